This is an optimization exercise on Yosys and OpenROAD, whose aim is small area, a short achievable clock period and few clock cycles, not a production implementation. Where RTL was checked, it was by simulation tests only, not by an equivalence proof against the original. Order is by start time. A run may have started before the one above it ended, and the first run may already hold edits. Not every run is shown, and edits may drop behaviour that the tests do not exercise. Only the layout flow was run in runs 3 to 15; the RTL was not checked for function there.

File: flow/run.sh
#!/bin/bash
# synth_recipe.tcl (not shown) runs the flow's synth.tcl, then flattens the netlist and writes it again
# the make line also repeats each setting of config.mk as NAME=value (left out here)
make -C /OpenROAD-flow-scripts/flow DESIGN_CONFIG=/design/flow/config.mk WORK_HOME=/design/flow/orfs CLKGATE_MAP_FILE= SYNTH_SCRIPT=/design/flow/synth_recipe.tcl finish
File: flow/design.v
module SME(clk,reset,chardata,isstring,ispattern,valid,match,match_index);
input clk;
input reset;
input [7:0] chardata;
input isstring;
input ispattern;
output reg match;
output [4:0] match_index;
output  valid;
reg [3:0]cur_state,next_state;
parameter IDLE=4'd0,STRING=4'd1,PATTERN=4'd2,STR_MATCH=4'd3,PAT_MATCH=4'd4,OUT=4'd5;
parameter wbeg=8'h5E,wend=8'h24,wany=8'h2E;
reg true;
reg new_str;
reg [31:0]vec_beg;
reg [5:0]strm_counter,patm_counter;
reg [5:0]string_counter,pattern_counter;
reg [7:0]string_data[31:0];
reg [7:0]pattern_data[31:0];
reg fir_match,match_finish2;
reg [5:0]string_number;
wire is_str,is_pat;
wire match_finish1;
assign is_str=isstring;
assign is_pat=ispattern;
assign valid=(cur_state==OUT)?1:0;
assign match_finish1=((cur_state==STR_MATCH)&(strm_counter==string_number))?1:0;
assign match_index=strm_counter-1; 
always @(posedge clk) begin
    match<=true;
end
always @(*) begin
    if(cur_state==PAT_MATCH)begin
       if((patm_counter==pattern_counter-1)&(true)) 
            match_finish2=1;
        else
            match_finish2=0;
    end
    else
        match_finish2=0;
end
wire pbeg=(pattern_data[0]==wbeg);
wire [5:0]fk=pbeg?6'd1:6'd0;
wire [7:0]fpc=pattern_data[fk];
wire [6:0]fq={1'b0,strm_counter};
wire [7:0]fsc=string_data[fq[4:0]];
reg fbeg_ok,fchr_ok;
always @(*) begin
    fbeg_ok=(~pbeg)|(strm_counter==0)|(string_data[strm_counter[4:0]-5'd1]==8'h20);
    if((fpc==wend)&(fk==pattern_counter-1))
        fchr_ok=(fq=={1'b0,string_number})|((fq<{1'b0,string_number})&(fsc==8'h20));
    else
        fchr_ok=(fq<{1'b0,string_number})&((fpc==wany)|(fpc==fsc));
end
always @(*) begin
    if(cur_state==STR_MATCH)
        fir_match=fbeg_ok&fchr_ok;
    else
        fir_match=0;
end
always @(posedge clk or posedge reset) begin
    if(reset)
        cur_state<=IDLE;
    else
        cur_state<=next_state;
end
always @(*) begin
    case (cur_state)
        IDLE:next_state=(is_str)?STRING:(is_pat)?PATTERN:IDLE;
        STRING:next_state=(is_str)?STRING:PATTERN;
        PATTERN:next_state=(ispattern)?PATTERN:STR_MATCH;
        STR_MATCH:begin
            if(match_finish1)
                next_state=OUT;
            else if(fir_match)
                next_state=PAT_MATCH;
            else
                next_state=STR_MATCH;
        end
        PAT_MATCH:begin
            if((true)|(patm_counter==0))begin
                if(match_finish2)
                    next_state=OUT;
                else 
                    next_state=PAT_MATCH;
            end
            else
            next_state=STR_MATCH;
        end
        OUT:next_state=(is_str)?STRING:(is_pat)?PATTERN:IDLE;
        default: next_state=IDLE;
    endcase    
end
always @(posedge clk) begin
    if(ispattern)
        new_str<=1;
    else if(is_str)
        new_str<=0;
end
always @(posedge clk or posedge reset) begin
    if(reset)
        string_counter<=0;
    else if(is_str)
       string_counter<=string_counter+1;
    else 
        string_counter<=0;
end
always @(posedge clk or posedge reset) begin
    if(reset)
        string_number<=0;
    else if(is_str)
        string_number<=string_counter+1;
end
always @(posedge clk or posedge reset) begin
    if(reset)
        pattern_counter<=0;
    else if(ispattern)
        pattern_counter<=pattern_counter+1;
    else if(match_finish2|match_finish1)
        pattern_counter<=0;
end
always @(posedge clk) begin
    if(is_str)
        string_data[string_counter]<=chardata;
end
always @(posedge clk) begin
    if(is_pat)
        pattern_data[pattern_counter]<=chardata;
end
always @(posedge clk or posedge reset) begin
    if(reset)
        strm_counter<=0;
    else if(cur_state==STR_MATCH)
        strm_counter<=strm_counter+1;
    else if(cur_state==OUT)
        strm_counter<=0;
end
always @(posedge clk or posedge reset) begin
    if(reset)
        patm_counter<=0;
    else if(cur_state==PAT_MATCH)begin
        patm_counter<=patm_counter+1;
    end
    else
        patm_counter<=0;
end
wire [7:0]tpc=pattern_data[patm_counter[4:0]];
wire [6:0]tq={1'b0,strm_counter}+{1'b0,patm_counter}-7'd1-{6'd0,pbeg};
wire [7:0]tsc=string_data[tq[4:0]];
always @(*) begin
    if(cur_state==PAT_MATCH)begin
        if(pbeg&(patm_counter==0))
            true=1;
        else if((tpc==wend)&(patm_counter==pattern_counter-1))
            true=(tq=={1'b0,string_number})|((tq<{1'b0,string_number})&(tsc==8'h20));
        else
            true=(tq<{1'b0,string_number})&((tpc==wany)|(tpc==tsc));
    end
    else
        true=0;
end
endmodule
File: flow/config.mk
export PLATFORM = sky130hd
export DESIGN_NAME = SME
export DESIGN_NICKNAME = SME
export VERILOG_FILES = /design/flow/design.v
export SDC_FILE = /design/flow/constraint.sdc
export NUM_CORES = 4
export LEC_CHECK = 0
export CAP_MARGIN = 20
export CORE_MARGIN = 2
export CORE_UTILIZATION = 40
export SLEW_MARGIN = 20
File: flow/constraint.sdc
create_clock -name core_clock -period 6.5 [get_ports {clk}]
set_input_delay 1.3000 -clock core_clock [delete_from_list [all_inputs] [get_ports {clk}]]
set_output_delay 1.3000 -clock core_clock [all_outputs]
set_load 0.01 [all_outputs]
==> results of run 1 <==
## flip-flops by register name, summed over array words and instances, names as in the netlist, 3 cells and up
| register | flops |
|---|---|
| pattern_counter | 6 |
| patm_counter | 6 |
| strm_counter | 6 |
| string_number | 6 |
| pattern_data | 256 |
| string_data | 256 |
| string_counter | 6 |
| cur_state | 3 |
## cell usage after synthesis (8+ instances only)
cell	number	area share
and2_1	8	0.0019
nand4_1	24	0.0058
buf_2	30	0.0058
nor2b_1	14	0.0034
nand3_1	89	0.017
mux4_1	9	0.0091
nand2_1	87	0.013
mux4_2	147	0.13
nor3_1	20	0.0038
buf_1	17	0.0024
xnor2_1	27	0.0091
o21ai_0	30	0.0058
edfxtp_1	512	0.59
dfrtp_1	33	0.032
ha_1	37	0.018
nor4b_1	22	0.0074
nor2_1	113	0.016
clkbuf_1	40	0.0058
nand2b_1	9	0.0022
a21oi_1	38	0.0073
a31oi_1	16	0.0038
nor4_1	30	0.0072
a22oi_1	19	0.0055
mux2i_1	114	0.044
a22o_1	8	0.0027
inv_1	41	0.0059
mux2_2	9	0.0039
or3_1	12	0.0029
## worst max-delay path: stages (launching register included)
cell and delay, ps:
edfxtp_1 430, nor3_1 250, and4_1 330, clkinv_1 130, fa_2 390, ha_1 250
fa_2 450, xnor2_4 190, clkinv_1 430, buf_4 390, buf_4 180, mux4_2 220
o21ai_0 90, o211a_1 200, or3_1 300, a2111oi_0 490, a31oi_1 180, o22ai_2 260
o21ai_1 120, and3_1 260, a211o_1 320
## routing by layer
layer,up-vias,share of wire,GRT usage
met3,154,0.086,0.0423
li1,6837,-,-
met5,-,0,0
met2,880,0.47,0.384
met1,8345,0.40,0.324
met4,0,0.040,0.0872
## worst max path at each step
stage	start	endpoint	depth (start not counted)
after floorplan	strm_counter[1]	pattern_counter[5]	23
after global placement	pattern_data[0][0]	pattern_counter[4]	20
after detailed placement	pattern_data[0][0]	pattern_counter[4]	20
after CTS	pattern_data[0][0]	pattern_counter[4]	20
after global routing	pattern_data[0][1]	pattern_counter[4]	18
final	pattern_data[0][0]	pattern_counter[4]	20
## cell families after synthesis
family	count (synthesis)
flip-flops	546
multiplexers	279
XOR/XNOR	36
AO/OA/AOI/OAI	177
AND/OR/NAND/NOR	469
adder cells (fa/ha/maj)	39
buffers and inverters	144
## area by class of cell
type / instances / area (sq um) / share of cell area
timing repair buffer: 56 / 438 / 0.0149
clock inverter: 44 / 629 / 0.0215
multi-input combinational: 1000 / 9300 / 0.317
clock buffer: 61 / 1440 / 0.0492
sequential: 546 / 16200 / 0.554
inverter: 50 / 188 / 0.00641
antenna: 1 / 2.50 / 0.0000854
tap: 855 / 1070 / 0.0365
## per-stage QoR
step                instances  hold WS [ps]   util
global route             2612           573  0.454
finish                   2613           535  0.455
global placement         2507           527  0.422
CTS                      2612           540  0.454
detailed placement       2507           531  0.422
floorplan                1690           483      -
==> results.json, run 1 <==
{
  "outcome": "no timing/DRC/antenna violations",
  "setup.worst_path.class": "reg2reg",
  "fin_area_sq_um": 29300,
  "slew_headroom": 0.281,
  "htree_levels": 2,
  "setup_viol": 0,
  "grt_max_degree": 65,
  "yosys.cell_types.count": 76,
  "num_vias": 16216,
  "synth_area_sq_um": 26100,
  "netlist_instances": 1690,
  "post-cts-setup-buffer-count": 0,
  "cts_buffers": 57,
  "hold_violations": 0,
  "synth-simple-area-share": 0.0929,
  "cts_tree": "done",
  "die_x_microns": 259,
  "hpwlAfterDp_microns": 54500,
  "routed_via_density": 6.21,
  "ios": 19,
  "fillers": 5650,
  "clock_path_buffers": 3,
  "rsz0062_at_grt": "no",
  "die_h_microns": 259,
  "reg2reg_to": "pattern_counter[4]",
  "layout.cells.most_common": "edfxtp_1",
  "port_buffers": 18,
  "drive_gt1_frac": 0.183,
  "period_share": 0.922,
  "antenna_found_initial": 0,
  "fin_skew_ps": 43.8,
  "worstHoldPathType": "reg2reg",
  "r2r_slack_ps": 510,
  "ys_warn_count": 1,
  "critPathCaptureType": "flip-flop",
  "worstHoldEndpoint": "strm_counter[5]",
  "yosysSeqAreaShare": 0.621,
  "cts_root_buf": "clkbuf_16",
  "ys_ff_latch": 546,
  "max_freq_mhz": 167,
  "ant_nets": 0,
  "grt_usage": 0.238,
  "ctsResizeCount": 0,
  "row_count": 93,
  "synth-adder-area-share": 0.0193,
  "setup_ws_ps": 509,
  "grt_pass1_vias": 16254,
  "synth_edf_count": 512,
  "drc": 0,
  "gp_congestion": 1.01,
  "syn_avg_cell_area_sq_um": 15.4,
  "synth_top_family_by_area": "multiplexers",
  "synth-async-reset-ratio": 0.0604,
  "fp.coreArea_sq_um": 64500,
  "initial_core_util": 0.405,
  "place_ws_ps": 565,
  "fin_nets": 1762,
  "wirelength_microns": 79700,
  "die-area_sq_um": 67300,
  "cts_hold_buf": 0,
  "synth_flop_cell": "edfxtp_1",
  "reg2reg_depth": 20,
  "cap_violations": 0,
  "drtPass1Iterations": 8,
  "clkTransAtPathRegs_ps": 70,
  "path_max_fanout": 17,
  "finalSetupTns_ps": 0,
  "cp.required_ps": 7020,
  "place_area_sq_um": 27200,
  "hp-start": "strm_counter[5]",
  "synth-xor-area-share": 0.0133,
  "synthesis.nets": 1741,
  "clkLatencyLatePin_ps": 640,
  "finalMaxSlewViolations": 0,
  "r2r-start": "pattern_data[0][0]",
  "synth_mux_area_frac": 0.183,
  "grt-ovfl-total": 0,
  "drt-wirelength-per-cell_microns": 30.5,
  "drt_iter0_drc": 2026,
  "layout_common_cells": "edfxtp_1, mux4_2, mux2i_1",
  "synth_compound_area_frac": 0.0462,
  "arrival_ps": 6510,
  "fin_crit_ps": 5990,
  "grt_pass1_wl_microns": 116000,
  "worst_pin_slew_ps": 1080,
  "hold_depth": 1,
  "clock-sinks": 546,
  "area_growth_pct": 12.2,
  "start_kind": "flip-flop"
}
Testbench counts, summed over its fixed seeds: cycles 64,889.
Power of run 1 is not shown: the default activity estimate is doubtful for this run.
==> run 2, diff against run 1 <==
==> flow/design.v (replaced) <==
module SME(clk,reset,chardata,isstring,ispattern,valid,match,match_index);
input clk;
input reset;
input [7:0] chardata;
input isstring;
input ispattern;
output match;
output [4:0] match_index;
output valid;
reg [7:0] str [0:31];
reg [31:0] d;
reg [4:0] len_m1;      
reg [4:0] base;        
reg str_r, pat_r, anch;
reg valid_r, match_r;
reg [4:0] idx_r;
wire first = ~pat_r;
wire is_beg = (chardata == 8'h5E);
wire is_end = (chardata == 8'h24);
wire is_any = (chardata == 8'h2E);
integer i;
always @(posedge clk) begin
    if (isstring) begin
        str[0] <= chardata;
        for (i = 1; i < 32; i = i + 1)
            str[i] <= str[i-1];
    end
end
reg [31:0] mask, sp, eq, begok, endok;
always @(*) begin
    for (i = 0; i < 32; i = i + 1) begin
        mask[i] = (i <= len_m1);
        sp[i]   = (str[i] == 8'h20);
        eq[i]   = is_any | (str[i] == chardata);
    end
    for (i = 0; i < 32; i = i + 1) begin
        begok[i] = mask[i] & ((i == 31) ? 1'b1 : (~mask[i+1] | sp[i+1]));
        endok[i] = (i == 0) ? 1'b1 : sp[i-1];
    end
end
reg [31:0] x, d_next;
always @(*) begin
    for (i = 0; i < 32; i = i + 1)
        x[i] = first ? mask[i] : anch ? begok[i] : ((i == 31) ? 1'b0 : d[i+1]);
    if (is_end)
        d_next = d & endok;
    else
        d_next = eq & x;
end
always @(posedge clk) d <= d_next;
always @(posedge clk or posedge reset) begin
    if (reset) begin
        str_r <= 1'b0;
        pat_r <= 1'b0;
        valid_r <= 1'b0;
    end else begin
        str_r <= isstring;
        pat_r <= ispattern;
        valid_r <= pat_r & ~ispattern;
    end
end
always @(posedge clk) begin
    anch <= first & is_beg;
    if (isstring)
        len_m1 <= str_r ? len_m1 + 5'd1 : 5'd0;
    if (ispattern) begin
        if (first)
            base <= is_beg ? len_m1 + 5'd1 : len_m1;
        else if (!is_end)
            base <= base - 5'd1;
    end
end
reg [4:0] hi;
always @(*) begin
    hi = 5'd0;
    for (i = 0; i < 32; i = i + 1)
        if (d[i]) hi = i;
end
always @(posedge clk) begin
    match_r <= |d;
    idx_r <= base - hi;
end
assign valid = valid_r;
assign match = match_r;
assign match_index = idx_r;
endmodule
==> run 2 against run 1 <==
Net effect:
- wire length shrank 56%
- non-clock buffer count shrank 24
- setup slack gained 2700 ps
- final cell count shrank 36%
- die area shrank 43%
- sequential share of layout area shrank 1.6 points
- synthesized area shrank 44%
- largest cell class unchanged
==> results.json, run 2 <==
{
  "fp.coreArea_sq_um": 36400,
  "critPathCaptureType": "flip-flop",
  "wirelength_microns": 34800,
  "synth_area_sq_um": 14700,
  "worstHoldPathType": "reg2reg",
  "critPathMaxStageDelay_ps": 700,
  "arrival_ps": 3690,
  "worst_pin_slew_ps": 1060,
  "clock_path_buffers": 3,
  "num_vias": 9400,
  "ys_ff_latch": 308,
  "place_inst": 1596,
  "clkTransAtPathRegs_ps": 60,
  "grt_max_degree": 148,
  "slew_headroom": 0.289,
  "hold_violations": 0,
  "synth_flop_cell": "edfxtp_1",
  "routed_via_density": 5.66,
  "clock-sinks": 308,
  "fin_crit_ps": 3260,
  "htree_levels": 2,
  "clkLatencyLatePin_ps": 530,
  "synthesis.nets": 1180,
  "grt_pass1_vias": 9528,
  "die_h_microns": 196,
  "grt_pass1_wl_microns": 54100,
  "drtPass1Iterations": 5,
  "die_x_microns": 196,
  "syn_avg_cell_area_sq_um": 12.7,
  "num_antenna_cells": 0,
  "grt-ovfl-total": 0,
  "row_count": 70,
  "max_freq_mhz": 306,
  "largest-register": "str",
  "area_growth_pct": 11.8,
  "hpwlAfterDp_microns": 22400,
  "reg_top3": "str (256), d (32)",
  "drive_gt1_frac": 0.0797,
  "post-cts-setup-buffer-count": 0,
  "largest_register_ffs": 256,
  "start_kind": "input pin",
  "place_ws_ps": 2720,
  "die-area_sq_um": 38400,
  "port_buffers": 18,
  "period_share": 0.502,
  "yosys.cell_types.count": 68,
  "crit_path_cell_trace": "buf_2 -> buf_4 -> or4b_4 -> nor2_4 -> a21oi_1 -> a221o_1 -> o21ai_0",
  "antenna_found_initial": 0,
  "final_cells": 1660,
  "cp.required_ps": 6930,
  "finalMaxSlewViolations": 0,
  "slowest_stage": "nor2_4",
  "drc": 0,
  "ant_nets": 0,
  "synth_top_area_share": 0.545,
  "drt_iter0_drc": 747,
  "yosysSeqAreaShare": 0.601,
  "setup_viol": 0,
  "initial_core_util": 0.404,
  "path_max_fanout": 35,
  "finalSetupTns_ps": 0,
  "netlist_instances": 1158,
  "synth_edf_count": 267,
  "ios": 19,
  "fin_skew_ps": 29.1,
  "fin_nets": 1187,
  "setup.worst_path.class": "in2reg",
  "layout.cells.most_common": "edfxtp_1",
  "yosysMostFrequentCell": "edfxtp_1",
  "ys_warn_count": 2,
  "rsz0062_at_grt": "no",
  "cts_tree": "done",
  "synth-async-reset-ratio": 0.00974,
  "cts_buffers": 35,
  "synthTopCellsByCount": "edfxtp_1, xor2_1, nor4_1",
  "cts_root_buf": "clkbuf_16",
  "gp_congestion": 0.869,
  "layout_common_cells": "edfxtp_1, xor2_1, nor4_1",
  "drt-wirelength-per-cell_microns": 20.9,
  "outcome": "no timing/DRC/antenna violations",
  "synth_area_leaders": "edfxtp_1, xor2_1, dfxtp_1",
  "cap_violations": 0,
  "ctsResizeCount": 0,
  "setup_ws_ps": 3240,
  "yosys.area.top_type": "edfxtp_1",
  "grt_usage": 0.180,
  "cts_hold_buf": 0
}
[run 2: cell families after synthesis]
logic type / after synthesis / synth area share
adders and majority gates: 10 / 0.00901
DFF: 308 / 0.601
buffers and inverters: 84 / 0.0262
AOI/OAI and AO/OA: 180 / 0.0806
xor gates and xnor gates: 268 / 0.159
muxes: 7 / 0.00493
and+or+nand+nor: 301 / 0.119
[run 2: per-layer routing]
metal,part of all wire,global-route usage,up-vias
met4,0.022,0.0513,0
met1,0.46,0.249,4728
met2,0.47,0.299,224
met3,0.046,0.0241,62
met5,0,0,-
li1,-,-,4386
[run 2: worst max-delay path: cells and delay by family]
family,cells,cell delay (ps)
and+or+nand+nor,2,1370
AOI/OAI and AO/OA,3,590
buffers and inverters,2,400
[run 2: final timing paths]
check,start,end,slack (ps),depth (start not counted)
max,chardata[4],d[20],3240,7
min,str[19][4],str[20][4],490,0
max reg2reg,len_m1[0],d[25],3580,7
min reg2reg,str[19][4],str[20][4],490,0
max in group asynchronous,reset,pat_r,5390,2
min in group asynchronous,reset,valid_r,950,2
[run 2: stage by stage]
| stage | hold WS (ps) | utilization | cell area [sq um] |
|---|---|---|---|
| 6_report | 491 | 0.452 | 16500 |
| 5_1_grt | 504 | 0.452 | 16500 |
| 4_1_cts | 490 | 0.452 | 16500 |
| 3_5_place_dp | 477 | 0.419 | 15300 |
| 3_3_place_gp | 469 | 0.419 | 15300 |
| 2_1_floorplan | 439 | - | 14700 |
[run 2: layout make-up]
cell class | count | area, sq um
Inverter | 22 | 82.6
Fill cell | 3264 | 20000
Timing Repair Buffer | 32 | 263
Sequential cell | 308 | 8850
Multi-Input combinational cell | 766 | 5490
Tap cell | 468 | 586
Clock buffer | 44 | 981
Clock inverter | 20 | 214
Testbench counts for the RTL of run 2, summed over its fixed seeds: cycles 24,912.
Power of run 2 is not shown: the default activity estimate is doubtful for this run.
==> run 3, diff against run 2 <==
==> flow/design.v (replaced) <==
module SME(clk,reset,chardata,isstring,ispattern,valid,match,match_index);
input clk;
input reset;
input [7:0] chardata;
input isstring;
input ispattern;
output match;
output [4:0] match_index;
output valid;
localparam N = 33;
reg [7:0] ring [0:N-1];
reg [N-1:0] vld;
reg [N-1:0] d;
reg [5:0] p;           
reg [3:0] m;           
reg [4:0] pm;          
reg str_r, pat_r, anch;
reg valid_r, match_r;
reg [4:0] idx_r;
wire first = ~pat_r;
wire newstr = isstring & ~str_r;
wire is_beg = (chardata == 8'h5E);
wire is_end = (chardata == 8'h24);
wire is_any = (chardata == 8'h2E);
integer i;
always @(posedge clk) begin
    ring[0] <= isstring ? chardata : ring[N-1];
    for (i = 1; i < N; i = i + 1)
        ring[i] <= ring[i-1];
    vld[0] <= isstring | (vld[N-1] & ~newstr);
    for (i = 1; i < N; i = i + 1)
        vld[i] <= vld[i-1] & ~newstr;
end
reg [N-1:0] sp, eq, begok, endok, x, d_next;
always @(*) begin
    for (i = 0; i < N; i = i + 1) begin
        sp[i] = (ring[i] == 8'h20);
        eq[i] = is_any | (ring[i] == chardata);
    end
    for (i = 0; i < N; i = i + 1) begin
        begok[i] = vld[i] & (~vld[(i+1)%N] | sp[(i+1)%N]);
        endok[i] = ~vld[(i+N-1)%N] | sp[(i+N-1)%N];
        x[i] = first ? vld[i] : anch ? begok[i] : (d[(i+1)%N] & vld[i]);
    end
    for (i = 0; i < N; i = i + 1)
        d_next[(i+1)%N] = is_end ? (d[i] & endok[i]) : (eq[i] & x[i]);
end
always @(posedge clk) d <= d_next;
reg [5:0] p_next;
reg [3:0] m_next;
always @(*) begin
    p_next = newstr ? 6'd0 : (p == N-1) ? 6'd0 : p + 6'd1;
    m_next = m;
    if (ispattern) begin
        if (first)
            m_next = is_beg ? 4'd0 : 4'd1;
        else if (!is_end)
            m_next = m + 4'd1;
    end
end
always @(posedge clk) begin
    p <= p_next;
    m <= m_next;
    pm <= p_next[4:0] - {1'b0, m_next} + 5'd1;
    anch <= first & is_beg;
end
always @(posedge clk or posedge reset) begin
    if (reset) begin
        str_r <= 1'b0;
        pat_r <= 1'b0;
        valid_r <= 1'b0;
    end else begin
        str_r <= isstring;
        pat_r <= ispattern;
        valid_r <= pat_r & ~ispattern;
    end
end
reg [N-1:0] lo;
reg [4:0] jl, jd;
reg wrap;
always @(*) begin
    for (i = 0; i < N; i = i + 1)
        lo[i] = d[i] & (i <= p);
    jl = 5'd0;
    jd = 5'd0;
    for (i = 0; i < N; i = i + 1) begin
        if (lo[i]) jl = i;
        if (d[i]) jd = i;
    end
    wrap = ~|lo;
end
always @(posedge clk) begin
    match_r <= |d;
    idx_r <= pm - (wrap ? jd : jl) + {4'd0, wrap};
end
assign valid = valid_r;
assign match = match_r;
assign match_index = idx_r;
endmodule
==> run 3 against run 2 <==
Net effect:
- setup slack worse by 1500 ps
- final cell count up 16%
- sequential share of layout area shrank 9.5 points
- synthesized area down 1.9%
- clock-buffer cell count increased by 9
- critical path depth grew 13
- maximum frequency down 31%
- first-iteration DRC count rose by 1.9%
==> results.json, run 3 <==
{
  "cts_hold_buf": 0,
  "slowest_stage": "or4_1",
  "synth_flop_cell": "dfxtp_1",
  "netlist_instances": 1449,
  "clock_path_buffers": 3,
  "period_share": 0.726,
  "critPathMaxStageDelay_ps": 660,
  "grt_pass1_wl_microns": 60600,
  "cts_buffers": 37,
  "yosys.cell_types.count": 71,
  "drc": 0,
  "yosysSeqAreaShare": 0.493,
  "syn_avg_cell_area_sq_um": 9.97,
  "clkLatencyLatePin_ps": 520,
  "hold_violations": 0,
  "clock-sinks": 355,
  "critPathCaptureType": "flip-flop",
  "fillers": 3357,
  "drt-wirelength-per-cell_microns": 19.8,
  "worstHoldPathType": "reg2reg",
  "layout_common_cells": "dfxtp_1, xnor2_1, o21ai_0",
  "reg_top3": "ring (264), d (33), vld (33)",
  "post-cts-setup-buffer-count": 0,
  "hpwlAfterDp_microns": 25400,
  "ant_nets": 0,
  "routed_via_density": 5.50,
  "outcome": "no timing/DRC/antenna violations",
  "cp.required_ps": 6900,
  "die_x_microns": 194,
  "ctsResizeCount": 0,
  "synth_area_sq_um": 14400,
  "synth_area_leaders": "dfxtp_1, xnor2_1, o21ai_0",
  "ios": 19,
  "row_count": 69,
  "fp.coreArea_sq_um": 35600,
  "grt-ovfl-total": 0,
  "largest-register": "ring",
  "layout.cells.most_common": "dfxtp_1",
  "antenna_found_initial": 0,
  "grt_pass1_vias": 10585,
  "drtPass1Iterations": 5,
  "synth_top_area_share": 0.488,
  "arrival_ps": 5120,
  "cts_tree": "done",
  "fin_skew_ps": 22.5,
  "setup.worst_path.class": "reg2reg",
  "critPathBufInv": 4,
  "reg2reg_depth": 20,
  "area_growth_pct": 11.3,
  "fin_crit_ps": 4720,
  "synth-async-reset-ratio": 0.00845,
  "start_kind": "flip-flop",
  "cpMostUsedCell": "inv_1",
  "drive_gt1_frac": 0.0868,
  "finalMaxSlewViolations": 0,
  "critical_path_depth": 20,
  "cts_root_buf": "clkbuf_16",
  "num_antenna_cells": 0,
  "yosysMostFrequentCell": "dfxtp_1",
  "finalSetupTns_ps": 0,
  "path_max_fanout": 11,
  "grt_usage": 0.199,
  "hold_depth": 0,
  "rsz0062_at_grt": "no",
  "die_h_microns": 194,
  "cap_violations": 0,
  "synthesis.nets": 1482,
  "wirelength_microns": 38100,
  "synthTopCellsByCount": "dfxtp_1, xnor2_1, o21ai_0",
  "final_util": 0.452,
  "crit_family": "simple AND/OR/NAND/NOR gates",
  "setup_viol": 0,
  "port_buffers": 18,
  "crit_path_cell_trace": "inv_1 -> ha_1 -> or2_1 -> and3_1 -> a2111oi_0 -> nand2_1 -> or4_1 -> nand2_1 -> o2bb2ai_1 -> o31ai_1 -> ha_1 -> inv_1 -> ha_1 -> inv_1 -> fa_1 -> inv_1 -> a21o_1 -> a21oi_1 -> xnor2_1 -> xnor2_1",
  "fin_nets": 1472,
  "clkTransAtPathRegs_ps": 60,
  "slew_headroom": 0.380,
  "largest_register_ffs": 264,
  "ys_ff_latch": 355,
  "drt_iter0_drc": 761,
  "gp_congestion": 0.897,
  "worst_pin_slew_ps": 928,
  "yosys.area.top_type": "dfxtp_1",
  "synth_edf_count": 0,
  "die-area_sq_um": 37700,
  "max_freq_mhz": 212,
  "initial_core_util": 0.406,
  "grt_max_degree": 45,
  "num_vias": 10579,
  "htree_levels": 2,
  "ys_warn_count": 2
}
==> run 3: cell types whose count changed after synthesis, moves of 82 or more <==
cell      change
dfxtp_1     +314
edfxtp_1    -267
nor4_1       -82
o21ai_0     +100
xnor2_1     +210
xor2_1      -203
==> run 3: worst paths after layout <==
path | from | slack [ps] | to
max | p[0] | 1780 | idx_r[4]
min | ring[12][3] | 360 | ring[13][3]
max reg2reg | p[0] | 1780 | idx_r[4]
min reg2reg | ring[12][3] | 360 | ring[13][3]
max in group asynchronous | reset | 5390 | pat_r
min in group asynchronous | reset | 970 | valid_r
==> run 3: cells by family (layout without fill, tap and decap cells) <==
group | count (synthesis) | in the layout | synth area share
simple gates | 389 | 389 | 0.158
flops | 355 | 355 | 0.493
buf+inv | 118 | 132 | 0.0321
xor+xnor | 275 | 275 | 0.167
mux | 32 | 32 | 0.0229
compound gates | 259 | 259 | 0.108
fa+ha+maj | 21 | 21 | 0.0192
==> run 3: layout make-up <==
| cell class | instances | area [sq um] | area share |
|---|---|---|---|
| sequential | 355 | 7120 | 0.443 |
| multi-input combinational | 976 | 6870 | 0.427 |
| clock buffer | 53 | 1040 | 0.0645 |
| tap | 461 | 577 | 0.0359 |
| timing repair buffer | 33 | 253 | 0.0157 |
| inverter | 36 | 135 | 0.00841 |
| clock inverter | 10 | 78.8 | 0.00490 |
==> run 3: metal layers <==
metal / track usage / up-vias / routed length, microns / part of all wire
li1: - / 5089 / - / -
met1: 0.293 / 5158 / 18900 / 0.50
met2: 0.310 / 280 / 16900 / 0.44
met3: 0.0238 / 52 / 1670 / 0.044
met4: 0.0508 / 0 / 701 / 0.018
met5: 0 / - / 0 / 0
==> run 3: metrics by stage <==
stage / hold slack (ps) / setup WS [ps] / cell area [sq um] / instances
floorplan: 359 / 1970 / 14400 / 1449
global placement: 367 / 1680 / 15000 / 1861
detailed placement: 367 / 1670 / 15000 / 1861
CTS: 370 / 1880 / 16100 / 1924
global route: 375 / 1480 / 16100 / 1924
finish: 362 / 1780 / 16100 / 1924
Power of run 3 is not shown: the default activity estimate is doubtful for this run.
==> run 4, diff against run 3 <==
--- a/flow/config.mk
+++ b/flow/config.mk
@@ -9,3 +9,4 @@
 export CORE_MARGIN = 2
-export CORE_UTILIZATION = 40
+export CORE_UTILIZATION = 60
+export SETUP_SLACK_MARGIN = 4.0
 export SLEW_MARGIN = 20
==> run 4 against run 3 <==
Net effect:
- non-clock buffer count grew 50
- via count up 4.4%
- first-iteration DRC count is 50% higher
- wire length up 3.2%
- global-route usage increased by 11 points
- sequential cell count unchanged
- design area up 5.7%
- synthesized cell count unchanged
- register-to-register slack better by 810 ps
- clock skew shrank 5.7 ps
- critical path type unchanged
- highest routed layer unchanged
==> results.json, run 4 <==
{
  "num_vias": 11040,
  "layout_common_cells": "dfxtp_1, xnor2_1, o21ai_0",
  "cap_violations": 0,
  "synth-async-reset-ratio": 0.00845,
  "cts_buffers": 36,
  "synthTopCellsByCount": "dfxtp_1, xnor2_1, o21ai_0",
  "outcome": "no timing/DRC/antenna violations",
  "grt_pass1_wl_microns": 61800,
  "place_area_sq_um": 14900,
  "num_antenna_cells": 0,
  "reg_top3": "ring (264), d (33), vld (33)",
  "synth_flop_cell": "dfxtp_1",
  "grt_max_degree": 44,
  "fin_hold_ws_ps": 368,
  "cts_tree": "done",
  "slowest_stage": "or4_4",
  "hold_violations": 0,
  "finalMaxSlewViolations": 0,
  "largest_register_ffs": 264,
  "drt_iter0_drc": 1141,
  "grt-ovfl-total": 0,
  "largest-register": "ring",
  "drt-wirelength-per-cell_microns": 21.5,
  "ios": 19,
  "gp_congestion": 0.904,
  "wirelength_microns": 39300,
  "drive_gt1_frac": 0.165,
  "clkTransAtPathRegs_ps": 60,
  "worstHoldPathType": "reg2reg",
  "hpwlAfterDp_microns": 24300,
  "synth-xor-area-share": 0.167,
  "worst_pin_slew_ps": 770,
  "fp.coreArea_sq_um": 23500,
  "synth_area_sq_um": 14400,
  "setup.worst_path.class": "reg2reg",
  "clock_path_buffers": 3,
  "path_max_fanout": 8,
  "die-area_sq_um": 25300,
  "htree_levels": 2,
  "synth_edf_count": 0,
  "grt_usage": 0.305,
  "synthesis.nets": 1482,
  "finalSetupTns_ps": 0,
  "synth_area_leaders": "dfxtp_1, xnor2_1, o21ai_0",
  "rsz0062_at_grt": "yes",
  "critPathMaxStageDelay_ps": 550,
  "period_share": 0.602,
  "synth_top_area_share": 0.488,
  "synth_compound_area_frac": 0.108,
  "clkLatencyLatePin_ps": 520,
  "critPathCaptureType": "flip-flop",
  "yosysSeqAreaShare": 0.493,
  "ys_warn_count": 2,
  "synth_top_family_by_area": "XOR/XNOR gates",
  "setup_viol": 0,
  "slew_headroom": 0.487,
  "yosys.cell_types.count": 71,
  "fin_crit_ps": 3910,
  "fin_skew_ps": 16.8,
  "synth_mux_area_frac": 0.0229,
  "area_growth_pct": 17.6,
  "row_count": 56,
  "die_h_microns": 159,
  "yosysMostFrequentCell": "dfxtp_1",
  "initial_core_util": 0.614,
  "routed_via_density": 6.03,
  "fin_nets": 1522,
  "synth-simple-area-share": 0.158,
  "antenna_found_initial": 0,
  "cp.required_ps": 6900,
  "start_kind": "flip-flop",
  "ys_ff_latch": 355,
  "ant_nets": 0,
  "netlist_instances": 1449,
  "grt_pass1_vias": 11059,
  "syn_avg_cell_area_sq_um": 9.97,
  "crit_path_cell_trace": "or3_4 -> o31ai_4 -> a31oi_4 -> a2111o_1 -> or4_4 -> buf_6 -> o21ai_2 -> a21oi_2 -> ha_1 -> inv_2 -> fa_2 -> inv_1 -> a21o_1 -> a21oi_2 -> xnor2_1 -> xnor2_1",
  "drtPass1Iterations": 6,
  "synth-adder-area-share": 0.0192,
  "fin_area_sq_um": 17000,
  "arrival_ps": 4310,
  "max_freq_mhz": 256,
  "cts_root_buf": "clkbuf_16",
  "die_x_microns": 159,
  "layout.cells.most_common": "dfxtp_1",
  "drc": 0,
  "yosys.area.top_type": "dfxtp_1",
  "port_buffers": 18,
  "clock-sinks": 355
}
==> run 4: kinds of logic after synthesis <==
family          count (synthesis)
flops                         355
xor+xnor                      275
mux                            32
simple gates                  389
compound gates                259
fa+ha+maj                      21
buf+inv                       118
==> run 4: final timing paths <==
check	from	to	slack, ps	cells after the start
worst max-delay path	p[0]	idx_r[4]	2590	16
min in group asynchronous	reset	pat_r	950	2
worst max register to register	p[0]	idx_r[4]	2590	16
max in group asynchronous	reset	str_r	5410	2
worst min register to register	ring[16][7]	ring[17][7]	370	0
worst min-delay path	ring[16][7]	ring[17][7]	370	0
==> run 4: timing repair <==
| item | 4_1_cts | 5_1_grt |
|---|---|---|
| endpoints found under the setup margin | 59 | 48 |
| gates resized for setup | 75 | 61 |
| pin swaps | 14 | 25 |
| hold buffers | 0 | 0 |
| setup buffers | 27 | 18 |
| cloned | 4 | 4 |
==> run 4: final cells by class <==
class	count	area (sq um)
clock buffers	51	1070
clock inverters	10	114
fillers	1830	6560
inverters	36	143
multi-input cells	977	7240
flip-flops and latches	355	7150
well taps	319	399
repair buffers	83	880
==> run 4: critical path: cells and delay by family (launching register included) <==
family,cells,cell delay [ps]
AOI/OAI and AO/OA,7,1190
and+or+nand+nor,2,980
adders and majority gates,2,720
DFF,1,380
xor gates and xnor gates,2,270
buffers and inverters,3,260
==> run 4: layer usage <==
layer  GRT usage  wire, microns  up-vias
li1            -              -     5189
met1       0.415          17200     5340
met2       0.494          18200      426
met3      0.0576           2940       85
met4      0.0934           1070        0
met5           0              0        -
==> run 4: through the flow <==
stage | setup WS, ps | cells | util
2_1_floorplan | 2150 | 1449 | -
3_3_place_gp | 1890 | 1717 | 0.632
3_5_place_dp | 1820 | 1717 | 0.632
4_1_cts | 2580 | 1809 | 0.706
5_1_grt | 2420 | 1831 | 0.722
6_report | 2590 | 1831 | 0.722
Power of run 4 is not shown: the default activity estimate is doubtful for this run.
==> run 5, diff against run 4 <==
--- a/flow/design.v
+++ b/flow/design.v
@@ -16,3 +16,3 @@
 reg [4:0] pm;          
-reg str_r, pat_r, anch;
+reg str_r, pat_r;
 reg valid_r, match_r;
@@ -24,2 +24,3 @@
 wire is_any = (chardata == 8'h2E);
+wire [7:0] cc = (is_beg | is_end) ? 8'h20 : chardata;
 integer i;
@@ -33,15 +34,12 @@
 end
-reg [N-1:0] sp, eq, begok, endok, x, d_next;
+reg [N-1:0] eq, vb, ve, d_next;
 always @(*) begin
     for (i = 0; i < N; i = i + 1) begin
-        sp[i] = (ring[i] == 8'h20);
-        eq[i] = is_any | (ring[i] == chardata);
-    end
-    for (i = 0; i < N; i = i + 1) begin
-        begok[i] = vld[i] & (~vld[(i+1)%N] | sp[(i+1)%N]);
-        endok[i] = ~vld[(i+N-1)%N] | sp[(i+N-1)%N];
-        x[i] = first ? vld[i] : anch ? begok[i] : (d[(i+1)%N] & vld[i]);
+        eq[i] = is_any | (ring[i] == cc);
+        vb[i] = ~vld[i] & vld[(i+N-1)%N];    
+        ve[i] = ~vld[i] & vld[(i+1)%N];      
     end
     for (i = 0; i < N; i = i + 1)
-        d_next[(i+1)%N] = is_end ? (d[i] & endok[i]) : (eq[i] & x[i]);
+        d_next[(i+1)%N] = ((eq[i] & vld[i]) | (first & is_beg & vb[i]) | (is_end & ve[i]))
+                          & (first | d[(i+1)%N]);
 end
@@ -53,8 +51,4 @@
     m_next = m;
-    if (ispattern) begin
-        if (first)
-            m_next = is_beg ? 4'd0 : 4'd1;
-        else if (!is_end)
-            m_next = m + 4'd1;
-    end
+    if (ispattern)
+        m_next = first ? {3'd0, ~is_beg} : m + 4'd1;
 end
@@ -64,3 +58,2 @@
     pm <= p_next[4:0] - {1'b0, m_next} + 5'd1;
-    anch <= first & is_beg;
 end
@@ -78,4 +71,3 @@
 reg [N-1:0] lo;
-reg [4:0] jl, jd;
-reg wrap;
+reg [5:0] jl, jd;
 always @(*) begin
@@ -83,4 +75,4 @@
         lo[i] = d[i] & (i <= p);
-    jl = 5'd0;
-    jd = 5'd0;
+    jl = 6'd0;
+    jd = 6'd0;
     for (i = 0; i < N; i = i + 1) begin
@@ -89,7 +81,8 @@
     end
-    wrap = ~|lo;
 end
+wire [4:0] idx_lo = pm - jl[4:0];
+wire [4:0] idx_wr = pm - jd[4:0] + 5'd1;
 always @(posedge clk) begin
     match_r <= |d;
-    idx_r <= pm - (wrap ? jd : jl) + {4'd0, wrap};
+    idx_r <= (|lo) ? idx_lo : idx_wr;
 end
==> run 5 against run 4 <==
Net effect:
- sequential share of layout area decreased by 1.8 points
- first-iteration DRC count fell by 6.6%
- via count increased by 1.3%
- critical path depth unchanged
- sequential cell count shrank 1
- clock-buffer cell count is 2 lower
- global-route usage up 2.7 points
- setup slack better by 480 ps
- non-clock buffer count grew 26
- utilization grew 3.4 points
- wire length increased by 4.9%
- register-to-register slack better by 480 ps
- highest routed layer unchanged
==> results.json, run 5 <==
{
  "clock-sinks": 354,
  "reg_top3": "ring (264), d (33), vld (33)",
  "grt_max_degree": 47,
  "worst_pin_slew_ps": 628,
  "place_inst": 1717,
  "drive_gt1_frac": 0.194,
  "hp-start": "ring[22][7]",
  "synth_top_area_share": 0.493,
  "row_count": 56,
  "max_freq_mhz": 291,
  "setup.worst_path.class": "reg2reg",
  "die-area_sq_um": 25000,
  "yosysMostFrequentCell": "dfxtp_1",
  "num_vias": 11189,
  "grt_usage": 0.331,
  "wirelength_microns": 41300,
  "num_antenna_cells": 0,
  "yosys.cell_types.count": 71,
  "finalMaxSlewViolations": 0,
  "cap_violations": 0,
  "hpwlAfterDp_microns": 22600,
  "clkLatencyLatePin_ps": 530,
  "finalSetupTns_ps": 0,
  "synth-async-reset-ratio": 0.00847,
  "synth_edf_count": 0,
  "initial_core_util": 0.609,
  "hold_violations": 0,
  "layout.cells.most_common": "dfxtp_1",
  "htree_levels": 2,
  "fin_hold_ws_ps": 351,
  "drt-wirelength-per-cell_microns": 22.2,
  "clkTransAtPathRegs_ps": 60,
  "fin_crit_ps": 3430,
  "die_h_microns": 158,
  "synth_area_leaders": "dfxtp_1, xor2_1, xnor2_1",
  "ys_ff_latch": 354,
  "outcome": "no timing/DRC/antenna violations",
  "grt_pass1_wl_microns": 62200,
  "r2r-start": "p[1]",
  "drtPass1Iterations": 5,
  "cts_tree": "done",
  "yosysSeqAreaShare": 0.499,
  "startpoint": "p[1]",
  "area_growth_pct": 24.2,
  "ant_nets": 0,
  "gp_congestion": 0.915,
  "ys_warn_count": 2,
  "critPathCaptureType": "flip-flop",
  "clock_path_buffers": 3,
  "largest-register": "ring",
  "largest_register_ffs": 264,
  "final_cells": 1860,
  "fin_nets": 1554,
  "synthTopCellsByCount": "dfxtp_1, xor2_1, a21oi_1",
  "port_buffers": 18,
  "setup_viol": 0,
  "synthesis.nets": 1484,
  "worstHoldPathType": "reg2reg",
  "arrival_ps": 3880,
  "antenna_found_initial": 0,
  "ios": 19,
  "period_share": 0.528,
  "grt_pass1_vias": 10734,
  "slew_headroom": 0.581,
  "die_x_microns": 158,
  "syn_avg_cell_area_sq_um": 9.85,
  "grt-ovfl-total": 0,
  "drt_iter0_drc": 1066,
  "cts_root_buf": "clkbuf_16",
  "layout_common_cells": "dfxtp_1, xor2_1, a21oi_1",
  "yosys.area.top_type": "dfxtp_1",
  "fin_skew_ps": 21.8,
  "routed_via_density": 6.02,
  "netlist_instances": 1446,
  "cts_buffers": 36,
  "cts_hold_buf": 0,
  "fp.coreArea_sq_um": 23400,
  "drc": 0,
  "path_max_fanout": 7,
  "rsz0062_at_grt": "yes",
  "synth_flop_cell": "dfxtp_1",
  "start_kind": "flip-flop",
  "synth_area_sq_um": 14200,
  "cp.required_ps": 6950
}
[run 5: cells by family after synthesis]
family	count (synthesis)	synth area share
multiplexers	13	0.0102
buffers and inverters	111	0.0342
XOR/XNOR	246	0.151
adder cells (fa/ha/maj)	26	0.0244
flip-flops	354	0.499
AO/OA/AOI/OAI	356	0.160
AND/OR/NAND/NOR	340	0.122
[run 5: worst max-delay path, stage by stage (launching register included)]
cell and delay, ps:
dfxtp_4 380, ha_4 200, or4_4 530, o21ai_2 190
nand2b_1 100, a21oi_2 150, o311ai_2 150, a21oi_2 180
ha_2 180, inv_1 50, fa_2 360, a21o_1 200
a21oi_2 160, xor2_2 190, xor2_1 160, nor2_1 60
a21oi_1 110
[run 5: metrics by stage]
stage / instance area, sq um / utilization / worst slack [ps]
2_1_floorplan: 14600 / - / 3140
4_1_cts: 17300 / 0.741 / 3090
5_1_grt: 17700 / 0.756 / 2900
6_report: 17700 / 0.756 / 3070
3_5_place_dp: 14800 / 0.634 / 2170
3_3_place_gp: 14800 / 0.634 / 2230
[run 5: cell type report]
| class | count | area, sq um |
|---|---|---|
| multi-input combinational | 983 | 7380 |
| clock inverter | 14 | 159 |
| clock buffer | 49 | 1000 |
| timing repair buffer | 109 | 1500 |
| sequential | 354 | 7130 |
| inverter | 32 | 123 |
| tap | 319 | 399 |
| fill | 1603 | 5720 |
[run 5: worst paths after layout]
| check | endpoint | slack, ps | cells past startpoint |
|---|---|---|---|
| worst max-delay path | idx_r[4] | 3070 | 16 |
| worst min-delay path | ring[23][7] | 350 | 0 |
| worst max register to register | idx_r[4] | 3070 | 16 |
| worst min register to register | ring[23][7] | 350 | 0 |
| max in group asynchronous | pat_r | 5440 | 2 |
| min in group asynchronous | valid_r | 940 | 2 |
[run 5: what timing repair did]
item | CTS | global route
gates resized for setup | 174 | 46
endpoints found under the setup margin | 55 | 42
setup buffers | 44 | 18
cloned | 17 | 1
pin swaps | 59 | 30
[run 5: metal layers]
layer | GRT usage | vias up | wire (microns)
met2 | 0.547 | 441 | 19500
met4 | 0.124 | 0 | 1430
met1 | 0.431 | 5417 | 17600
met3 | 0.0676 | 116 | 2670
met5 | 0 | - | 0
li1 | - | 5215 | -
Power of run 5 is not shown: the default activity estimate is doubtful for this run.
==> run 6, diff against run 5 <==
--- a/flow/config.mk
+++ b/flow/config.mk
@@ -9,4 +9,3 @@
 export CORE_MARGIN = 2
-export CORE_UTILIZATION = 60
-export SETUP_SLACK_MARGIN = 4.0
+export CORE_UTILIZATION = 40
 export SLEW_MARGIN = 20
==> run 6 against run 5 <==
Net effect:
- first-iteration DRC count is 47% lower
- design area fell by 9.4%
- highest routed layer unchanged
- clock-buffer cell count grew 4
- critical path type unchanged
- critical endpoint unchanged
- final cell count rose by 3.7%
- utilization fell by 30 points
- synthesized area unchanged
- setup slack worse by 720 ps
- synthesized cell count unchanged
==> results.json, run 6 <==
{
  "drt-wirelength-per-cell_microns": 16.9,
  "fin_hold_ws_ps": 347,
  "synth_top_area_share": 0.493,
  "ys_ff_latch": 354,
  "start_kind": "flip-flop",
  "grt-ovfl-total": 0,
  "initial_core_util": 0.403,
  "routed_via_density": 5.24,
  "arrival_ps": 4610,
  "cap_violations": 0,
  "worst_pin_slew_ps": 888,
  "largest-register": "ring",
  "yosys.cell_types.count": 71,
  "synthesis.nets": 1484,
  "cts_root_buf": "clkbuf_16",
  "yosysMostFrequentCell": "dfxtp_1",
  "cts_hold_buf": 0,
  "post-cts-setup-buffer-count": 0,
  "outcome": "no timing/DRC/antenna violations",
  "synth_area_leaders": "dfxtp_1, xor2_1, xnor2_1",
  "met2_usage": 0.294,
  "fin_nets": 1479,
  "hold_violations": 0,
  "ctsResizeCount": 0,
  "cts_tree": "done",
  "fin_skew_ps": 18.4,
  "grt_max_degree": 69,
  "die_x_microns": 193,
  "syn_avg_cell_area_sq_um": 9.85,
  "fp.coreArea_sq_um": 35300,
  "clock_path_buffers": 3,
  "yosysSeqAreaShare": 0.499,
  "max_freq_mhz": 241,
  "synth-async-reset-ratio": 0.00847,
  "worstHoldPathType": "reg2reg",
  "grt_usage": 0.181,
  "grt_pass1_vias": 9949,
  "num_vias": 10102,
  "num_antenna_cells": 0,
  "netlist_instances": 1446,
  "use_met1": 0.246,
  "die-area_sq_um": 37100,
  "clkTransAtPathRegs_ps": 60,
  "final_util": 0.454,
  "rsz0062_at_grt": "no",
  "setup_viol": 0,
  "port_buffers": 18,
  "clock-sinks": 354,
  "reg_top3": "ring (264), d (33), vld (33)",
  "ant_nets": 0,
  "row_count": 69,
  "htree_levels": 2,
  "drtPass1Iterations": 6,
  "die_h_microns": 193,
  "setup.worst_path.class": "reg2reg",
  "top_usage_layer": "met2",
  "cp.required_ps": 6950,
  "synth_edf_count": 0,
  "layout.cells.most_common": "dfxtp_1",
  "path_max_fanout": 13,
  "critPathCaptureType": "flip-flop",
  "slew_headroom": 0.408,
  "ys_warn_count": 2,
  "yosys.area.top_type": "dfxtp_1",
  "ios": 19,
  "synthTopCellsByCount": "dfxtp_1, xor2_1, a21oi_1",
  "period_share": 0.639,
  "drt_iter0_drc": 566,
  "finalSetupTns_ps": 0,
  "antenna_found_initial": 0,
  "hpwlAfterDp_microns": 22300,
  "area_growth_pct": 12.5,
  "use_met3": 0.0253,
  "reg2reg_depth": 17,
  "largest_register_ffs": 264,
  "synth_flop_cell": "dfxtp_1",
  "hold_depth": 0,
  "layout_common_cells": "dfxtp_1, xor2_1, a21oi_1",
  "synth_area_sq_um": 14200,
  "wirelength_microns": 32700,
  "gp_congestion": 0.943,
  "finalMaxSlewViolations": 0,
  "drive_gt1_frac": 0.0722,
  "clkLatencyLatePin_ps": 530,
  "grt_pass1_wl_microns": 53600,
  "fin_crit_ps": 4150,
  "cts_buffers": 38,
  "drc": 0
}
run 6: cell counts after synthesis:
No cell type changed its count.
run 6: final timing paths:
kind,startpoint,endpoint,slack (ps)
worst max register to register,p[0],idx_r[4],2350
worst min-delay path,ring[29][1],ring[30][1],350
min in group asynchronous,reset,str_r,950
worst min register to register,ring[29][1],ring[30][1],350
worst max-delay path,p[0],idx_r[4],2350
max in group asynchronous,reset,valid_r,5420
run 6: kinds of logic (layout without fill, tap and decap cells):
family                   count (synthesis)  count (layout)  share of synthesized area
multiplexers                            13              13                     0.0102
adder cells (fa/ha/maj)                 26              26                     0.0244
XOR/XNOR                               246             246                      0.151
buffers and inverters                  111             133                     0.0342
flip-flops                             354             354                      0.499
AO/OA/AOI/OAI                          356             356                      0.160
AND/OR/NAND/NOR                        340             340                      0.122
run 6: area by class of cell:
type                            instances  area (sq um)
Clock buffer                           53          1070
Clock inverter                         14           204
Fill cell                            3259         19300
Inverter                               32           120
Multi-Input combinational cell        981          6670
Sequential cell                       354          7100
Tap cell                              461           577
Timing Repair Buffer                   34           280
run 6: critical path, stage by stage, from the launching register on:
cell and delay, ps:
dfxtp_1 560, inv_1 120, ha_1 320, or4_1 520
o21ai_0 300, nand2b_1 90, a21oi_1 150, o311ai_0 210
a21oi_1 240, ha_1 170, inv_1 60, fa_1 410
a21o_1 200, a21oi_1 170, xor2_1 230, xor2_1 170
nor2_1 50, a21oi_1 100
run 6: metal layers:
layer,part of all wire,wire length [microns]
met2,0.45,14800
met3,0.045,1470
met4,0.026,853
met1,0.48,15500
met5,0,0
run 6: stage by stage:
step                      setup slack (ps)  cells  area, sq um
final                                 2350   1929        16000
after global routing                  2090   1929        16000
after CTS                             2370   1929        16000
after detailed placement              1980   1862        14700
after global placement                2020   1862        14700
after floorplan                       2890   1446        14200
Power of run 6 is not shown: the default activity estimate is doubtful for this run.
==> run 7, diff against run 6 <==
--- a/flow/config.mk
+++ b/flow/config.mk
@@ -7,5 +7,7 @@
 export LEC_CHECK = 0
+export ABC_AREA = 1
 export CAP_MARGIN = 20
 export CORE_MARGIN = 2
-export CORE_UTILIZATION = 40
+export CORE_UTILIZATION = 60
+export SETUP_SLACK_MARGIN = 4.0
 export SLEW_MARGIN = 20
==> run 7 against run 6 <==
Net effect:
- still clean on timing, DRC and antenna
- die area shrank 36%
- first-iteration DRC count grew to 2.8 times the previous value
- critical path depth up 26
- wire length is 63% higher
- utilization increased by 36 points
- setup slack improved by 460 ps
- design area is 12% higher
- critical endpoint unchanged
==> results.json, run 7 <==
{
  "largest_register_ffs": 264,
  "num_vias": 12553,
  "place_ws_ps": 1620,
  "area_growth_pct": 32.1,
  "routed_via_density": 6.33,
  "drc": 0,
  "cp.required_ps": 6910,
  "drt-wirelength-per-cell_microns": 26.9,
  "cts_root_buf": "clkbuf_16",
  "num_antenna_cells": 0,
  "synth_flop_cell": "dfxtp_1",
  "max_freq_mhz": 271,
  "layout_common_cells": "dfxtp_1, nand2_1, nor2_1",
  "cap_violations": 0,
  "ios": 19,
  "die_h_microns": 154,
  "antenna_found_initial": 0,
  "finalMaxSlewViolations": 0,
  "layout.cells.most_common": "dfxtp_1",
  "fin_nets": 1713,
  "worst_pin_slew_ps": 735,
  "ant_nets": 0,
  "synth_edf_count": 0,
  "clkLatencyLatePin_ps": 540,
  "grt_pass1_vias": 11783,
  "hp-start": "ring[16][6]",
  "setup.worst_path.class": "reg2reg",
  "gp_congestion": 0.965,
  "yosys.cell_types.count": 48,
  "hpwlAfterDp_microns": 25000,
  "fin_hold_ws_ps": 357,
  "ys_ff_latch": 354,
  "reg_top3": "ring (264), d (33), vld (33)",
  "rsz0062_at_grt": "yes",
  "yosys.area.top_type": "dfxtp_1",
  "drt_iter0_drc": 1603,
  "cts_tree": "done",
  "synth-async-reset-ratio": 0.00847,
  "grt_usage": 0.385,
  "critPathBufInv": 2,
  "initial_core_util": 0.616,
  "cts_buffers": 36,
  "grt-ovfl-total": 0,
  "die-area_sq_um": 23800,
  "drive_gt1_frac": 0.240,
  "crit_family": "simple AND/OR/NAND/NOR gates",
  "grt_max_degree": 33,
  "synth_top_area_share": 0.519,
  "netlist_instances": 1508,
  "r2r-start": "p[0]",
  "fin_crit_ps": 3690,
  "final_util": 0.814,
  "met2_usage": 0.645,
  "clkTransAtPathRegs_ps": 60,
  "cpMostUsedCell": "nand2_1",
  "hold_violations": 0,
  "critPathMaxStageDelay_ps": 390,
  "synth_area_leaders": "dfxtp_1, xor2_1, nand2_1",
  "setup_viol": 0,
  "row_count": 54,
  "slowest_stage": "dfxtp_4",
  "clock-sinks": 354,
  "synthTopCellsByCount": "dfxtp_1, nand2_1, nor2_1",
  "port_buffers": 18,
  "wirelength_microns": 53200,
  "start_kind": "flip-flop",
  "worstHoldPathType": "reg2reg",
  "grt_pass1_wl_microns": 69300,
  "clock_path_buffers": 3,
  "largest-register": "ring",
  "yosysMostFrequentCell": "dfxtp_1",
  "ys_warn_count": 2,
  "drtPass1Iterations": 8,
  "startpoint": "p[0]",
  "outcome": "no timing/DRC/antenna violations",
  "setup_ws_ps": 2810,
  "use_met1": 0.468,
  "synth_area_sq_um": 13500,
  "top_usage_layer": "met2",
  "use_met3": 0.0719,
  "fin_skew_ps": 29.8,
  "synthesis.nets": 1546,
  "slew_headroom": 0.509,
  "period_share": 0.568,
  "critPathCaptureType": "flip-flop",
  "path_max_fanout": 4,
  "fp.coreArea_sq_um": 22000,
  "arrival_ps": 4100,
  "die_x_microns": 154,
  "finalSetupTns_ps": 0,
  "syn_avg_cell_area_sq_um": 8.97,
  "htree_levels": 2,
  "yosysSeqAreaShare": 0.525
}
==> run 7: cell count changes after synthesis, sizes merged, moves of 30 or more <==
cell   delta
inv     +110
and2     -34
or2      +31
o22a     -33
xnor2    -31
nor2     +42
a21oi   -103
nand2   +158
o22ai    +30
a21o     -40
==> run 7: metal layers <==
metal	part of all wire	up-vias	wire, microns
met4	0.094	0	5030
met2	0.45	965	24000
met3	0.11	342	6050
met5	0	-	0
met1	0.34	5944	18200
li1	-	5302	-
==> run 7: cell type report <==
| type | count | area, sq um |
|---|---|---|
| sequential | 354 | 7110 |
| multi-input combinational | 960 | 6560 |
| fill | 1189 | 4090 |
| timing repair buffer | 170 | 1910 |
| clock buffer | 57 | 1070 |
| inverter | 142 | 603 |
| tap | 280 | 350 |
| timing repair inverter | 11 | 146 |
| clock inverter | 8 | 120 |
==> run 7: final timing paths <==
| kind | slack (ps) | depth (start not counted) | endpoint |
|---|---|---|---|
| hold / removal | 360 | 0 | ring[17][6] |
| hold reg to reg | 360 | 0 | ring[17][6] |
| setup reg to reg | 2810 | 43 | idx_r[4] |
| setup / recovery | 2810 | 43 | idx_r[4] |
| min in group asynchronous | 1010 | 2 | str_r |
| max in group asynchronous | 5250 | 2 | pat_r |
==> run 7: worst reg2reg max path: cells and delay by family, from the launching register on <==
family          cells  cell delay (ps)
simple gates       34             1950
fa+ha+maj           3              700
flops               1              390
xor+xnor            2              260
compound gates      1              130
buf+inv             2               90
mux                 1               80
==> run 7: timing repair <==
item,in CTS,in global routing
resized for setup,247,68
pin swaps,86,80
cloned,16,1
hold buffers,0,0
endpoints found under the setup margin,58,41
buffers inserted,94,41
==> run 7: stage by stage <==
| step | instances | area (sq um) |
|---|---|---|
| after global placement | 1765 | 14100 |
| after detailed placement | 1765 | 14100 |
| after global routing | 1982 | 17900 |
| final | 1982 | 17900 |
| after floorplan | 1508 | 13900 |
| after CTS | 1940 | 17100 |
==> run 7: cells by family after synthesis <==
| group | after synthesis | synth area share |
|---|---|---|
| flip-flops | 354 | 0.525 |
| buffers and inverters | 196 | 0.0577 |
| AO/OA/AOI/OAI | 195 | 0.0889 |
| multiplexers | 2 | 0.00157 |
| XOR/XNOR | 187 | 0.121 |
| AND/OR/NAND/NOR | 548 | 0.180 |
| adder cells (fa/ha/maj) | 26 | 0.0257 |
Power of run 7 is not shown: the default activity estimate is doubtful for this run.
==> run 8, diff against run 7 <==
--- a/flow/design.v
+++ b/flow/design.v
@@ -16,2 +16,4 @@
 reg [4:0] pm;          
+reg [4:0] pm1;         
+reg [N-1:0] le;        
 reg str_r, pat_r;
@@ -58,2 +60,5 @@
     pm <= p_next[4:0] - {1'b0, m_next} + 5'd1;
+    pm1 <= p_next[4:0] - {1'b0, m_next} + 5'd2;
+    for (i = 0; i < N; i = i + 1)
+        le[i] <= (i <= p_next);
 end
@@ -74,3 +79,3 @@
     for (i = 0; i < N; i = i + 1)
-        lo[i] = d[i] & (i <= p);
+        lo[i] = d[i] & le[i];
     jl = 6'd0;
@@ -83,3 +88,3 @@
 wire [4:0] idx_lo = pm - jl[4:0];
-wire [4:0] idx_wr = pm - jd[4:0] + 5'd1;
+wire [4:0] idx_wr = pm1 - jd[4:0];
 always @(posedge clk) begin
==> run 8 against run 7 <==
Net effect:
- still clean on timing, DRC and antenna
- sequential cell count rose by 38
- first-iteration DRC count is 40% lower
- sequential share of layout area rose by 2.4 points
- final cell count grew 3.3%
- clock-buffer cell count down 5
- clock skew is 14 ps lower
- die area is 5.5% higher
- hold slack about the same
- critical path type unchanged
- highest routed layer is now met5
==> results.json, run 8 <==
{
  "outcome": "no timing/DRC/antenna violations",
  "area_growth_pct": 30.5,
  "setup.worst_path.class": "reg2reg",
  "grt-ovfl-total": 0,
  "antenna_found_initial": 4,
  "drt-wirelength-per-cell_microns": 22.1,
  "final_cells": 2048,
  "fin_skew_ps": 15.5,
  "grt_max_degree": 37,
  "critPathCapture": "idx_r[4]",
  "fp.coreArea_sq_um": 23400,
  "largest_register_ffs": 264,
  "hpwlAfterDp_microns": 23300,
  "crit_family": "simple AND/OR/NAND/NOR gates",
  "yosys.area.top_type": "dfxtp_1",
  "path_max_fanout": 5,
  "arrival_ps": 3820,
  "die-area_sq_um": 25100,
  "synth_top_area_share": 0.545,
  "gp_congestion": 0.875,
  "htree_levels": 2,
  "grt_pass1_wl_microns": 64400,
  "initial_core_util": 0.610,
  "critPathCaptureType": "flip-flop",
  "r2r_slack_ps": 3100,
  "ant_nets": 0,
  "clock_path_buffers": 3,
  "ios": 19,
  "grt_pass1_vias": 11365,
  "syn_avg_cell_area_sq_um": 9.34,
  "reg2reg_depth": 36,
  "port_buffers": 18,
  "row_count": 56,
  "hold_violations": 0,
  "drive_gt1_frac": 0.235,
  "largest-register": "ring",
  "fin_area_sq_um": 18600,
  "drt_iter0_drc": 960,
  "yosysSeqAreaShare": 0.550,
  "place_inst": 1829,
  "rsz0062_at_grt": "yes",
  "routed_via_density": 5.70,
  "num_antenna_cells": 0,
  "cts_root_buf": "clkbuf_16",
  "cap_violations": 0,
  "period_share": 0.523,
  "cp.required_ps": 6920,
  "num_vias": 11664,
  "synthesis.nets": 1561,
  "reg2reg_to": "idx_r[4]",
  "synth_area_leaders": "dfxtp_1, xor2_1, nand2_1",
  "cts_tree": "done",
  "worstHoldPathType": "reg2reg",
  "start_kind": "flip-flop",
  "critPathMaxStageDelay_ps": 430,
  "cts_buffers": 40,
  "startpoint": "d[5]",
  "ys_ff_latch": 392,
  "yosysMostFrequentCell": "dfxtp_1",
  "synth_area_sq_um": 14300,
  "drtPass1Iterations": 6,
  "place_area_sq_um": 14800,
  "worst_pin_slew_ps": 851,
  "max_freq_mhz": 294,
  "finalMaxSlewViolations": 0,
  "fin_crit_ps": 3400,
  "setup_viol": 0,
  "yosys.cell_types.count": 58,
  "slowest_stage": "dfxtp_1",
  "fillers": 1468,
  "synth_edf_count": 0,
  "finalSetupTns_ps": 0,
  "synth-async-reset-ratio": 0.00765,
  "synthTopCellsByCount": "dfxtp_1, nand2_1, nor2_1",
  "ys_warn_count": 2,
  "r2r-start": "d[5]",
  "slew_headroom": 0.429,
  "synth_flop_cell": "dfxtp_1",
  "critical_path_depth": 36,
  "die_x_microns": 158,
  "clkTransAtPathRegs_ps": 60,
  "die_h_microns": 158,
  "grt_usage": 0.344,
  "clkLatencyLatePin_ps": 540,
  "cpMostUsedCell": "nand2_1",
  "layout.cells.most_common": "dfxtp_1",
  "layout_common_cells": "dfxtp_1, nand2_1, nor2_1",
  "fin_nets": 1729,
  "clock-sinks": 392,
  "drc": 0,
  "wirelength_microns": 45200,
  "netlist_instances": 1529,
  "fin_hold_ws_ps": 357,
  "critPathBufInv": 1
}
run 8: cell types whose count changed after synthesis, moves of 17 or more:
cell,change
o22ai_1,-64
dfxtp_1,+38
nand2_1,+20
nor2_1,-17
o221ai_1,+31
o21ai_0,+23
run 8: final cells by class:
type	instances	area, sq um	share of cell area
Multi-Input combinational cell	964	6580	0.353
Clock buffer	52	1140	0.0610
Timing Repair Buffer	163	1750	0.0941
Inverter	130	554	0.0297
Clock inverter	22	277	0.0148
Sequential cell	392	7870	0.422
Timing Repair inverter	6	68.8	0.00369
Tap cell	319	399	0.0214
run 8: repair_timing:
action | CTS | global route
gates resized for setup | 216 | 81
hold buffers | 0 | 0
buffers inserted | 103 | 25
endpoints found under the setup margin | 91 | 55
pin swaps | 88 | 87
gates cloned | 14 | 2
run 8: kinds of logic (layout without fill, tap and decap cells):
group | Yosys count | in the layout | share of synthesized area
AND/OR/NAND/NOR | 535 | 539 | 0.166
flip-flops | 392 | 392 | 0.550
AO/OA/AOI/OAI | 211 | 211 | 0.0946
XOR/XNOR | 192 | 192 | 0.118
buffers and inverters | 177 | 373 | 0.0509
adder cells (fa/ha/maj) | 20 | 20 | 0.0191
other | 1 | 1 | 0.000262
multiplexers | 1 | 1 | 0.000701
run 8: routing by layer:
layer,GRT usage,vias up,part of all wire
met5,0,-,0.00051
met4,0.173,4,0.056
met3,0.0645,181,0.062
met2,0.583,529,0.49
met1,0.421,5587,0.40
li1,-,5363,-
run 8: worst min-delay path by stage:
stage	slack [ps]	cells after the start	endpoint	startpoint
global route	360	0	ring[31][4]	ring[30][4]
floorplan	330	0	ring[16][5]	ring[15][5]
CTS	360	0	ring[31][5]	ring[30][5]
detailed placement	340	0	ring[20][5]	ring[19][5]
global placement	340	0	ring[20][5]	ring[19][5]
finish	360	0	ring[31][5]	ring[30][5]
run 8: metrics by stage:
stage	util	setup slack, ps
finish	0.796	3100
global route	0.796	2750
CTS	0.768	3090
detailed placement	0.632	1440
global placement	0.632	1550
floorplan	-	3020
Power of run 8 is not shown: the default activity estimate is doubtful for this run.
==> run 9, diff against run 8 <==
==> flow/design.v (replaced) <==
module SME(clk,reset,chardata,isstring,ispattern,valid,match,match_index);
input clk;
input reset;
input [7:0] chardata;
input isstring;
input ispattern;
output match;
output [4:0] match_index;
output valid;
reg [7:0] str [0:31];
reg [32:0] d;          
reg dn;                
reg [4:0] len_m1;      
reg [3:0] m;           
reg [4:0] base;        
reg str_r, pat_r;
reg valid_r, match_r;
reg [4:0] idx_r;
wire first = ~pat_r;
wire is_beg = (chardata == 8'h5E);
wire is_end = (chardata == 8'h24);
wire is_any = (chardata == 8'h2E);
wire [7:0] cc = (is_beg | is_end) ? 8'h20 : chardata;
integer i;
always @(posedge clk) begin
    if (isstring) begin
        str[0] <= chardata;
        for (i = 1; i < 32; i = i + 1)
            str[i] <= str[i-1];
    end
end
reg [31:0] mask, pos0;
reg [32:0] d_next;
wire [31:0] eq;
genvar g;
generate
    for (g = 0; g < 32; g = g + 1) begin : cmp
        SME_eq8 u_eq (.a(str[g]), .b(cc), .eq(eq[g]));
    end
endgenerate
always @(*) begin
    for (i = 0; i < 32; i = i + 1) begin
        mask[i] = (i <= len_m1);
        pos0[i] = (i == 0) ? 1'b0 : (mask[i-1] & ~mask[i]);    
    end
    for (i = 0; i < 32; i = i + 1)
        d_next[i] = ((first | d[i+1]) & (is_any | eq[i]) & mask[i]) | (first & is_beg & pos0[i]);
    d_next[32] = first & is_beg & mask[31];
end
reg [3:0] m_next;
always @(*) begin
    m_next = m;
    if (ispattern)
        m_next = first ? {3'd0, ~is_beg} : m + 4'd1;
end
always @(posedge clk) begin
    d <= d_next;
    dn <= is_end & d[0];
    m <= m_next;
    base <= len_m1 + 5'd1 - {1'b0, m_next};
    if (isstring)
        len_m1 <= str_r ? len_m1 + 5'd1 : 5'd0;
end
always @(posedge clk or posedge reset) begin
    if (reset) begin
        str_r <= 1'b0;
        pat_r <= 1'b0;
        valid_r <= 1'b0;
    end else begin
        str_r <= isstring;
        pat_r <= ispattern;
        valid_r <= pat_r & ~ispattern;
    end
end
function [4:0] pe32;
    input [31:0] x;
    reg [15:0] a1; reg [15:0] i1;
    reg [7:0] a2; reg [15:0] i2;
    reg [3:0] a3; reg [11:0] i3;
    reg [1:0] a4; reg [7:0] i4;
    integer k;
    begin
        for (k = 0; k < 16; k = k + 1) begin
            a1[k] = x[2*k+1] | x[2*k];
            i1[k] = x[2*k+1] | ~x[2*k];
        end
        for (k = 0; k < 8; k = k + 1) begin
            a2[k] = a1[2*k+1] | a1[2*k];
            i2[2*k+:2] = (a1[2*k+1] | ~a1[2*k]) ? {1'b1, i1[2*k+1]} : {1'b0, i1[2*k]};
        end
        for (k = 0; k < 4; k = k + 1) begin
            a3[k] = a2[2*k+1] | a2[2*k];
            i3[3*k+:3] = (a2[2*k+1] | ~a2[2*k]) ? {1'b1, i2[4*k+2+:2]} : {1'b0, i2[4*k+:2]};
        end
        for (k = 0; k < 2; k = k + 1) begin
            a4[k] = a3[2*k+1] | a3[2*k];
            i4[4*k+:4] = (a3[2*k+1] | ~a3[2*k]) ? {1'b1, i3[6*k+3+:3]} : {1'b0, i3[6*k+:3]};
        end
        pe32 = (a4[1] | ~a4[0]) ? {1'b1, i4[7:4]} : {1'b0, i4[3:0]};
    end
endfunction
always @(posedge clk) begin
    match_r <= (|d[31:0]) | dn;
    idx_r <= base - pe32(d[31:0]);
end
assign valid = valid_r;
assign match = match_r;
assign match_index = idx_r;
endmodule
module SME_eq8(a, b, eq);
input [7:0] a;
input [7:0] b;
output eq;
assign eq = (a == b);
endmodule
--- a/flow/config.mk
+++ b/flow/config.mk
@@ -7,3 +7,2 @@
 export LEC_CHECK = 0
-export ABC_AREA = 1
 export CAP_MARGIN = 20
@@ -11,3 +10,4 @@
 export CORE_UTILIZATION = 60
-export SETUP_SLACK_MARGIN = 4.0
+export SETUP_SLACK_MARGIN = 3.5
 export SLEW_MARGIN = 20
+export SYNTH_HIERARCHICAL = 1
==> run 9 against run 8 <==
Net effect:
- still clean on timing, DRC and antenna
- sequential share of layout area rose by 10 points
- via count fell by 26%
- utilization shrank 4.5 points
- register-to-register slack better by 280 ps
- clock skew decreased by 0.73 ps
- design area decreased by 9.2%
- critical path type is now in2reg
- highest routed layer is now met4
==> results.json, run 9 <==
{
  "area_growth_pct": 23.5,
  "gp_congestion": 0.899,
  "ys_warn_count": 9,
  "slew_headroom": 0.401,
  "fin_nets": 1117,
  "layout.cells.most_common": "edfxtp_1",
  "row_count": 55,
  "path_max_fanout": 8,
  "fin_skew_ps": 14.8,
  "largest_register_ffs": 256,
  "num_antenna_cells": 0,
  "drt_iter0_drc": 797,
  "rsz0062_at_grt": "yes",
  "synth_area_sq_um": 13700,
  "synth_top_area_share": 0.572,
  "fp.coreArea_sq_um": 22500,
  "outcome": "no timing/DRC/antenna violations",
  "critPathCaptureType": "flip-flop",
  "synthTopCellsByCount": "xnor2_1, edfxtp_1, nand4_1",
  "reg2reg_depth": 11,
  "wirelength_microns": 35700,
  "r2r_slack_ps": 3380,
  "clock_path_buffers": 3,
  "yosysSeqAreaShare": 0.649,
  "finalMaxSlewViolations": 0,
  "die-area_sq_um": 24000,
  "htree_levels": 2,
  "initial_core_util": 0.609,
  "synth_edf_count": 261,
  "setup.worst_path.class": "in2reg",
  "synthesis.nets": 1021,
  "drive_gt1_frac": 0.245,
  "hp-start": "str[10][4]",
  "synth-async-reset-ratio": 0.00958,
  "worst_pin_slew_ps": 898,
  "place_inst": 1282,
  "setup_viol": 0,
  "yosys.area.top_type": "edfxtp_1",
  "clkTransAtPathRegs_ps": 60,
  "grt_pass1_vias": 8644,
  "cap_violations": 0,
  "die_h_microns": 155,
  "grt_max_degree": 158,
  "start_kind": "input pin",
  "synth_area_leaders": "edfxtp_1, xnor2_1, dfxtp_1",
  "drtPass1Iterations": 6,
  "max_freq_mhz": 314,
  "reg2reg_to": "idx_r[4]",
  "routed_via_density": 6.19,
  "synth_flop_cell": "edfxtp_1",
  "hold_violations": 0,
  "drc": 0,
  "yosys.cell_types.count": 58,
  "num_vias": 8654,
  "yosysMostFrequentCell": "xnor2_1",
  "r2r-start": "d[8]",
  "layout_common_cells": "edfxtp_1, xnor2_1, xnor2_2",
  "period_share": 0.490,
  "clkLatencyLatePin_ps": 510,
  "finalSetupTns_ps": 0,
  "worstHoldEndpoint": "str[11][4]",
  "final_cells": 1397,
  "drt-wirelength-per-cell_microns": 25.6,
  "worstHoldPathType": "reg2reg",
  "ant_nets": 0,
  "syn_avg_cell_area_sq_um": 13.8,
  "ios": 19,
  "grt-ovfl-total": 0,
  "fin_crit_ps": 3190,
  "grt_usage": 0.299,
  "clock-sinks": 313,
  "ys_ff_latch": 313,
  "arrival_ps": 3580,
  "cts_root_buf": "clkbuf_16",
  "die_x_microns": 155,
  "cts_tree": "done",
  "cts_buffers": 34,
  "cts_hold_buf": 0,
  "grt_pass1_wl_microns": 53100,
  "cp.required_ps": 6890,
  "largest-register": "str",
  "port_buffers": 18,
  "hpwlAfterDp_microns": 18900,
  "reg_top3": "str (256), d (33)",
  "hold_depth": 0,
  "antenna_found_initial": 1,
  "netlist_instances": 994
}
-- run 9: changes by cell type in the layout (fill, tap and decap cells not counted), sizes merged, moves of 36 or more --
cell    change
a31oi      -36
buf        -91
dfxtp     -340
edfxtp    +261
inv       -103
nand2     -233
nand4      +40
nor2       -76
o21ai      -40
or2        -36
xnor2     +179
xor2      -105
-- run 9: cells by family (layout without fill, tap and decap cells) --
group | Yosys count | count (layout) | synth area share
flops | 313 | 313 | 0.649
xor+xnor | 266 | 266 | 0.170
simple gates | 236 | 248 | 0.0932
compound gates | 113 | 113 | 0.0555
buf+inv | 46 | 152 | 0.0132
fa+ha+maj | 15 | 15 | 0.0148
mux | 5 | 5 | 0.00375
-- run 9: what timing repair did --
item	CTS	global route
endpoints found under the setup margin	38	36
pin swaps	61	103
gates resized for setup	117	112
cloned	15	1
setup buffers	32	9
-- run 9: cell type report --
cell class | count | area [sq um]
fillers | 1392 | 5590
well taps | 285 | 357
inverters | 24 | 90.1
repair buffers | 70 | 881
clock buffers | 48 | 945
clock inverters | 10 | 97.6
flip-flops and latches | 313 | 8910
multi-input cells | 647 | 5640
-- run 9: per-module statistics from Yosys (local to each module, per instance) --
module | cells | flops+latches
SME | 642 | 313
SME_eq8 | 11 | 0
-- run 9: how the worst max path moves through the flow --
stage | slack [ps] | to | from | cells past startpoint
floorplan | 3070 | base[4] | chardata[0] | 10
global placement | 2350 | base[4] | chardata[2] | 12
detailed placement | 2280 | d[20] | chardata[5] | 11
CTS | 3320 | idx_r[4] | d[8] | 11
global route | 3290 | d[13] | chardata[6] | 13
finish | 3310 | d[13] | chardata[6] | 13
-- run 9: through the flow --
step | area, sq um | setup slack (ps) | utilization | hold slack (ps)
floorplan | 13800 | 3070 | - | 392
CTS | 16100 | 3320 | 0.717 | 463
detailed placement | 14300 | 2280 | 0.634 | 456
global route | 16900 | 3290 | 0.752 | 473
finish | 16900 | 3310 | 0.752 | 462
global placement | 14300 | 2350 | 0.634 | 453
-- run 9: per-layer routing --
metal | part of all wire | wire [microns] | vias up | global-route usage
met5 | 0 | 0 | - | 0
met4 | 0.044 | 1560 | 0 | 0.134
met3 | 0.084 | 3000 | 105 | 0.0727
met2 | 0.46 | 16500 | 375 | 0.461
met1 | 0.41 | 14600 | 4301 | 0.407
li1 | - | - | 3873 | -
-- run 9: critical path, stage by stage --
cell and delay, ps:
buf_12 100, or3b_4 410, nor3_4 170, o21ai_4 100, buf_12 180, buf_16 130
and2_4 240, buf_4 170, xnor2_2 140, nand4_1 160, nor2_2 180, nor2_1 90
o32ai_2 180
Power of run 9 is not shown: the default activity estimate is doubtful for this run.
==> run 10, diff against run 9 <==
--- a/flow/config.mk
+++ b/flow/config.mk
@@ -10,3 +10,3 @@
 export CORE_UTILIZATION = 60
-export SETUP_SLACK_MARGIN = 3.5
+export SETUP_SLACK_MARGIN = 4.0
 export SLEW_MARGIN = 20
==> run 10 against run 9 <==
Net effect:
- design area rose by 3.8%
- via count rose by 2.3%
- non-clock buffer count rose by 49
- utilization rose by 2.9 points
- highest routed layer unchanged
- synthesized cell count did not move
- synthesized area did not move
==> results.json, run 10 <==
{
  "outcome": "no timing/DRC/antenna violations",
  "fin_skew_ps": 12.9,
  "cts_buffers": 34,
  "crit_path_cell_trace": "buf_12 -> or3b_4 -> nor3_4 -> o21ai_4 -> buf_6 -> and2_4 -> buf_4 -> xnor2_2 -> nand4_1 -> nor2_4 -> o221ai_2 -> o31ai_2 -> a22o_1",
  "clkLatencyLatePin_ps": 510,
  "num_antenna_cells": 0,
  "ys_warn_count": 9,
  "initial_core_util": 0.609,
  "synth_area_leaders": "edfxtp_1, xnor2_1, dfxtp_1",
  "grt_max_degree": 145,
  "drtPass1Iterations": 6,
  "synth_flop_cell": "edfxtp_1",
  "critPathBufInv": 3,
  "max_freq_mhz": 317,
  "setup.worst_path.class": "in2reg",
  "crit_family": "simple AND/OR/NAND/NOR gates",
  "yosys.area.top_type": "edfxtp_1",
  "ant_nets": 0,
  "antenna_found_initial": 0,
  "critPathMaxStageDelay_ps": 410,
  "grt-ovfl-total": 0,
  "finalMaxSlewViolations": 0,
  "largest-register": "str",
  "area_growth_pct": 28.2,
  "die_x_microns": 155,
  "die-area_sq_um": 24000,
  "grt_usage": 0.294,
  "start_kind": "input pin",
  "grt_pass1_vias": 8991,
  "synth_area_sq_um": 13700,
  "yosysSeqAreaShare": 0.649,
  "drc": 0,
  "fillers": 1287,
  "worst_pin_slew_ps": 876,
  "ios": 19,
  "layout.cells.most_common": "edfxtp_1",
  "layout_common_cells": "edfxtp_1, xnor2_1, xnor2_2",
  "cts_hold_buf": 0,
  "drt-wirelength-per-cell_microns": 24.7,
  "cts_root_buf": "clkbuf_16",
  "hpwlAfterDp_microns": 18500,
  "fin_crit_ps": 3160,
  "final_util": 0.780,
  "cp.required_ps": 6960,
  "synthTopCellsByCount": "xnor2_1, edfxtp_1, nand4_1",
  "period_share": 0.486,
  "cap_violations": 0,
  "cts_tree": "done",
  "synth_edf_count": 261,
  "port_buffers": 18,
  "path_max_fanout": 8,
  "rsz0062_at_grt": "yes",
  "syn_avg_cell_area_sq_um": 13.8,
  "slowest_stage": "or3b_4",
  "netlist_instances": 994,
  "synth-async-reset-ratio": 0.00958,
  "num_vias": 8857,
  "drive_gt1_frac": 0.294,
  "die_h_microns": 155,
  "hold_violations": 0,
  "clock-sinks": 313,
  "largest_register_ffs": 256,
  "grt_pass1_wl_microns": 52700,
  "critPathCaptureType": "flip-flop",
  "htree_levels": 2,
  "gp_congestion": 0.964,
  "reg_top3": "str (256), d (33)",
  "setup_viol": 0,
  "arrival_ps": 3610,
  "fin_nets": 1166,
  "synth_top_area_share": 0.572,
  "finalSetupTns_ps": 0,
  "fp.coreArea_sq_um": 22500,
  "yosys.cell_types.count": 58,
  "clock_path_buffers": 3,
  "ys_ff_latch": 313,
  "clkTransAtPathRegs_ps": 60,
  "wirelength_microns": 35800,
  "routed_via_density": 6.12,
  "row_count": 55,
  "yosysMostFrequentCell": "xnor2_1",
  "worstHoldPathType": "reg2reg",
  "slew_headroom": 0.416,
  "synthesis.nets": 1021,
  "drt_iter0_drc": 1028
}
==> run 10: cell count changes in the layout (fill, tap and decap cells not counted), sizes merged <==
cell           delta
buf              +49
dlygate4sd2       +8
bufinv            -1
clkinv            +2
clkdlybuf4s50     -8
bufbuf            +1
==> run 10: path summary, 6_finish.rpt <==
path	start	to	slack, ps	depth (start not counted)
max reg2reg	d[0]	idx_r[4]	3420	11
max	chardata[4]	d[11]	3340	13
max in group asynchronous	reset	pat_r	5400	2
min	str[19][7]	str[20][7]	470	0
min in group asynchronous	reset	str_r	950	2
min reg2reg	str[19][7]	str[20][7]	470	0
==> run 10: metrics by stage <==
step                      instance area, sq um  worst slack, ps  hold slack [ps]  cells
after floorplan                          13800             3070              392    994
after global placement                   14300             2300              450   1282
after detailed placement                 14300             2200              456   1282
after CTS                                16900             3350              470   1416
after global routing                     17600             3290              478   1448
final                                    17600             3340              471   1448
==> run 10: logic make-up after synthesis <==
family | after synthesis | synth area share
DFF | 313 | 0.649
xor gates and xnor gates | 266 | 0.170
and+or+nand+nor | 236 | 0.0932
AOI/OAI and AO/OA | 113 | 0.0555
buffers and inverters | 46 | 0.0132
adders and majority gates | 15 | 0.0148
muxes | 5 | 0.00375
==> run 10: per-module statistics from Yosys (local to each module, per instance) <==
| module | flops+latches | times used |
|---|---|---|
| SME | 313 | 1 |
| SME_eq8 | 0 | 32 |
==> run 10: timing repair <==
action | in CTS | in global routing
buffers inserted | 59 | 31
pin swaps | 144 | 91
cloned | 15 | 1
resized for setup | 208 | 66
hold endpoints to repair | 0 | 0
endpoints found under the setup margin | 170 | 93
==> run 10: worst register-to-register path, cell delays in order, from the launching register on <==
cell and delay (ps):
dfxtp_1 340, or4_4 530, or4_4 520, and3b_2 240, buf_4 150, o31ai_4 290, fa_2 250, inv_1 40
a21o_1 180, a21oi_2 140, xor2_1 200, xnor2_1 90
==> run 10: cell type report <==
| class | instances | area (sq um) | share of cell area |
|---|---|---|---|
| clock buffer | 49 | 948 | 0.0540 |
| clock inverter | 11 | 81.3 | 0.00463 |
| inverter | 24 | 90.1 | 0.00513 |
| multi-input combinational | 647 | 5770 | 0.329 |
| sequential | 313 | 8910 | 0.507 |
| tap | 285 | 357 | 0.0203 |
| timing repair buffer | 119 | 1410 | 0.0801 |
==> run 10: layer usage <==
| layer | GRT usage | part of all wire |
|---|---|---|
| met5 | 0 | 0 |
| met4 | 0.142 | 0.049 |
| met3 | 0.0540 | 0.063 |
| met2 | 0.472 | 0.47 |
| met1 | 0.392 | 0.42 |
Power of run 10 is not shown: the default activity estimate is doubtful for this run.
==> run 11, diff against run 10 <==
--- a/flow/design.v
+++ b/flow/design.v
@@ -10,8 +10,7 @@
 reg [7:0] str [0:31];
-reg [32:0] d;          
+reg [31:0] d;
 reg dn;                
 reg [4:0] len_m1;      
-reg [3:0] m;           
 reg [4:0] base;        
-reg str_r, pat_r;
+reg str_r, pat_r, anch;
 reg valid_r, match_r;
@@ -22,3 +21,3 @@
 wire is_any = (chardata == 8'h2E);
-wire [7:0] cc = (is_beg | is_end) ? 8'h20 : chardata;
+wire [7:0] cc = {chardata[7:3], chardata[2] & ~is_end, chardata[1:0]};
 integer i;
@@ -31,31 +30,25 @@
 end
-reg [31:0] mask, pos0;
-reg [32:0] d_next;
-wire [31:0] eq;
+wire [31:0] eq, sp;
 genvar g;
 generate
-    for (g = 0; g < 32; g = g + 1) begin : cmp
+    for (g = 0; g < 32; g = g + 1) begin : stage
         SME_eq8 u_eq (.a(str[g]), .b(cc), .eq(eq[g]));
+        SME_sp u_sp (.a(str[g]), .sp(sp[g]));
     end
 endgenerate
+reg [31:0] mask, begok, x;
 always @(*) begin
+    for (i = 0; i < 32; i = i + 1)
+        mask[i] = (i <= len_m1);
     for (i = 0; i < 32; i = i + 1) begin
-        mask[i] = (i <= len_m1);
-        pos0[i] = (i == 0) ? 1'b0 : (mask[i-1] & ~mask[i]);    
+        begok[i] = mask[i] & ((i == 31) ? 1'b1 : (~mask[i+1] | sp[i+1]));
+        x[i] = first ? mask[i] : anch ? begok[i] : ((i == 31) ? 1'b0 : d[i+1]);
     end
-    for (i = 0; i < 32; i = i + 1)
-        d_next[i] = ((first | d[i+1]) & (is_any | eq[i]) & mask[i]) | (first & is_beg & pos0[i]);
-    d_next[32] = first & is_beg & mask[31];
-end
-reg [3:0] m_next;
-always @(*) begin
-    m_next = m;
-    if (ispattern)
-        m_next = first ? {3'd0, ~is_beg} : m + 4'd1;
 end
 always @(posedge clk) begin
-    d <= d_next;
+    d <= x & (eq | {32{is_any}});
     dn <= is_end & d[0];
-    m <= m_next;
-    base <= len_m1 + 5'd1 - {1'b0, m_next};
+    anch <= first & is_beg;
+    if (ispattern)
+        base <= first ? (is_beg ? len_m1 + 5'd1 : len_m1) : base - 5'd1;
     if (isstring)
@@ -75,3 +68,3 @@
 function [4:0] pe32;
-    input [31:0] x;
+    input [31:0] v;
     reg [15:0] a1; reg [15:0] i1;
@@ -83,4 +76,4 @@
         for (k = 0; k < 16; k = k + 1) begin
-            a1[k] = x[2*k+1] | x[2*k];
-            i1[k] = x[2*k+1] | ~x[2*k];
+            a1[k] = v[2*k+1] | v[2*k];
+            i1[k] = v[2*k+1] | ~v[2*k];
         end
@@ -102,4 +95,4 @@
 always @(posedge clk) begin
-    match_r <= (|d[31:0]) | dn;
-    idx_r <= base - pe32(d[31:0]);
+    match_r <= (|d) | dn;
+    idx_r <= base - pe32(d);
 end
@@ -115 +108,6 @@
 endmodule
+module SME_sp(a, sp);
+input [7:0] a;
+output sp;
+assign sp = (a == 8'h20);
+endmodule
==> run 11 against run 10 <==
Net effect:
- critical path type unchanged
- via count grew 2.7%
- still clean on timing, DRC and antenna
- design area shrank 5.9%
- wire length shrank 6.0%
- hold slack lost 1.9 ps
- die area grew 3.7%
- sequential cell count shrank 4
- clock skew shrank 4.8 ps
- maximum frequency grew 10%
- synthesized area grew 3.8%
- utilization shrank 7.2 points
- register-to-register slack gained 320 ps
- first-iteration DRC count shrank 14%
==> results.json, run 11 <==
{
  "outcome": "no timing/DRC/antenna violations",
  "synth-simple-area-share": 0.131,
  "drive_gt1_frac": 0.137,
  "grt-ovfl-total": 0,
  "fin_skew_ps": 8.10,
  "r2r_slack_ps": 3740,
  "grt_usage": 0.268,
  "ys_warn_count": 9,
  "worstHoldPathType": "reg2reg",
  "ant_nets": 0,
  "fin_hold_ws_ps": 470,
  "fin_nets": 1162,
  "path_max_fanout": 6,
  "die-area_sq_um": 24900,
  "cts_root_buf": "clkbuf_16",
  "area_growth_pct": 16.2,
  "cp.required_ps": 6980,
  "yosys.cell_types.count": 67,
  "max_freq_mhz": 350,
  "crit_path_cell_trace": "buf_6 -> or4b_4 -> nor4_4 -> nor2b_4 -> buf_12 -> buf_16 -> buf_4 -> xnor2_2 -> nand4_1 -> nor2_1 -> o221ai_1 -> nor2_1",
  "cts_tree": "done",
  "cap_violations": 0,
  "synth_top_area_share": 0.562,
  "synth_compound_area_frac": 0.0573,
  "slew_headroom": 0.380,
  "row_count": 56,
  "synth-xor-area-share": 0.165,
  "slowest_stage": "or4b_4",
  "die_x_microns": 158,
  "hold_violations": 0,
  "largest-register": "str",
  "clkLatencyLatePin_ps": 550,
  "fillers": 1661,
  "synth_mux_area_frac": 0.00150,
  "cpMostUsedCell": "nor2_1",
  "yosysSeqAreaShare": 0.624,
  "htree_levels": 1,
  "critPathCaptureType": "flip-flop",
  "yosys.area.top_type": "edfxtp_1",
  "largest_register_ffs": 256,
  "synthTopCellsByCount": "edfxtp_1, xnor2_1, nor2_1",
  "hpwlAfterDp_microns": 20300,
  "layout.cells.most_common": "edfxtp_1",
  "drt-wirelength-per-cell_microns": 22.7,
  "reg_top3": "str (256), d (32)",
  "wirelength_microns": 33600,
  "routed_via_density": 6.13,
  "critPathMaxStageDelay_ps": 570,
  "grt_pass1_vias": 8731,
  "synth-async-reset-ratio": 0.00971,
  "grt_pass1_wl_microns": 50500,
  "die_h_microns": 158,
  "drtPass1Iterations": 7,
  "syn_avg_cell_area_sq_um": 13.2,
  "netlist_instances": 1074,
  "period_share": 0.440,
  "synth_area_leaders": "edfxtp_1, xnor2_1, dfxtp_1",
  "clkTransAtPathRegs_ps": 60,
  "synth_top_family_by_area": "XOR/XNOR gates",
  "r2r-start": "d[11]",
  "ios": 19,
  "ys_ff_latch": 309,
  "fin_crit_ps": 2860,
  "setup.worst_path.class": "in2reg",
  "num_antenna_cells": 0,
  "antenna_found_initial": 0,
  "startpoint": "chardata[4]",
  "drc": 0,
  "reg2reg_depth": 12,
  "initial_core_util": 0.609,
  "crit_family": "simple AND/OR/NAND/NOR gates",
  "layout_common_cells": "edfxtp_1, xnor2_1, nor2_1",
  "reg2reg_to": "idx_r[4]",
  "synth_edf_count": 266,
  "setup_viol": 0,
  "cts_buffers": 31,
  "synth_area_sq_um": 14200,
  "synthesis.nets": 1096,
  "gp_congestion": 0.922,
  "port_buffers": 18,
  "critical_path_depth": 12,
  "rsz0062_at_grt": "yes",
  "arrival_ps": 3340,
  "clock-sinks": 309,
  "worst_pin_slew_ps": 930,
  "fp.coreArea_sq_um": 23300,
  "yosysMostFrequentCell": "edfxtp_1",
  "critPathCapture": "d[7]",
  "drt_iter0_drc": 880,
  "start_kind": "input pin",
  "clock_path_buffers": 3,
  "finalMaxSlewViolations": 0,
  "critPathBufInv": 4,
  "synth_flop_cell": "edfxtp_1",
  "synth-adder-area-share": 0.00933,
  "num_vias": 9097,
  "grt_max_degree": 157,
  "finalSetupTns_ps": 0
}
## run 11: cell types whose count changed after synthesis, moves of 11 or more
cell     before  now
nor3_1       10   21
o21ai_0      28    9
nor2_1       64  103
nor4_1        6   34
a21oi_1      16   38
and4b_1       0   31
and2_1       17    5
## run 11: worst reg2reg max path: stages, from the launching register on
cell and delay (ps):
dfxtp_4 360, or4_4 570, nor2_4 190, nand2_2 90, o32ai_2 230, a21oi_2 110, ha_2 200, fa_2 380
inv_2 60, a21o_1 130, a21oi_2 70, xor2_1 150, xnor2_1 120
## run 11: cell families (layout without fill, tap and decap cells)
logic type | count (synthesis) | after routing
AND/OR/NAND/NOR | 320 | 321
flip-flops | 309 | 309
XOR/XNOR | 268 | 268
AO/OA/AOI/OAI | 121 | 121
buffers and inverters | 44 | 133
adder cells (fa/ha/maj) | 10 | 10
multiplexers | 2 | 2
## run 11: how the worst min path moves through the flow
stage / start / to / cells after the start
6_report: str[0][5] / str[1][5] / 0
5_1_grt: str[0][0] / str[1][0] / 0
4_1_cts: str[0][1] / str[1][1] / 0
3_5_place_dp: str[0][5] / str[1][5] / 0
3_3_place_gp: str[0][7] / str[1][7] / 0
2_1_floorplan: dn / match_r / 2
## run 11: layout make-up
| cell class | instances | area (sq um) | share of cell area |
|---|---|---|---|
| inverters | 21 | 78.8 | 0.00477 |
| multi-input cells | 722 | 5570 | 0.337 |
| well taps | 319 | 399 | 0.0242 |
| flip-flops and latches | 309 | 8870 | 0.537 |
| clock inverters | 9 | 63.8 | 0.00386 |
| clock buffers | 48 | 890 | 0.0539 |
| repair buffers | 55 | 646 | 0.0391 |
## run 11: timing repair
action                     4_1_cts  5_1_grt
pin swaps                       70       63
gates resized for setup         56       35
cloned                           4        1
setup endpoints to repair       45      178
hold buffers                     0        0
setup buffers                   17        4
## run 11: stage by stage
step,setup slack [ps],std cells,cell area (sq um),utilization
floorplan,3450,1074,14300,-
global placement,2710,1399,14800,0.635
detailed placement,2640,1400,14800,0.636
CTS,3730,1478,16300,0.698
global route,3590,1483,16500,0.708
finish,3640,1483,16500,0.708
## run 11: metal layers
layer / wire [microns] / vias to the layer above / GRT usage / part of all wire
li1: - / 4184 / - / -
met1: 14600 / 4560 / 0.392 / 0.44
met2: 16100 / 311 / 0.431 / 0.48
met3: 2390 / 42 / 0.0372 / 0.071
met4: 474 / 0 / 0.0602 / 0.014
met5: 0 / - / 0 / 0
## run 11: Yosys stat by module, one instance, submodules excluded
module / cells / copies in the design
SME_eq8: 11 / 32
SME_sp: 3 / 31
SME: 629 / 1
Power of run 11 is not shown: the default activity estimate is doubtful for this run.
==> run 12, diff against run 11 <==
--- a/flow/config.mk
+++ b/flow/config.mk
@@ -7,2 +7,3 @@
 export LEC_CHECK = 0
+export ABC_CLOCK_PERIOD_IN_PS = 2500
 export CAP_MARGIN = 20
==> run 12 against run 11 <==
Net effect:
- still clean on timing, DRC and antenna
- first-iteration DRC count unchanged
- synthesized cell count unchanged
- design area unchanged
- global-route usage unchanged
- die area unchanged
- clock skew unchanged
- maximum frequency unchanged
- highest routed layer unchanged
==> results.json, run 12 <==
{
  "outcome": "no timing/DRC/antenna violations",
  "crit_family": "simple AND/OR/NAND/NOR gates",
  "place_inst": 1400,
  "slew_headroom": 0.380,
  "synth_area_sq_um": 14200,
  "port_buffers": 18,
  "htree_levels": 1,
  "ys_warn_count": 9,
  "synthTopCellsByCount": "edfxtp_1, xnor2_1, nor2_1",
  "cap_violations": 0,
  "drt-wirelength-per-cell_microns": 22.7,
  "arrival_ps": 3340,
  "cp.required_ps": 6980,
  "routed_via_density": 6.13,
  "grt_pass1_wl_microns": 50500,
  "fin_nets": 1162,
  "drtPass1Iterations": 7,
  "die_h_microns": 158,
  "largest_register_ffs": 256,
  "final_cells": 1483,
  "cpMostUsedCell": "nor2_1",
  "hold_violations": 0,
  "layout_common_cells": "edfxtp_1, xnor2_1, nor2_1",
  "fillers": 1661,
  "startpoint": "chardata[4]",
  "antenna_found_initial": 0,
  "ant_nets": 0,
  "crit_path_cell_trace": "buf_6 -> or4b_4 -> nor4_4 -> nor2b_4 -> buf_12 -> buf_16 -> buf_4 -> xnor2_2 -> nand4_1 -> nor2_1 -> o221ai_1 -> nor2_1",
  "layout.cells.most_common": "edfxtp_1",
  "drt_iter0_drc": 880,
  "cts_buffers": 31,
  "fp.coreArea_sq_um": 23300,
  "critPathMaxStageDelay_ps": 570,
  "num_vias": 9097,
  "ys_ff_latch": 309,
  "area_growth_pct": 16.2,
  "clock_path_buffers": 3,
  "gp_congestion": 0.922,
  "worst_pin_slew_ps": 930,
  "fin_crit_ps": 2860,
  "grt_pass1_vias": 8731,
  "hp-start": "str[0][5]",
  "drc": 0,
  "critPathBufInv": 4,
  "yosysSeqAreaShare": 0.624,
  "synth_area_leaders": "edfxtp_1, xnor2_1, dfxtp_1",
  "setup_viol": 0,
  "num_antenna_cells": 0,
  "start_kind": "input pin",
  "die_x_microns": 158,
  "fin_hold_ws_ps": 470,
  "synth_top_area_share": 0.562,
  "synth_flop_cell": "edfxtp_1",
  "initial_core_util": 0.609,
  "ios": 19,
  "clock-sinks": 309,
  "path_max_fanout": 6,
  "clkTransAtPathRegs_ps": 60,
  "netlist_instances": 1074,
  "synthesis.nets": 1096,
  "yosysMostFrequentCell": "edfxtp_1",
  "critPathCaptureType": "flip-flop",
  "syn_avg_cell_area_sq_um": 13.2,
  "reg_top3": "str (256), d (32)",
  "drive_gt1_frac": 0.137,
  "hpwlAfterDp_microns": 20300,
  "finalSetupTns_ps": 0,
  "cts_root_buf": "clkbuf_16",
  "yosys.cell_types.count": 67,
  "row_count": 56,
  "slowest_stage": "or4b_4",
  "grt-ovfl-total": 0,
  "grt_usage": 0.268,
  "largest-register": "str",
  "synth_edf_count": 266,
  "fin_skew_ps": 8.10,
  "cts_tree": "done",
  "cts_hold_buf": 0,
  "period_share": 0.440,
  "finalMaxSlewViolations": 0,
  "yosys.area.top_type": "edfxtp_1",
  "r2r-start": "d[11]",
  "max_freq_mhz": 350,
  "synth-async-reset-ratio": 0.00971,
  "die-area_sq_um": 24900,
  "setup.worst_path.class": "in2reg",
  "worstHoldPathType": "reg2reg",
  "wirelength_microns": 33600,
  "clkLatencyLatePin_ps": 550,
  "rsz0062_at_grt": "yes",
  "grt_max_degree": 157
}
## run 12: cell counts after synthesis
Identical to the previous run, type by type.
## run 12: final timing paths
check | end | slack, ps | cells past startpoint
min | str[1][5] | 470 | 0
min in group asynchronous | pat_r | 920 | 2
max in group asynchronous | valid_r | 5450 | 2
max | d[7] | 3640 | 12
min reg2reg | str[1][5] | 470 | 0
max reg2reg | idx_r[4] | 3740 | 12
## run 12: cells by family (layout without fill, tap and decap cells)
group                    after synthesis  after routing  synth area share
AND/OR/NAND/NOR                      320            321             0.131
flip-flops                           309            309             0.624
XOR/XNOR                             268            268             0.165
AO/OA/AOI/OAI                        121            121            0.0573
buffers and inverters                 44            133            0.0125
adder cells (fa/ha/maj)               10             10           0.00933
multiplexers                           2              2           0.00150
## run 12: what timing repair did
item	CTS	global route
pin swaps	70	63
gates cloned	4	1
endpoints found under the setup margin	45	178
buffers inserted	17	4
resized for setup	56	35
## run 12: final cells by class
cell class | instances | area, sq um | area share
well taps | 319 | 399 | 0.0242
repair buffers | 55 | 646 | 0.0391
clock buffers | 48 | 890 | 0.0539
multi-input cells | 722 | 5570 | 0.337
clock inverters | 9 | 63.8 | 0.00386
inverters | 21 | 78.8 | 0.00477
flip-flops and latches | 309 | 8870 | 0.537
## run 12: metal layers
metal | global-route usage | vias to the layer above | share of wire
met4 | 0.0602 | 0 | 0.014
met5 | 0 | - | 0
li1 | - | 4184 | -
met2 | 0.431 | 311 | 0.48
met3 | 0.0372 | 42 | 0.071
met1 | 0.392 | 4560 | 0.44
## run 12: through the flow
stage / setup slack [ps] / instance area, sq um / util
2_1_floorplan: 3450 / 14300 / -
6_report: 3640 / 16500 / 0.708
3_5_place_dp: 2640 / 14800 / 0.636
5_1_grt: 3590 / 16500 / 0.708
4_1_cts: 3730 / 16300 / 0.698
3_3_place_gp: 2710 / 14800 / 0.635
## run 12: worst reg2reg max path, cell delays in order (launching register included)
cell and delay (ps):
dfxtp_4 360, or4_4 570, nor2_4 190, nand2_2 90, o32ai_2 230, a21oi_2 110
ha_2 200, fa_2 380, inv_2 60, a21o_1 130, a21oi_2 70, xor2_1 150
xnor2_1 120
## run 12: Yosys stat by module (local to each module, per instance)
module   cells inside  flip-flops and latches  cell area, sq um  copies in the design
SME               629                     309             10800                     1
SME_eq8            11                       0              86.3                    32
SME_sp              3                       0              20.0                    31
Power of run 12 is not shown: the default activity estimate is doubtful for this run.
==> run 13, diff against run 12 <==
==> flow/design.v (replaced) <==
module SME(clk,reset,chardata,isstring,ispattern,valid,match,match_index);
input clk;
input reset;
input [7:0] chardata;
input isstring;
input ispattern;
output match;
output [4:0] match_index;
output valid;
reg [7:0] str [0:31];
reg [31:0] d;
reg dn;                
reg [4:0] len_m1;      
reg [4:0] base;        
reg str_r, pat_r, anch;
reg valid_r, match_r;
reg [4:0] idx_r;
wire first = ~pat_r;
wire is_beg = (chardata == 8'h5E);
wire is_end = (chardata == 8'h24);
wire is_any = (chardata == 8'h2E);
integer i;
always @(posedge clk) begin
    if (isstring) begin
        str[0] <= chardata;
        for (i = 1; i < 32; i = i + 1)
            str[i] <= str[i-1];
    end
end
reg [31:0] mask, begok, x;
wire [31:0] sp, d_next;
genvar g;
generate
    for (g = 0; g < 32; g = g + 1) begin : stage
        SME_stage u_st (.s(str[g]), .c(chardata), .is_any(is_any), .is_end(is_end),
                        .x(x[g]), .d(d_next[g]), .sp(sp[g]));
    end
endgenerate
always @(*) begin
    for (i = 0; i < 32; i = i + 1)
        mask[i] = (i <= len_m1);
    for (i = 0; i < 32; i = i + 1) begin
        begok[i] = mask[i] & ((i == 31) ? 1'b1 : (~mask[i+1] | sp[i+1]));
        x[i] = first ? mask[i] : anch ? begok[i] : ((i == 31) ? 1'b0 : d[i+1]);
    end
end
always @(posedge clk) begin
    d <= d_next;
    dn <= is_end & d[0];
    anch <= first & is_beg;
    if (ispattern)
        base <= first ? (is_beg ? len_m1 + 5'd1 : len_m1) : base - 5'd1;
    if (isstring)
        len_m1 <= str_r ? len_m1 + 5'd1 : 5'd0;
end
always @(posedge clk or posedge reset) begin
    if (reset) begin
        str_r <= 1'b0;
        pat_r <= 1'b0;
        valid_r <= 1'b0;
    end else begin
        str_r <= isstring;
        pat_r <= ispattern;
        valid_r <= pat_r & ~ispattern;
    end
end
function [2:0] pe8;
    input [7:0] v;
    begin
        pe8[2] = |v[7:4];
        pe8[1] = (|v[7:6]) | (~|v[7:4] & |v[3:2]);
        pe8[0] = v[7] | (~v[6] & v[5]) | (~|v[6:4] & v[3]) | (~|v[6:2] & v[1]);
    end
endfunction
wire [3:0] grp;
wire [4:0] cand [0:3];
generate
    for (g = 0; g < 4; g = g + 1) begin : grp_pe
        assign grp[g] = |d[8*g+:8];
        assign cand[g] = base - {g[1:0], pe8(d[8*g+:8])};
    end
endgenerate
always @(posedge clk) begin
    match_r <= (|grp) | dn;
    idx_r <= grp[3] ? cand[3] : grp[2] ? cand[2] : grp[1] ? cand[1] : grp[0] ? cand[0] : base + 5'd1;
end
assign valid = valid_r;
assign match = match_r;
assign match_index = idx_r;
endmodule
module SME_stage(s, c, is_any, is_end, x, d, sp);
input [7:0] s;
input [7:0] c;
input is_any;
input is_end;
input x;
output d;
output sp;
assign sp = (s == 8'h20);
assign d = x & (is_end ? sp : (is_any | (s == c)));
endmodule
--- a/flow/config.mk
+++ b/flow/config.mk
@@ -7,3 +7,2 @@
 export LEC_CHECK = 0
-export ABC_CLOCK_PERIOD_IN_PS = 2500
 export CAP_MARGIN = 20
@@ -11,3 +10,5 @@
 export CORE_UTILIZATION = 60
-export SETUP_SLACK_MARGIN = 4.0
+export CTS_BUF_LIST = sky130_fd_sc_hd__clkbuf_8
+export CTS_CLUSTER_SIZE = 24
+export SETUP_SLACK_MARGIN = 4.2
 export SLEW_MARGIN = 20
==> run 13 against run 12 <==
Net effect:
- utilization increased by 1.6 points
- via count up 8.7%
- global-route usage grew 3.1 points
- first-iteration DRC count up 12%
- hold slack better by 12 ps
- critical path type is now reg2reg
- setup slack gained 2.1 ps
- critical path depth did not move
- synthesized area increased by 2.9%
- final cell count grew 10%
- die area is 2.9% higher
- non-clock buffer count increased by 32
==> results.json, run 13 <==
{
  "worstHoldPathType": "reg2reg",
  "yosysMostFrequentCell": "edfxtp_1",
  "synth-async-reset-ratio": 0.00971,
  "slew_headroom": 0.408,
  "setup.worst_path.class": "reg2reg",
  "finalMaxSlewViolations": 0,
  "cts_tree": "done",
  "startpoint": "d[1]",
  "layout.cells.most_common": "edfxtp_1",
  "r2r_slack_ps": 3640,
  "worstHoldEndpoint": "str[21][5]",
  "layout_common_cells": "edfxtp_1, xnor2_1, nor2_1",
  "syn_avg_cell_area_sq_um": 12.7,
  "start_kind": "flip-flop",
  "die-area_sq_um": 25700,
  "cts_buffers": 50,
  "drtPass1Iterations": 5,
  "critPathCaptureType": "flip-flop",
  "synth_area_leaders": "edfxtp_1, xnor2_1, dfxtp_1",
  "cap_violations": 0,
  "synth_flop_cell": "edfxtp_1",
  "grt-ovfl-total": 0,
  "drive_gt1_frac": 0.190,
  "row_count": 57,
  "ios": 19,
  "crit_path_cell_trace": "or4_4 -> nor4b_4 -> nor4b_4 -> nor3_2 -> o22a_1 -> ha_2 -> fa_2 -> inv_2 -> a21o_1 -> a21oi_2 -> xnor2_1 -> xnor2_1",
  "outcome": "no timing/DRC/antenna violations",
  "clkTransAtPathRegs_ps": 70,
  "hpwlAfterDp_microns": 20600,
  "antenna_found_initial": 0,
  "clock_path_buffers": 3,
  "fin_skew_ps": 18.4,
  "yosys.area.top_type": "edfxtp_1",
  "final_util": 0.724,
  "reg2reg_depth": 12,
  "r2r-start": "d[1]",
  "worst_pin_slew_ps": 887,
  "grt_pass1_vias": 9797,
  "ys_ff_latch": 309,
  "period_share": 0.440,
  "synth_area_sq_um": 14600,
  "reg_top3": "str (256), d (32)",
  "area_growth_pct": 19.3,
  "ys_warn_count": 9,
  "fin_nets": 1295,
  "hp-start": "str[20][5]",
  "drc": 0,
  "arrival_ps": 3330,
  "port_buffers": 18,
  "final-seq-area_sq_um": 8880,
  "grt_max_degree": 140,
  "largest-register": "str",
  "die_x_microns": 160,
  "cts_root_buf": "clkbuf_8",
  "max_freq_mhz": 350,
  "hold_violations": 0,
  "yosysSeqAreaShare": 0.606,
  "path_max_fanout": 4,
  "gp_congestion": 0.855,
  "wirelength_microns": 38200,
  "netlist_instances": 1153,
  "grt_usage": 0.299,
  "fin_hold_ws_ps": 481,
  "fillers": 1628,
  "htree_levels": 2,
  "synth_top_area_share": 0.546,
  "num_antenna_cells": 0,
  "setup_viol": 0,
  "synthesis.nets": 1175,
  "largest_register_ffs": 256,
  "fin_crit_ps": 2860,
  "synthTopCellsByCount": "edfxtp_1, xnor2_1, nor2_1",
  "reg2reg_to": "idx_r[4]",
  "cp.required_ps": 6970,
  "die_h_microns": 160,
  "grt_pass1_wl_microns": 57600,
  "clkLatencyLatePin_ps": 570,
  "hold_depth": 0,
  "ant_nets": 0,
  "routed_via_density": 6.05,
  "rsz0062_at_grt": "yes",
  "num_vias": 9892,
  "finalSetupTns_ps": 0,
  "initial_core_util": 0.607,
  "yosys.cell_types.count": 61,
  "critPathMaxStageDelay_ps": 530,
  "synth_edf_count": 266,
  "slowest_stage": "or4_4",
  "multi_input_area_sq_um": 5760,
  "drt-wirelength-per-cell_microns": 23.4,
  "clock-sinks": 309,
  "fp.coreArea_sq_um": 24100,
  "drt_iter0_drc": 987
}
run 13: cell types whose count changed in the layout (fill, tap and decap cells not counted), sizes merged, moves of 6 or more:
cell         change
a21oi           -13
dlygate4sd2      -6
o22ai           -12
o211a           +33
o21ai           +36
inv             +47
a21o             +7
o32ai            -8
nand2            +6
buf             +36
clkbuf          +11
run 13: how the worst max path moves through the flow:
stage / cells past startpoint / slack [ps] / end
after detailed placement: 8 / 2660 / d[10]
after global routing: 12 / 3560 / idx_r[4]
final: 12 / 3640 / idx_r[4]
after global placement: 8 / 2710 / d[2]
after floorplan: 4 / 2570 / d[0]
after CTS: 12 / 3600 / idx_r[4]
run 13: cell type report:
cell class,count,share of cell area
repair buffers,87,0.0691
clock inverters,31,0.0105
flip-flops and latches,309,0.508
clock buffers,60,0.0473
inverters,52,0.0119
multi-input cells,773,0.330
well taps,324,0.0232
run 13: cells by family after synthesis:
family	Yosys count	synth area share
DFF	309	0.606
adders and majority gates	10	0.00906
and+or+nand+nor	330	0.128
xor gates and xnor gates	268	0.160
buffers and inverters	71	0.0185
AOI/OAI and AO/OA	163	0.0766
muxes	2	0.00145
run 13: stage by stage:
step           instance area, sq um  cells  setup WS (ps)
6_report                      17500   1636           3640
5_1_grt                       17500   1636           3560
4_1_cts                       17100   1625           3600
3_5_place_dp                  15300   1489           2660
3_3_place_gp                  15300   1489           2710
2_1_floorplan                 14700   1153           2570
run 13: repair_timing:
item	4_1_cts	5_1_grt
gates cloned	13	1
hold buffers	0	0
pin swaps	24	24
setup endpoints to repair	188	174
buffers inserted	32	10
gates resized for setup	132	76
run 13: Yosys stat by module, one instance, submodules excluded:
module | cell area (sq um) | copies in the design
SME_stage | 125 | 32
SME | 10600 | 1
run 13: metal layers:
metal | vias up | part of all wire | wire length (microns) | track usage
met4 | 0 | 0.031 | 1170 | 0.106
met5 | - | 0 | 0 | 0
li1 | 4545 | - | - | -
met3 | 78 | 0.077 | 2930 | 0.0639
met2 | 413 | 0.47 | 17800 | 0.470
met1 | 4856 | 0.43 | 16300 | 0.415
run 13: critical path: cells and delay by family (launching register included):
family	cells	cell delay, ps
AND/OR/NAND/NOR	4	1160
flip-flops	1	340
buffers and inverters	1	30
adder cells (fa/ha/maj)	2	400
XOR/XNOR	2	360
AO/OA/AOI/OAI	3	470
Power of run 13 is not shown: the default activity estimate is doubtful for this run.
==> run 14, diff against run 13 <==
--- a/flow/config.mk
+++ b/flow/config.mk
@@ -10,5 +10,3 @@
 export CORE_UTILIZATION = 60
-export CTS_BUF_LIST = sky130_fd_sc_hd__clkbuf_8
-export CTS_CLUSTER_SIZE = 24
-export SETUP_SLACK_MARGIN = 4.2
+export SETUP_SLACK_MARGIN = 4.0
 export SLEW_MARGIN = 20
==> run 14 against run 13 <==
Net effect:
- sequential share of layout area down 0.26 points
- final cell count is 2.0% lower
- highest routed layer unchanged
- clock-buffer cell count shrank 8
- wire length grew 1.3%
- hold slack gained 5.2 ps
- register-to-register slack gained 70 ps
- design area increased by 0.45%
- utilization is 0.33 points higher
- first-iteration DRC count is 7.7% higher
- clock skew is essentially flat
- synthesized cell count stayed put
- maximum frequency grew 2.5%
==> results.json, run 14 <==
{
  "hpwlAfterDp_microns": 20700,
  "rsz0062_at_grt": "yes",
  "synthesis.nets": 1175,
  "grt_max_degree": 134,
  "place_inst": 1490,
  "finalMaxSlewViolations": 0,
  "synth_edf_count": 266,
  "arrival_ps": 3210,
  "synth_area_sq_um": 14600,
  "worst_pin_slew_ps": 797,
  "gp_congestion": 0.868,
  "clkLatencyLatePin_ps": 510,
  "r2r_slack_ps": 3710,
  "max_freq_mhz": 359,
  "die_h_microns": 160,
  "final_cells": 1604,
  "port_buffers": 18,
  "synth_flop_cell": "edfxtp_1",
  "grt_pass1_wl_microns": 57500,
  "path_max_fanout": 2,
  "fin_nets": 1277,
  "period_share": 0.429,
  "ys_ff_latch": 309,
  "area_growth_pct": 19.9,
  "largest_register_ffs": 256,
  "slew_headroom": 0.468,
  "grt_usage": 0.293,
  "fin_crit_ps": 2790,
  "synth_area_leaders": "edfxtp_1, xnor2_1, dfxtp_1",
  "fp.coreArea_sq_um": 24100,
  "clock_path_buffers": 3,
  "netlist_instances": 1153,
  "syn_avg_cell_area_sq_um": 12.7,
  "reg2reg_to": "idx_r[4]",
  "grt_pass1_vias": 9811,
  "drt-wirelength-per-cell_microns": 24.1,
  "ant_nets": 0,
  "reg2reg_depth": 12,
  "final-seq-area_sq_um": 8870,
  "ios": 19,
  "synth-async-reset-ratio": 0.00971,
  "layout.cells.most_common": "edfxtp_1",
  "row_count": 57,
  "initial_core_util": 0.607,
  "drt_iter0_drc": 1063,
  "worstHoldPathType": "reg2reg",
  "hold_violations": 0,
  "finalSetupTns_ps": 0,
  "drive_gt1_frac": 0.159,
  "yosysSeqAreaShare": 0.606,
  "fin_skew_ps": 18.1,
  "grt-ovfl-total": 0,
  "outcome": "no timing/DRC/antenna violations",
  "cts_tree": "done",
  "cap_violations": 0,
  "synth_top_area_share": 0.546,
  "fillers": 1642,
  "critPathCaptureType": "flip-flop",
  "clock-sinks": 309,
  "layout_common_cells": "edfxtp_1, xnor2_1, nor2_1",
  "synthTopCellsByCount": "edfxtp_1, xnor2_1, nor2_1",
  "multi_input_area_sq_um": 5790,
  "die-area_sq_um": 25700,
  "num_antenna_cells": 0,
  "antenna_found_initial": 0,
  "htree_levels": 2,
  "start_kind": "flip-flop",
  "hold_depth": 0,
  "cts_buffers": 34,
  "yosysMostFrequentCell": "edfxtp_1",
  "drtPass1Iterations": 5,
  "r2r-start": "d[2]",
  "yosys.cell_types.count": 61,
  "setup.worst_path.class": "reg2reg",
  "drc": 0,
  "yosys.area.top_type": "edfxtp_1",
  "largest-register": "str",
  "routed_via_density": 6.23,
  "cp.required_ps": 6920,
  "num_vias": 9996,
  "startpoint": "d[2]",
  "die_x_microns": 160,
  "cts_root_buf": "clkbuf_16",
  "setup_viol": 0,
  "ys_warn_count": 9,
  "clkTransAtPathRegs_ps": 60,
  "reg_top3": "str (256), d (32)",
  "critPathCapture": "idx_r[4]",
  "wirelength_microns": 38700
}
## run 14: cell counts after synthesis
No cell type changed its count.
## run 14: worst min path at each step
| stage | from | end | slack [ps] |
|---|---|---|---|
| 3_5_place_dp | dn | match_r | 470 |
| 3_3_place_gp | dn | match_r | 440 |
| 6_report | str[25][6] | str[26][6] | 490 |
| 5_1_grt | str[25][6] | str[26][6] | 500 |
| 4_1_cts | dn | match_r | 490 |
| 2_1_floorplan | dn | match_r | 390 |
## run 14: cell type report
type,count,area share
clock buffers,52,0.0571
inverters,52,0.0114
well taps,324,0.0231
repair buffers,85,0.0686
flip-flops and latches,309,0.506
multi-input cells,773,0.330
clock inverters,9,0.00414
## run 14: cells by family (layout without fill, tap and decap cells)
| logic type | count (synthesis) | after routing | synth area share |
|---|---|---|---|
| flip-flops | 309 | 309 | 0.606 |
| AO/OA/AOI/OAI | 163 | 163 | 0.0766 |
| multiplexers | 2 | 2 | 0.00145 |
| adder cells (fa/ha/maj) | 10 | 10 | 0.00906 |
| buffers and inverters | 71 | 198 | 0.0185 |
| AND/OR/NAND/NOR | 330 | 330 | 0.128 |
| XOR/XNOR | 268 | 268 | 0.160 |
## run 14: per-module statistics from Yosys, one instance, submodules excluded
module / area (sq um) / cells inside / times used / flip-flops and latches
SME: 10600 / 609 / 1 / 309
SME_stage: 125 / 17 / 32 / 0
## run 14: what timing repair did
| action | CTS | global route |
|---|---|---|
| buffers inserted | 26 | 9 |
| gates cloned | 12 | 6 |
| gates resized for setup | 87 | 85 |
| pin swaps | 22 | 22 |
| endpoints found under the setup margin | 181 | 40 |
| hold buffers | 0 | 0 |
## run 14: per-layer routing
layer  track usage  vias up  wire length [microns]  share of wire
met5             0        -                      0              0
met4        0.0897        0                   1140          0.029
met3        0.0483       87                   3490          0.090
met2         0.462      455                  17700           0.46
met1         0.423     4952                  16400           0.42
li1              -     4502                      -              -
## run 14: per-stage QoR
stage	cell area, sq um	utilization	worst slack [ps]	hold slack, ps
floorplan	14700	-	2570	391
global placement	15300	0.634	2900	440
detailed placement	15300	0.634	2830	472
CTS	17100	0.710	3610	487
global route	17500	0.728	3610	499
finish	17500	0.728	3710	487
## run 14: worst max-delay path, cell delays in order, from the launching register on
cell and delay (ps):
dfxtp_2 320, or4_4 560, nor4b_4 300, nor4b_4 90, nor3_2 200, o22a_1 210
ha_2 200, fa_2 200, inv_1 40, a21o_1 150, a21oi_2 130, xnor2_1 140
xnor2_1 160
Power of run 14 is not shown: the default activity estimate is doubtful for this run.
==> run 15, diff against run 14 <==
==> flow/design.v: back to that of run 11 <==
--- a/flow/config.mk
+++ b/flow/config.mk
@@ -10,3 +10,3 @@
 export CORE_UTILIZATION = 60
-export SETUP_SLACK_MARGIN = 4.0
+export SETUP_SLACK_MARGIN = 3.5
 export SLEW_MARGIN = 20
==> run 15 against run 14 <==
Net effect:
- critical path depth stayed put
- design area is 6.8% lower
- non-clock buffer count is 40 lower
- critical path type is now in2reg
==> results.json, run 15 <==
{
  "worstHoldEndpoint": "str[1][0]",
  "grt_pass1_vias": 8893,
  "setup.worst_path.class": "in2reg",
  "clock_path_buffers": 3,
  "clkTransAtPathRegs_ps": 60,
  "clkLatencyLatePin_ps": 510,
  "row_count": 56,
  "routed_via_density": 6.20,
  "reg2reg_to": "idx_r[4]",
  "top_layer": "met4",
  "die-area_sq_um": 24900,
  "synth_area_leaders": "edfxtp_1, xnor2_1, dfxtp_1",
  "port_buffers": 18,
  "cts_tree": "done",
  "fillers": 1618,
  "drt-wirelength-per-cell_microns": 23.4,
  "num_antenna_cells": 0,
  "synth-async-reset-ratio": 0.00971,
  "area_growth_pct": 15.0,
  "num_vias": 9158,
  "rsz0062_at_grt": "yes",
  "place_ws_ps": 2510,
  "synth_flop_cell": "edfxtp_1",
  "slew_headroom": 0.317,
  "clock-sinks": 309,
  "m1WireLength_microns": 14600,
  "wirelength_microns": 34600,
  "synthTopCellsByCount": "edfxtp_1, xnor2_1, nor2_1",
  "r2r_slack_ps": 3650,
  "yosysSeqAreaShare": 0.624,
  "start_kind": "input pin",
  "wl_met3_microns": 2840,
  "reg_top3": "str (256), d (32)",
  "period_share": 0.455,
  "outcome": "no timing/DRC/antenna violations",
  "netlist_instances": 1074,
  "worst_pin_slew_ps": 1020,
  "max_freq_mhz": 338,
  "yosys.area.top_type": "edfxtp_1",
  "worstHoldPathType": "reg2reg",
  "path_max_fanout": 8,
  "route.met2.wl_microns": 16500,
  "hold_depth": 0,
  "grt_usage": 0.281,
  "cap_violations": 0,
  "cts_hold_buf": 0,
  "yosys.cell_types.count": 67,
  "synth_area_sq_um": 14200,
  "ys_warn_count": 9,
  "die_x_microns": 158,
  "hp-start": "str[0][0]",
  "gp_congestion": 0.852,
  "hold_violations": 0,
  "drtPass1Iterations": 5,
  "fp.coreArea_sq_um": 23300,
  "place_area_sq_um": 14800,
  "drt_iter0_drc": 756,
  "drive_gt1_frac": 0.118,
  "fin_skew_ps": 19.5,
  "cts_buffers": 34,
  "grt_max_degree": 143,
  "synthesis.nets": 1096,
  "finalSetupTns_ps": 0,
  "grt_pass1_wl_microns": 51900,
  "initial_core_util": 0.609,
  "finalMaxSlewViolations": 0,
  "htree_levels": 2,
  "slowest_stage": "or4b_4",
  "fin_area_sq_um": 16300,
  "grt-ovfl-total": 0,
  "fin_nets": 1155,
  "yosysMostFrequentCell": "edfxtp_1",
  "die_h_microns": 158,
  "layout_common_cells": "edfxtp_1, xnor2_1, nor2_1",
  "synth_top_area_share": 0.562,
  "layout.cells.most_common": "edfxtp_1",
  "largest-register": "str",
  "arrival_ps": 3370,
  "largest_register_ffs": 256,
  "setup_viol": 0,
  "critPathCaptureType": "flip-flop",
  "fin_crit_ps": 2950,
  "setup_ws_ps": 3550,
  "syn_avg_cell_area_sq_um": 13.2,
  "ant_nets": 0,
  "r2r-start": "d[30]",
  "critPathBufInv": 4,
  "antenna_found_initial": 0,
  "hpwlAfterDp_microns": 20200,
  "ios": 19,
  "reg2reg_depth": 11,
  "ys_ff_latch": 309,
  "cp.required_ps": 6920,
  "cts_root_buf": "clkbuf_16",
  "drc": 0,
  "synth_edf_count": 266,
  "critPathMaxStageDelay_ps": 530,
  "crit_family": "simple AND/OR/NAND/NOR gates",
  "crit_path_cell_trace": "buf_12 -> buf_12 -> or4b_4 -> nor4_4 -> nor2b_4 -> buf_12 -> buf_12 -> xnor2_2 -> nand4_1 -> nor2_1 -> nor2_1 -> a211oi_1",
  "cpMostUsedCell": "buf_12"
}
==> run 15: logic make-up after synthesis <==
group | count (synthesis) | synth area share
xor+xnor | 268 | 0.165
fa+ha+maj | 10 | 0.00933
mux | 2 | 0.00150
buf+inv | 44 | 0.0125
simple gates | 320 | 0.131
flops | 309 | 0.624
compound gates | 121 | 0.0573
==> run 15: per-module statistics from Yosys (local to each module, per instance) <==
module,cell area [sq um],flip-flops and latches
SME_sp,20.0,0
SME,10800,309
SME_eq8,86.3,0
==> run 15: worst max path at each step <==
stage / start / end / slack [ps] / cells after the start
global route: chardata[4] / d[8] / 3430 / 11
detailed placement: chardata[4] / d[2] / 2510 / 11
global placement: chardata[4] / d[2] / 2630 / 11
floorplan: chardata[4] / d[22] / 3450 / 9
CTS: chardata[4] / d[1] / 3450 / 12
finish: chardata[4] / d[25] / 3550 / 12
==> run 15: per-stage QoR <==
step | std cells | utilization | hold slack [ps]
global placement | 1398 | 0.633 | 451
detailed placement | 1398 | 0.633 | 457
CTS | 1472 | 0.694 | 470
floorplan | 1074 | - | 410
global route | 1477 | 0.701 | 484
finish | 1477 | 0.701 | 471
==> run 15: area by class of cell <==
class | count | area, sq um | share of cell area
Multi-Input combinational cell | 722 | 5420 | 0.331
Timing Repair Buffer | 45 | 563 | 0.0344
Tap cell | 319 | 399 | 0.0244
Clock buffer | 53 | 983 | 0.0602
Clock inverter | 8 | 42.5 | 0.00260
Inverter | 21 | 78.8 | 0.00482
Sequential cell | 309 | 8860 | 0.542
==> run 15: repair_timing <==
| action | 4_1_cts | 5_1_grt |
|---|---|---|
| cloned | 5 | 1 |
| buffers inserted | 8 | 4 |
| resized for setup | 38 | 19 |
| pin swaps | 46 | 23 |
| endpoints found under the setup margin | 32 | 34 |
==> run 15: per-layer routing <==
layer	track usage	vias to the layer above
li1	-	4165
met1	0.400	4547
met5	0	-
met2	0.452	398
met3	0.0545	48
met4	0.0641	0
Power of run 15 is not shown: the default activity estimate is doubtful for this run.
==> run 16, diff against run 15 <==
==> flow/design.v (replaced) <==
module SME(clk,reset,chardata,isstring,ispattern,valid,match,match_index);
input clk;
input reset;
input [7:0] chardata;
input isstring;
input ispattern;
output match;
output [4:0] match_index;
output valid;
reg [7:0] str [0:31];
reg [31:0] d;
reg dn;                
reg [4:0] len_m1;      
reg [4:0] base;        
reg str_r, pat_r, anch;
reg valid_r, match_r;
reg [4:0] idx_r;
wire first = ~pat_r;
wire is_beg = (chardata == 8'h5E);
wire is_end = (chardata == 8'h24);
integer i;
always @(posedge clk) begin
    if (isstring) begin
        str[0] <= chardata;
        for (i = 1; i < 32; i = i + 1)
            str[i] <= str[i-1];
    end
end
reg [31:0] mask, begok, x;
wire [31:0] sp, d_next;
genvar g;
generate
    for (g = 0; g < 4; g = g + 1) begin : grp
        SME_grp u_grp (.s({str[8*g+7], str[8*g+6], str[8*g+5], str[8*g+4],
                           str[8*g+3], str[8*g+2], str[8*g+1], str[8*g]}),
                       .c(chardata), .x(x[8*g+:8]), .d(d_next[8*g+:8]), .sp(sp[8*g+:8]));
    end
endgenerate
always @(*) begin
    for (i = 0; i < 32; i = i + 1)
        mask[i] = (i <= len_m1);
    for (i = 0; i < 32; i = i + 1) begin
        begok[i] = mask[i] & ((i == 31) ? 1'b1 : (~mask[i+1] | sp[i+1]));
        x[i] = first ? mask[i] : anch ? begok[i] : ((i == 31) ? 1'b0 : d[i+1]);
    end
end
always @(posedge clk) begin
    d <= d_next;
    dn <= is_end & d[0];
    anch <= first & is_beg;
    if (ispattern)
        base <= first ? (is_beg ? len_m1 + 5'd1 : len_m1) : base - 5'd1;
    if (isstring)
        len_m1 <= str_r ? len_m1 + 5'd1 : 5'd0;
end
always @(posedge clk or posedge reset) begin
    if (reset) begin
        str_r <= 1'b0;
        pat_r <= 1'b0;
        valid_r <= 1'b0;
    end else begin
        str_r <= isstring;
        pat_r <= ispattern;
        valid_r <= pat_r & ~ispattern;
    end
end
wire [3:0] gany;
wire [4:0] cand [0:3];
generate
    for (g = 0; g < 4; g = g + 1) begin : gidx
        wire [1:0] hi0 = base[4:3] - g;
        wire [1:0] hi1 = base[4:3] - g - 1;
        SME_gidx u_gidx (.d(d[8*g+:8]), .lo(base[2:0]), .hi0(hi0), .hi1(hi1),
                         .any(gany[g]), .cand(cand[g]));
    end
endgenerate
always @(posedge clk) begin
    match_r <= (|gany) | dn;
    idx_r <= gany[3] ? cand[3] : gany[2] ? cand[2] : gany[1] ? cand[1] : gany[0] ? cand[0] : base + 5'd1;
end
assign valid = valid_r;
assign match = match_r;
assign match_index = idx_r;
endmodule
module SME_grp(s, c, x, d, sp);
input [63:0] s;
input [7:0] c;
input [7:0] x;
output [7:0] d;
output [7:0] sp;
wire is_any = (c == 8'h2E);
wire is_end = (c == 8'h24);
genvar j;
generate
    for (j = 0; j < 8; j = j + 1) begin : st
        assign sp[j] = (s[8*j+:8] == 8'h20);
        assign d[j] = x[j] & (is_end ? sp[j] : (is_any | (s[8*j+:8] == c)));
    end
endgenerate
endmodule
module SME_gidx(d, lo, hi0, hi1, any, cand);
input [7:0] d;
input [2:0] lo;
input [1:0] hi0;
input [1:0] hi1;
output any;
output [4:0] cand;
wire [2:0] l;
assign l[2] = |d[7:4];
assign l[1] = (|d[7:6]) | (~|d[7:4] & |d[3:2]);
assign l[0] = d[7] | (~d[6] & d[5]) | (~|d[6:4] & d[3]) | (~|d[6:2] & d[1]);
wire [3:0] diff = {1'b0, lo} - {1'b0, l};
assign any = |d;
assign cand = {diff[3] ? hi1 : hi0, diff[2:0]};
endmodule
--- a/flow/config.mk
+++ b/flow/config.mk
@@ -10,3 +10,3 @@
 export CORE_UTILIZATION = 60
-export SETUP_SLACK_MARGIN = 3.5
+export SETUP_SLACK_MARGIN = 4.0
 export SLEW_MARGIN = 20
==> run 16 against run 15 <==
Net effect:
- non-clock buffer count grew 11
- critical endpoint is now base[3]
- die area grew 10%
- largest cell class unchanged
- setup slack gained 420 ps
- still clean on timing, DRC and antenna
==> results.json, run 16 <==
{
  "yosys.area.top_type": "edfxtp_1",
  "clock_path_buffers": 3,
  "synth_flop_cell": "edfxtp_1",
  "ys_warn_count": 9,
  "num_vias": 10453,
  "synthTopCellsByCount": "edfxtp_1, xor2_1, nor4_1",
  "start_kind": "input pin",
  "synth_area_sq_um": 15700,
  "max_freq_mhz": 394,
  "hold_depth": 2,
  "fillers": 1915,
  "cap_violations": 0,
  "fin_skew_ps": 24.4,
  "area_growth_pct": 11.0,
  "grt_pass1_wl_microns": 56700,
  "yosysSeqAreaShare": 0.563,
  "outcome": "no timing/DRC/antenna violations",
  "largest-register": "str",
  "hpwlAfterDp_microns": 23000,
  "cts_tree": "done",
  "synth_area_leaders": "edfxtp_1, xor2_1, dfxtp_1",
  "grt_pass1_vias": 10036,
  "critical_path_depth": 5,
  "netlist_instances": 1269,
  "cts_buffers": 36,
  "ys_ff_latch": 309,
  "worst_pin_slew_ps": 1110,
  "drtPass1Iterations": 6,
  "grt_max_degree": 144,
  "fin_crit_ps": 2540,
  "antenna_found_initial": 0,
  "die_h_microns": 166,
  "synth_edf_count": 266,
  "rsz0062_at_grt": "yes",
  "grt_usage": 0.263,
  "setup.worst_path.class": "in2reg",
  "finalMaxSlewViolations": 0,
  "crit_family": "compound AO/OA/AOI/OAI gates",
  "layout.cells.most_common": "edfxtp_1",
  "synthesis.nets": 1303,
  "syn_avg_cell_area_sq_um": 12.4,
  "critPathCaptureType": "flip-flop",
  "initial_core_util": 0.608,
  "die-area_sq_um": 27500,
  "setup_viol": 0,
  "row_count": 59,
  "drt-wirelength-per-cell_microns": 22.4,
  "cp.required_ps": 6760,
  "arrival_ps": 2800,
  "drt_iter0_drc": 1097,
  "worstHoldPathType": "reg2reg",
  "fin_nets": 1329,
  "drive_gt1_frac": 0.109,
  "die_x_microns": 166,
  "reg_top3": "str (256), d (32)",
  "routed_via_density": 6.31,
  "slowest_stage": "o31a_1",
  "slew_headroom": 0.260,
  "period_share": 0.390,
  "yosys.cell_types.count": 73,
  "crit_path_cell_trace": "buf_6 -> buf_12 -> nand4b_1 -> o31a_1 -> o31a_1",
  "path_max_fanout": 23,
  "finalSetupTns_ps": 0,
  "clkLatencyLatePin_ps": 530,
  "synth_top_area_share": 0.507,
  "clkTransAtPathRegs_ps": 60,
  "critPathMaxStageDelay_ps": 380,
  "num_antenna_cells": 0,
  "drc": 0,
  "largest_register_ffs": 256,
  "htree_levels": 2,
  "cts_root_buf": "clkbuf_16",
  "cpMostUsedCell": "o31a_1",
  "clock-sinks": 309,
  "reg2reg_depth": 11,
  "wirelength_microns": 37100,
  "ant_nets": 0,
  "port_buffers": 18,
  "synth-async-reset-ratio": 0.00971,
  "hold_violations": 0,
  "yosysMostFrequentCell": "edfxtp_1",
  "fp.coreArea_sq_um": 25900,
  "grt-ovfl-total": 0,
  "gp_congestion": 0.903,
  "ios": 19,
  "critPathBufInv": 2,
  "layout_common_cells": "edfxtp_1, xor2_1, nor4_1"
}
## run 16: cell count changes after synthesis, sizes merged, moves of 13 or more
| cell | change |
|---|---|
| xor2 | +258 |
| buf | +29 |
| inv | +22 |
| xnor2 | -256 |
| o21ai | +34 |
| nor4 | +66 |
| nor2 | -51 |
| nand2 | +46 |
| clkbuf | +17 |
| a21oi | +17 |
| nand4 | -61 |
| o31ai | +13 |
## run 16: worst register-to-register path, delay by kind of cell (launching register included)
| family | cells | cell delay [ps] |
|---|---|---|
| simple gates | 6 | 690 |
| compound gates | 2 | 480 |
| flops | 1 | 370 |
| mux | 1 | 340 |
| fa+ha+maj | 1 | 270 |
| buf+inv | 1 | 160 |
## run 16: kinds of logic (layout without fill, tap and decap cells)
family,after synthesis,count (layout),synth area share
multiplexers,9,9,0.00644
AND/OR/NAND/NOR,348,349,0.137
flip-flops,309,309,0.563
buffers and inverters,112,164,0.0390
adder cells (fa/ha/maj),22,22,0.0194
XOR/XNOR,270,270,0.150
AO/OA/AOI/OAI,199,199,0.0850
## run 16: final cells by class
class                           instances  area (sq um)  area share
Sequential cell                       309          8870       0.507
Multi-Input combinational cell        849          6410       0.367
Clock buffer                           48           997      0.0571
Timing Repair Buffer                   56           504      0.0289
Tap cell                              335           419      0.0240
Inverter                               43           161     0.00924
Clock inverter                         17           113     0.00644
## run 16: through the flow
step                cell area (sq um)   util  setup slack [ps]  std cells  hold WS, ps
floorplan                       15700      -              4090       1269          395
global placement                16000  0.616              2910       1566          421
detailed placement              16000  0.616              2810       1566          446
CTS                             17100  0.662              3830       1633          460
global route                    17500  0.674              3930       1657          491
finish                          17500  0.674              3960       1657          467
## run 16: what timing repair did
item                                   in CTS  in global routing
buffers inserted                            2                 23
gates cloned                                0                  1
pin swaps                                   0                  6
endpoints found under the hold margin       0                  0
resized for setup                          22                 26
setup endpoints to repair                 110                160
hold buffers                                0                  0
## run 16: metal layers
layer	GRT usage	share of wire
met2	0.416	0.46
met1	0.379	0.45
met4	0.0703	0.023
met3	0.0503	0.070
met5	0	0
## run 16: worst paths after layout
check,startpoint,to,slack [ps]
max in group asynchronous,reset,valid_r,5340
worst min register to register,dn,match_r,470
worst max register to register,d[19],idx_r[3],4070
worst max-delay path,chardata[6],base[3],3960
min in group asynchronous,reset,pat_r,970
worst min-delay path,dn,match_r,470
## run 16: modules after synthesis (local to each module, per instance)
module | area, sq um | cells inside
SME | 10700 | 609
SME_grp | 1080 | 141
SME_gidx | 175 | 24
Testbench counts for the RTL of run 16, summed over its fixed seeds: cycles 24,912.
Power of run 16 is not shown: the default activity estimate is doubtful for this run.
==> run 17, diff against run 16 <==
--- a/flow/design.v
+++ b/flow/design.v
@@ -51,3 +51,3 @@
     if (ispattern)
-        base <= first ? (is_beg ? len_m1 + 5'd1 : len_m1) : base - 5'd1;
+        base <= first ? len_m1 : anch ? base : base - 5'd1;
     if (isstring)
--- a/flow/config.mk
+++ b/flow/config.mk
@@ -10,3 +10,3 @@
 export CORE_UTILIZATION = 60
-export SETUP_SLACK_MARGIN = 4.0
+export SETUP_SLACK_MARGIN = 4.3
 export SLEW_MARGIN = 20
==> run 17 against run 16 <==
Net effect:
- synthesized cell count fell by 1.4%
- final cell count fell by 0.60%
- critical path depth fell by 4
- synthesized area barely moved
- register-to-register slack improved by 180 ps
- largest cell class unchanged
==> results.json, run 17 <==
{
  "largest-register": "str",
  "ys_warn_count": 9,
  "cp.required_ps": 5200,
  "layout.cells.most_common": "edfxtp_1",
  "critPathMaxStageDelay_ps": 350,
  "setup.worst_path.class": "reg2out",
  "drt_iter0_drc": 1000,
  "synth_top_area_share": 0.507,
  "synth-async-reset-ratio": 0.00971,
  "ys_ff_latch": 309,
  "setup_viol": 0,
  "grt_pass1_wl_microns": 57900,
  "yosys.cell_types.count": 76,
  "start_kind": "flip-flop",
  "drive_gt1_frac": 0.162,
  "clkLatencyLatePin_ps": 520,
  "num_vias": 10392,
  "rsz0062_at_grt": "yes",
  "syn_avg_cell_area_sq_um": 12.6,
  "grt_pass1_vias": 10262,
  "hold_violations": 0,
  "reg_top3": "str (256), d (32)",
  "synth_area_sq_um": 15700,
  "cts_buffers": 34,
  "num_antenna_cells": 0,
  "synthTopCellsByCount": "edfxtp_1, xor2_1, nor4_1",
  "synth_area_leaders": "edfxtp_1, xor2_1, dfxtp_1",
  "slew_headroom": 0.582,
  "die_h_microns": 166,
  "drtPass1Iterations": 5,
  "crit_family": "flip-flops",
  "finalSetupTns_ps": 0,
  "fp.coreArea_sq_um": 25900,
  "cts_tree": "done",
  "period_share": 0.353,
  "ant_nets": 0,
  "port_buffers": 18,
  "critPathCaptureType": "output pin",
  "grt_usage": 0.269,
  "slowest_stage": "dfrtp_1",
  "synth_flop_cell": "edfxtp_1",
  "htree_levels": 2,
  "die-area_sq_um": 27600,
  "row_count": 59,
  "antenna_found_initial": 0,
  "wirelength_microns": 37700,
  "yosys.area.top_type": "edfxtp_1",
  "cts_root_buf": "clkbuf_16",
  "grt_max_degree": 100,
  "synthesis.nets": 1285,
  "path_max_fanout": 1,
  "drc": 0,
  "hpwlAfterDp_microns": 23100,
  "netlist_instances": 1251,
  "initial_core_util": 0.608,
  "ios": 19,
  "fin_crit_ps": 2290,
  "finalMaxSlewViolations": 0,
  "yosysMostFrequentCell": "edfxtp_1",
  "clkTransAtPathRegs_ps": 60,
  "layout_common_cells": "edfxtp_1, xor2_1, nor4_1",
  "arrival_ps": 990,
  "gp_congestion": 0.856,
  "outcome": "no timing/DRC/antenna violations",
  "area_growth_pct": 13.3,
  "largest_register_ffs": 256,
  "cap_violations": 0,
  "routed_via_density": 6.31,
  "clock_path_buffers": 3,
  "yosysSeqAreaShare": 0.563,
  "worst_pin_slew_ps": 625,
  "synth_edf_count": 266,
  "crit_path_cell_trace": "buf_2",
  "die_x_microns": 166,
  "critPathBufInv": 1,
  "drt-wirelength-per-cell_microns": 22.9,
  "grt-ovfl-total": 0,
  "max_freq_mhz": 436,
  "fin_skew_ps": 17.5,
  "fin_nets": 1321,
  "clock-sinks": 309,
  "worstHoldPathType": "reg2reg"
}
## run 17: changes by cell type in the layout (fill, tap and decap cells not counted), sizes merged, moves of 4 or more
cell         delta
o21ai           -8
dlygate4sd2     -7
buf            +12
a21oi           +7
or3             +5
or4             -4
inv             -4
## run 17: area by class of cell
type	instances	area, sq um
flip-flops and latches	309	8890
fillers	1839	8070
well taps	335	419
multi-input cells	839	6530
clock buffers	46	1000
inverters	41	154
clock inverters	15	141
repair buffers	62	704
## run 17: modules after synthesis (local to each module, per instance)
module / times used / area (sq um)
SME: 1 / 10700
SME_grp: 4 / 1080
SME_gidx: 4 / 175
## run 17: per-stage QoR
stage                util  hold WS (ps)  area [sq um]  setup WS, ps  cells
floorplan               -           395         15800          4280   1251
global placement    0.615           449         15900          3180   1553
detailed placement  0.615           450         15900          3190   1553
CTS                 0.679           474         17600          4210   1640
global route        0.688           498         17800          4120   1647
finish              0.688           469         17800          4210   1647
## run 17: final timing paths
kind | from | endpoint | slack (ps) | depth (start not counted)
max | valid_r | valid | 4210 | 1
min | dn | match_r | 470 | 2
max reg2reg | d[20] | idx_r[0] | 4250 | 7
min reg2reg | dn | match_r | 470 | 2
max in group asynchronous | reset | pat_r | 5330 | 2
min in group asynchronous | reset | valid_r | 980 | 2
## run 17: repair_timing
item                                   CTS  global route
gates resized for setup                112            31
buffers inserted                        25             5
hold buffers                             0             0
gates cloned                             1             2
setup endpoints to repair              212           107
endpoints found under the hold margin    0             0
pin swaps                               22            10
## run 17: cell families after synthesis
family / after synthesis / share of synthesized area
xor+xnor: 271 / 0.151
simple gates: 347 / 0.136
mux: 11 / 0.00771
fa+ha+maj: 22 / 0.0194
flops: 309 / 0.563
compound gates: 188 / 0.0807
buf+inv: 103 / 0.0425
## run 17: metal layers
| metal | up-vias | part of all wire | track usage |
|---|---|---|---|
| met5 | - | 0 | 0 |
| met3 | 65 | 0.071 | 0.0469 |
| met1 | 5211 | 0.44 | 0.384 |
| li1 | 4731 | - | - |
| met2 | 385 | 0.47 | 0.427 |
| met4 | 0 | 0.022 | 0.0813 |
## run 17: worst reg2reg max path: stages (launching register included)
cell,delay [ps]
dfxtp_2,350
nor4_4,260
buf_4,180
buf_4,110
nand3_1,430
inv_1,360
o311ai_0,180
a21oi_1,260
Testbench counts for the RTL of run 17, summed over its fixed seeds: cycles 24,912.
Power of run 17 is not shown: the default activity estimate is doubtful for this run.
==> run 18, diff against run 17 <==
--- a/flow/config.mk
+++ b/flow/config.mk
@@ -10,3 +10,3 @@
 export CORE_UTILIZATION = 60
-export SETUP_SLACK_MARGIN = 4.3
+export SETUP_SLACK_MARGIN = 4.6
 export SLEW_MARGIN = 20
==> run 18 against run 17 <==
Net effect:
- critical path depth grew 10
- wire length grew 16%
- non-clock buffer count increased by 50
- clock-buffer cell count rose by 1
- synthesized cell count unchanged
- design area is 6.5% higher
- hold slack better by 15 ps
- critical endpoint is now idx_r[3]
==> results.json, run 18 <==
{
  "outcome": "no timing/DRC/antenna violations",
  "period_share": 0.358,
  "clock-sinks": 309,
  "ant_nets": 0,
  "cp.required_ps": 6880,
  "synth_area_leaders": "edfxtp_1, xor2_1, dfxtp_1",
  "worstHoldPathType": "reg2reg",
  "grt_pass1_wl_microns": 64800,
  "worst_pin_slew_ps": 724,
  "path_max_fanout": 3,
  "clkLatencyLatePin_ps": 520,
  "cts_tree": "done",
  "max_freq_mhz": 430,
  "synth_flop_cell": "edfxtp_1",
  "die_h_microns": 166,
  "layout.cells.most_common": "edfxtp_1",
  "antenna_found_initial": 0,
  "rsz0062_at_grt": "yes",
  "port_buffers": 18,
  "clock_path_buffers": 3,
  "fin_skew_ps": 16.8,
  "row_count": 59,
  "routed_via_density": 6.40,
  "grt-ovfl-total": 0,
  "ios": 19,
  "synthesis.nets": 1285,
  "num_antenna_cells": 0,
  "yosysSeqAreaShare": 0.563,
  "drt-wirelength-per-cell_microns": 25.9,
  "fillers": 1678,
  "synth_top_area_share": 0.507,
  "ys_ff_latch": 309,
  "htree_levels": 2,
  "drc": 0,
  "cts_root_buf": "clkbuf_16",
  "drtPass1Iterations": 7,
  "layout_common_cells": "edfxtp_1, xor2_1, nor4_1",
  "area_growth_pct": 20.7,
  "drt_iter0_drc": 1249,
  "clkTransAtPathRegs_ps": 60,
  "critPathCaptureType": "flip-flop",
  "initial_core_util": 0.608,
  "synth_edf_count": 266,
  "finalSetupTns_ps": 0,
  "finalMaxSlewViolations": 0,
  "synth-async-reset-ratio": 0.00971,
  "fp.coreArea_sq_um": 25900,
  "die_x_microns": 166,
  "yosys.cell_types.count": 76,
  "fin_nets": 1371,
  "syn_avg_cell_area_sq_um": 12.6,
  "grt_usage": 0.312,
  "synth_area_sq_um": 15700,
  "grt_max_degree": 76,
  "hold_violations": 0,
  "grt_pass1_vias": 10580,
  "netlist_instances": 1251,
  "setup.worst_path.class": "reg2reg",
  "slew_headroom": 0.518,
  "start_kind": "flip-flop",
  "arrival_ps": 2700,
  "yosysMostFrequentCell": "edfxtp_1",
  "ys_warn_count": 9,
  "wirelength_microns": 43900,
  "largest_register_ffs": 256,
  "yosys.area.top_type": "edfxtp_1",
  "die-area_sq_um": 27600,
  "num_vias": 10862,
  "synthTopCellsByCount": "edfxtp_1, xor2_1, nor4_1",
  "reg_top3": "str (256), d (32)",
  "hpwlAfterDp_microns": 22900,
  "cap_violations": 0,
  "drive_gt1_frac": 0.222,
  "cts_buffers": 34,
  "setup_viol": 0,
  "gp_congestion": 0.837,
  "largest-register": "str",
  "fin_crit_ps": 2320
}
[run 18: per-module statistics from Yosys (local to each module, per instance)]
module / flops+latches / cells / cell area, sq um
SME: 309 / 591 / 10700
SME_gidx: 0 / 24 / 175
SME_grp: 0 / 141 / 1080
[run 18: cells by family after synthesis]
kind of cell	count (synthesis)	synth area share
simple gates	347	0.136
flops	309	0.563
xor+xnor	271	0.151
compound gates	188	0.0807
buf+inv	103	0.0425
fa+ha+maj	22	0.0194
mux	11	0.00771
[run 18: repair_timing]
item                       CTS  global route
gates cloned                19             1
setup endpoints to repair  310            54
buffers inserted            43            21
hold buffers                 0             0
gates resized for setup    159            56
pin swaps                   59            34
[run 18: worst paths after layout]
path	startpoint	endpoint	slack (ps)	cells after the start
min reg2reg	dn	match_r	480	2
max reg2reg	d[3]	idx_r[3]	4180	11
min in group asynchronous	reset	str_r	970	2
max	d[3]	idx_r[3]	4180	11
max in group asynchronous	reset	pat_r	5350	2
min	dn	match_r	480	2
[run 18: metal layers]
layer  vias up  part of all wire  track usage
met5         -                 0            0
met4         0             0.036        0.110
met3        96             0.090       0.0732
met2       526              0.45        0.480
met1      5401              0.42        0.440
li1       4839                 -            -
[run 18: cell type report]
cell class,instances,area [sq um],share of cell area
inverters,41,154,0.00810
flip-flops and latches,309,8890,0.468
repair buffers,112,1660,0.0873
clock inverters,15,141,0.00744
clock buffers,47,1000,0.0528
multi-input cells,839,6730,0.354
well taps,335,419,0.0221
[run 18: per-stage QoR]
step | hold WS (ps) | instance area (sq um) | cells | setup slack [ps] | utilization
final | 484 | 19000 | 1698 | 4180 | 0.733
after global routing | 500 | 19000 | 1698 | 4100 | 0.733
after CTS | 478 | 18600 | 1676 | 4170 | 0.716
after detailed placement | 469 | 16000 | 1552 | 3250 | 0.616
after global placement | 474 | 16000 | 1552 | 3340 | 0.616
after floorplan | 395 | 15800 | 1251 | 4280 | -
[run 18: critical path, cell delays in order (launching register included)]
cell	delay, ps
dfxtp_4	380
nor2_4	60
nor3_2	200
nor3_2	70
buf_4	160
ha_4	270
nand2_4	60
o21ai_4	170
mux2_4	320
nor2b_2	120
a2111oi_2	50
a221o_1	340
Power of run 18 is not shown: the default activity estimate is doubtful for this run.
==> run 19, diff against run 18 <==
--- a/flow/config.mk
+++ b/flow/config.mk
@@ -10,3 +10,5 @@
 export CORE_UTILIZATION = 60
-export SETUP_SLACK_MARGIN = 4.6
+export CTS_CLUSTER_DIAMETER = 120
+export CTS_CLUSTER_SIZE = 30
+export SETUP_SLACK_MARGIN = 4.3
 export SLEW_MARGIN = 20
==> run 19 against run 18 <==
Net effect:
- sequential share of layout area rose by 5.3 points
- utilization decreased by 7.5 points
- largest cell class unchanged
- clock skew up 7.3 ps
- first-iteration DRC count shrank 26%
==> results.json, run 19 <==
{
  "outcome": "no timing/DRC/antenna violations",
  "fp.coreArea_sq_um": 25900,
  "grt-ovfl-total": 0,
  "arrival_ps": 2740,
  "routed_via_density": 6.26,
  "cts_tree": "done",
  "drc": 0,
  "drtPass1Iterations": 5,
  "reg_top3": "str (256), d (32)",
  "port_buffers": 18,
  "drt_iter0_drc": 925,
  "layout_common_cells": "edfxtp_1, xor2_1, nor4_1",
  "ios": 19,
  "die-area_sq_um": 27600,
  "hpwlAfterDp_microns": 23100,
  "yosysSeqAreaShare": 0.563,
  "finalMaxSlewViolations": 0,
  "clock-sinks": 309,
  "ant_nets": 0,
  "ys_ff_latch": 309,
  "clock_path_buffers": 3,
  "grt_usage": 0.261,
  "start_kind": "flip-flop",
  "reg2reg_to": "idx_r[3]",
  "synthesis.nets": 1285,
  "cap_violations": 0,
  "yosys.cell_types.count": 76,
  "fin_skew_ps": 24.1,
  "largest_register_ffs": 256,
  "final-seq-area_sq_um": 8890,
  "antenna_found_initial": 0,
  "die_h_microns": 166,
  "cts_hold_buf": 0,
  "critPathCaptureType": "flip-flop",
  "cts_root_buf": "clkbuf_16",
  "grt_max_degree": 100,
  "num_antenna_cells": 0,
  "rsz0062_at_grt": "yes",
  "reg2reg_depth": 8,
  "finalSetupTns_ps": 0,
  "layout.cells.most_common": "edfxtp_1",
  "r2r_slack_ps": 4170,
  "syn_avg_cell_area_sq_um": 12.6,
  "fillers": 1933,
  "cts_buffers": 14,
  "ys_warn_count": 9,
  "critPathCapture": "idx_r[3]",
  "multi_input_area_sq_um": 6490,
  "grt_pass1_wl_microns": 56800,
  "yosysMostFrequentCell": "edfxtp_1",
  "period_share": 0.358,
  "netlist_instances": 1251,
  "max_freq_mhz": 429,
  "cp.required_ps": 6910,
  "row_count": 59,
  "worstHoldPathType": "reg2reg",
  "synthTopCellsByCount": "edfxtp_1, xor2_1, nor4_1",
  "largest-register": "str",
  "clkLatencyLatePin_ps": 520,
  "fin_nets": 1303,
  "num_vias": 10090,
  "synth_edf_count": 266,
  "yosys.area.top_type": "edfxtp_1",
  "worst_pin_slew_ps": 578,
  "drt-wirelength-per-cell_microns": 22.5,
  "synth_area_sq_um": 15700,
  "grt_pass1_vias": 10027,
  "setup_viol": 0,
  "synth-async-reset-ratio": 0.00971,
  "setup.worst_path.class": "reg2reg",
  "clkTransAtPathRegs_ps": 120,
  "htree_levels": 1,
  "synth_area_leaders": "edfxtp_1, xor2_1, dfxtp_1",
  "synth_flop_cell": "edfxtp_1",
  "slew_headroom": 0.615,
  "r2r-start": "d[5]",
  "die_x_microns": 166,
  "startpoint": "d[5]",
  "path_max_fanout": 4,
  "initial_core_util": 0.608,
  "area_growth_pct": 8.37,
  "hold_violations": 0,
  "synth_top_area_share": 0.507,
  "wirelength_microns": 36300,
  "gp_congestion": 0.856,
  "drive_gt1_frac": 0.134,
  "fin_crit_ps": 2330
}
==> run 19: cell families after synthesis <==
kind of cell / count (synthesis) / synth area share
flops: 309 / 0.563
mux: 11 / 0.00771
compound gates: 188 / 0.0807
simple gates: 347 / 0.136
fa+ha+maj: 22 / 0.0194
buf+inv: 103 / 0.0425
xor+xnor: 271 / 0.151
==> run 19: worst min-delay path by stage <==
stage | endpoint | cells past startpoint | startpoint | slack (ps)
after floorplan | match_r | 2 | dn | 390
final | match_r | 2 | dn | 480
after CTS | match_r | 2 | dn | 480
after global placement | match_r | 2 | dn | 450
after detailed placement | match_r | 2 | dn | 450
after global routing | str[1][4] | 0 | str[0][4] | 510
==> run 19: timing repair <==
item                       CTS  global route
resized for setup          108            27
gates cloned                 1             0
pin swaps                   21             6
hold endpoints to repair     0             0
setup buffers               28             6
setup endpoints to repair  212            52
==> run 19: per-module statistics from Yosys (local to each module, per instance) <==
| module | times used | flip-flops and latches | cells | cell area [sq um] |
|---|---|---|---|---|
| SME_gidx | 4 | 0 | 24 | 175 |
| SME | 1 | 309 | 591 | 10700 |
| SME_grp | 4 | 0 | 141 | 1080 |
==> run 19: cell type report <==
| cell class | instances | share of cell area |
|---|---|---|
| inverter | 41 | 0.00902 |
| sequential | 309 | 0.521 |
| clock buffer | 23 | 0.0238 |
| timing repair buffer | 64 | 0.0395 |
| clock inverter | 1 | 0.00176 |
| tap | 335 | 0.0246 |
| multi-input combinational | 839 | 0.380 |
==> run 19: metrics by stage <==
stage | cells | setup slack, ps | instance area (sq um) | util | hold WS, ps
finish | 1612 | 4170 | 17100 | 0.658 | 482
global route | 1612 | 4080 | 17100 | 0.658 | 511
CTS | 1606 | 4170 | 16900 | 0.652 | 478
detailed placement | 1553 | 3190 | 15900 | 0.615 | 450
global placement | 1553 | 3180 | 15900 | 0.615 | 449
floorplan | 1251 | 4280 | 15800 | - | 395
==> run 19: per-layer routing <==
| layer | part of all wire | global-route usage | vias to the layer above | wire, microns |
|---|---|---|---|---|
| met4 | 0.022 | 0.0571 | 0 | 785 |
| met1 | 0.45 | 0.383 | 5041 | 16200 |
| met2 | 0.47 | 0.429 | 337 | 17100 |
| li1 | - | - | 4665 | - |
| met5 | 0 | 0 | - | 0 |
| met3 | 0.062 | 0.0265 | 47 | 2260 |
==> run 19: worst max-delay path: stages, from the launching register on <==
cell       delay [ps]
dfxtp_4           390
nor4_4            370
ha_1              360
a21oi_2           200
o21ai_4            90
mux2_4            320
nor2b_4           130
a2111oi_2          50
a221o_1           320
Power of run 19 is not shown: the default activity estimate is doubtful for this run.
==> run 20, diff against run 19 <==
--- a/flow/config.mk
+++ b/flow/config.mk
@@ -9,6 +9,6 @@
 export CORE_MARGIN = 2
-export CORE_UTILIZATION = 60
-export CTS_CLUSTER_DIAMETER = 120
-export CTS_CLUSTER_SIZE = 30
-export SETUP_SLACK_MARGIN = 4.3
+export CORE_UTILIZATION = 70
+export CTS_CLUSTER_DIAMETER = 100
+export CTS_CLUSTER_SIZE = 24
+export SETUP_SLACK_MARGIN = 4.4
 export SLEW_MARGIN = 20
==> run 20 against run 19 <==
Net effect:
- wire length rose by 11%
- utilization rose by 14 points
- critical path depth fell by 7
- non-clock buffer count rose by 23
- setup slack improved by 14 ps
- synthesized area did not move
- sequential share of layout area fell by 1.6 points
- die area fell by 14%
- clock skew fell by 9.6 ps
- synthesized cell count did not move
- critical path type is now reg2out
- critical endpoint is now valid
- highest routed layer unchanged
==> results.json, run 20 <==
{
  "outcome": "no timing/DRC/antenna violations",
  "crit_family": "flip-flops",
  "htree_levels": 1,
  "setup_viol": 0,
  "final_util": 0.802,
  "antenna_found_initial": 0,
  "path_max_fanout": 1,
  "grt_pass1_vias": 10378,
  "fin_nets": 1329,
  "clock_path_buffers": 3,
  "synth_flop_cell": "edfxtp_1",
  "num_vias": 10764,
  "critPathBufInv": 1,
  "yosys.area.top_type": "edfxtp_1",
  "synth_top_family_by_area": "XOR/XNOR gates",
  "synth_edf_count": 266,
  "synth_compound_area_frac": 0.0807,
  "worstHoldPathType": "reg2reg",
  "cp.required_ps": 5200,
  "worst_pin_slew_ps": 583,
  "synth_area_sq_um": 15700,
  "yosysMostFrequentCell": "edfxtp_1",
  "place_ws_ps": 3250,
  "slowest_stage": "dfrtp_1",
  "netlist_instances": 1251,
  "cts_root_buf": "clkbuf_16",
  "layout_common_cells": "edfxtp_1, xor2_1, nor4_1",
  "drive_gt1_frac": 0.166,
  "yosysSeqAreaShare": 0.563,
  "row_count": 54,
  "yosys.cell_types.count": 76,
  "synth_top_area_share": 0.507,
  "hold_violations": 0,
  "fillers": 1252,
  "period_share": 0.356,
  "synthTopCellsByCount": "edfxtp_1, xor2_1, nor4_1",
  "routed_via_density": 6.79,
  "multi_input_area_sq_um": 6590,
  "die-area_sq_um": 23700,
  "fin_crit_ps": 2320,
  "clkTransAtPathRegs_ps": 100,
  "crit_path_cell_trace": "buf_2",
  "syn_avg_cell_area_sq_um": 12.6,
  "rsz0062_at_grt": "yes",
  "area_growth_pct": 11.8,
  "layout.cells.most_common": "edfxtp_1",
  "setup.worst_path.class": "reg2out",
  "synth-adder-area-share": 0.0194,
  "finalMaxSlewViolations": 0,
  "clkLatencyLatePin_ps": 520,
  "drt_iter0_drc": 1400,
  "hpwlAfterDp_microns": 22200,
  "max_freq_mhz": 432,
  "wirelength_microns": 40300,
  "initial_core_util": 0.717,
  "largest-register": "str",
  "synth-async-reset-ratio": 0.00971,
  "synth_area_leaders": "edfxtp_1, xor2_1, dfxtp_1",
  "ios": 19,
  "ys_warn_count": 9,
  "synth-xor-area-share": 0.151,
  "die_h_microns": 154,
  "final-seq-area_sq_um": 8900,
  "cap_violations": 0,
  "critPathCaptureType": "output pin",
  "cts_buffers": 16,
  "arrival_ps": 1020,
  "reg_top3": "str (256), d (32)",
  "critPathMaxStageDelay_ps": 370,
  "synth_mux_area_frac": 0.00771,
  "drc": 0,
  "gp_congestion": 0.846,
  "drtPass1Iterations": 5,
  "start_kind": "flip-flop",
  "ys_ff_latch": 309,
  "finalSetupTns_ps": 0,
  "grt_usage": 0.304,
  "fin_skew_ps": 14.5,
  "grt_pass1_wl_microns": 55700,
  "grt_max_degree": 75,
  "ant_nets": 0,
  "num_antenna_cells": 0,
  "cts_tree": "done",
  "largest_register_ffs": 256,
  "port_buffers": 18,
  "fp.coreArea_sq_um": 22000,
  "grt-ovfl-total": 0,
  "drt-wirelength-per-cell_microns": 25.4,
  "clock-sinks": 309,
  "synthesis.nets": 1285,
  "slew_headroom": 0.611,
  "die_x_microns": 154,
  "setup_ws_ps": 4180,
  "synth-simple-area-share": 0.136
}
[run 20: changes by cell type in the layout (fill, tap and decap cells not counted), sizes merged]
cell	delta
clkbuf	+15
buf	+10
bufbuf	+2
nor2b	+1
[run 20: worst paths after layout]
path	start	to	slack (ps)	cells past startpoint
worst max-delay path	valid_r	valid	4180	1
worst min-delay path	dn	match_r	450	2
worst max register to register	d[6]	idx_r[3]	4240	9
worst min register to register	dn	match_r	450	2
max in group asynchronous	reset	pat_r	5340	2
min in group asynchronous	reset	valid_r	970	2
[run 20: worst reg2reg max path: cells and delay by family, from the launching register on]
kind,cells,cell delay [ps]
AO/OA/AOI/OAI,3,620
adder cells (fa/ha/maj),1,190
buffers and inverters,1,150
flip-flops,1,360
multiplexers,1,340
AND/OR/NAND/NOR,3,480
[run 20: logic make-up after synthesis]
family	count (synthesis)
AOI/OAI and AO/OA	188
muxes	11
buffers and inverters	103
and+or+nand+nor	347
adders and majority gates	22
xor gates and xnor gates	271
DFF	309
[run 20: modules after synthesis, one instance, submodules excluded]
module / cell area, sq um / flops+latches / cells inside / copies in the design
SME_grp: 1080 / 0 / 141 / 4
SME: 10700 / 309 / 591 / 1
SME_gidx: 175 / 0 / 24 / 4
[run 20: metal layers]
metal  up-vias  part of all wire  wire length (microns)  global-route usage
li1       4726                 -                      -                   -
met1      5292              0.39                  15800               0.425
met2       609              0.46                  18700               0.500
met3       137              0.10                   4060              0.0411
met4         0             0.043                   1750              0.0948
met5         -                 0                      0                   0
[run 20: area by class of cell]
| class | count | share of cell area |
|---|---|---|
| timing repair buffer | 87 | 0.0651 |
| sequential | 309 | 0.506 |
| inverter | 41 | 0.00874 |
| clock inverter | 1 | 0.000284 |
| tap | 280 | 0.0199 |
| clock buffer | 27 | 0.0263 |
| multi-input combinational | 840 | 0.374 |
[run 20: through the flow]
step           hold WS, ps  cell area (sq um)  instances
6_report               450              17600       1585
5_1_grt                469              17600       1585
4_1_cts                455              16900       1556
3_5_place_dp           432              15900       1497
3_3_place_gp           435              15900       1497
2_1_floorplan          395              15800       1251
[run 20: repair_timing]
item                       in CTS  in global routing
gates resized for setup       121                 47
setup endpoints to repair     164                 40
pin swaps                      26                 26
hold endpoints to repair        0                  0
setup buffers                  28                 15
cloned                          3                 14
hold buffers                    0                  0
Power of run 20 is not shown: the default activity estimate is doubtful for this run.
==> run 21, diff against run 20 <==
--- a/flow/config.mk
+++ b/flow/config.mk
@@ -9,6 +9,6 @@
 export CORE_MARGIN = 2
-export CORE_UTILIZATION = 70
+export CORE_UTILIZATION = 80
 export CTS_CLUSTER_DIAMETER = 100
 export CTS_CLUSTER_SIZE = 24
-export SETUP_SLACK_MARGIN = 4.4
+export SETUP_SLACK_MARGIN = 4.3
 export SLEW_MARGIN = 20
==> run 21 against run 20 <==
Net effect:
- first-iteration DRC count rose by 23%
- register-to-register slack got worse by 80 ps
- utilization grew 7.3 points
- global-route usage is 6.1 points higher
- critical path type is now reg2reg
- highest routed layer unchanged
==> results.json, run 21 <==
{
  "hp-start": "dn",
  "ios": 19,
  "finalSetupTns_ps": 0,
  "synth_edf_count": 266,
  "critPathCaptureType": "flip-flop",
  "critPathMaxStageDelay_ps": 360,
  "final_util": 0.875,
  "drtPass1Iterations": 6,
  "htree_levels": 1,
  "die_h_microns": 144,
  "synthTopCellsByCount": "edfxtp_1, xor2_1, nor4_1",
  "finalMaxSlewViolations": 0,
  "yosys.area.top_type": "edfxtp_1",
  "cts_root_buf": "clkbuf_16",
  "grt_max_degree": 99,
  "ant_nets": 0,
  "reg_top3": "str (256), d (32)",
  "netlist_instances": 1251,
  "slew_headroom": 0.532,
  "layout_common_cells": "edfxtp_1, xor2_1, nor4_1",
  "hold_depth": 2,
  "drt-wirelength-per-cell_microns": 24.9,
  "drive_gt1_frac": 0.135,
  "yosysSeqAreaShare": 0.563,
  "reg2reg_depth": 10,
  "synth_area_sq_um": 15700,
  "cap_violations": 0,
  "syn_avg_cell_area_sq_um": 12.6,
  "start_kind": "flip-flop",
  "die_x_microns": 144,
  "clock-sinks": 309,
  "fin_crit_ps": 2340,
  "ys_warn_count": 9,
  "fillers": 926,
  "worstHoldPathType": "reg2reg",
  "cts_buffers": 16,
  "synth_flop_cell": "edfxtp_1",
  "fin_skew_ps": 17.3,
  "synth-async-reset-ratio": 0.00971,
  "cpMostUsedCell": "nor3_2",
  "path_max_fanout": 3,
  "rsz0062_at_grt": "yes",
  "grt-ovfl-total": 0,
  "setup.worst_path.class": "reg2reg",
  "grt_pass1_wl_microns": 57700,
  "outcome": "no timing/DRC/antenna violations",
  "die-area_sq_um": 20800,
  "crit_path_cell_trace": "nor2_4 -> nor3_2 -> nor3_2 -> ha_1 -> nand2_1 -> o21ai_2 -> mux2_4 -> nor2b_4 -> a2111oi_2 -> a221o_1",
  "area_growth_pct": 7.77,
  "clock_path_buffers": 3,
  "slowest_stage": "dfxtp_2",
  "arrival_ps": 2720,
  "fin_nets": 1306,
  "gp_congestion": 0.900,
  "antenna_found_initial": 0,
  "synth_top_area_share": 0.507,
  "ys_ff_latch": 309,
  "drc": 0,
  "grt_usage": 0.365,
  "row_count": 51,
  "setup_viol": 0,
  "fp.coreArea_sq_um": 19400,
  "hpwlAfterDp_microns": 22200,
  "synthesis.nets": 1285,
  "drt_iter0_drc": 1728,
  "r2r-start": "d[2]",
  "largest_register_ffs": 256,
  "num_vias": 11019,
  "hold_violations": 0,
  "cts_hold_buf": 0,
  "initial_core_util": 0.812,
  "wirelength_microns": 38500,
  "r2r_slack_ps": 4160,
  "yosysMostFrequentCell": "edfxtp_1",
  "grt_pass1_vias": 10721,
  "layout.cells.most_common": "edfxtp_1",
  "worstHoldEndpoint": "match_r",
  "cts_tree": "done",
  "worst_pin_slew_ps": 699,
  "largest-register": "str",
  "synth_area_leaders": "edfxtp_1, xor2_1, dfxtp_1",
  "cp.required_ps": 6880,
  "num_antenna_cells": 0,
  "reg2reg_to": "idx_r[3]",
  "routed_via_density": 7.12,
  "yosys.cell_types.count": 76,
  "max_freq_mhz": 428,
  "port_buffers": 18,
  "period_share": 0.359,
  "clkLatencyLatePin_ps": 510,
  "clkTransAtPathRegs_ps": 100
}
==> run 21: cell counts after synthesis <==
Identical to the previous run, type by type.
==> run 21: layout make-up <==
cell class                 instances  area (sq um)  area share
sequential                       309          8890       0.524
multi-input combinational        839          6450       0.380
timing repair buffer              65           667      0.0393
clock buffer                      27           463      0.0273
tap                              265           332      0.0195
inverter                          41           154     0.00907
clock inverter                     1          5.00    0.000295
==> run 21: worst max-delay path, delay by kind of cell, from the launching register on <==
family	cells	cell delay (ps)
AOI/OAI and AO/OA	3	620
adders and majority gates	1	200
DFF	1	360
muxes	1	340
and+or+nand+nor	5	690
==> run 21: logic make-up after synthesis <==
| logic type | count (synthesis) | synth area share |
|---|---|---|
| compound gates | 188 | 0.0807 |
| mux | 11 | 0.00771 |
| simple gates | 347 | 0.136 |
| flops | 309 | 0.563 |
| xor+xnor | 271 | 0.151 |
| buf+inv | 103 | 0.0425 |
| fa+ha+maj | 22 | 0.0194 |
==> run 21: metal layers <==
metal  part of all wire  GRT usage  wire length, microns
met3               0.12     0.0623                  4450
met5                  0          0                     0
met4              0.045      0.140                  1720
met2               0.48      0.606                 18600
met1               0.36      0.486                 13700
==> run 21: what timing repair did <==
| action | in CTS | in global routing |
|---|---|---|
| pin swaps | 21 | 5 |
| setup buffers | 30 | 6 |
| setup endpoints to repair | 211 | 29 |
| resized for setup | 101 | 22 |
| cloned | 1 | 0 |
==> run 21: per-module statistics from Yosys (local to each module, per instance) <==
module    flops+latches  cells
SME_grp               0    141
SME_gidx              0     24
SME                 309    591
==> run 21: worst max-delay path by stage <==
stage           startpoint        to  slack [ps]  cells after the start
2_1_floorplan  chardata[6]     d[10]        4280                      5
3_3_place_gp   chardata[2]     d[13]        3400                      6
3_5_place_dp   chardata[2]      d[7]        3260                      6
4_1_cts            valid_r     valid        4200                      1
5_1_grt              d[10]  idx_r[2]        4010                     10
6_report              d[2]  idx_r[3]        4160                     10
==> run 21: stage by stage <==
step	instances	setup slack [ps]	hold slack, ps	area, sq um
CTS	1541	4200	465	16800
detailed placement	1482	3260	442	15800
global route	1547	4010	496	17000
floorplan	1251	4280	395	15800
global placement	1482	3400	437	15800
finish	1547	4160	487	17000
Power of run 21 is not shown: the default activity estimate is doubtful for this run.
==> run 22, diff against run 21 <==
--- a/flow/config.mk
+++ b/flow/config.mk
@@ -9,3 +9,3 @@
 export CORE_MARGIN = 2
-export CORE_UTILIZATION = 80
+export CORE_UTILIZATION = 70
 export CTS_CLUSTER_DIAMETER = 100
@@ -14,2 +14 @@
 export SLEW_MARGIN = 20
-export SYNTH_HIERARCHICAL = 1
==> run 22 against run 21 <==
Net effect:
- clock-buffer cell count did not move
- final cell count fell by 1.5%
- sequential share of layout area fell by 1.4 points
- synthesized cell count fell by 6.6%
- critical path depth fell by 2
- wire length rose by 9.5%
- synthesized area fell by 6.1%
==> results.json, run 22 <==
{
  "rsz0062_at_grt": "yes",
  "arrival_ps": 2910,
  "synth-simple-area-share": 0.127,
  "drive_gt1_frac": 0.195,
  "die_x_microns": 149,
  "port_buffers": 18,
  "drc": 0,
  "clkLatencyLatePin_ps": 530,
  "cts_buffers": 16,
  "crit_path_cell_trace": "buf_12 -> nor3b_4 -> nand3_4 -> nor2_4 -> buf_12 -> a21oi_2 -> a221o_1 -> a311oi_1",
  "clock-sinks": 309,
  "yosys.cell_types.count": 63,
  "fin_nets": 1273,
  "cp.required_ps": 6920,
  "clock_path_buffers": 3,
  "die-area_sq_um": 22300,
  "finalMaxSlewViolations": 0,
  "synthesis.nets": 1203,
  "slew_headroom": 0.488,
  "initial_core_util": 0.708,
  "row_count": 53,
  "largest_register_ffs": 256,
  "crit_family": "simple AND/OR/NAND/NOR gates",
  "ant_nets": 0,
  "worst_pin_slew_ps": 768,
  "synth_compound_area_frac": 0.0671,
  "yosysMostFrequentCell": "edfxtp_1",
  "synth_area_sq_um": 14800,
  "syn_avg_cell_area_sq_um": 12.6,
  "synth_area_leaders": "edfxtp_1, xor2_1, dfxtp_1",
  "ios": 19,
  "path_max_fanout": 5,
  "cts_hold_buf": 0,
  "critPathMaxStageDelay_ps": 320,
  "grt_max_degree": 114,
  "ys_warn_count": 3,
  "wirelength_microns": 42200,
  "finalSetupTns_ps": 0,
  "fillers": 1092,
  "synth_mux_area_frac": 0.00279,
  "num_vias": 10578,
  "r2r-start": "len_m1[3]",
  "layout_common_cells": "edfxtp_1, xor2_1, nor2_1",
  "grt-ovfl-total": 0,
  "fin_crit_ps": 2500,
  "hpwlAfterDp_microns": 21100,
  "reg_top3": "str (256), d (32)",
  "largest-register": "str",
  "cap_violations": 0,
  "synth-adder-area-share": 0.0207,
  "hold_violations": 0,
  "num_antenna_cells": 0,
  "layout.cells.most_common": "edfxtp_1",
  "die_h_microns": 149,
  "synthTopCellsByCount": "edfxtp_1, xor2_1, nor4_1",
  "synth_edf_count": 266,
  "synth_top_family_by_area": "XOR/XNOR gates",
  "outcome": "no timing/DRC/antenna violations",
  "max_freq_mhz": 400,
  "setup.worst_path.class": "in2reg",
  "grt_pass1_wl_microns": 58800,
  "ys_ff_latch": 309,
  "synth-xor-area-share": 0.159,
  "routed_via_density": 6.94,
  "start_kind": "input pin",
  "setup_viol": 0,
  "startpoint": "chardata[0]",
  "drt_iter0_drc": 1625,
  "grt_usage": 0.354,
  "grt_pass1_vias": 9958,
  "area_growth_pct": 17.8,
  "cts_root_buf": "clkbuf_16",
  "fp.coreArea_sq_um": 20900,
  "fin_skew_ps": 26.4,
  "period_share": 0.384,
  "yosysSeqAreaShare": 0.600,
  "critPathCaptureType": "flip-flop",
  "netlist_instances": 1169,
  "worstHoldPathType": "reg2reg",
  "synth-async-reset-ratio": 0.00971,
  "gp_congestion": 0.917,
  "critPathBufInv": 2,
  "synth_top_area_share": 0.540,
  "drtPass1Iterations": 5,
  "clkTransAtPathRegs_ps": 100,
  "synth_flop_cell": "edfxtp_1",
  "hp-start": "str[29][5]",
  "drt-wirelength-per-cell_microns": 27.7,
  "antenna_found_initial": 0,
  "cpMostUsedCell": "buf_12",
  "htree_levels": 1,
  "cts_tree": "done",
  "yosys.area.top_type": "edfxtp_1",
  "slowest_stage": "nor3b_4"
}
-- run 22: changes by cell type in the layout (fill, tap and decap cells not counted), sizes merged, moves of 12 or more --
cell | before | now
and4b | 32 | 9
nand2 | 68 | 55
xor2 | 261 | 235
xnor2 | 10 | 34
inv | 41 | 18
nor2 | 56 | 68
nor4b | 8 | 25
o21ai | 44 | 15
buf | 62 | 97
-- run 22: layout make-up --
type                       instances  area (sq um)  area share
clock inverter                     1          5.00    0.000288
multi-input combinational        782          6220       0.357
sequential                       309          8870       0.510
clock buffer                      27           463      0.0266
tap                              275           344      0.0198
inverter                          19          71.3     0.00410
timing repair buffer             111          1430      0.0822
-- run 22: what timing repair did --
| item | CTS | global route |
|---|---|---|
| resized for setup | 128 | 95 |
| pin swaps | 27 | 31 |
| cloned | 11 | 4 |
| setup buffers | 29 | 36 |
| endpoints found under the setup margin | 157 | 44 |
-- run 22: cells by family (layout without fill, tap and decap cells) --
kind of cell	after synthesis	count (layout)
buf+inv	79	158
compound gates	157	157
xor+xnor	269	269
flops	309	309
fa+ha+maj	22	22
mux	4	4
simple gates	329	330
-- run 22: metrics by stage --
step / worst slack, ps / area (sq um) / hold WS, ps / std cells / util
2_1_floorplan: 3880 / 14900 / 391 / 1169 / -
3_3_place_gp: 2730 / 15100 / 470 / 1416 / 0.725
3_5_place_dp: 2550 / 15100 / 462 / 1416 / 0.725
4_1_cts: 4180 / 16600 / 488 / 1484 / 0.794
5_1_grt: 3980 / 17400 / 516 / 1524 / 0.833
6_report: 4000 / 17400 / 493 / 1524 / 0.833
-- run 22: worst paths after layout --
check / endpoint / slack (ps) / cells past startpoint
setup reg to reg: d[6] / 4200 / 4
max in group asynchronous: str_r / 5430 / 2
hold reg to reg: str[30][5] / 490 / 0
setup / recovery: d[6] / 4000 / 8
min in group asynchronous: pat_r / 940 / 2
hold / removal: str[30][5] / 490 / 0
-- run 22: metal layers --
layer	GRT usage	part of all wire
met1	0.509	0.37
met2	0.552	0.46
met3	0.0615	0.13
met4	0.124	0.039
met5	0	0
Power of run 22 is not shown: the default activity estimate is doubtful for this run.
==> run 23, diff against run 22 <==
--- a/flow/config.mk
+++ b/flow/config.mk
@@ -12,3 +12,4 @@
 export CTS_CLUSTER_SIZE = 24
-export SETUP_SLACK_MARGIN = 4.3
+export SETUP_SLACK_MARGIN = 4.2
 export SLEW_MARGIN = 20
+export SYNTH_HIERARCHICAL = 1
==> run 23 against run 22 <==
Net effect:
- die area up 6.3%
- still clean
- wire length down 17%
- sequential share of layout area up 2.1 points
- highest routed layer unchanged
==> results.json, run 23 <==
{
  "row_count": 54,
  "gp_congestion": 0.891,
  "path_max_fanout": 4,
  "max_freq_mhz": 428,
  "drtPass1Iterations": 5,
  "yosys.area.top_type": "edfxtp_1",
  "die_h_microns": 154,
  "arrival_ps": 2710,
  "cts_root_buf": "clkbuf_16",
  "outcome": "no timing/DRC/antenna violations",
  "critPathMaxStageDelay_ps": 490,
  "ios": 19,
  "hold_violations": 0,
  "cts_buffers": 16,
  "synth-adder-area-share": 0.0194,
  "clkLatencyLatePin_ps": 510,
  "synthesis.nets": 1285,
  "largest_register_ffs": 256,
  "synth_edf_count": 266,
  "fin_crit_ps": 2330,
  "routed_via_density": 6.57,
  "largest-register": "str",
  "synth_area_sq_um": 15700,
  "grt_pass1_wl_microns": 54800,
  "layout_common_cells": "edfxtp_1, xor2_1, nor4_1",
  "synth_top_area_share": 0.507,
  "synth-xor-area-share": 0.151,
  "wirelength_microns": 35100,
  "synthTopCellsByCount": "edfxtp_1, xor2_1, nor4_1",
  "synth-simple-area-share": 0.136,
  "grt-ovfl-total": 0,
  "worstHoldPathType": "reg2reg",
  "final_cells": 1545,
  "ys_warn_count": 9,
  "yosysSeqAreaShare": 0.563,
  "cap_violations": 0,
  "start_kind": "flip-flop",
  "syn_avg_cell_area_sq_um": 12.6,
  "drt-wirelength-per-cell_microns": 22.7,
  "place_inst": 1497,
  "area_growth_pct": 6.24,
  "yosys.cell_types.count": 76,
  "cts_tree": "done",
  "grt_max_degree": 140,
  "fp.coreArea_sq_um": 22000,
  "ys_ff_latch": 309,
  "slew_headroom": 0.365,
  "place_ws_ps": 3180,
  "die_x_microns": 154,
  "drc": 0,
  "drive_gt1_frac": 0.102,
  "crit_path_cell_trace": "nor4_4 -> ha_4 -> a21oi_2 -> o21ai_2 -> mux2_1 -> nand3b_1 -> a21oi_1 -> a221o_1",
  "synth-async-reset-ratio": 0.00971,
  "period_share": 0.359,
  "fin_skew_ps": 22.6,
  "fillers": 1394,
  "synth_mux_area_frac": 0.00771,
  "htree_levels": 1,
  "cp.required_ps": 6880,
  "grt_usage": 0.293,
  "clock_path_buffers": 3,
  "drt_iter0_drc": 1049,
  "ant_nets": 0,
  "rsz0062_at_grt": "yes",
  "hpwlAfterDp_microns": 22300,
  "crit_family": "compound AO/OA/AOI/OAI gates",
  "clock-sinks": 309,
  "port_buffers": 18,
  "worst_pin_slew_ps": 953,
  "setup_ws_ps": 4170,
  "clkTransAtPathRegs_ps": 100,
  "yosysMostFrequentCell": "edfxtp_1",
  "initial_core_util": 0.717,
  "netlist_instances": 1251,
  "setup.worst_path.class": "reg2reg",
  "num_vias": 10152,
  "finalMaxSlewViolations": 0,
  "critPathBufInv": 0,
  "synth_flop_cell": "edfxtp_1",
  "synth_area_leaders": "edfxtp_1, xor2_1, dfxtp_1",
  "critPathCaptureType": "flip-flop",
  "reg_top3": "str (256), d (32)",
  "setup_viol": 0,
  "synth_top_family_by_area": "XOR/XNOR gates",
  "layout.cells.most_common": "edfxtp_1",
  "die-area_sq_um": 23700,
  "grt_pass1_vias": 9850,
  "antenna_found_initial": 0,
  "num_antenna_cells": 0,
  "synth_compound_area_frac": 0.0807,
  "finalSetupTns_ps": 0,
  "slowest_stage": "nor4_4",
  "fin_nets": 1289
}
run 23: area by class of cell:
class	count	area, sq um	area share
clock buffer	27	463	0.0277
clock inverter	1	5.00	0.000299
inverter	41	154	0.00920
multi-input combinational	839	6380	0.382
sequential	309	8870	0.531
tap	280	350	0.0209
timing repair buffer	48	495	0.0296
run 23: routing by layer:
metal | vias to the layer above | GRT usage | wire, microns | part of all wire
met4 | 0 | 0.0881 | 902 | 0.026
met5 | - | 0 | 0 | 0
met2 | 377 | 0.475 | 16600 | 0.47
li1 | 4642 | - | - | -
met3 | 57 | 0.0440 | 2260 | 0.064
met1 | 5076 | 0.416 | 15400 | 0.44
run 23: Yosys stat by module (local to each module, per instance):
module / cells inside / times used / flops+latches
SME: 591 / 1 / 309
SME_gidx: 24 / 4 / 0
SME_grp: 141 / 4 / 0
run 23: per-stage QoR:
step | cell area (sq um) | hold WS [ps] | util
3_3_place_gp | 15800 | 454 | 0.720
4_1_cts | 16500 | 480 | 0.752
3_5_place_dp | 15800 | 449 | 0.720
2_1_floorplan | 15700 | 395 | -
5_1_grt | 16700 | 501 | 0.762
6_report | 16700 | 483 | 0.762
run 23: worst paths after layout:
path                                  from         end  slack, ps  cells after the start
worst min-delay path            str[17][5]  str[18][5]        480                      0
min in group asynchronous            reset       str_r        990                      2
worst min register to register  str[17][5]  str[18][5]        480                      0
worst max-delay path                 d[12]    idx_r[3]       4170                      8
worst max register to register       d[12]    idx_r[3]       4170                      8
max in group asynchronous            reset       pat_r       5330                      2
run 23: logic make-up after synthesis:
family,count (synthesis)
multiplexers,11
buffers and inverters,103
AO/OA/AOI/OAI,188
flip-flops,309
XOR/XNOR,271
AND/OR/NAND/NOR,347
adder cells (fa/ha/maj),22
run 23: repair_timing:
item	in CTS	in global routing
hold buffers	0	0
gates cloned	0	1
gates resized for setup	67	31
setup endpoints to repair	183	135
pin swaps	5	9
setup buffers	12	7
Power of run 23 is not shown: the default activity estimate is doubtful for this run.
==> run 24, diff against run 23 <==
--- a/flow/config.mk
+++ b/flow/config.mk
@@ -12,3 +12,3 @@
 export CTS_CLUSTER_SIZE = 24
-export SETUP_SLACK_MARGIN = 4.2
+export SETUP_SLACK_MARGIN = 4.3
 export SLEW_MARGIN = 20
==> run 24 against run 23 <==
Net effect:
- hold slack lost 13 ps
- via count grew 1.4%
- setup slack better by 27 ps
- critical path type is now reg2out
- global-route usage rose by 0.87 points
==> results.json, run 24 <==
{
  "outcome": "no timing/DRC/antenna violations",
  "finalMaxSlewViolations": 0,
  "yosys.area.top_type": "edfxtp_1",
  "num_antenna_cells": 0,
  "synthesis.nets": 1285,
  "syn_avg_cell_area_sq_um": 12.6,
  "layout_common_cells": "edfxtp_1, xor2_1, nor4_1",
  "critPathBufInv": 1,
  "path_max_fanout": 1,
  "ant_nets": 0,
  "cts_hold_buf": 0,
  "port_buffers": 18,
  "clock_path_buffers": 3,
  "synth_flop_cell": "edfxtp_1",
  "drive_gt1_frac": 0.131,
  "fp.coreArea_sq_um": 22000,
  "fin_skew_ps": 18.4,
  "yosysSeqAreaShare": 0.563,
  "area_growth_pct": 7.87,
  "cp.required_ps": 5200,
  "die_x_microns": 154,
  "cap_violations": 0,
  "ys_warn_count": 9,
  "fin_crit_ps": 2310,
  "grt_max_degree": 75,
  "fin_area_sq_um": 17000,
  "crit_family": "flip-flops",
  "slowest_stage": "dfrtp_1",
  "hold_violations": 0,
  "ys_ff_latch": 309,
  "hpwlAfterDp_microns": 22200,
  "worst_pin_slew_ps": 625,
  "yosysMostFrequentCell": "edfxtp_1",
  "antenna_found_initial": 0,
  "die-area_sq_um": 23700,
  "clock-sinks": 309,
  "setup.worst_path.class": "reg2out",
  "ios": 19,
  "critPathMaxStageDelay_ps": 370,
  "largest_register_ffs": 256,
  "clkLatencyLatePin_ps": 520,
  "htree_levels": 1,
  "place_area_sq_um": 15900,
  "wirelength_microns": 36200,
  "gp_congestion": 0.846,
  "reg_top3": "str (256), d (32)",
  "fillers": 1352,
  "num_vias": 10293,
  "fin_nets": 1300,
  "synth_area_sq_um": 15700,
  "max_freq_mhz": 433,
  "synth_top_area_share": 0.507,
  "largest-register": "str",
  "row_count": 54,
  "layout.cells.most_common": "edfxtp_1",
  "cts_buffers": 16,
  "grt-ovfl-total": 0,
  "synth-async-reset-ratio": 0.00971,
  "synth_edf_count": 266,
  "die_h_microns": 154,
  "drc": 0,
  "drt-wirelength-per-cell_microns": 23.3,
  "r2r_slack_ps": 4250,
  "critPathCaptureType": "output pin",
  "cts_root_buf": "clkbuf_16",
  "crit_path_cell_trace": "buf_2",
  "grt_pass1_wl_microns": 55400,
  "drt_iter0_drc": 1076,
  "grt_usage": 0.302,
  "rsz0062_at_grt": "yes",
  "synth_area_leaders": "edfxtp_1, xor2_1, dfxtp_1",
  "period_share": 0.355,
  "synthTopCellsByCount": "edfxtp_1, xor2_1, nor4_1",
  "slew_headroom": 0.583,
  "cts_tree": "done",
  "grt_pass1_vias": 10316,
  "yosys.cell_types.count": 76,
  "netlist_instances": 1251,
  "clkTransAtPathRegs_ps": 110,
  "routed_via_density": 6.62,
  "drtPass1Iterations": 7,
  "worstHoldPathType": "reg2reg",
  "start_kind": "flip-flop",
  "arrival_ps": 1010,
  "initial_core_util": 0.717,
  "setup_viol": 0,
  "finalSetupTns_ps": 0
}
-- run 24: layout make-up --
cell class                 count  area (sq um)  area share
timing repair buffer          58           667      0.0393
tap                          280           350      0.0206
clock buffer                  27           463      0.0273
sequential                   309          8900       0.524
inverter                      41           154     0.00906
clock inverter                 1          5.00    0.000295
multi-input combinational    840          6450       0.380
-- run 24: per-stage QoR --
step	hold slack (ps)	std cells	worst slack, ps	utilization
2_1_floorplan	395	1251	4280	-
3_3_place_gp	435	1497	3360	0.722
3_5_place_dp	432	1497	3250	0.722
4_1_cts	455	1551	4180	0.766
5_1_grt	469	1556	4160	0.773
6_report	470	1556	4190	0.773
-- run 24: logic make-up (layout without fill, tap and decap cells) --
| group | Yosys count | count (layout) | synth area share |
|---|---|---|---|
| xor gates and xnor gates | 271 | 271 | 0.151 |
| DFF | 309 | 309 | 0.563 |
| muxes | 11 | 11 | 0.00771 |
| adders and majority gates | 22 | 22 | 0.0194 |
| and+or+nand+nor | 347 | 348 | 0.136 |
| AOI/OAI and AO/OA | 188 | 188 | 0.0807 |
| buffers and inverters | 103 | 127 | 0.0425 |
-- run 24: what timing repair did --
item                                    in CTS  in global routing
hold endpoints to repair                     0                  0
setup buffers                               23                  4
gates cloned                                 3                  1
gates resized for setup                     96                 30
endpoints found under the setup margin     163                 40
pin swaps                                   16                 17
-- run 24: worst paths after layout --
path,depth (start not counted),to,from
min reg2reg,2,match_r,dn
max reg2reg,8,idx_r[3],d[20]
max in group asynchronous,2,pat_r,reset
max,1,valid,valid_r
min,2,match_r,dn
min in group asynchronous,2,str_r,reset
-- run 24: Yosys stat by module (local to each module, per instance) --
module    copies in the design  cell area [sq um]
SME_grp                      4               1080
SME_gidx                     4                175
SME                          1              10700
-- run 24: metal layers --
metal,wire length (microns),global-route usage,up-vias
met1,15000,0.423,5068
met2,17400,0.498,485
li1,-,-,4666
met3,2980,0.0443,74
met4,875,0.0877,0
met5,0,0,-
Power of run 24 is not shown: the default activity estimate is doubtful for this run.
==> run 25, diff against run 24 <==
--- a/flow/config.mk
+++ b/flow/config.mk
@@ -12,2 +12,3 @@
 export CTS_CLUSTER_SIZE = 24
+export PLACE_DENSITY = 0.8
 export SETUP_SLACK_MARGIN = 4.3
==> run 25 against run 24 <==
Net effect:
- clock skew is 4.7 ps higher
- via count is 0.25% higher
- final cell count is 0.26% higher
- register-to-register slack worse by 40 ps
- critical path depth stayed put
- die area stayed put
- highest routed layer unchanged
==> results.json, run 25 <==
{
  "grt_pass1_vias": 10109,
  "drt_iter0_drc": 1400,
  "grt_usage": 0.295,
  "die_h_microns": 154,
  "setup_viol": 0,
  "cts_root_buf": "clkbuf_16",
  "layout.cells.most_common": "edfxtp_1",
  "rsz0062_at_grt": "yes",
  "num_antenna_cells": 0,
  "drc": 0,
  "start_kind": "flip-flop",
  "cap_violations": 0,
  "clock-sinks": 309,
  "grt-ovfl-total": 0,
  "clkTransAtPathRegs_ps": 100,
  "clkLatencyLatePin_ps": 520,
  "cp.required_ps": 5200,
  "synthTopCellsByCount": "edfxtp_1, xor2_1, nor4_1",
  "port_buffers": 18,
  "drive_gt1_frac": 0.139,
  "die-area_sq_um": 23700,
  "layout_common_cells": "edfxtp_1, xor2_1, nor4_1",
  "routed_via_density": 6.61,
  "ys_warn_count": 9,
  "critPathMaxStageDelay_ps": 370,
  "fillers": 1352,
  "synth_flop_cell": "edfxtp_1",
  "largest-register": "str",
  "drtPass1Iterations": 6,
  "wirelength_microns": 35400,
  "area_growth_pct": 7.90,
  "yosysSeqAreaShare": 0.563,
  "synth_top_area_share": 0.507,
  "synth_edf_count": 266,
  "hpwlAfterDp_microns": 22000,
  "synth_area_sq_um": 15700,
  "max_freq_mhz": 435,
  "slew_headroom": 0.544,
  "synth-async-reset-ratio": 0.00971,
  "critPathBufInv": 1,
  "cts_buffers": 16,
  "outcome": "no timing/DRC/antenna violations",
  "ios": 19,
  "clock_path_buffers": 3,
  "path_max_fanout": 1,
  "yosysMostFrequentCell": "edfxtp_1",
  "cts_tree": "done",
  "worst_pin_slew_ps": 683,
  "syn_avg_cell_area_sq_um": 12.6,
  "num_vias": 10319,
  "gp_congestion": 0.915,
  "arrival_ps": 1000,
  "hold_violations": 0,
  "synthesis.nets": 1285,
  "yosys.cell_types.count": 76,
  "fin_crit_ps": 2300,
  "ys_ff_latch": 309,
  "fin_nets": 1304,
  "crit_family": "flip-flops",
  "r2r_slack_ps": 4210,
  "setup.worst_path.class": "reg2out",
  "period_share": 0.354,
  "fin_skew_ps": 23.1,
  "fp.coreArea_sq_um": 22000,
  "ant_nets": 0,
  "htree_levels": 1,
  "row_count": 54,
  "slowest_stage": "dfrtp_1",
  "grt_pass1_wl_microns": 54800,
  "worstHoldPathType": "reg2reg",
  "drt-wirelength-per-cell_microns": 22.7,
  "crit_path_cell_trace": "buf_2",
  "critPathCaptureType": "output pin",
  "cts_hold_buf": 0,
  "finalMaxSlewViolations": 0,
  "netlist_instances": 1251,
  "grt_max_degree": 124,
  "yosys.area.top_type": "edfxtp_1",
  "fin_hold_ws_ps": 453,
  "final_util": 0.774,
  "largest_register_ffs": 256,
  "die_x_microns": 154,
  "finalSetupTns_ps": 0,
  "antenna_found_initial": 0,
  "initial_core_util": 0.717,
  "synth_area_leaders": "edfxtp_1, xor2_1, dfxtp_1",
  "reg_top3": "str (256), d (32)"
}
-- run 25: layout make-up --
cell class	count	area, sq um	area share
clock buffer	27	463	0.0273
clock inverter	1	5.00	0.000295
inverter	41	154	0.00906
multi-input combinational	840	6510	0.383
sequential	309	8900	0.524
tap	280	350	0.0206
timing repair buffer	62	603	0.0355
-- run 25: final timing paths --
kind                            startpoint      end  depth (start not counted)
worst max-delay path               valid_r    valid                          1
worst min-delay path                    dn  match_r                          2
worst max register to register   len_m1[2]     d[7]                          6
worst min register to register          dn  match_r                          2
max in group asynchronous            reset    pat_r                          2
min in group asynchronous            reset    str_r                          2
-- run 25: repair_timing --
action,4_1_cts,5_1_grt
gates resized for setup,91,49
pin swaps,18,24
setup buffers,20,11
gates cloned,1,0
setup endpoints to repair,188,97
-- run 25: metal layers --
metal | GRT usage | share of wire | vias to the layer above
met5 | 0 | 0 | -
met4 | 0.0717 | 0.026 | 0
met3 | 0.0586 | 0.10 | 88
met2 | 0.472 | 0.47 | 540
met1 | 0.422 | 0.40 | 5029
li1 | - | - | 4662
-- run 25: logic make-up (layout without fill, tap and decap cells) --
family / Yosys count / count (layout) / synth area share
AND/OR/NAND/NOR: 347 / 348 / 0.136
flip-flops: 309 / 309 / 0.563
XOR/XNOR: 271 / 271 / 0.151
AO/OA/AOI/OAI: 188 / 188 / 0.0807
buffers and inverters: 103 / 131 / 0.0425
adder cells (fa/ha/maj): 22 / 22 / 0.0194
multiplexers: 11 / 11 / 0.00771
-- run 25: per-stage QoR --
stage	worst slack (ps)	cells	cell area, sq um
after floorplan	4280	1251	15800
after global placement	3420	1500	15900
after detailed placement	3390	1500	15900
after CTS	4180	1549	16700
after global routing	4170	1560	17000
final	4200	1560	17000
-- run 25: tightest hold or removal path: cells and delay by family, from the launching register on --
| kind | cells | cell delay, ps |
|---|---|---|
| flops | 1 | 330 |
| simple gates | 2 | 100 |
-- run 25: per-module statistics from Yosys (local to each module, per instance) --
module | times used | area, sq um | cells inside | flip-flops and latches
SME | 1 | 10700 | 591 | 309
SME_grp | 4 | 1080 | 141 | 0
SME_gidx | 4 | 175 | 24 | 0
Power of run 25 is not shown: the default activity estimate is doubtful for this run.
==> run 26, diff against run 25 <==
--- a/flow/config.mk
+++ b/flow/config.mk
@@ -7,3 +7,3 @@
 export LEC_CHECK = 0
-export CAP_MARGIN = 20
+export CAP_MARGIN = 5
 export CORE_MARGIN = 2
@@ -12,5 +12,4 @@
 export CTS_CLUSTER_SIZE = 24
-export PLACE_DENSITY = 0.8
 export SETUP_SLACK_MARGIN = 4.3
-export SLEW_MARGIN = 20
+export SLEW_MARGIN = 5
 export SYNTH_HIERARCHICAL = 1
==> run 26 against run 25 <==
Net effect:
- still clean on timing, DRC and antenna
- hold slack gained 18 ps
- first-iteration DRC count shrank 23%
- global-route usage grew 0.69 points
- wire length grew 2.3%
- register-to-register slack gained 40 ps
- critical endpoint unchanged
- highest routed layer unchanged
==> results.json, run 26 <==
{
  "drt-wirelength-per-cell_microns": 23.3,
  "drt_iter0_drc": 1076,
  "max_freq_mhz": 433,
  "synthTopCellsByCount": "edfxtp_1, xor2_1, nor4_1",
  "fin_hold_ws_ps": 470,
  "die_h_microns": 154,
  "ios": 19,
  "cts_root_buf": "clkbuf_16",
  "synth_top_area_share": 0.507,
  "clkLatencyLatePin_ps": 520,
  "fp.coreArea_sq_um": 22000,
  "synth-adder-area-share": 0.0194,
  "slowest_stage": "dfrtp_1",
  "critPathBufInv": 1,
  "drtPass1Iterations": 7,
  "synth-async-reset-ratio": 0.00971,
  "place_area_sq_um": 15900,
  "outcome": "no timing/DRC/antenna violations",
  "hpwlAfterDp_microns": 22200,
  "finalMaxSlewViolations": 0,
  "layout_common_cells": "edfxtp_1, xor2_1, nor4_1",
  "synth_flop_cell": "edfxtp_1",
  "period_share": 0.355,
  "synthesis.nets": 1285,
  "yosysMostFrequentCell": "edfxtp_1",
  "drc": 0,
  "die_x_microns": 154,
  "final-seq-area_sq_um": 8900,
  "layout.cells.most_common": "edfxtp_1",
  "synth-simple-area-share": 0.136,
  "rsz0062_at_grt": "yes",
  "multi_input_area_sq_um": 6450,
  "synth_top_family_by_area": "XOR/XNOR gates",
  "grt-ovfl-total": 0,
  "routed_via_density": 6.62,
  "syn_avg_cell_area_sq_um": 12.6,
  "area_growth_pct": 7.87,
  "finalSetupTns_ps": 0,
  "worstHoldPathType": "reg2reg",
  "critPathCaptureType": "output pin",
  "clock_path_buffers": 3,
  "yosys.cell_types.count": 76,
  "synth_compound_area_frac": 0.0807,
  "port_buffers": 18,
  "drive_gt1_frac": 0.131,
  "slew_headroom": 0.583,
  "clkTransAtPathRegs_ps": 110,
  "ant_nets": 0,
  "arrival_ps": 1010,
  "htree_levels": 1,
  "synth_area_sq_um": 15700,
  "yosys.area.top_type": "edfxtp_1",
  "die-area_sq_um": 23700,
  "gp_congestion": 0.846,
  "setup_viol": 0,
  "crit_path_cell_trace": "buf_2",
  "ys_ff_latch": 309,
  "fin_crit_ps": 2310,
  "crit_family": "flip-flops",
  "cap_violations": 0,
  "hold_violations": 0,
  "path_max_fanout": 1,
  "initial_core_util": 0.717,
  "fin_skew_ps": 18.4,
  "fin_area_sq_um": 17000,
  "setup.worst_path.class": "reg2out",
  "grt_max_degree": 75,
  "num_antenna_cells": 0,
  "largest_register_ffs": 256,
  "antenna_found_initial": 0,
  "yosysSeqAreaShare": 0.563,
  "cts_buffers": 16,
  "netlist_instances": 1251,
  "synth_mux_area_frac": 0.00771,
  "cp.required_ps": 5200,
  "clock-sinks": 309,
  "worst_pin_slew_ps": 625,
  "row_count": 54,
  "reg_top3": "str (256), d (32)",
  "grt_pass1_wl_microns": 55400,
  "ys_warn_count": 9,
  "largest-register": "str",
  "grt_usage": 0.302,
  "synth-xor-area-share": 0.151,
  "cts_tree": "done",
  "fin_nets": 1300,
  "start_kind": "flip-flop",
  "num_vias": 10293,
  "fillers": 1352,
  "critPathMaxStageDelay_ps": 370,
  "grt_pass1_vias": 10316,
  "wirelength_microns": 36200,
  "synth_area_leaders": "edfxtp_1, xor2_1, dfxtp_1",
  "synth_edf_count": 266
}
[run 26: cell types whose count changed in the layout (fill, tap and decap cells not counted), moves of 3 or more]
cell,delta
buf_4,-6
a21oi_2,+4
buf_6,-4
a21oi_4,-3
[run 26: what timing repair did]
item                       in CTS  in global routing
setup buffers                  23                  4
pin swaps                      16                 17
setup endpoints to repair     163                 40
resized for setup              96                 30
hold buffers                    0                  0
gates cloned                    3                  1
[run 26: modules after synthesis, one instance, submodules excluded]
module | cells inside | cell area [sq um]
SME | 591 | 10700
SME_grp | 141 | 1080
SME_gidx | 24 | 175
[run 26: area by class of cell]
class	instances	share of cell area
Inverter	41	0.00906
Clock inverter	1	0.000295
Sequential cell	309	0.524
Multi-Input combinational cell	840	0.380
Tap cell	280	0.0206
Timing Repair Buffer	58	0.0393
Clock buffer	27	0.0273
[run 26: tightest hold or removal path, cell delays in order, from the launching register on]
cell     delay, ps
dfxtp_1        320
nor3_1          60
nand2_1         60
[run 26: path summary, 6_finish.rpt]
path	startpoint	endpoint	slack [ps]	depth (start not counted)
min in group asynchronous	reset	str_r	960	2
hold / removal	dn	match_r	470	2
hold reg to reg	dn	match_r	470	2
setup reg to reg	d[20]	idx_r[3]	4250	8
max in group asynchronous	reset	pat_r	5360	2
setup / recovery	valid_r	valid	4190	1
[run 26: cells by family (layout without fill, tap and decap cells)]
family | Yosys count | after routing
fa+ha+maj | 22 | 22
flops | 309 | 309
buf+inv | 103 | 127
simple gates | 347 | 348
xor+xnor | 271 | 271
compound gates | 188 | 188
mux | 11 | 11
[run 26: metrics by stage]
step | utilization | instances | setup slack, ps
3_3_place_gp | 0.722 | 1497 | 3360
4_1_cts | 0.766 | 1551 | 4180
6_report | 0.773 | 1556 | 4190
3_5_place_dp | 0.722 | 1497 | 3250
2_1_floorplan | - | 1251 | 4280
5_1_grt | 0.773 | 1556 | 4160
[run 26: per-layer routing]
layer | track usage | part of all wire | up-vias
met4 | 0.0877 | 0.024 | 0
met3 | 0.0443 | 0.082 | 74
met1 | 0.423 | 0.41 | 5068
met5 | 0 | 0 | -
met2 | 0.498 | 0.48 | 485
li1 | - | - | 4666
Power of run 26 is not shown: the default activity estimate is doubtful for this run.
==> run 27, diff against run 26 <==
--- a/flow/config.mk
+++ b/flow/config.mk
@@ -7,3 +7,5 @@
 export LEC_CHECK = 0
-export CAP_MARGIN = 5
+export CAP_MARGIN = 20
+export CELL_PAD_IN_SITES_DETAIL_PLACEMENT = 0
+export CELL_PAD_IN_SITES_GLOBAL_PLACEMENT = 0
 export CORE_MARGIN = 2
@@ -13,3 +15,3 @@
 export SETUP_SLACK_MARGIN = 4.3
-export SLEW_MARGIN = 5
+export SLEW_MARGIN = 20
 export SYNTH_HIERARCHICAL = 1
==> run 27 against run 26 <==
Net effect:
- still clean
- sequential share of layout area unchanged
- first-iteration DRC count unchanged
- via count unchanged
- wire length unchanged
- critical path depth unchanged
- maximum frequency unchanged
- utilization unchanged
==> results.json, run 27 <==
{
  "outcome": "no timing/DRC/antenna violations",
  "yosys.area.top_type": "edfxtp_1",
  "finalMaxSlewViolations": 0,
  "hold_violations": 0,
  "clock_path_buffers": 3,
  "routed_via_density": 6.62,
  "cp.required_ps": 5200,
  "critPathMaxStageDelay_ps": 370,
  "htree_levels": 1,
  "drt_iter0_drc": 1076,
  "cts_tree": "done",
  "largest_register_ffs": 256,
  "synth_area_leaders": "edfxtp_1, xor2_1, dfxtp_1",
  "initial_core_util": 0.717,
  "synth-async-reset-ratio": 0.00971,
  "grt_pass1_vias": 10316,
  "reg_top3": "str (256), d (32)",
  "drt-wirelength-per-cell_microns": 23.3,
  "synth_edf_count": 266,
  "fp.coreArea_sq_um": 22000,
  "period_share": 0.355,
  "cap_violations": 0,
  "setup.worst_path.class": "reg2out",
  "slowest_stage": "dfrtp_1",
  "die_h_microns": 154,
  "rsz0062_at_grt": "yes",
  "worstHoldPathType": "reg2reg",
  "fin_crit_ps": 2310,
  "area_growth_pct": 7.87,
  "drive_gt1_frac": 0.131,
  "num_vias": 10293,
  "fin_nets": 1300,
  "die-area_sq_um": 23700,
  "die_x_microns": 154,
  "yosys.cell_types.count": 76,
  "worstHoldEndpoint": "match_r",
  "fin_skew_ps": 18.4,
  "reg2reg_depth": 8,
  "critPathBufInv": 1,
  "slew_headroom": 0.583,
  "ys_warn_count": 9,
  "largest-register": "str",
  "synth_area_sq_um": 15700,
  "grt_max_degree": 75,
  "port_buffers": 18,
  "crit_path_cell_trace": "buf_2",
  "cts_buffers": 16,
  "row_count": 54,
  "layout.cells.most_common": "edfxtp_1",
  "synthTopCellsByCount": "edfxtp_1, xor2_1, nor4_1",
  "worst_pin_slew_ps": 625,
  "gp_congestion": 0.846,
  "cts_hold_buf": 0,
  "grt_usage": 0.302,
  "yosysMostFrequentCell": "edfxtp_1",
  "crit_family": "flip-flops",
  "syn_avg_cell_area_sq_um": 12.6,
  "clock-sinks": 309,
  "num_antenna_cells": 0,
  "grt-ovfl-total": 0,
  "finalSetupTns_ps": 0,
  "hold_depth": 2,
  "wirelength_microns": 36200,
  "yosysSeqAreaShare": 0.563,
  "ios": 19,
  "r2r_slack_ps": 4250,
  "synth_top_area_share": 0.507,
  "netlist_instances": 1251,
  "antenna_found_initial": 0,
  "hpwlAfterDp_microns": 22200,
  "drc": 0,
  "setup_viol": 0,
  "grt_pass1_wl_microns": 55400,
  "ant_nets": 0,
  "clkLatencyLatePin_ps": 520,
  "final_cells": 1556,
  "synth_flop_cell": "edfxtp_1",
  "start_kind": "flip-flop",
  "place_inst": 1497,
  "synthesis.nets": 1285,
  "max_freq_mhz": 433,
  "ys_ff_latch": 309,
  "critPathCaptureType": "output pin",
  "hp-start": "dn",
  "clkTransAtPathRegs_ps": 110,
  "path_max_fanout": 1,
  "r2r-start": "d[20]",
  "arrival_ps": 1010,
  "drtPass1Iterations": 7,
  "layout_common_cells": "edfxtp_1, xor2_1, nor4_1",
  "cts_root_buf": "clkbuf_16",
  "reg2reg_to": "idx_r[3]"
}
run 27: routing by layer:
metal	GRT usage	wire, microns	part of all wire	vias up
met1	0.423	15000	0.41	5068
met4	0.0877	875	0.024	0
met2	0.498	17400	0.48	485
met3	0.0443	2980	0.082	74
met5	0	0	0	-
li1	-	-	-	4666
run 27: repair_timing:
action	4_1_cts	5_1_grt
gates cloned	3	1
pin swaps	16	17
setup endpoints to repair	163	40
gates resized for setup	96	30
buffers inserted	23	4
run 27: worst max path at each step:
stage                           start  endpoint  slack, ps  cells after the start
after detailed placement  chardata[6]     d[12]       3250                      6
final                         valid_r     valid       4190                      1
after global routing          valid_r     valid       4160                      1
after global placement    chardata[6]     d[13]       3360                      6
after CTS                     valid_r     valid       4180                      1
after floorplan           chardata[6]     d[10]       4280                      5
run 27: final cells by class:
type | instances | area [sq um]
Timing Repair Buffer | 58 | 667
Tap cell | 280 | 350
Multi-Input combinational cell | 840 | 6450
Sequential cell | 309 | 8900
Clock buffer | 27 | 463
Inverter | 41 | 154
Fill cell | 1352 | 4980
Clock inverter | 1 | 5.00
run 27: cell families (layout without fill, tap and decap cells):
logic type | Yosys count | in the layout | synth area share
AND/OR/NAND/NOR | 347 | 348 | 0.136
adder cells (fa/ha/maj) | 22 | 22 | 0.0194
AO/OA/AOI/OAI | 188 | 188 | 0.0807
multiplexers | 11 | 11 | 0.00771
XOR/XNOR | 271 | 271 | 0.151
buffers and inverters | 103 | 127 | 0.0425
flip-flops | 309 | 309 | 0.563
run 27: worst min-delay path: stages, from the launching register on:
cell	delay, ps
dfxtp_1	320
nor3_1	60
nand2_1	60
run 27: per-module statistics from Yosys, one instance, submodules excluded:
module	cells	flops+latches	cell area [sq um]	times used
SME_gidx	24	0	175	4
SME	591	309	10700	1
SME_grp	141	0	1080	4
run 27: stage by stage:
stage | hold WS, ps | area, sq um | util | worst slack (ps)
after detailed placement | 432 | 15900 | 0.722 | 3250
after global routing | 469 | 17000 | 0.773 | 4160
after CTS | 455 | 16800 | 0.766 | 4180
after floorplan | 395 | 15800 | - | 4280
after global placement | 435 | 15900 | 0.722 | 3360
final | 470 | 17000 | 0.773 | 4190
Power of run 27 is not shown: the default activity estimate is doubtful for this run.
==> run 28, diff against run 27 <==
--- a/flow/config.mk
+++ b/flow/config.mk
@@ -8,4 +8,2 @@
 export CAP_MARGIN = 20
-export CELL_PAD_IN_SITES_DETAIL_PLACEMENT = 0
-export CELL_PAD_IN_SITES_GLOBAL_PLACEMENT = 0
 export CORE_MARGIN = 2
@@ -17 +15,2 @@
 export SYNTH_HIERARCHICAL = 1
+export TNS_END_PERCENT = 10
==> run 28 against run 27 <==
Net effect:
- utilization down 0.47 points
- setup slack worse by 20 ps
- clock skew up 8.8 ps
- clock-buffer cell count unchanged
- register-to-register slack worse by 60 ps
- design area down 0.61%
- hold slack better by 27 ps
- synthesized area unchanged
- critical path depth unchanged
- maximum frequency down 0.86%
- wire length down 1.6%
- non-clock buffer count up 1
- critical path type unchanged
- largest cell class unchanged
==> results.json, run 28 <==
{
  "outcome": "no timing/DRC/antenna violations",
  "critPathMaxStageDelay_ps": 380,
  "critPathBufInv": 1,
  "arrival_ps": 1030,
  "drc": 0,
  "die_x_microns": 154,
  "drtPass1Iterations": 5,
  "largest_register_ffs": 256,
  "drt_iter0_drc": 1103,
  "clkLatencyLatePin_ps": 530,
  "cp.required_ps": 5200,
  "cts_buffers": 16,
  "synth_top_area_share": 0.507,
  "final_util": 0.769,
  "hold_violations": 0,
  "setup.worst_path.class": "reg2out",
  "yosys.cell_types.count": 76,
  "worst_pin_slew_ps": 946,
  "fin_crit_ps": 2330,
  "yosysSeqAreaShare": 0.563,
  "worstHoldPathType": "reg2reg",
  "cts_root_buf": "clkbuf_16",
  "start_kind": "flip-flop",
  "slew_headroom": 0.369,
  "area_growth_pct": 7.21,
  "cts_tree": "done",
  "cap_violations": 0,
  "grt_pass1_wl_microns": 54700,
  "fin_nets": 1300,
  "ys_ff_latch": 309,
  "finalSetupTns_ps": 0,
  "yosys.area.top_type": "edfxtp_1",
  "grt_usage": 0.297,
  "fp.coreArea_sq_um": 22000,
  "syn_avg_cell_area_sq_um": 12.6,
  "netlist_instances": 1251,
  "layout.cells.most_common": "edfxtp_1",
  "layout_common_cells": "edfxtp_1, xor2_1, nor4_1",
  "drive_gt1_frac": 0.124,
  "routed_via_density": 6.58,
  "period_share": 0.358,
  "wirelength_microns": 35600,
  "row_count": 54,
  "fin_skew_ps": 27.1,
  "largest-register": "str",
  "die_h_microns": 154,
  "num_vias": 10234,
  "reg_top3": "str (256), d (32)",
  "antenna_found_initial": 0,
  "initial_core_util": 0.717,
  "grt_pass1_vias": 9987,
  "reg2reg_depth": 10,
  "fin_hold_ws_ps": 498,
  "die-area_sq_um": 23700,
  "rsz0062_at_grt": "yes",
  "slowest_stage": "dfrtp_1",
  "synth_flop_cell": "edfxtp_1",
  "htree_levels": 1,
  "synth_area_sq_um": 15700,
  "num_antenna_cells": 0,
  "crit_path_cell_trace": "buf_2",
  "hp-start": "str[28][4]",
  "synthesis.nets": 1285,
  "critPathCaptureType": "output pin",
  "synthTopCellsByCount": "edfxtp_1, xor2_1, nor4_1",
  "crit_family": "flip-flops",
  "worstHoldEndpoint": "str[29][4]",
  "ys_warn_count": 9,
  "clkTransAtPathRegs_ps": 100,
  "gp_congestion": 0.886,
  "yosysMostFrequentCell": "edfxtp_1",
  "drt-wirelength-per-cell_microns": 22.9,
  "hold_depth": 0,
  "ios": 19,
  "ant_nets": 0,
  "setup_viol": 0,
  "reg2reg_to": "idx_r[3]",
  "r2r_slack_ps": 4190,
  "synth_edf_count": 266,
  "synth-async-reset-ratio": 0.00971,
  "port_buffers": 18,
  "max_freq_mhz": 430,
  "clock-sinks": 309,
  "fillers": 1407,
  "r2r-start": "d[2]",
  "hpwlAfterDp_microns": 22600,
  "synth_area_leaders": "edfxtp_1, xor2_1, dfxtp_1",
  "path_max_fanout": 1,
  "clock_path_buffers": 3,
  "grt-ovfl-total": 0,
  "grt_max_degree": 106,
  "finalMaxSlewViolations": 0
}
[run 28: changes by cell type in the layout (fill, tap and decap cells not counted), moves of 3 or more]
cell     delta
buf_4      +11
a21oi_2     -4
nor4_2      +3
a21oi_1     +3
dfxtp_1     +3
buf_2       -7
[run 28: how the worst max path moves through the flow]
stage	start	end	cells past startpoint
after global routing	d[10]	idx_r[2]	10
after global placement	chardata[6]	d[13]	6
after floorplan	chardata[6]	d[10]	5
final	valid_r	valid	1
after CTS	idx_r[2]	match_index[2]	1
after detailed placement	chardata[7]	d[14]	6
[run 28: cell families after synthesis]
group,count (synthesis),share of synthesized area
DFF,309,0.563
and+or+nand+nor,347,0.136
AOI/OAI and AO/OA,188,0.0807
buffers and inverters,103,0.0425
adders and majority gates,22,0.0194
xor gates and xnor gates,271,0.151
muxes,11,0.00771
[run 28: routing by layer]
| layer | vias to the layer above | global-route usage | wire (microns) |
|---|---|---|---|
| met5 | - | 0 | 0 |
| met3 | 49 | 0.0541 | 2840 |
| li1 | 4662 | - | - |
| met1 | 5067 | 0.426 | 15300 |
| met4 | 0 | 0.0832 | 697 |
| met2 | 456 | 0.471 | 16700 |
[run 28: area by class of cell]
type | instances | area, sq um | share of cell area
Timing Repair Buffer | 59 | 616 | 0.0365
Multi-Input combinational cell | 839 | 6400 | 0.379
Inverter | 41 | 154 | 0.00912
Clock inverter | 1 | 5.00 | 0.000297
Sequential cell | 309 | 8890 | 0.527
Tap cell | 280 | 350 | 0.0208
Clock buffer | 27 | 463 | 0.0274
[run 28: per-stage QoR]
step                cells  setup slack, ps  instance area, sq um
detailed placement   1498             3220                 15900
floorplan            1251             4280                 15800
finish               1556             4170                 16900
CTS                  1551             4110                 16800
global route         1556             4140                 16900
global placement     1498             3310                 15900
[run 28: modules after synthesis (local to each module, per instance)]
module / area, sq um / flip-flops and latches / copies in the design
SME: 10700 / 309 / 1
SME_grp: 1080 / 0 / 4
SME_gidx: 175 / 0 / 4
[run 28: timing repair]
action / in CTS / in global routing
hold buffers: 0 / 0
setup endpoints to repair: 206 / 199
resized for setup: 88 / 26
setup buffers: 24 / 5
pin swaps: 15 / 7
gates cloned: 1 / 0
hold endpoints to repair: 0 / 0
Power of run 28 is not shown: the default activity estimate is doubtful for this run.
==> run 29, diff against run 28 <==
--- a/flow/config.mk
+++ b/flow/config.mk
@@ -9,3 +9,3 @@
 export CORE_MARGIN = 2
-export CORE_UTILIZATION = 70
+export CORE_UTILIZATION = 65
 export CTS_CLUSTER_DIAMETER = 100
@@ -15,2 +15 @@
 export SYNTH_HIERARCHICAL = 1
-export TNS_END_PERCENT = 10
==> run 29 against run 28 <==
Net effect:
- sequential cell count did not move
- hold slack got worse by 43 ps
- register-to-register slack barely moved
- largest cell class unchanged
- critical path depth rose by 7
- wire length rose by 0.17%
- final cell count rose by 2.7%
==> results.json, run 29 <==
{
  "outcome": "no timing/DRC/antenna violations",
  "arrival_ps": 2690,
  "start_kind": "flip-flop",
  "die-area_sq_um": 25500,
  "synth-xor-area-share": 0.151,
  "yosysMostFrequentCell": "edfxtp_1",
  "drtPass1Iterations": 5,
  "fin_skew_ps": 26.8,
  "ant_nets": 0,
  "cp.required_ps": 6890,
  "synth-adder-area-share": 0.0194,
  "hold_violations": 0,
  "fillers": 1657,
  "fin_hold_ws_ps": 455,
  "cts_hold_buf": 0,
  "clkTransAtPathRegs_ps": 100,
  "clock-sinks": 309,
  "layout_common_cells": "edfxtp_1, xor2_1, nor4_1",
  "yosysSeqAreaShare": 0.563,
  "synth-async-reset-ratio": 0.00971,
  "r2r-start": "d[14]",
  "netlist_instances": 1251,
  "synth_edf_count": 266,
  "drt_iter0_drc": 981,
  "wirelength_microns": 35700,
  "synth-simple-area-share": 0.136,
  "layout.cells.most_common": "edfxtp_1",
  "cts_buffers": 16,
  "num_vias": 10200,
  "reg_top3": "str (256), d (32)",
  "synth_mux_area_frac": 0.00771,
  "worst_pin_slew_ps": 603,
  "initial_core_util": 0.667,
  "critPathBufInv": 0,
  "yosys.cell_types.count": 76,
  "period_share": 0.354,
  "r2r_slack_ps": 4200,
  "grt_usage": 0.270,
  "drive_gt1_frac": 0.134,
  "area_growth_pct": 8.12,
  "drt-wirelength-per-cell_microns": 22.3,
  "antenna_found_initial": 0,
  "num_antenna_cells": 0,
  "synth_area_sq_um": 15700,
  "clkLatencyLatePin_ps": 520,
  "hpwlAfterDp_microns": 22200,
  "grt-ovfl-total": 0,
  "max_freq_mhz": 434,
  "hp-start": "dn",
  "hold_depth": 2,
  "gp_congestion": 0.856,
  "ys_warn_count": 9,
  "reg2reg_depth": 8,
  "setup.worst_path.class": "reg2reg",
  "clock_path_buffers": 3,
  "crit_path_cell_trace": "nor4_2 -> ha_1 -> a21oi_2 -> o21ai_2 -> mux2_1 -> nand3b_1 -> a21oi_1 -> a221o_1",
  "path_max_fanout": 5,
  "reg2reg_to": "idx_r[3]",
  "drc": 0,
  "port_buffers": 18,
  "cts_root_buf": "clkbuf_16",
  "slew_headroom": 0.598,
  "grt_pass1_vias": 9816,
  "setup_viol": 0,
  "grt_pass1_wl_microns": 54200,
  "final_cells": 1598,
  "synthesis.nets": 1285,
  "fp.coreArea_sq_um": 23600,
  "finalSetupTns_ps": 0,
  "crit_family": "compound AO/OA/AOI/OAI gates",
  "worstHoldEndpoint": "match_r",
  "fin_nets": 1303,
  "cts_tree": "done",
  "row_count": 56,
  "yosys.area.top_type": "edfxtp_1",
  "grt_max_degree": 136,
  "finalMaxSlewViolations": 0,
  "place_inst": 1536,
  "die_x_microns": 160,
  "routed_via_density": 6.38,
  "synth_top_area_share": 0.507,
  "syn_avg_cell_area_sq_um": 12.6,
  "cap_violations": 0,
  "die_h_microns": 160,
  "largest_register_ffs": 256,
  "synth_flop_cell": "edfxtp_1",
  "slowest_stage": "dfxtp_1",
  "synth_top_family_by_area": "XOR/XNOR gates",
  "synthTopCellsByCount": "edfxtp_1, xor2_1, nor4_1",
  "critPathCaptureType": "flip-flop",
  "critPathMaxStageDelay_ps": 400,
  "fin_crit_ps": 2300,
  "rsz0062_at_grt": "yes",
  "ys_ff_latch": 309,
  "synth_area_leaders": "edfxtp_1, xor2_1, dfxtp_1",
  "worstHoldPathType": "reg2reg",
  "ios": 19,
  "synth_compound_area_frac": 0.0807,
  "largest-register": "str",
  "htree_levels": 1
}
==> run 29: cell counts after synthesis <==
Identical to the previous run, type by type.
==> run 29: tightest hold or removal path, delay by kind of cell (launching register included) <==
family           cells  cell delay, ps
DFF                  1             330
and+or+nand+nor      2             110
==> run 29: cell families after synthesis <==
logic type / count (synthesis)
DFF: 309
buffers and inverters: 103
and+or+nand+nor: 347
xor gates and xnor gates: 271
adders and majority gates: 22
muxes: 11
AOI/OAI and AO/OA: 188
==> run 29: timing repair <==
item,CTS,global route
gates resized for setup,87,40
pin swaps,16,19
cloned,1,1
endpoints found under the setup margin,176,109
setup buffers,19,13
hold endpoints to repair,0,0
==> run 29: modules after synthesis (local to each module, per instance) <==
module	cell area, sq um	copies in the design	cells inside
SME	10700	1	591
SME_gidx	175	4	24
SME_grp	1080	4	141
==> run 29: worst max-delay path by stage <==
stage                      startpoint       end  cells past startpoint
final                           d[14]  idx_r[3]                      8
after global routing            d[14]  idx_r[3]                      8
after CTS                     valid_r     valid                      1
after detailed placement  chardata[3]     d[30]                      5
after global placement    chardata[3]     d[15]                      6
after floorplan           chardata[6]     d[10]                      5
==> run 29: cell type report <==
type                    count  area (sq um)  share of cell area
clock buffers              28           477              0.0280
inverters                  41           154             0.00904
multi-input cells         839          6440               0.379
flip-flops and latches    309          8890               0.522
well taps                 319           399              0.0234
repair buffers             62           656              0.0385
==> run 29: routing by layer <==
metal,vias to the layer above,share of wire,global-route usage
met1,5070,0.43,0.390
li1,4672,-,-
met4,0,0.018,0.0587
met3,50,0.076,0.0322
met5,-,0,0
met2,408,0.48,0.446
==> run 29: metrics by stage <==
step | util | instance area (sq um) | setup WS, ps
CTS | 0.709 | 16700 | 4180
floorplan | - | 15800 | 4280
global placement | 0.673 | 15900 | 3310
detailed placement | 0.673 | 15900 | 3230
global route | 0.721 | 17000 | 4090
finish | 0.721 | 17000 | 4200
Power of run 29 is not shown: the default activity estimate is doubtful for this run.
==> run 30, diff against run 29 <==
--- a/flow/config.mk
+++ b/flow/config.mk
@@ -9,5 +9,5 @@
 export CORE_MARGIN = 2
-export CORE_UTILIZATION = 65
+export CORE_UTILIZATION = 70
 export CTS_CLUSTER_DIAMETER = 100
-export CTS_CLUSTER_SIZE = 24
+export CTS_CLUSTER_SIZE = 30
 export SETUP_SLACK_MARGIN = 4.3
==> run 30 against run 29 <==
Net effect:
- still clean on timing, DRC and antenna
- non-clock buffer count down 1
- clock skew grew 25 ps
- synthesized cell count is the same
- sequential share of layout area up 0.086 points
- design area hardly changed
- die area fell by 7.0%
- critical path depth shrank 7
- hold slack got worse by 2.6 ps
- largest cell class unchanged
==> results.json, run 30 <==
{
  "outcome": "no timing/DRC/antenna violations",
  "drive_gt1_frac": 0.135,
  "die_x_microns": 154,
  "yosys.area.top_type": "edfxtp_1",
  "antenna_found_initial": 0,
  "arrival_ps": 1030,
  "cts_root_buf": "clkbuf_16",
  "grt_pass1_vias": 10259,
  "cp.required_ps": 5200,
  "grt-ovfl-total": 0,
  "port_buffers": 18,
  "critPathCapture": "valid",
  "initial_core_util": 0.717,
  "place_ws_ps": 3250,
  "clock_path_buffers": 3,
  "syn_avg_cell_area_sq_um": 12.6,
  "period_share": 0.359,
  "fillers": 1329,
  "largest-register": "str",
  "cts_buffers": 14,
  "worstHoldPathType": "reg2reg",
  "critPathCaptureType": "output pin",
  "clkLatencyLatePin_ps": 540,
  "htree_levels": 1,
  "routed_via_density": 6.63,
  "drt_iter0_drc": 1054,
  "cts_hold_buf": 0,
  "ys_warn_count": 9,
  "synthTopCellsByCount": "edfxtp_1, xor2_1, nor4_1",
  "row_count": 54,
  "reg2reg_to": "idx_r[3]",
  "max_freq_mhz": 429,
  "grt_usage": 0.299,
  "drc": 0,
  "netlist_instances": 1251,
  "drtPass1Iterations": 5,
  "fin_skew_ps": 52.2,
  "layout_common_cells": "edfxtp_1, xor2_1, nor4_1",
  "critPathMaxStageDelay_ps": 370,
  "ant_nets": 0,
  "num_antenna_cells": 0,
  "gp_congestion": 0.846,
  "die_h_microns": 154,
  "multi_input_area_sq_um": 6500,
  "slowest_stage": "dfrtp_1",
  "yosysMostFrequentCell": "edfxtp_1",
  "rsz0062_at_grt": "yes",
  "cts_tree": "done",
  "critical_path_depth": 1,
  "final-seq-area_sq_um": 8900,
  "synth_area_sq_um": 15700,
  "critPathBufInv": 1,
  "startpoint": "valid_r",
  "synth_top_area_share": 0.507,
  "synth_edf_count": 266,
  "synth_flop_cell": "edfxtp_1",
  "drt-wirelength-per-cell_microns": 23.3,
  "hold_violations": 0,
  "num_vias": 10317,
  "die-area_sq_um": 23700,
  "fin_crit_ps": 2330,
  "reg_top3": "str (256), d (32)",
  "r2r-start": "d[4]",
  "synthesis.nets": 1285,
  "ios": 19,
  "r2r_slack_ps": 4230,
  "crit_family": "flip-flops",
  "yosysSeqAreaShare": 0.563,
  "clkTransAtPathRegs_ps": 130,
  "wirelength_microns": 36300,
  "finalSetupTns_ps": 0,
  "ys_ff_latch": 309,
  "slew_headroom": 0.584,
  "setup.worst_path.class": "reg2out",
  "synth_area_leaders": "edfxtp_1, xor2_1, dfxtp_1",
  "largest_register_ffs": 256,
  "reg2reg_depth": 8,
  "area_growth_pct": 8.05,
  "grt_pass1_wl_microns": 55100,
  "clock-sinks": 309,
  "synth-async-reset-ratio": 0.00971,
  "setup_viol": 0,
  "finalMaxSlewViolations": 0,
  "fin_nets": 1301,
  "hpwlAfterDp_microns": 22200,
  "grt_max_degree": 75,
  "setup_ws_ps": 4170,
  "yosys.cell_types.count": 76,
  "cap_violations": 0,
  "layout.cells.most_common": "edfxtp_1",
  "start_kind": "flip-flop",
  "path_max_fanout": 1,
  "worst_pin_slew_ps": 624,
  "fp.coreArea_sq_um": 22000,
  "crit_path_cell_trace": "buf_2"
}
[run 30: cell counts after synthesis]
Identical to the previous run, type by type.
[run 30: per-module statistics from Yosys, one instance, submodules excluded]
module / copies in the design / cells
SME: 1 / 591
SME_grp: 4 / 141
SME_gidx: 4 / 24
[run 30: logic make-up after synthesis]
group,count (synthesis),share of synthesized area
flops,309,0.563
simple gates,347,0.136
xor+xnor,271,0.151
compound gates,188,0.0807
fa+ha+maj,22,0.0194
buf+inv,103,0.0425
mux,11,0.00771
[run 30: area by class of cell]
class / instances / share of cell area
Clock buffer: 22 / 0.0224
Clock inverter: 2 / 0.00272
Inverter: 41 / 0.00905
Multi-Input combinational cell: 840 / 0.382
Sequential cell: 309 / 0.523
Tap cell: 280 / 0.0206
Timing Repair Buffer: 61 / 0.0401
[run 30: repair_timing]
item                                    4_1_cts  5_1_grt
pin swaps                                    19       21
buffers inserted                             23        7
endpoints found under the setup margin      163       39
resized for setup                            93       42
gates cloned                                  3        1
[run 30: how the worst min path moves through the flow]
| stage | from | endpoint | slack (ps) | cells after the start |
|---|---|---|---|---|
| 2_1_floorplan | dn | match_r | 390 | 2 |
| 3_3_place_gp | dn | match_r | 430 | 2 |
| 3_5_place_dp | dn | match_r | 430 | 2 |
| 4_1_cts | dn | match_r | 460 | 2 |
| 5_1_grt | dn | match_r | 480 | 2 |
| 6_report | str[29][5] | str[30][5] | 450 | 0 |
[run 30: layer usage]
metal	track usage	wire length [microns]	share of wire	vias to the layer above
met5	0	0	0	-
met4	0.0859	851	0.023	0
met3	0.0499	3370	0.093	84
met2	0.488	17300	0.48	517
met1	0.420	14700	0.41	5054
li1	-	-	-	4662
[run 30: through the flow]
step	area (sq um)	hold slack (ps)	utilization	cells
6_report	17000	452	0.775	1555
5_1_grt	17000	476	0.775	1555
4_1_cts	16800	460	0.763	1547
3_5_place_dp	15900	432	0.722	1497
3_3_place_gp	15900	435	0.722	1497
2_1_floorplan	15800	395	-	1251
Power of run 30 is not shown: the default activity estimate is doubtful for this run.

afterwards: timing with drivers on the ports:
The flow's constraints put no driver on any port. The routed layouts listed below were extracted and timed again, unchanged, in two steps.
Step 1 assumes that a clkbuf_16 drives the clock port and a buf_2 every other input.
Step 2 adds t to the input delays and takes it off the output delays; t is the mean of the earliest and latest rising clock arrival at the registers after step 1. Input paths then give back, and output paths get back, about the clock's delay inside the block.
Three values: ideal ports, drivers, drivers and shift; two values: the first two.
run | shift t [ns] | setup slack, ns | hold slack, ns | worst register clock-pin slew, ns | pins driven straight from the clock port
run 1 | 0.687 | 0.509 / 0.509 / 0.509 | 0.535 / 0.535 / 0.535 | 0.07 / 0.07 | 1
run 2 | 0.561 | 3.237 / 3.265 / 2.704 | 0.491 / 0.491 / 0.491 | 0.06 / 0.06 | 1
run 3 | 0.559 | 1.780 / 1.780 / 1.675 | 0.362 / 0.362 / 0.362 | 0.06 / 0.06 | 1
run 4 | 0.565 | 2.587 / 2.587 / 2.091 | 0.368 / 0.368 / 0.368 | 0.06 / 0.06 | 1
run 5 | 0.571 | 3.066 / 3.066 / 2.961 | 0.351 / 0.351 / 0.351 | 0.07 / 0.07 | 1
run 6 | 0.572 | 2.347 / 2.347 / 1.955 | 0.347 / 0.347 / 0.347 | 0.06 / 0.06 | 1
run 7 | 0.581 | 2.805 / 2.805 / 2.578 | 0.357 / 0.357 / 0.357 | 0.08 / 0.08 | 1
run 8 | 0.580 | 3.099 / 3.099 / 2.840 | 0.357 / 0.357 / 0.357 | 0.07 / 0.07 | 1
run 9 | 0.556 | 3.314 / 3.307 / 2.750 | 0.462 / 0.462 / 0.462 | 0.06 / 0.06 | 1
run 10 | 0.555 | 3.342 / 3.327 / 2.772 | 0.471 / 0.471 / 0.471 | 0.06 / 0.06 | 1
run 11 | 0.597 | 3.640 / 3.660 / 3.063 | 0.470 / 0.470 / 0.470 | 0.06 / 0.06 | 1
run 12 | 0.597 | 3.640 / 3.660 / 3.063 | 0.470 / 0.470 / 0.470 | 0.06 / 0.06 | 1
run 13 | 0.607 | 3.642 / 3.642 / 3.306 | 0.481 / 0.481 / 0.481 | 0.07 / 0.07 | 1
run 14 | 0.558 | 3.711 / 3.711 / 3.187 | 0.487 / 0.487 / 0.487 | 0.06 / 0.06 | 1
run 15 | 0.554 | 3.546 / 3.549 / 2.994 | 0.471 / 0.471 / 0.471 | 0.06 / 0.06 | 1
run 16 | 0.560 | 3.963 / 3.973 / 3.413 | 0.467 / 0.467 / 0.467 | 0.06 / 0.06 | 1
run 17 | 0.559 | 4.206 / 4.158 / 3.744 | 0.469 / 0.469 / 0.469 | 0.07 / 0.07 | 1
run 18 | 0.564 | 4.175 / 4.148 / 3.831 | 0.484 / 0.484 / 0.484 | 0.06 / 0.06 | 1
run 19 | 0.555 | 4.170 / 4.136 / 3.737 | 0.482 / 0.482 / 0.482 | 0.12 / 0.12 | 1
run 20 | 0.562 | 4.184 / 4.132 / 3.799 | 0.450 / 0.450 / 0.450 | 0.10 / 0.10 | 1
run 21 | 0.553 | 4.164 / 4.163 / 3.721 | 0.487 / 0.487 / 0.487 | 0.10 / 0.10 | 1
run 22 | 0.566 | 4.003 / 3.996 / 3.430 | 0.493 / 0.493 / 0.493 | 0.10 / 0.10 | 1
run 23 | 0.551 | 4.166 / 4.151 / 3.701 | 0.483 / 0.483 / 0.483 | 0.10 / 0.10 | 1
run 24 | 0.562 | 4.193 / 4.139 / 3.756 | 0.470 / 0.470 / 0.470 | 0.11 / 0.11 | 1
run 25 | 0.553 | 4.200 / 4.151 / 3.786 | 0.453 / 0.453 / 0.453 | 0.10 / 0.10 | 1
run 26 | 0.562 | 4.193 / 4.139 / 3.756 | 0.470 / 0.470 / 0.470 | 0.11 / 0.11 | 1
run 27 | 0.562 | 4.193 / 4.139 / 3.756 | 0.470 / 0.470 / 0.470 | 0.11 / 0.11 | 1
run 28 | 0.565 | 4.173 / 4.123 / 3.691 | 0.498 / 0.498 / 0.498 | 0.10 / 0.10 | 1
run 29 | 0.559 | 4.197 / 4.148 / 3.820 | 0.455 / 0.455 / 0.455 | 0.10 / 0.10 | 1
run 30 | 0.562 | 4.169 / 4.122 / 3.757 | 0.452 / 0.452 / 0.452 | 0.13 / 0.13 | 1
After both steps setup and hold are still met in every run listed.
